What follows belongs to an exercise in optimizing a design on an open flow for small area; a production flow would make more cautious choices. Where RTL was checked, it was by simulation tests only, not by an equivalence proof against the original. Order is by start time. A run may have started before the one above it ended, and the first run may already hold edits. The series may have gaps, and a smaller design here may also do less where the tests do not look. The RTL of runs 2, 4 to 6, 8, 18, 21 and 22 was laid out without a check of its function. Power and IR drop assume default switching activity.

[flow/constraint.sdc]
create_clock -name core_clock -period 5.0 [get_ports {clk}]
set_input_delay 1.0000 -clock core_clock [delete_from_list [all_inputs] [get_ports {clk}]]
set_output_delay 1.0000 -clock core_clock [all_outputs]
set_load 0.01 [all_outputs]
[flow/run.sh]
#!/bin/bash
# synth_recipe.tcl (not shown) runs the flow's synth.tcl, then flattens the netlist and writes it again
# the make line also repeats each setting of config.mk as NAME=value (left out here)
make -C /OpenROAD-flow-scripts/flow DESIGN_CONFIG=/design/flow/config.mk WORK_HOME=/design/flow/orfs CLKGATE_MAP_FILE= SYNTH_SCRIPT=/design/flow/synth_recipe.tcl finish
[flow/config.mk]
export PLATFORM = sky130hd
export DESIGN_NAME = rgb_led
export DESIGN_NICKNAME = rgb_led
export VERILOG_FILES = /design/flow/design.v
export SDC_FILE = /design/flow/constraint.sdc
export NUM_CORES = 4
export LEC_CHECK = 0
export CAP_MARGIN = 20
export CORE_MARGIN = 2
export CORE_UTILIZATION = 40
export PLACE_DENSITY = 0.6
export SLEW_MARGIN = 20
[flow/design.v]
`default_nettype none
module led_mux(
	input clk,
	input rst,
	input [10:0] ledir,
	input [10:0] ledig,
	input [10:0] ledib,
	output [10:0] ledc,
	output [2:0] leda
);
	reg prev_tim;
	reg [10:0] timer;
	reg [1:0] color;
	reg [10:0] led_out_latch;
	always @(posedge clk) begin
		if (rst) begin
			prev_tim <= 0;
			timer <= 0;
			color <= 0;
			led_out_latch <= 0;
		end else begin
			timer <= timer + 1;
			prev_tim <= timer[10];
			if (prev_tim != timer[10]) begin
				case (color)
					0: color <= 1;
					1: color <= 2;
					2: color <= 0;
				endcase
			end
			case (color)
				0: begin
					led_out_latch[0] <= ledir[0];
					led_out_latch[1] <= ledib[1];
					led_out_latch[2] <= ledir[2];
					led_out_latch[3] <= ledib[3];
					led_out_latch[4] <= ledir[4];
					led_out_latch[5] <= ledib[5];
					led_out_latch[6] <= ledib[6];
					led_out_latch[7] <= ledig[7];
					led_out_latch[8] <= ledig[8];
					led_out_latch[9] <= ledir[9];
					led_out_latch[10] <= ledir[10];
				end
				1: begin
					led_out_latch[0] <= ledig[0];
					led_out_latch[1] <= ledig[1];
					led_out_latch[2] <= ledig[2];
					led_out_latch[3] <= ledig[3];
					led_out_latch[4] <= ledig[4];
					led_out_latch[5] <= ledig[5];
					led_out_latch[6] <= ledig[6];
					led_out_latch[7] <= ledir[7];
					led_out_latch[8] <= ledir[8];
					led_out_latch[9] <= ledig[9];
					led_out_latch[10] <= ledig[10];
				end
				2: begin
					led_out_latch[0] <= ledib[0];
					led_out_latch[1] <= ledir[1];
					led_out_latch[2] <= ledib[2];
					led_out_latch[3] <= ledir[3];
					led_out_latch[4] <= ledib[4];
					led_out_latch[5] <= ledir[5];
					led_out_latch[6] <= ledir[6];
					led_out_latch[7] <= ledib[7];
					led_out_latch[8] <= ledib[8];
					led_out_latch[9] <= ledib[9];
					led_out_latch[10] <= ledib[10];
				end
			endcase
		end
	end
	assign ledc = led_out_latch;
	assign leda = 3'b001 << color;
endmodule
module led_pdm(
	input clk,
	input rst,
	input [16-1:0] pdm_level,
	output pdm_out
);
	reg [16+1:0] pdm_sigma;
	always @(posedge clk) begin
		if (rst)
			pdm_sigma <= 0;
		else
        	pdm_sigma <= pdm_sigma + {pdm_out, pdm_out, pdm_level};
	end
	assign pdm_out = ~pdm_sigma[16+1];
endmodule
module led_cycler(
	input clk,
	input rst,
	input tick,
	output [2:0] rgb
);
parameter SOFFSET = 0;
parameter SSTART = 0;
	reg [15:0] red;
	reg [15:0] grn;
	reg [15:0] blu;
	reg [16:0] counter;
	reg [2:0] rgb_s;
	always @(posedge clk) begin
			if (rst) begin
				red <= 0;
				grn <= 0;
				blu <= 0;
				counter <= SOFFSET;
				rgb_s <= SSTART;
			end else if (tick) begin
				case (rgb_s)
					0: begin
						if (counter[16] == 0) begin
							red <= 0;
							grn <= grn - 1;
							blu <= blu + 1;
							counter <= counter + 1;
						end else begin
							red <= 0;
							grn <= 0;
							blu <= 16'hFFFF;
							counter <= 0;
							rgb_s <= 1;
						end
					end
					1: begin
						if (counter[16] == 0) begin
							red <= red + 1;
							grn <= 0;
							blu <= blu - 1;
							counter <= counter + 1;
						end else begin
							red <= 16'hFFFF;
							grn <= 0;
							blu <= 0;
							counter <= 0;
							rgb_s <= 2;
						end
					end
					2: begin
						if (counter[16] == 0) begin
							red <= red - 1;
							grn <= grn + 1;
							blu <= 0;
							counter <= counter + 1;
						end else begin
							red <= 0;
							grn <= 16'hFFFF;
							blu <= 0;
							counter <= 0;
							rgb_s <= 0;
						end
					end
				endcase  
			end
	end
	wire redo;
	led_pdm led_pdm_red_inst (
		clk,
		rst,
		red,
		redo
	);
	wire grno;
	led_pdm led_pdm_grn_inst (
		clk,
		rst,
		grn,
		grno
	);
	wire bluo;
	led_pdm led_pdm_blu_inst (
		clk,
		rst,
		blu,
		bluo
	);
	assign rgb = {bluo, grno, redo};
endmodule
module rgb_led(
	input  clk,
	input  rst,
	input  tick,
	output [10:0] ledc,
	output [2:0] leda
);
	wire [10:0] lcred;
	wire [10:0] lcgrn;
	wire [10:0] lcblu;
	led_cycler #(
		.SOFFSET(0),
		.SSTART(0)
	) ledcyc0 (
		clk,
		rst,
		tick,
		{lcblu[0], lcred[0], lcgrn[0]}
	);
	led_cycler #(
		.SOFFSET(17873),
		.SSTART(0)
	) ledcyc1 (
		clk,
		rst,
		tick,
		{lcblu[1], lcred[1], lcgrn[1]}
	);
	led_cycler #(
		.SOFFSET(35746),
		.SSTART(0)
	) ledcyc2 (
		clk,
		rst,
		tick,
		{lcblu[2], lcred[2], lcgrn[2]}
	);
	led_cycler #(
		.SOFFSET(53619),
		.SSTART(0)
	) ledcyc3 (
		clk,
		rst,
		tick,
		{lcblu[3], lcred[3], lcgrn[3]}
	);
	led_cycler #(
		.SOFFSET(5957),
		.SSTART(1)
	) ledcyc4 (
		clk,
		rst,
		tick,
		{lcblu[4], lcred[4], lcgrn[4]}
	);
	led_cycler #(
		.SOFFSET(23830),
		.SSTART(1)
	) ledcyc5 (
		clk,
		rst,
		tick,
		{lcblu[5], lcred[5], lcgrn[5]}
	);
	led_cycler #(
		.SOFFSET(41704),
		.SSTART(1)
	) ledcyc6 (
		clk,
		rst,
		tick,
		{lcblu[6], lcred[6], lcgrn[6]}
	);
	led_cycler #(
		.SOFFSET(59577),
		.SSTART(1)
	) ledcyc7 (
		clk,
		rst,
		tick,
		{lcblu[7], lcred[7], lcgrn[7]}
	);
	led_cycler #(
		.SOFFSET(11915),
		.SSTART(2)
	) ledcyc8 (
		clk,
		rst,
		tick,
		{lcblu[8], lcred[8], lcgrn[8]}
	);
	led_cycler #(
		.SOFFSET(29788),
		.SSTART(2)
	) ledcyc9 (
		clk,
		rst,
		tick,
		{lcblu[9], lcred[9], lcgrn[9]}
	);
	led_cycler #(
		.SOFFSET(47661),
		.SSTART(2)
	) ledcyc10 (
		clk,
		rst,
		tick,
		{lcblu[10], lcred[10], lcgrn[10]}
	);
	led_mux led_mux_inst (
		clk,
		rst,
		lcred,
		lcgrn,
		lcblu,
		ledc,
		leda
	);
endmodule  
==> results of run 1 <==
[power groups by stage]
| stage | clock [mW] | combinational (mW) | sequential, mW |
|---|---|---|---|
| global route | 13.3 | 8.08 | 13.1 |
| finish | 12.5 | 7.08 | 12.9 |
| global placement | 0 | 6.77 | 13.1 |
| CTS | 12.9 | 7.05 | 12.9 |
| floorplan | 0 | 6.01 | 12.6 |
| detailed placement | 0 | 7.01 | 13.1 |
[worst paths after layout]
check                              from                    end  slack, ns  depth (start not counted)
setup / recovery  led_mux_inst.color[0]                leda[2]       1.26                          3
hold / removal    led_mux_inst.timer[0]  led_mux_inst.timer[0]       0.45                          1
setup reg to reg       ledcyc5.rgb_s[1]         ledcyc5.blu[7]       1.68                         10
hold reg to reg   led_mux_inst.timer[0]  led_mux_inst.timer[0]       0.45                          1
[worst max-delay path: stages, from the launching register on]
cell	delay (ns)
dfxtp_1	0.34
inv_1	0.09
ha_2	0.80
clkdlybuf4s50_1	0.70
[per-stage QoR]
stage / util, % / cells / worst slack, ns / hold slack, ns
after CTS: 43.7 / 14800 / 1.17 / 0.451
after floorplan: - / 12100 / 2.39 / 0.413
final: 43.7 / 14800 / 1.26 / 0.449
after global placement: 41.2 / 14500 / 1.21 / 0.429
after global routing: 43.7 / 14800 / 1.19 / 0.475
after detailed placement: 41.2 / 14500 / 1.16 / 0.442
[kinds of logic (layout without fill, tap and decap cells)]
| logic type | after synthesis | after routing | synth area share, % |
|---|---|---|---|
| AOI/OAI and AO/OA | 3528 | 3528 | 23.9 |
| other | 0 | 2 | 0 |
| DFF | 1356 | 1356 | 29.6 |
| buffers and inverters | 1086 | 792 | 4.50 |
| xor gates and xnor gates | 728 | 728 | 6.96 |
| muxes | 79 | 79 | 0.938 |
| and+or+nand+nor | 4572 | 4572 | 24.0 |
| adders and majority gates | 720 | 720 | 10.1 |
[routing by layer]
metal	routed length (um)	part of all wire (%)	vias up	GRT usage, %
met5	0	0	-	0
met4	4230	1.8	0	5.14
met3	9960	4.2	307	2.24
met2	108000	46	1917	32.6
met1	112000	48	40500	26.5
li1	-	-	42900	-
[layout by cell type (no fill, tap or decap), types with 42 or more instances in the layout]
cell	instances
a211o_1	42
a211oi_1	122
a21o_1	189
a21oi_1	945
a221oi_1	54
a22oi_1	111
a31oi_1	178
and2_1	61
and3_1	219
and4_1	46
buf_4	77
clkbuf_16	171
dfxtp_1	1355
ha_1	683
inv_1	383
mux2_2	45
nand2_1	934
nand2b_1	83
nand3_1	401
nand4_1	154
nor2_1	1487
nor2b_1	180
nor3_1	497
nor4_1	150
o211ai_1	68
o21a_1	140
o21ai_0	1055
o21bai_1	58
o221ai_1	64
o22ai_1	85
o31ai_1	50
or3_1	105
or4_1	46
xnor2_1	375
xor2_1	353
[layout make-up]
| class | instances | area (um2) |
|---|---|---|
| Antenna cell | 2 | 5.00 |
| Clock buffer | 249 | 4940 |
| Clock inverter | 53 | 676 |
| Fill cell | 22400 | 128000 |
| Inverter | 391 | 1480 |
| Multi-Input combinational cell | 9627 | 60500 |
| Sequential cell | 1356 | 27100 |
| Tap cell | 3009 | 3760 |
| Timing Repair Buffer | 99 | 858 |
==> results.json, run 1 <==
{
  "status": "timing/DRC/antenna clean",
  "final_weighted_congestion_in_routability_driven_placement": 0.867,
  "cp-start-kind": "register",
  "cts_num_sinks": 1356,
  "unrepaired_setup_endpoints_after_global_routing": "false",
  "yosys.area.top_type": "dfxtp_1",
  "cts_repair_resize_count": 0,
  "ir_worst_vdd_mv": 0.377,
  "netlist_top_cells_area": "dfxtp_1, ha_1, nor2_1",
  "highest_achievable_clock_rate_mhz": 268,
  "drive_gt1_share_pct": 4.37,
  "switching_share_pct": 31.2,
  "cts_hold_buf": 0,
  "floorplan.initialDensity_pct": 40.3,
  "report.final.setup_viol": 0,
  "slew-limit-headroom_pct": 27.7,
  "std_cell_rows": 175,
  "hold_path_class": "reg -> reg",
  "synthDistinctLibCells": 97,
  "clkSlewWorstSetupHoldPaths_ns": 0.06,
  "boundaryPins": 17,
  "synth.most_common_cell": "nor2_1",
  "grt_first_pass_wirelength_um": 396000,
  "ys.warnings.count": 13,
  "track_usage_pct": 19.5,
  "grt_antenna_before_repair": 1,
  "clock_latency_ns": 0.81,
  "h-tree-depth": 4,
  "synth.cell_area_mm2": 0.0917,
  "clkPwrFrac_pct": 38.4,
  "grt_max_degree": 152,
  "dr.pass1.iters": 6,
  "first_global_vias": 81000,
  "drt_iter0_markers": 6355,
  "fin_skew_ns": 0.0333,
  "post_synth_inst_count": 12100,
  "total_leakage_power_nw": 40.1,
  "wl_um": 234000,
  "min_period_over_period_pct": 74.7,
  "route.detailed.vias_per_inst": 5.79,
  "finish.instance_area_mm2": 0.0993,
  "worst-slew-pin-transition_ns": 1.08,
  "post_cts_buffers": 0,
  "synth-seq-cells": 1356,
  "number_of_enable_flip_flop_cells_after_synthesis": 0,
  "final_hpwl_from_detailed_placement_um": 156000,
  "report.final.slew_viol_count": 0,
  "setup.worst_path.class": "reg -> out",
  "clk_root_buffer_cell": "clkbuf_16",
  "p_int_mw": 22.3,
  "post_dp_cell_area_mm2": 0.0937,
  "tritoncts": "built",
  "synthArstFlopShare_pct": 0,
  "routed_via_count": 85600,
  "final_hold_viol_count": 0,
  "worst_ep_arrival_time_ns": 2.74,
  "power.net_switching_mw": 10.1,
  "route.detailed.wl_per_inst_um": 15.9,
  "grt_overflow": 0,
  "total_power_mw": 32.5,
  "synth_seq_area_share_pct": 29.6,
  "synth_commonest_cells": "nor2_1, dfxtp_1, o21ai_0, a21oi_1, nand2_1",
  "power.combinational.fraction_pct": 21.8,
  "critPathMaxFanout": 12,
  "die_x_um": 483,
  "power.density_mw_per_mm2": 327,
  "syn2layout_area_growth_pct": 8.36,
  "crit_required_ns": 4.00,
  "layout_min_cycle_time_ns": 3.74,
  "post-synth-top-area-fraction_pct": 29.6,
  "antenna_left": 0,
  "finalSetupTns_ns": 0,
  "nets": 12400,
  "die-area_mm2": 0.233,
  "ys_dominant_reg_cell": "dfxtp_1",
  "cts_max_path_buffers": 3,
  "tritoncts.num_buffers": 165,
  "detail_route.drc_violations": 0,
  "core_area_mm2": 0.227,
  "worst_setup_path_end_kind": "output pin",
  "max_cap_viol_count": 0,
  "chipHeight_um": 483,
  "port_buffers": 16,
  "synth.avg_cell_area_um2": 7.59,
  "seq_power_share_pct": 39.8
}
==> run 2, diff against run 1 <==
==> flow/design.v (replaced) <==
`default_nettype none
module led_rca #(parameter N = 8) (
	input [N-1:0] a,
	input [N-1:0] b,
	input ci,
	output [N-1:0] s,
	output co
);
	wire [N:0] c;
	assign c[0] = ci;
	genvar i;
	generate for (i = 0; i < N; i = i + 1) begin : g
		assign s[i] = a[i] ^ b[i] ^ c[i];
		assign c[i+1] = (a[i] & b[i]) | (c[i] & (a[i] ^ b[i]));
	end endgenerate
	assign co = c[N];
endmodule
module led_pdm #(parameter LO = 8) (
	input clk,
	input rst,                 
	input rst_d,               
	input [LO-1:0] lvl_lo,     
	input ci_lo,
	input [15-LO:0] lvl_hi,    
	output co
);
	reg [LO-1:0] acc_lo;
	reg [15-LO:0] acc_hi;
	reg c_mid;
	wire [LO-1:0] s_lo;
	wire [15-LO:0] s_hi;
	wire c_lo;
	led_rca #(LO) add_lo (acc_lo, lvl_lo, ci_lo, s_lo, c_lo);
	led_rca #(16-LO) add_hi (acc_hi, lvl_hi, c_mid, s_hi, co);
	always @(posedge clk) begin
		acc_lo <= rst ? {LO{1'b0}} : s_lo;
		c_mid <= c_lo;
		acc_hi <= rst_d ? {(16-LO){1'b0}} : s_hi;
	end
endmodule
module led_cycler(
	input clk,
	input rst,
	input rst_d,
	input tick_d,
	output [2:0] rgb
);
parameter SOFFSET = 0;
parameter SSTART = 0;
	localparam LO = 8;
	localparam [16:0] FIRST_END = 17'd65536 - SOFFSET;
	reg [16:0] q;
	reg [1:0] ph;
	reg first;
	wire done = first ? (q == FIRST_END) : q[16];
	wire [17:0] ic;
	wire [16:0] qinc;
	assign ic[0] = 1'b1;
	genvar i;
	generate for (i = 0; i < 17; i = i + 1) begin : ginc
		assign qinc[i] = q[i] ^ ic[i];
		assign ic[i+1] = q[i] & ic[i];
	end endgenerate
	reg [16:0] q_n;
	reg [1:0] ph_n;
	reg first_n;
	always @(*) begin
		q_n = q;
		ph_n = ph;
		first_n = first;
		if (rst_d) begin
			q_n = 17'd0;
			ph_n = SSTART;
			first_n = 1'b1;
		end else if (tick_d) begin
			if (done) begin
				q_n = 17'd0;
				ph_n = (ph == 2'd2) ? 2'd0 : ph + 2'd1;
				first_n = 1'b0;
			end else begin
				q_n = qinc;
			end
		end
	end
	always @(posedge clk) begin
		q <= q_n;
		ph <= ph_n;
		first <= first_n;
	end
	wire [2:0] up_n = {ph_n == 2'd0, ph_n == 2'd2, ph_n == 2'd1};
	wire [2:0] dn_n = {ph_n == 2'd1, ph_n == 2'd0, ph_n == 2'd2};
	wire [2:0] up = {ph == 2'd0, ph == 2'd2, ph == 2'd1};
	wire [2:0] dn = {ph == 2'd1, ph == 2'd0, ph == 2'd2};
	wire zf = first & ~|q[15:0];
	wire [2:0] co;
	genvar k;
	generate for (k = 0; k < 3; k = k + 1) begin : gp
		wire [LO-1:0] lvl_lo = {LO{up_n[k]}} & q_n[LO-1:0] | {LO{dn_n[k]}} & ~q_n[LO-1:0];
		wire [15-LO:0] lvl_hi = {(16-LO){up[k]}} & q[15:LO] | {(16-LO){dn[k]}} & ~q[15:LO];
		led_pdm #(LO) pdm (clk, rst, rst_d, lvl_lo, dn_n[k] & first_n, lvl_hi, co[k]);
	end endgenerate
	assign rgb = co & {3{~zf}};
endmodule
module rgb_led(
	input  clk,
	input  rst,
	input  tick,
	output [10:0] ledc,
	output [2:0] leda
);
	reg rst_d, tick_d;
	always @(posedge clk) begin
		rst_d <= rst;
		tick_d <= tick;
	end
	wire [2:0] c0, c1, c2, c3, c4, c5, c6, c7, c8, c9, c10;
	led_cycler #(.SOFFSET(0),     .SSTART(0)) ledcyc0  (clk, rst, rst_d, tick_d, c0);
	led_cycler #(.SOFFSET(17873), .SSTART(0)) ledcyc1  (clk, rst, rst_d, tick_d, c1);
	led_cycler #(.SOFFSET(35746), .SSTART(0)) ledcyc2  (clk, rst, rst_d, tick_d, c2);
	led_cycler #(.SOFFSET(53619), .SSTART(0)) ledcyc3  (clk, rst, rst_d, tick_d, c3);
	led_cycler #(.SOFFSET(5957),  .SSTART(1)) ledcyc4  (clk, rst, rst_d, tick_d, c4);
	led_cycler #(.SOFFSET(23830), .SSTART(1)) ledcyc5  (clk, rst, rst_d, tick_d, c5);
	led_cycler #(.SOFFSET(41704), .SSTART(1)) ledcyc6  (clk, rst, rst_d, tick_d, c6);
	led_cycler #(.SOFFSET(59577), .SSTART(1)) ledcyc7  (clk, rst, rst_d, tick_d, c7);
	led_cycler #(.SOFFSET(11915), .SSTART(2)) ledcyc8  (clk, rst, rst_d, tick_d, c8);
	led_cycler #(.SOFFSET(29788), .SSTART(2)) ledcyc9  (clk, rst, rst_d, tick_d, c9);
	led_cycler #(.SOFFSET(47661), .SSTART(2)) ledcyc10 (clk, rst, rst_d, tick_d, c10);
	wire [10:0] lcred = {c10[1], c9[1], c8[1], c7[1], c6[1], c5[1], c4[1], c3[1], c2[1], c1[1], c0[1]};
	wire [10:0] lcgrn = {c10[0], c9[0], c8[0], c7[0], c6[0], c5[0], c4[0], c3[0], c2[0], c1[0], c0[0]};
	wire [10:0] lcblu = {c10[2], c9[2], c8[2], c7[2], c6[2], c5[2], c4[2], c3[2], c2[2], c1[2], c0[2]};
	wire [10:0] ledir = lcred | {11{rst_d}};
	wire [10:0] ledig = lcgrn | {11{rst_d}};
	wire [10:0] ledib = lcblu | {11{rst_d}};
	reg [9:0] timer;
	reg [1:0] col;
	reg [10:0] led_out_latch;
	always @(posedge clk) begin
		if (rst) begin
			timer <= 0;
			col <= 2'd3;
			led_out_latch <= 0;
		end else begin
			timer <= timer + 1'b1;
			case (col)
				2'd3: col <= 2'd0;
				2'd0: if (timer == 0) col <= 2'd1;
				2'd1: if (timer == 0) col <= 2'd2;
				default: if (timer == 0) col <= 2'd0;
			endcase
			case (col)
				2'd1: begin
					led_out_latch[0] <= ledig[0];
					led_out_latch[1] <= ledig[1];
					led_out_latch[2] <= ledig[2];
					led_out_latch[3] <= ledig[3];
					led_out_latch[4] <= ledig[4];
					led_out_latch[5] <= ledig[5];
					led_out_latch[6] <= ledig[6];
					led_out_latch[7] <= ledir[7];
					led_out_latch[8] <= ledir[8];
					led_out_latch[9] <= ledig[9];
					led_out_latch[10] <= ledig[10];
				end
				2'd2: begin
					led_out_latch[0] <= ledib[0];
					led_out_latch[1] <= ledir[1];
					led_out_latch[2] <= ledib[2];
					led_out_latch[3] <= ledir[3];
					led_out_latch[4] <= ledib[4];
					led_out_latch[5] <= ledir[5];
					led_out_latch[6] <= ledir[6];
					led_out_latch[7] <= ledib[7];
					led_out_latch[8] <= ledib[8];
					led_out_latch[9] <= ledib[9];
					led_out_latch[10] <= ledib[10];
				end
				default: begin
					led_out_latch[0] <= ledir[0];
					led_out_latch[1] <= ledib[1];
					led_out_latch[2] <= ledir[2];
					led_out_latch[3] <= ledib[3];
					led_out_latch[4] <= ledir[4];
					led_out_latch[5] <= ledib[5];
					led_out_latch[6] <= ledib[6];
					led_out_latch[7] <= ledig[7];
					led_out_latch[8] <= ledig[8];
					led_out_latch[9] <= ledir[9];
					led_out_latch[10] <= ledir[10];
				end
			endcase
		end
	end
	assign ledc = led_out_latch;
	assign leda = {col == 2'd2, col == 2'd1, col[1] == col[0]};
endmodule  
==> run 2 against run 1 <==
Against the previous run:
- the layout now fails its checks (setup timing)
- sequential share of layout area increased by 0.70 points
- clock-buffer cell count shrank 110
- first-iteration DRC count fell by 79%
- core utilization grew 5.4 points
- via count is 62% lower
- sequential cell count is 550 lower
- synthesized cell count shrank 59%
- worst setup slack worse by 1.5 ns
- total power fell by 47%
- global-route usage is 2.7 points lower
- cell count is 53% lower
- clock skew decreased by 0.0082 ns
- critical endpoint is now ledcyc8.gp[2].pdm.acc_lo[7]
- largest cell class unchanged
==> results.json, run 2 <==
{
  "status": "finished with violations",
  "check-failures": "setup timing",
  "seq_area_mm2": 0.0162,
  "fin_skew_ns": 0.0251,
  "nets": 6070,
  "reg2regPathDepth": 18,
  "final_hold_viol_count": 0,
  "total_leakage_power_nw": 24.5,
  "layout_common_cells": "nor2_1, dfxtp_1, inv_1",
  "std_cell_rows": 126,
  "synth.most_common_cell": "dfxtp_1",
  "cp-start-kind": "register",
  "boundaryPins": 17,
  "report.final.slew_viol_count": 0,
  "synth-seq-cells": 806,
  "hold_slack_final_ns": 0.454,
  "multi_input_logic_area_mm2": 0.0292,
  "ir_worst_vdd_mv": 0.294,
  "final_hpwl_from_detailed_placement_um": 70500,
  "routed_via_count": 32400,
  "worst-r2r-setup-slack_ns": -0.26,
  "grt_antenna_before_repair": 0,
  "worst_ep_arrival_time_ns": 5.80,
  "yosys.area.top_type": "dfxtp_1",
  "drt_iter0_markers": 1324,
  "route.detailed.vias_per_inst": 4.65,
  "wl_um": 99400,
  "unrepaired_setup_endpoints_after_global_routing": "true",
  "synth_seq_area_share_pct": 34.0,
  "detail_route.drc_violations": 0,
  "ys_dominant_reg_cell": "dfxtp_1",
  "worst_setup_path_end_kind": "register",
  "drive_gt1_share_pct": 24.5,
  "min_period_over_period_pct": 105,
  "placedCellCount": 6697,
  "port_buffers": 16,
  "floorplan.initialDensity_pct": 40.3,
  "synth_xor_area_share_pct": 5.50,
  "worst_r2r_dst": "ledcyc8.gp[2].pdm.acc_lo[7]",
  "finish.instance_area_mm2": 0.0578,
  "synthSimpleGateAreaFrac_pct": 15.2,
  "slew-limit-headroom_pct": 52.0,
  "critPathMaxFanout": 4,
  "cts_num_sinks": 806,
  "synth_compound_gate_area_share_pct": 4.34,
  "setup.worst_path.class": "reg -> reg",
  "tritoncts": "built",
  "highest_achievable_clock_rate_mhz": 190,
  "die_x_um": 349,
  "hold_path_class": "reg -> reg",
  "core_area_mm2": 0.118,
  "total_power_mw": 17.2,
  "final_cell_count_no_fill": 6961,
  "max_cap_viol_count": 0,
  "power.density_mw_per_mm2": 297,
  "final_weighted_congestion_in_routability_driven_placement": 0.834,
  "synth.area.mux_share_pct": 5.87,
  "first_global_vias": 33900,
  "synthArstFlopShare_pct": 0,
  "critical_path.reg2reg.startpoint": "ledcyc8.q[13]",
  "post_dp_cell_area_mm2": 0.0527,
  "grt_first_pass_wirelength_um": 169000,
  "h-tree-depth": 3,
  "chipHeight_um": 349,
  "fin_ws_ns": -0.257,
  "critical_path.startpoint": "ledcyc8.q[13]",
  "dr.pass1.iters": 5,
  "worst-slew-pin-transition_ns": 0.721,
  "tritoncts.num_buffers": 93,
  "ys.warnings.count": 13,
  "number_of_enable_flip_flop_cells_after_synthesis": 0,
  "grt_overflow": 0,
  "syn2layout_area_growth_pct": 21.7,
  "crit_required_ns": 5.54,
  "netlist_top_cells_area": "dfxtp_1, fa_1, nor2_1",
  "report.final.setup_viol": 8,
  "layout_min_cycle_time_ns": 5.26,
  "worstSetupEndpoint": "ledcyc8.gp[2].pdm.acc_lo[7]",
  "synth_commonest_cells": "dfxtp_1, nor2_1, inv_1, fa_1, nand2_1",
  "utilization_pct": 49.0,
  "synth.cell_area_mm2": 0.0475,
  "synth_fa_ha_area_share_pct": 27.2,
  "clock_latency_ns": 0.66,
  "clk_root_buffer_cell": "clkbuf_16",
  "layout.filler_cells": 10900,
  "cts_max_path_buffers": 3,
  "die-area_mm2": 0.122,
  "mostFrequentLayoutCell": "nor2_1",
  "finalSetupTns_ns": -0.897,
  "synth.avg_cell_area_um2": 9.54,
  "detailedPlace.worstSlack_ns": -0.407,
  "post_synth_inst_count": 4979,
  "largest_family_of_logic_cells_by_synthesized_area": "adder cells",
  "antenna_left": 0,
  "clkSlewWorstSetupHoldPaths_ns": 0.06,
  "synthDistinctLibCells": 85,
  "route.detailed.wl_per_inst_um": 14.3,
  "track_usage_pct": 16.8,
  "grt_max_degree": 88,
  "post-synth-top-area-fraction_pct": 34.0,
  "num_antenna_cells": 0
}
==> run 2: power breakdown <==
part,switching (mW),leakage (nW),internal (mW)
Clock,2.79,1.57,4.33
Combinational,1.53,16.4,1.27
Sequential,0.207,6.55,7.05
Total,4.53,24.5,12.7
==> run 2: cell type report <==
cell class                      count  area share, %
Clock inverter                     28          0.725
Tap cell                         1536           3.32
Clock buffer                      139           4.80
Inverter                          682           4.46
Sequential cell                   806           28.0
Multi-Input combinational cell   3178           50.4
Timing Repair Buffer              592           8.23
==> run 2: worst max-delay path, cell delays in order (launching register included) <==
cell	delay (ns)
dfxtp_2	0.32
or4_4	0.55
buf_6	0.14
o41ai_4	0.40
nand2_1	0.15
xor2_1	0.16
or4_4	0.51
fa_2	0.35
fa_2	0.34
fa_2	0.34
fa_2	0.34
fa_2	0.34
inv_2	0.06
fa_2	0.18
inv_2	0.04
fa_2	0.32
inv_2	0.06
fa_1	0.39
nor2b_1	0.13
==> run 2: metal layers <==
metal  vias to the layer above  GRT usage, %  share of wire (%)
li1                      16100             -                  -
met1                     15800          22.7                 47
met2                       332          27.9                 47
met3                       156          2.38                2.9
met4                         0          4.98                2.5
met5                         -             0                  0
==> run 2: what timing repair did <==
item	in CTS	in global routing
gates cloned	0	0
setup buffers	76	27
hold buffers	0	0
pin swaps	192	159
hold endpoints to repair	0	0
setup endpoints to repair	37	47
resized for setup	215	189
==> run 2: cells by family (layout without fill, tap and decap cells) <==
logic type               Yosys count  in the layout
buffers and inverters            995           1441
AO/OA/AOI/OAI                    338            338
flip-flops                       806            806
adder cells (fa/ha/maj)          714            714
XOR/XNOR                         298            298
AND/OR/NAND/NOR                 1557           1557
multiplexers                     271            271
==> run 2: how the worst min path moves through the flow <==
| stage | start | end | slack (ns) | cells after the start |
|---|---|---|---|---|
| global route | timer[0] | timer[0] | 0.49 | 1 |
| finish | timer[0] | timer[0] | 0.45 | 1 |
| floorplan | timer[0] | timer[0] | 0.43 | 1 |
| CTS | timer[0] | timer[0] | 0.46 | 1 |
| detailed placement | timer[0] | timer[0] | 0.45 | 1 |
| global placement | timer[0] | timer[0] | 0.45 | 1 |
==> run 3, diff against run 2 <==
--- a/flow/design.v
+++ b/flow/design.v
@@ -15,32 +15,10 @@
 	end endgenerate
 	assign co = c[N];
 endmodule
-module led_pdm #(parameter LO = 8) (
-	input clk,
-	input rst,                 
-	input rst_d,               
-	input [LO-1:0] lvl_lo,     
-	input ci_lo,
-	input [15-LO:0] lvl_hi,    
-	output co
-);
-	reg [LO-1:0] acc_lo;
-	reg [15-LO:0] acc_hi;
-	reg c_mid;
-	wire [LO-1:0] s_lo;
-	wire [15-LO:0] s_hi;
-	wire c_lo;
-	led_rca #(LO) add_lo (acc_lo, lvl_lo, ci_lo, s_lo, c_lo);
-	led_rca #(16-LO) add_hi (acc_hi, lvl_hi, c_mid, s_hi, co);
-	always @(posedge clk) begin
-		acc_lo <= rst ? {LO{1'b0}} : s_lo;
-		c_mid <= c_lo;
-		acc_hi <= rst_d ? {(16-LO){1'b0}} : s_hi;
-	end
-endmodule
 module led_cycler(
 	input clk,
 	input rst,
+	input tick,
 	input rst_d,
 	input tick_d,
 	output [2:0] rgb
@@ -48,11 +26,12 @@
 parameter SOFFSET = 0;
 parameter SSTART = 0;
 	localparam LO = 8;
+	localparam HI = 16 - LO;
 	localparam [16:0] FIRST_END = 17'd65536 - SOFFSET;
 	reg [16:0] q;
 	reg [1:0] ph;
 	reg first;
-	wire done = first ? (q == FIRST_END) : q[16];
+	reg done;     
 	wire [17:0] ic;
 	wire [16:0] qinc;
 	assign ic[0] = 1'b1;
@@ -86,20 +65,44 @@
 		q <= q_n;
 		ph <= ph_n;
 		first <= first_n;
+		done <= done_n;
 	end
-	wire [2:0] up_n = {ph_n == 2'd0, ph_n == 2'd2, ph_n == 2'd1};
-	wire [2:0] dn_n = {ph_n == 2'd1, ph_n == 2'd0, ph_n == 2'd2};
-	wire [2:0] up = {ph == 2'd0, ph == 2'd2, ph == 2'd1};
-	wire [2:0] dn = {ph == 2'd1, ph == 2'd0, ph == 2'd2};
+	wire chg = ~rst_d & tick_d & done;
+	wire done_n = first_n ? (q_n == FIRST_END) : q_n[16];
+	wire chg_n = ~rst & tick & done_n;
+	reg [LO-1:0] u_lo, d_lo, z_lo;
+	reg [HI-1:0] u_hi, d_hi, z_hi;
+	reg cu_mid, cd_mid;
+	wire [LO-1:0] su_lo, sd_lo;
+	wire [HI-1:0] su_hi, sd_hi;
+	wire cu_lo, cd_lo, cu, cd;
+	led_rca #(LO) add_u_lo (u_lo, q_n[LO-1:0], 1'b0, su_lo, cu_lo);
+	led_rca #(LO) add_d_lo (d_lo, ~q_n[LO-1:0], first_n, sd_lo, cd_lo);
+	led_rca #(HI) add_u_hi (u_hi, q[15:LO], cu_mid, su_hi, cu);
+	led_rca #(HI) add_d_hi (d_hi, ~q[15:LO], cd_mid, sd_hi, cd);
+	wire lo_rot = chg_n;
+	wire lo_run = ~rst & ~chg_n;
+	wire lo_keep = ~rst & chg_n;
+	wire hi_rot = chg;
+	wire hi_run = ~rst_d & ~chg;
+	wire hi_keep = ~rst_d & chg;
+	always @(posedge clk) begin
+		cu_mid <= cu_lo;
+		cd_mid <= cd_lo;
+		u_lo <= {LO{lo_keep}} & z_lo | {LO{lo_run}} & su_lo;
+		d_lo <= {LO{lo_keep}} & su_lo | {LO{lo_run}} & sd_lo;
+		z_lo <= {LO{lo_keep}} & sd_lo | {LO{lo_run}} & z_lo;
+		u_hi <= {HI{hi_keep}} & z_hi | {HI{hi_run}} & su_hi;
+		d_hi <= {HI{hi_keep}} & su_hi | {HI{hi_run}} & sd_hi;
+		z_hi <= {HI{hi_keep}} & sd_hi | {HI{hi_run}} & z_hi;
+	end
 	wire zf = first & ~|q[15:0];
-	wire [2:0] co;
-	genvar k;
-	generate for (k = 0; k < 3; k = k + 1) begin : gp
-		wire [LO-1:0] lvl_lo = {LO{up_n[k]}} & q_n[LO-1:0] | {LO{dn_n[k]}} & ~q_n[LO-1:0];
-		wire [15-LO:0] lvl_hi = {(16-LO){up[k]}} & q[15:LO] | {(16-LO){dn[k]}} & ~q[15:LO];
-		led_pdm #(LO) pdm (clk, rst, rst_d, lvl_lo, dn_n[k] & first_n, lvl_hi, co[k]);
-	end endgenerate
-	assign rgb = co & {3{~zf}};
+	wire ou = cu;
+	wire od = cd & ~zf;
+	wire r = (ph == 2'd1) ? ou : (ph == 2'd2) ? od : 1'b0;
+	wire g = (ph == 2'd2) ? ou : (ph == 2'd0) ? od : 1'b0;
+	wire b = (ph == 2'd0) ? ou : (ph == 2'd1) ? od : 1'b0;
+	assign rgb = {b, g, r};
 endmodule
 module rgb_led(
 	input  clk,
@@ -114,17 +117,17 @@
 		tick_d <= tick;
 	end
 	wire [2:0] c0, c1, c2, c3, c4, c5, c6, c7, c8, c9, c10;
-	led_cycler #(.SOFFSET(0),     .SSTART(0)) ledcyc0  (clk, rst, rst_d, tick_d, c0);
-	led_cycler #(.SOFFSET(17873), .SSTART(0)) ledcyc1  (clk, rst, rst_d, tick_d, c1);
-	led_cycler #(.SOFFSET(35746), .SSTART(0)) ledcyc2  (clk, rst, rst_d, tick_d, c2);
-	led_cycler #(.SOFFSET(53619), .SSTART(0)) ledcyc3  (clk, rst, rst_d, tick_d, c3);
-	led_cycler #(.SOFFSET(5957),  .SSTART(1)) ledcyc4  (clk, rst, rst_d, tick_d, c4);
-	led_cycler #(.SOFFSET(23830), .SSTART(1)) ledcyc5  (clk, rst, rst_d, tick_d, c5);
-	led_cycler #(.SOFFSET(41704), .SSTART(1)) ledcyc6  (clk, rst, rst_d, tick_d, c6);
-	led_cycler #(.SOFFSET(59577), .SSTART(1)) ledcyc7  (clk, rst, rst_d, tick_d, c7);
-	led_cycler #(.SOFFSET(11915), .SSTART(2)) ledcyc8  (clk, rst, rst_d, tick_d, c8);
-	led_cycler #(.SOFFSET(29788), .SSTART(2)) ledcyc9  (clk, rst, rst_d, tick_d, c9);
-	led_cycler #(.SOFFSET(47661), .SSTART(2)) ledcyc10 (clk, rst, rst_d, tick_d, c10);
+	led_cycler #(.SOFFSET(0),     .SSTART(0)) ledcyc0  (clk, rst, tick, rst_d, tick_d, c0);
+	led_cycler #(.SOFFSET(17873), .SSTART(0)) ledcyc1  (clk, rst, tick, rst_d, tick_d, c1);
+	led_cycler #(.SOFFSET(35746), .SSTART(0)) ledcyc2  (clk, rst, tick, rst_d, tick_d, c2);
+	led_cycler #(.SOFFSET(53619), .SSTART(0)) ledcyc3  (clk, rst, tick, rst_d, tick_d, c3);
+	led_cycler #(.SOFFSET(5957),  .SSTART(1)) ledcyc4  (clk, rst, tick, rst_d, tick_d, c4);
+	led_cycler #(.SOFFSET(23830), .SSTART(1)) ledcyc5  (clk, rst, tick, rst_d, tick_d, c5);
+	led_cycler #(.SOFFSET(41704), .SSTART(1)) ledcyc6  (clk, rst, tick, rst_d, tick_d, c6);
+	led_cycler #(.SOFFSET(59577), .SSTART(1)) ledcyc7  (clk, rst, tick, rst_d, tick_d, c7);
+	led_cycler #(.SOFFSET(11915), .SSTART(2)) ledcyc8  (clk, rst, tick, rst_d, tick_d, c8);
+	led_cycler #(.SOFFSET(29788), .SSTART(2)) ledcyc9  (clk, rst, tick, rst_d, tick_d, c9);
+	led_cycler #(.SOFFSET(47661), .SSTART(2)) ledcyc10 (clk, rst, tick, rst_d, tick_d, c10);
 	wire [10:0] lcred = {c10[1], c9[1], c8[1], c7[1], c6[1], c5[1], c4[1], c3[1], c2[1], c1[1], c0[1]};
 	wire [10:0] lcgrn = {c10[0], c9[0], c8[0], c7[0], c6[0], c5[0], c4[0], c3[0], c2[0], c1[0], c0[0]};
 	wire [10:0] lcblu = {c10[2], c9[2], c8[2], c7[2], c6[2], c5[2], c4[2], c3[2], c2[2], c1[2], c0[2]};
--- a/flow/config.mk
+++ b/flow/config.mk
@@ -7,6 +7,8 @@
 export LEC_CHECK = 0
 export CAP_MARGIN = 20
 export CORE_MARGIN = 2
-export CORE_UTILIZATION = 40
-export PLACE_DENSITY = 0.6
+export CORE_UTILIZATION = 60
+export CTS_BUF_LIST = sky130_fd_sc_hd__clkbuf_4 sky130_fd_sc_hd__clkbuf_8
+export GPL_TIMING_DRIVEN = 0
+export PLACE_DENSITY = 0.7
 export SLEW_MARGIN = 20
==> run 3 against run 2 <==
Against the previous run:
- the run now finishes clean
- combinational power is 4% higher
- non-clock buffer count shrank 229
- sequential cell count stayed put
- critical path type unchanged
==> results.json, run 3 <==
{
  "clkSlewWorstSetupHoldPaths_ns": 0.06,
  "clock_latency_ns": 0.80,
  "synth_seq_area_share_pct": 40.4,
  "first_global_vias": 30300,
  "dr.pass1.iters": 5,
  "nets": 4837,
  "report.final.slew_viol_count": 0,
  "finish.instance_area_mm2": 0.0480,
  "worst-r2r-setup-slack_ns": 0.07,
  "worst_path_most_repeated_cell": "buf_4",
  "layout.filler_cells": 4667,
  "post_dp_cell_area_mm2": 0.0415,
  "detail_route.drc_violations": 0,
  "synth.most_common_cell": "dfxtp_1",
  "synth_commonest_cells": "dfxtp_1, inv_1, nand2_1, fa_1, nor2_1",
  "post_synth_inst_count": 3983,
  "cp-start-kind": "register",
  "netlist_top_cells_area": "dfxtp_1, fa_1, ha_1",
  "tritoncts.num_buffers": 140,
  "std_cell_rows": 94,
  "mostFrequentLayoutCell": "dfxtp_1",
  "layout_min_cycle_time_ns": 4.93,
  "syn2layout_area_growth_pct": 20.2,
  "ir_worst_vdd_mv": 0.279,
  "final_weighted_congestion_in_routability_driven_placement": 0.894,
  "ys.warnings.count": 12,
  "crit_required_ns": 5.72,
  "report.final.setup_viol": 0,
  "route.detailed.vias_per_inst": 5.68,
  "grt_overflow": 0,
  "floorplan.initialDensity_pct": 60.7,
  "number_of_enable_flip_flop_cells_after_synthesis": 0,
  "cts_max_path_buffers": 3,
  "boundaryPins": 17,
  "total_leakage_power_nw": 20.2,
  "routed_via_count": 29900,
  "chipHeight_um": 262,
  "finalSetupTns_ns": 0,
  "drt_iter0_markers": 2334,
  "timing.critical_path.slowest_cell_delay_ns": 0.36,
  "grt_max_degree": 18,
  "antenna_left": 0,
  "max_cap_viol_count": 0,
  "h-tree-depth": 4,
  "worst_path_max_delay_cell": "dfxtp_4",
  "worst-slew-pin-transition_ns": 1.35,
  "min_period_over_period_pct": 98.6,
  "grt_antenna_before_repair": 2,
  "wl_um": 109000,
  "highest_achievable_clock_rate_mhz": 203,
  "synthDistinctLibCells": 76,
  "timing.hold.worst_path_depth": 2,
  "reg2regPathDepth": 30,
  "cts_num_sinks": 806,
  "clk_root_buffer_cell": "clkbuf_8",
  "worst_hold_startpoint": "ledcyc7.z_hi[2]",
  "hold_slack_final_ns": 0.437,
  "post-synth-top-area-fraction_pct": 40.4,
  "hold_path_class": "reg -> reg",
  "setup.worst_path.class": "reg -> reg",
  "synth.cell_area_mm2": 0.0400,
  "die_x_um": 262,
  "cts_hold_buf": 0,
  "status": "timing/DRC/antenna clean",
  "final_hold_viol_count": 0,
  "die-area_mm2": 0.0687,
  "slew-limit-headroom_pct": 10.3,
  "worst_setup_path_end_kind": "register",
  "track_usage_pct": 32.2,
  "critical_path.reg2reg.startpoint": "ledcyc6.q[0]",
  "synth.avg_cell_area_um2": 10.0,
  "core_area_mm2": 0.0659,
  "tritoncts": "built",
  "synth-seq-cells": 806,
  "synthArstFlopShare_pct": 0,
  "layout_common_cells": "dfxtp_1, inv_1, nand2_1",
  "port_buffers": 16,
  "drive_gt1_share_pct": 20.6,
  "timing.hold.worst_endpoint": "ledcyc7.u_hi[2]",
  "power.density_mw_per_mm2": 343,
  "worst_r2r_dst": "ledcyc6.q[14]",
  "critPathMaxFanout": 2,
  "yosys.area.top_type": "dfxtp_1",
  "final_hpwl_from_detailed_placement_um": 71900,
  "fin_skew_ns": 0.0355,
  "grt_first_pass_wirelength_um": 169000,
  "ys_dominant_reg_cell": "dfxtp_1",
  "route.detailed.wl_per_inst_um": 20.8,
  "worst_ep_arrival_time_ns": 5.65
}
-- run 3: cell families after synthesis --
group                    after synthesis  synth area share, %
multiplexers                         203                 5.19
AO/OA/AOI/OAI                        681                 11.3
XOR/XNOR                              18                0.394
AND/OR/NAND/NOR                     1036                 12.7
flip-flops                           806                 40.4
adder cells (fa/ha/maj)              534                 23.1
buffers and inverters                705                 6.93
-- run 3: stage by stage --
step                utilization (%)  power [mW]  instances  setup slack, ns
floorplan                         -        9.13       3983          -0.0761
global placement               63.0        9.88       4863            -2.26
detailed placement             63.0        9.94       4864            -2.35
CTS                            71.0        16.5       5226           -0.118
global route                   72.9        17.3       5270          -0.0806
finish                         72.9        16.5       5270           0.0703
-- run 3: final cells by class --
| type | count | area [um2] | area share [%] |
|---|---|---|---|
| diodes | 1 | 2.50 | 0.00521 |
| plain buffers | 177 | 1680 | 3.49 |
| clock buffers | 231 | 2900 | 6.05 |
| clock inverters | 16 | 98.8 | 0.206 |
| inverters | 514 | 1940 | 4.03 |
| multi-input cells | 2475 | 22400 | 46.5 |
| flip-flops and latches | 806 | 16200 | 33.7 |
| well taps | 864 | 1080 | 2.25 |
| repair buffers | 186 | 1810 | 3.76 |
-- run 3: worst max path at each step --
stage                           end    startpoint  depth (start not counted)  slack, ns
floorplan           ledcyc4.z_lo[7]        tick_d                         22      -0.08
global placement    ledcyc8.z_lo[7]         rst_d                         19      -2.26
detailed placement  ledcyc7.z_lo[7]         rst_d                         18      -2.35
CTS                 ledcyc0.d_lo[7]        tick_d                         22      -0.12
global route        ledcyc5.d_lo[3]  ledcyc5.q[0]                         23      -0.08
finish                ledcyc6.q[14]  ledcyc6.q[0]                         30       0.07
-- run 3: timing repair --
item	in CTS	in global routing
buffers inserted	110	42
setup endpoints to repair	278	265
gates resized for setup	350	254
gates cloned	10	9
pin swaps	80	82
-- run 3: power by group --
group / switching (mW) / total, mW / internal (mW)
registers: 0.259 / 7.21 / 6.95
logic: 1.64 / 2.90 / 1.26
clock network: 2.74 / 6.39 / 3.65
total: 4.64 / 16.5 / 11.9
-- run 3: routing by layer --
metal / global-route usage (%) / wire (um) / vias to the layer above
li1: - / - / 13900
met1: 43.2 / 46000 / 14600
met2: 50.5 / 49800 / 1106
met3: 6.66 / 8800 / 276
met4: 14.4 / 4840 / 0
met5: 0 / 0 / -
-- run 3: worst max-delay path: cells and delay by family, from the launching register on --
kind | cells | cell delay [ns]
adder cells (fa/ha/maj) | 14 | 2.49
buffers and inverters | 14 | 1.75
flip-flops | 1 | 0.36
AND/OR/NAND/NOR | 1 | 0.14
AO/OA/AOI/OAI | 1 | 0.12
==> run 4, diff against run 3 <==
==> flow/design.v (replaced) <==
`default_nettype none
module led_rca #(parameter N = 8) (
	input [N-1:0] a,
	input [N-1:0] b,
	input ci,
	output [N-1:0] s,
	output co
);
	wire [N:0] c;
	assign c[0] = ci;
	genvar i;
	generate for (i = 0; i < N; i = i + 1) begin : g
		assign s[i] = a[i] ^ b[i] ^ c[i];
		assign c[i+1] = (a[i] & b[i]) | (c[i] & (a[i] ^ b[i]));
	end endgenerate
	assign co = c[N];
endmodule
module led_cycler(
	input clk,
	input rst,
	input tick,
	input rst_d,
	input tick_d,
	input [16:0] g,        
	input [16:0] g_n,      
	input g0,              
	output [2:0] rgb
);
parameter SOFFSET = 0;
parameter SSTART = 0;
	localparam LO = 8;
	localparam HI = 16 - LO;
	localparam [16:0] LAST = 17'd65536 - SOFFSET;    
	localparam [15:0] K1 = SOFFSET;                   
	localparam [15:0] K2 = SOFFSET - 1;               
	reg [1:0] ph;
	reg first;    
	reg w;        
	wire done = (g == LAST);
	wire done_n = (g_n == LAST);
	reg [1:0] ph_n;
	reg first_n, w_n;
	always @(*) begin
		ph_n = ph;
		first_n = first;
		w_n = w;
		if (rst_d) begin
			ph_n = SSTART;
			first_n = 1'b1;
			w_n = 1'b0;
		end else if (tick_d) begin
			if (done) begin
				ph_n = (ph == 2'd2) ? 2'd0 : ph + 2'd1;
				first_n = 1'b0;
				w_n = (SOFFSET != 0);
			end else if (g[16]) begin
				w_n = 1'b0;
			end
		end
	end
	always @(posedge clk) begin
		ph <= ph_n;
		first <= first_n;
		w <= w_n;
	end
	wire chg = ~rst_d & tick_d & done;
	wire chg_n = ~rst & tick & done_n;
	wire [15:0] k_n = {16{~first_n}} & (w_n ? K2 : K1);
	wire [15:0] k = {16{~first}} & (w ? K2 : K1);
	reg cl_mid;
	wire [LO-1:0] l_lo;
	wire [HI-1:0] l_hi;
	wire cl_lo, cl_unused;
	led_rca #(LO) add_l_lo (g_n[LO-1:0], k_n[LO-1:0], 1'b0, l_lo, cl_lo);
	led_rca #(HI) add_l_hi (g[15:LO], k[15:LO], cl_mid, l_hi, cl_unused);
	reg [LO-1:0] u_lo, d_lo, z_lo;
	reg [HI-1:0] u_hi, d_hi, z_hi;
	reg cu_mid, cd_mid;
	wire [LO-1:0] su_lo, sd_lo;
	wire [HI-1:0] su_hi, sd_hi;
	wire cu_lo, cd_lo, cu, cd;
	led_rca #(LO) add_u_lo (u_lo, l_lo, 1'b0, su_lo, cu_lo);
	led_rca #(LO) add_d_lo (d_lo, ~l_lo, first_n, sd_lo, cd_lo);
	led_rca #(HI) add_u_hi (u_hi, l_hi, cu_mid, su_hi, cu);
	led_rca #(HI) add_d_hi (d_hi, ~l_hi, cd_mid, sd_hi, cd);
	wire lo_run = ~rst & ~chg_n;
	wire lo_rot = ~rst & chg_n;
	wire hi_run = ~rst_d & ~chg;
	wire hi_rot = ~rst_d & chg;
	always @(posedge clk) begin
		cl_mid <= cl_lo;
		cu_mid <= cu_lo;
		cd_mid <= cd_lo;
		u_lo <= {LO{lo_rot}} & z_lo | {LO{lo_run}} & su_lo;
		d_lo <= {LO{lo_rot}} & su_lo | {LO{lo_run}} & sd_lo;
		z_lo <= {LO{lo_rot}} & sd_lo | {LO{lo_run}} & z_lo;
		u_hi <= {HI{hi_rot}} & z_hi | {HI{hi_run}} & su_hi;
		d_hi <= {HI{hi_rot}} & su_hi | {HI{hi_run}} & sd_hi;
		z_hi <= {HI{hi_rot}} & sd_hi | {HI{hi_run}} & z_hi;
	end
	wire zf = first & g0;
	wire ou = cu;
	wire od = cd & ~zf;
	wire r = (ph == 2'd1) ? ou : (ph == 2'd2) ? od : 1'b0;
	wire gr = (ph == 2'd2) ? ou : (ph == 2'd0) ? od : 1'b0;
	wire b = (ph == 2'd0) ? ou : (ph == 2'd1) ? od : 1'b0;
	assign rgb = {b, gr, r};
endmodule
module rgb_led(
	input  clk,
	input  rst,
	input  tick,
	output [10:0] ledc,
	output [2:0] leda
);
	reg rst_d, tick_d;
	always @(posedge clk) begin
		rst_d <= rst;
		tick_d <= tick;
	end
	reg [16:0] g;
	wire [16:0] g_n = rst_d ? 17'd0 : ~tick_d ? g : g[16] ? 17'd0 : g + 17'd1;
	always @(posedge clk)
		g <= g_n;
	wire g0 = ~|g[15:0];
	wire [2:0] c0, c1, c2, c3, c4, c5, c6, c7, c8, c9, c10;
	led_cycler #(.SOFFSET(0),     .SSTART(0)) ledcyc0  (clk, rst, tick, rst_d, tick_d, g, g_n, g0, c0);
	led_cycler #(.SOFFSET(17873), .SSTART(0)) ledcyc1  (clk, rst, tick, rst_d, tick_d, g, g_n, g0, c1);
	led_cycler #(.SOFFSET(35746), .SSTART(0)) ledcyc2  (clk, rst, tick, rst_d, tick_d, g, g_n, g0, c2);
	led_cycler #(.SOFFSET(53619), .SSTART(0)) ledcyc3  (clk, rst, tick, rst_d, tick_d, g, g_n, g0, c3);
	led_cycler #(.SOFFSET(5957),  .SSTART(1)) ledcyc4  (clk, rst, tick, rst_d, tick_d, g, g_n, g0, c4);
	led_cycler #(.SOFFSET(23830), .SSTART(1)) ledcyc5  (clk, rst, tick, rst_d, tick_d, g, g_n, g0, c5);
	led_cycler #(.SOFFSET(41704), .SSTART(1)) ledcyc6  (clk, rst, tick, rst_d, tick_d, g, g_n, g0, c6);
	led_cycler #(.SOFFSET(59577), .SSTART(1)) ledcyc7  (clk, rst, tick, rst_d, tick_d, g, g_n, g0, c7);
	led_cycler #(.SOFFSET(11915), .SSTART(2)) ledcyc8  (clk, rst, tick, rst_d, tick_d, g, g_n, g0, c8);
	led_cycler #(.SOFFSET(29788), .SSTART(2)) ledcyc9  (clk, rst, tick, rst_d, tick_d, g, g_n, g0, c9);
	led_cycler #(.SOFFSET(47661), .SSTART(2)) ledcyc10 (clk, rst, tick, rst_d, tick_d, g, g_n, g0, c10);
	wire [10:0] lcred = {c10[1], c9[1], c8[1], c7[1], c6[1], c5[1], c4[1], c3[1], c2[1], c1[1], c0[1]};
	wire [10:0] lcgrn = {c10[0], c9[0], c8[0], c7[0], c6[0], c5[0], c4[0], c3[0], c2[0], c1[0], c0[0]};
	wire [10:0] lcblu = {c10[2], c9[2], c8[2], c7[2], c6[2], c5[2], c4[2], c3[2], c2[2], c1[2], c0[2]};
	wire [10:0] ledir = lcred | {11{rst_d}};
	wire [10:0] ledig = lcgrn | {11{rst_d}};
	wire [10:0] ledib = lcblu | {11{rst_d}};
	reg [9:0] timer;
	reg [1:0] col;
	reg [10:0] led_out_latch;
	always @(posedge clk) begin
		if (rst) begin
			timer <= 0;
			col <= 2'd3;
			led_out_latch <= 0;
		end else begin
			timer <= timer + 1'b1;
			case (col)
				2'd3: col <= 2'd0;
				2'd0: if (timer == 0) col <= 2'd1;
				2'd1: if (timer == 0) col <= 2'd2;
				default: if (timer == 0) col <= 2'd0;
			endcase
			case (col)
				2'd1: begin
					led_out_latch[0] <= ledig[0];
					led_out_latch[1] <= ledig[1];
					led_out_latch[2] <= ledig[2];
					led_out_latch[3] <= ledig[3];
					led_out_latch[4] <= ledig[4];
					led_out_latch[5] <= ledig[5];
					led_out_latch[6] <= ledig[6];
					led_out_latch[7] <= ledir[7];
					led_out_latch[8] <= ledir[8];
					led_out_latch[9] <= ledig[9];
					led_out_latch[10] <= ledig[10];
				end
				2'd2: begin
					led_out_latch[0] <= ledib[0];
					led_out_latch[1] <= ledir[1];
					led_out_latch[2] <= ledib[2];
					led_out_latch[3] <= ledir[3];
					led_out_latch[4] <= ledib[4];
					led_out_latch[5] <= ledir[5];
					led_out_latch[6] <= ledir[6];
					led_out_latch[7] <= ledib[7];
					led_out_latch[8] <= ledib[8];
					led_out_latch[9] <= ledib[9];
					led_out_latch[10] <= ledib[10];
				end
				default: begin
					led_out_latch[0] <= ledir[0];
					led_out_latch[1] <= ledib[1];
					led_out_latch[2] <= ledir[2];
					led_out_latch[3] <= ledib[3];
					led_out_latch[4] <= ledir[4];
					led_out_latch[5] <= ledib[5];
					led_out_latch[6] <= ledib[6];
					led_out_latch[7] <= ledig[7];
					led_out_latch[8] <= ledig[8];
					led_out_latch[9] <= ledir[9];
					led_out_latch[10] <= ledir[10];
				end
			endcase
		end
	end
	assign ledc = led_out_latch;
	assign leda = {col == 2'd2, col == 2'd1, col[1] == col[0]};
endmodule  
--- a/flow/config.mk
+++ b/flow/config.mk
@@ -7,8 +7,7 @@
 export LEC_CHECK = 0
 export CAP_MARGIN = 20
 export CORE_MARGIN = 2
-export CORE_UTILIZATION = 60
-export CTS_BUF_LIST = sky130_fd_sc_hd__clkbuf_4 sky130_fd_sc_hd__clkbuf_8
+export CORE_UTILIZATION = 40
 export GPL_TIMING_DRIVEN = 0
-export PLACE_DENSITY = 0.7
+export PLACE_DENSITY = 0.6
 export SLEW_MARGIN = 20
==> run 4 against run 3 <==
Against the previous run:
- the layout now fails its checks (setup timing)
- clock-buffer cell count down 123
- first-iteration DRC count down 19%
- clock power down 12%
- clock skew down 0.012 ns
- critical path type unchanged
- highest routed layer is now met5
==> results.json, run 4 <==
{
  "status": "finished with violations",
  "check-failures": "setup timing",
  "cp-start-kind": "register",
  "cts_num_sinks": 647,
  "grt_overflow": 0,
  "worst-r2r-setup-slack_ns": -0.66,
  "grt_first_pass_wirelength_um": 160000,
  "h-tree-depth": 3,
  "tritoncts.num_buffers": 76,
  "clk_root_buffer_cell": "clkbuf_16",
  "die_x_um": 304,
  "total_power_mw": 15.0,
  "antenna_left": 0,
  "layout_min_cycle_time_ns": 5.66,
  "max_cap_viol_count": 0,
  "post_synth_inst_count": 3647,
  "finalSetupTns_ns": -17.00,
  "detail_route.drc_violations": 0,
  "synthDistinctLibCells": 64,
  "power.combinational.fraction_pct": 23.1,
  "nets": 4453,
  "synth.most_common_cell": "dfxtp_1",
  "ir_worst_vdd_mv": 0.226,
  "std_cell_rows": 110,
  "clock_latency_ns": 0.64,
  "synth.cell_area_mm2": 0.0360,
  "report.final.setup_viol": 64,
  "hold_path_class": "reg -> reg",
  "synth_commonest_cells": "dfxtp_1, inv_1, fa_1, nand2_1, nor2_1",
  "grt_antenna_before_repair": 6,
  "synth.avg_cell_area_um2": 9.88,
  "crit_required_ns": 5.52,
  "switching_share_pct": 29.4,
  "fin_ws_ns": -0.657,
  "tritoncts": "built",
  "route.detailed.vias_per_inst": 5.07,
  "cts_hold_buf": 0,
  "max_flop_register": "g",
  "route.detailed.wl_per_inst_um": 20.4,
  "critPathMaxFanout": 3,
  "first_global_vias": 26700,
  "number_of_enable_flip_flop_cells_after_synthesis": 0,
  "port_buffers": 16,
  "routed_via_count": 26200,
  "layout_common_cells": "dfxtp_1, inv_1, nand2_1",
  "highest_achievable_clock_rate_mhz": 177,
  "wl_um": 105000,
  "mostFrequentLayoutCell": "dfxtp_1",
  "dr.pass1.iters": 6,
  "power.density_mw_per_mm2": 340,
  "final_hpwl_from_detailed_placement_um": 72300,
  "clkPwrFrac_pct": 37.3,
  "reg2regPathDepth": 20,
  "power.net_switching_mw": 4.41,
  "drive_gt1_share_pct": 26.0,
  "largest_register_ff_count": 17,
  "largestRegisters": "g (17), led_out_latch (11), timer (10)",
  "p_int_mw": 10.6,
  "boundaryPins": 17,
  "total_leakage_power_nw": 17.6,
  "synth-seq-cells": 647,
  "syn2layout_area_growth_pct": 22.7,
  "worst_setup_path_end_kind": "register",
  "seq_power_share_pct": 39.5,
  "ys.warnings.count": 12,
  "min_period_over_period_pct": 113,
  "fin_skew_ns": 0.0232,
  "final_hold_viol_count": 0,
  "report.final.slew_viol_count": 0,
  "unrepaired_setup_endpoints_after_global_routing": "true",
  "final_weighted_congestion_in_routability_driven_placement": 0.919,
  "setup.worst_path.class": "reg -> reg",
  "grt_max_degree": 16,
  "cts_max_path_buffers": 3,
  "ys_dominant_reg_cell": "dfxtp_1",
  "drt_iter0_markers": 1882,
  "die-area_mm2": 0.0925,
  "worst-slew-pin-transition_ns": 1.21,
  "yosys.area.top_type": "dfxtp_1",
  "clkSlewWorstSetupHoldPaths_ns": 0.06,
  "synthArstFlopShare_pct": 0,
  "core_area_mm2": 0.0896,
  "layout.filler_cells": 8076,
  "num_antenna_cells": 0,
  "post-synth-top-area-fraction_pct": 36.0,
  "worst_ep_arrival_time_ns": 6.17,
  "chipHeight_um": 304,
  "timing.hold.worst_path_depth": 2,
  "netlist_top_cells_area": "dfxtp_1, fa_1, inv_1",
  "slew-limit-headroom_pct": 19.4,
  "synth_seq_area_share_pct": 36.0,
  "floorplan.initialDensity_pct": 40.2,
  "track_usage_pct": 22.7
}
-- run 4: worst paths after layout --
| check | end | from |
|---|---|---|
| worst max-delay path | ledcyc6.z_lo[7] | g[6] |
| worst min-delay path | ledcyc4.u_lo[6] | ledcyc4.z_lo[6] |
| worst max register to register | ledcyc6.z_lo[7] | g[6] |
| worst min register to register | ledcyc4.u_lo[6] | ledcyc4.z_lo[6] |
-- run 4: area by class of cell --
| class | count | area, um2 | area share [%] |
|---|---|---|---|
| Multi-Input combinational cell | 2301 | 22300 | 50.4 |
| Sequential cell | 647 | 13000 | 29.4 |
| Clock buffer | 108 | 2170 | 4.91 |
| Timing Repair Buffer | 225 | 2040 | 4.61 |
| Inverter | 492 | 1880 | 4.24 |
| Tap cell | 1176 | 1470 | 3.33 |
| Buffer | 180 | 1070 | 2.42 |
| Clock inverter | 32 | 309 | 0.699 |
-- run 4: worst max-delay path: stages, from the launching register on --
cell and delay, ns:
dfxtp_4 0.35, clkbuf_16 0.14, nand2b_4 0.14, or3_4 0.40, buf_6 0.14, or4_4 0.50, clkbuf_16 0.17, a21oi_4 0.25
ha_4 0.18, fa_2 0.47, fa_2 0.36, fa_2 0.35, fa_2 0.35, fa_2 0.34, inv_2 0.07, fa_2 0.19
inv_2 0.04, fa_2 0.33, inv_2 0.06, fa_2 0.44, mux2_4 0.27
-- run 4: cell families after synthesis --
| kind of cell | synth area share (%) |
|---|---|
| AOI/OAI and AO/OA | 8.05 |
| adders and majority gates | 27.1 |
| buffers and inverters | 7.49 |
| xor gates and xnor gates | 0.972 |
| DFF | 36.0 |
| and+or+nand+nor | 13.9 |
| muxes | 6.51 |
-- run 4: routing by layer --
metal / GRT usage [%] / vias to the layer above / part of all wire (%)
met4: 9.21 / 4 / 4.3
met1: 30.9 / 12800 / 44
li1: - / 12200 / -
met5: 0 / - / 0.022
met3: 4.49 / 231 / 6.6
met2: 35.5 / 861 / 45
-- run 4: what timing repair did --
item / in CTS / in global routing
buffers inserted: 181 / 54
gates cloned: 1 / 0
endpoints found under the setup margin: 205 / 127
pin swaps: 173 / 187
gates resized for setup: 391 / 187
hold endpoints to repair: 0 / 0
-- run 4: stage by stage --
step | worst slack, ns | util, % | hold slack, ns | area [um2] | std cells
6_report | -0.657 | 49.3 | 0.440 | 44200 | 5161
3_3_place_gp | -2.03 | 43.0 | 0.424 | 38500 | 4839
2_1_floorplan | -0.454 | - | 0.410 | 36900 | 3647
4_1_cts | -0.634 | 48.4 | 0.439 | 43400 | 5126
3_5_place_dp | -1.76 | 43.0 | 0.432 | 38600 | 4839
5_1_grt | -0.764 | 49.3 | 0.458 | 44200 | 5161
-- run 4: power groups by stage --
stage	Clock (mW)	Sequential, mW	Combinational, mW
global route	5.90	6.00	3.93
CTS	5.71	5.94	3.36
finish	5.61	5.94	3.47
detailed placement	0	6.04	3.08
global placement	0	6.03	3.05
floorplan	0	6.00	2.24
==> run 5, diff against run 4 <==
--- a/flow/design.v
+++ b/flow/design.v
@@ -21,14 +21,14 @@
 	input tick,
 	input rst_d,
 	input tick_d,
-	input [16:0] g,        
-	input [16:0] g_n,      
-	input g0,              
-	output [2:0] rgb
+	input [16:0] g0,       
+	input [16:0] g1,       
+	input g1z,             
+	output [2:0] rgb       
 );
 parameter SOFFSET = 0;
 parameter SSTART = 0;
-	localparam LO = 8;
+	localparam LO = 7;
 	localparam HI = 16 - LO;
 	localparam [16:0] LAST = 17'd65536 - SOFFSET;    
 	localparam [15:0] K1 = SOFFSET;                   
@@ -36,8 +36,8 @@
 	reg [1:0] ph;
 	reg first;    
 	reg w;        
-	wire done = (g == LAST);
-	wire done_n = (g_n == LAST);
+	reg done;     
+	wire done_n = (g0 == LAST);
 	reg [1:0] ph_n;
 	reg first_n, w_n;
 	always @(*) begin
@@ -53,7 +53,7 @@
 				ph_n = (ph == 2'd2) ? 2'd0 : ph + 2'd1;
 				first_n = 1'b0;
 				w_n = (SOFFSET != 0);
-			end else if (g[16]) begin
+			end else if (g1[16]) begin
 				w_n = 1'b0;
 			end
 		end
@@ -62,6 +62,7 @@
 		ph <= ph_n;
 		first <= first_n;
 		w <= w_n;
+		done <= done_n;
 	end
 	wire chg = ~rst_d & tick_d & done;
 	wire chg_n = ~rst & tick & done_n;
@@ -71,8 +72,8 @@
 	wire [LO-1:0] l_lo;
 	wire [HI-1:0] l_hi;
 	wire cl_lo, cl_unused;
-	led_rca #(LO) add_l_lo (g_n[LO-1:0], k_n[LO-1:0], 1'b0, l_lo, cl_lo);
-	led_rca #(HI) add_l_hi (g[15:LO], k[15:LO], cl_mid, l_hi, cl_unused);
+	led_rca #(LO) add_l_lo (g0[LO-1:0], k_n[LO-1:0], 1'b0, l_lo, cl_lo);
+	led_rca #(HI) add_l_hi (g1[15:LO], k[15:LO], cl_mid, l_hi, cl_unused);
 	reg [LO-1:0] u_lo, d_lo, z_lo;
 	reg [HI-1:0] u_hi, d_hi, z_hi;
 	reg cu_mid, cd_mid;
@@ -98,13 +99,10 @@
 		d_hi <= {HI{hi_rot}} & su_hi | {HI{hi_run}} & sd_hi;
 		z_hi <= {HI{hi_rot}} & sd_hi | {HI{hi_run}} & z_hi;
 	end
-	wire zf = first & g0;
-	wire ou = cu;
-	wire od = cd & ~zf;
-	wire r = (ph == 2'd1) ? ou : (ph == 2'd2) ? od : 1'b0;
-	wire gr = (ph == 2'd2) ? ou : (ph == 2'd0) ? od : 1'b0;
-	wire b = (ph == 2'd0) ? ou : (ph == 2'd1) ? od : 1'b0;
-	assign rgb = {b, gr, r};
+	wire od = cd & ~(first & g1z);
+	wire [2:0] is_u = {ph == 2'd0, ph == 2'd2, ph == 2'd1};    
+	wire [2:0] is_d = {ph == 2'd1, ph == 2'd0, ph == 2'd2};    
+	assign rgb = is_u & {3{cu}} | is_d & {3{od}};
 endmodule
 module rgb_led(
 	input  clk,
@@ -118,23 +116,24 @@
 		rst_d <= rst;
 		tick_d <= tick;
 	end
-	reg [16:0] g;
-	wire [16:0] g_n = rst_d ? 17'd0 : ~tick_d ? g : g[16] ? 17'd0 : g + 17'd1;
-	always @(posedge clk)
-		g <= g_n;
-	wire g0 = ~|g[15:0];
+	reg [16:0] g0, g1;
+	always @(posedge clk) begin
+		g0 <= rst ? 17'd0 : ~tick ? g0 : g0[16] ? 17'd0 : g0 + 17'd1;
+		g1 <= g0;
+	end
+	wire g1z = ~|g1[15:0];
 	wire [2:0] c0, c1, c2, c3, c4, c5, c6, c7, c8, c9, c10;
-	led_cycler #(.SOFFSET(0),     .SSTART(0)) ledcyc0  (clk, rst, tick, rst_d, tick_d, g, g_n, g0, c0);
-	led_cycler #(.SOFFSET(17873), .SSTART(0)) ledcyc1  (clk, rst, tick, rst_d, tick_d, g, g_n, g0, c1);
-	led_cycler #(.SOFFSET(35746), .SSTART(0)) ledcyc2  (clk, rst, tick, rst_d, tick_d, g, g_n, g0, c2);
-	led_cycler #(.SOFFSET(53619), .SSTART(0)) ledcyc3  (clk, rst, tick, rst_d, tick_d, g, g_n, g0, c3);
-	led_cycler #(.SOFFSET(5957),  .SSTART(1)) ledcyc4  (clk, rst, tick, rst_d, tick_d, g, g_n, g0, c4);
-	led_cycler #(.SOFFSET(23830), .SSTART(1)) ledcyc5  (clk, rst, tick, rst_d, tick_d, g, g_n, g0, c5);
-	led_cycler #(.SOFFSET(41704), .SSTART(1)) ledcyc6  (clk, rst, tick, rst_d, tick_d, g, g_n, g0, c6);
-	led_cycler #(.SOFFSET(59577), .SSTART(1)) ledcyc7  (clk, rst, tick, rst_d, tick_d, g, g_n, g0, c7);
-	led_cycler #(.SOFFSET(11915), .SSTART(2)) ledcyc8  (clk, rst, tick, rst_d, tick_d, g, g_n, g0, c8);
-	led_cycler #(.SOFFSET(29788), .SSTART(2)) ledcyc9  (clk, rst, tick, rst_d, tick_d, g, g_n, g0, c9);
-	led_cycler #(.SOFFSET(47661), .SSTART(2)) ledcyc10 (clk, rst, tick, rst_d, tick_d, g, g_n, g0, c10);
+	led_cycler #(.SOFFSET(0),     .SSTART(0)) ledcyc0  (clk, rst, tick, rst_d, tick_d, g0, g1, g1z, c0);
+	led_cycler #(.SOFFSET(17873), .SSTART(0)) ledcyc1  (clk, rst, tick, rst_d, tick_d, g0, g1, g1z, c1);
+	led_cycler #(.SOFFSET(35746), .SSTART(0)) ledcyc2  (clk, rst, tick, rst_d, tick_d, g0, g1, g1z, c2);
+	led_cycler #(.SOFFSET(53619), .SSTART(0)) ledcyc3  (clk, rst, tick, rst_d, tick_d, g0, g1, g1z, c3);
+	led_cycler #(.SOFFSET(5957),  .SSTART(1)) ledcyc4  (clk, rst, tick, rst_d, tick_d, g0, g1, g1z, c4);
+	led_cycler #(.SOFFSET(23830), .SSTART(1)) ledcyc5  (clk, rst, tick, rst_d, tick_d, g0, g1, g1z, c5);
+	led_cycler #(.SOFFSET(41704), .SSTART(1)) ledcyc6  (clk, rst, tick, rst_d, tick_d, g0, g1, g1z, c6);
+	led_cycler #(.SOFFSET(59577), .SSTART(1)) ledcyc7  (clk, rst, tick, rst_d, tick_d, g0, g1, g1z, c7);
+	led_cycler #(.SOFFSET(11915), .SSTART(2)) ledcyc8  (clk, rst, tick, rst_d, tick_d, g0, g1, g1z, c8);
+	led_cycler #(.SOFFSET(29788), .SSTART(2)) ledcyc9  (clk, rst, tick, rst_d, tick_d, g0, g1, g1z, c9);
+	led_cycler #(.SOFFSET(47661), .SSTART(2)) ledcyc10 (clk, rst, tick, rst_d, tick_d, g0, g1, g1z, c10);
 	wire [10:0] lcred = {c10[1], c9[1], c8[1], c7[1], c6[1], c5[1], c4[1], c3[1], c2[1], c1[1], c0[1]};
 	wire [10:0] lcgrn = {c10[0], c9[0], c8[0], c7[0], c6[0], c5[0], c4[0], c3[0], c2[0], c1[0], c0[0]};
 	wire [10:0] lcblu = {c10[2], c9[2], c8[2], c7[2], c6[2], c5[2], c4[2], c3[2], c2[2], c1[2], c0[2]};
==> run 5 against run 4 <==
Against the previous run:
- worst setup slack better by 0.57 ns
- non-clock buffer count shrank 183
- synthesized cell count is 7.1% lower
- largest power group unchanged
- critical path depth shrank 1
- the layout still fails its checks (setup timing)
- clock-buffer cell count fell by 5
- cell count fell by 8.2%
- combinational power shrank 8.1%
- first-iteration DRC count shrank 18%
- routed wire length down 13%
==> results.json, run 5 <==
{
  "status": "finished with violations",
  "yosys.area.top_type": "dfxtp_1",
  "placedCellCount": 4559,
  "worst-slew-pin-transition_ns": 1.15,
  "boundaryPins": 17,
  "synthArstFlopShare_pct": 0,
  "post_dp_cell_area_mm2": 0.0368,
  "track_usage_pct": 20.9,
  "ys.warnings.count": 12,
  "detail_route.drc_violations": 0,
  "largestRegisters": "g0 (17), g1 (17), led_out_latch (11)",
  "final_hpwl_from_detailed_placement_um": 64900,
  "route.detailed.wl_per_inst_um": 19.4,
  "power.density_mw_per_mm2": 376,
  "grt_first_pass_wirelength_um": 145000,
  "route.detailed.vias_per_inst": 5.02,
  "check-failures": "setup timing",
  "std_cell_rows": 108,
  "clock_latency_ns": 0.62,
  "chipHeight_um": 300,
  "synth.avg_cell_area_um2": 10.4,
  "antenna_left": 0,
  "unrepaired_setup_endpoints_after_global_routing": "true",
  "die-area_mm2": 0.0901,
  "cts_hold_buf": 0,
  "final_weighted_congestion_in_routability_driven_placement": 0.882,
  "report.final.slew_viol_count": 0,
  "netlist_top_cells_area": "dfxtp_1, fa_1, inv_1",
  "synth.cell_area_mm2": 0.0351,
  "min_period_over_period_pct": 102,
  "wl_um": 92100,
  "ir_worst_vdd_mv": 0.283,
  "number_of_enable_flip_flop_cells_after_synthesis": 0,
  "first_global_vias": 24500,
  "synth_seq_area_share_pct": 38.5,
  "cts_max_path_buffers": 3,
  "most_used_routing_layer_in_global_routing": "met2",
  "grt_overflow": 0,
  "post-synth-top-area-fraction_pct": 38.5,
  "final_hold_viol_count": 0,
  "critPathMaxFanout": 4,
  "grtUsageMet1_pct": 29.7,
  "core_area_mm2": 0.0869,
  "detailedPlace.worstSlack_ns": -1.78,
  "worst_setup_path_end_kind": "register",
  "worst_ep_arrival_time_ns": 5.57,
  "tritoncts": "built",
  "layout_common_cells": "dfxtp_1, inv_1, nand2_1",
  "highest_achievable_clock_rate_mhz": 197,
  "clkSlewWorstSetupHoldPaths_ns": 0.06,
  "grt_max_degree": 19,
  "dr.pass1.iters": 5,
  "grt_antenna_before_repair": 1,
  "fin_skew_ns": 0.0173,
  "floorplan.initialDensity_pct": 40.4,
  "synth_commonest_cells": "dfxtp_1, inv_1, fa_1, nand2_1, o21ai_0",
  "die_x_um": 300,
  "synth-seq-cells": 675,
  "mostFrequentLayoutCell": "dfxtp_1",
  "layout_min_cycle_time_ns": 5.09,
  "final_cell_count_no_fill": 4737,
  "setup.worst_path.class": "reg -> reg",
  "cp-start-kind": "register",
  "synth.most_common_cell": "dfxtp_1",
  "clk_root_buffer_cell": "clkbuf_16",
  "slew-limit-headroom_pct": 23.2,
  "total_leakage_power_nw": 16.9,
  "cts_num_sinks": 675,
  "ys_dominant_reg_cell": "dfxtp_1",
  "layout.filler_cells": 7898,
  "drt_iter0_markers": 1551,
  "fin_ws_ns": -0.0852,
  "finish.instance_area_mm2": 0.0410,
  "h-tree-depth": 3,
  "tritoncts.num_buffers": 75,
  "report.final.setup_viol": 5,
  "global_route.usage.met3_pct": 3.03,
  "syn2layout_area_growth_pct": 16.9,
  "crit_required_ns": 5.49,
  "max_cap_viol_count": 0,
  "grt_util_met2_pct": 32.5,
  "nets": 4053,
  "synthDistinctLibCells": 74,
  "hold_path_class": "reg -> reg",
  "port_buffers": 16,
  "drive_gt1_share_pct": 18.3,
  "post_synth_inst_count": 3388,
  "routed_via_count": 23800
}
run 5: worst paths after layout:
check	from	end	slack, ns	cells after the start
max	g1[7]	led_out_latch[7]	-0.09	19
min	g0[7]	g1[7]	0.34	0
max reg2reg	g1[7]	led_out_latch[7]	-0.09	19
min reg2reg	g0[7]	g1[7]	0.34	0
run 5: metal layers:
layer | wire, um | up-vias
li1 | - | 11300
met1 | 43000 | 11800
met2 | 41200 | 563
met3 | 4790 | 157
met4 | 3080 | 0
met5 | 0 | -
run 5: where the power goes:
part           switching, mW  total (mW)  internal (mW)
registers              0.230        6.21           5.98
clock network           2.34        6.05           3.70
logic                   1.75        3.19           1.44
total                   4.33        15.4           11.1
run 5: what timing repair did:
| item | 4_1_cts | 5_1_grt |
|---|---|---|
| setup buffers | 31 | 13 |
| resized for setup | 268 | 133 |
| pin swaps | 91 | 75 |
| setup endpoints to repair | 222 | 48 |
run 5: stage by stage:
step                util (%)  setup TNS (ns)  hold WS (ns)  power (mW)
finish                  47.2          -0.244         0.336        15.4
global route            47.2           -1.40         0.342        16.3
CTS                     46.7          -0.396         0.338        15.5
detailed placement      42.3         -162.53         0.334        9.19
global placement        42.3         -197.86         0.328        9.15
floorplan                  -         -0.0736         0.325        8.32
run 5: worst max-delay path: stages (launching register included):
cell	delay, ns
dfxtp_4	0.45
inv_8	0.08
buf_4	0.15
fa_1	0.55
inv_2	0.06
fa_2	0.34
fa_2	0.35
fa_2	0.36
fa_2	0.36
fa_2	0.35
fa_2	0.34
inv_2	0.07
fa_2	0.19
fa_2	0.20
fa_2	0.22
or2_2	0.11
a31oi_1	0.08
o21ai_1	0.18
o41ai_2	0.10
a211oi_2	0.39
run 5: kinds of logic (layout without fill, tap and decap cells):
group	Yosys count	after routing	synth area share, %
other cells	0	1	0
simple gates	843	843	12.7
compound gates	602	602	11.0
buf+inv	642	835	7.41
mux	49	49	1.48
fa+ha+maj	527	527	27.6
xor+xnor	50	50	1.25
flops	675	675	38.5
run 5: layout make-up:
type / instances / area [um2] / area share [%]
Clock buffer: 103 / 2240 / 5.46
Clock inverter: 32 / 455 / 1.11
Antenna cell: 1 / 2.50 / 0.00610
Inverter: 478 / 1810 / 4.41
Sequential cell: 675 / 13500 / 33.0
Timing Repair Buffer: 60 / 526 / 1.28
Tap cell: 1155 / 1450 / 3.52
Buffer: 162 / 938 / 2.29
Multi-Input combinational cell: 2071 / 20100 / 48.9
==> run 6, diff against run 5 <==
--- a/flow/config.mk
+++ b/flow/config.mk
@@ -7,7 +7,9 @@
 export LEC_CHECK = 0
 export CAP_MARGIN = 20
 export CORE_MARGIN = 2
-export CORE_UTILIZATION = 40
+export CORE_UTILIZATION = 55
+export CTS_CLUSTER_DIAMETER = 120
+export CTS_CLUSTER_SIZE = 30
 export GPL_TIMING_DRIVEN = 0
-export PLACE_DENSITY = 0.6
+export PLACE_DENSITY = 0.65
 export SLEW_MARGIN = 20
==> run 6 against run 5 <==
Against the previous run:
- the layout still fails its checks (setup timing)
- die area fell by 27%
- design area decreased by 5.3%
- clock power shrank 56%
- critical path type unchanged
- critical endpoint is now led_out_latch[0]
- highest routed layer unchanged
==> results.json, run 6 <==
{
  "floorplan.initialDensity_pct": 55.6,
  "route.detailed.wl_per_inst_um": 22.1,
  "synth.avg_cell_area_um2": 10.4,
  "antenna_left": 0,
  "chipHeight_um": 257,
  "status": "finished with violations",
  "crit_required_ns": 5.50,
  "worst_setup_path_end_kind": "register",
  "post_synth_inst_count": 3388,
  "core_area_mm2": 0.0631,
  "power.density_mw_per_mm2": 314,
  "final_cell_count_no_fill": 4328,
  "std_cell_rows": 92,
  "clkPwrFrac_pct": 22.1,
  "port_buffers": 16,
  "h-tree-depth": 1,
  "p_int_mw": 8.42,
  "synth-seq-cells": 675,
  "detailedPlace.worstSlack_ns": -1.74,
  "die-area_mm2": 0.0659,
  "wl_um": 95800,
  "slew-limit-headroom_pct": 22.2,
  "post-synth-top-area-fraction_pct": 38.5,
  "final_hpwl_from_detailed_placement_um": 68400,
  "grt_first_pass_wirelength_um": 149000,
  "syn2layout_area_growth_pct": 10.7,
  "number_of_enable_flip_flop_cells_after_synthesis": 0,
  "ys.warnings.count": 12,
  "layout_min_cycle_time_ns": 5.16,
  "worst_ep_arrival_time_ns": 5.67,
  "synth.most_common_cell": "dfxtp_1",
  "yosys.area.top_type": "dfxtp_1",
  "drive_gt1_share_pct": 17.3,
  "critPathMaxFanout": 4,
  "hold_path_class": "reg -> reg",
  "utilization_pct": 61.6,
  "largestRegisters": "g0 (17), g1 (17), led_out_latch (11)",
  "grt_antenna_before_repair": 1,
  "synth_commonest_cells": "dfxtp_1, inv_1, fa_1, nand2_1, o21ai_0",
  "cts_max_path_buffers": 3,
  "seq_power_share_pct": 51.0,
  "max_cap_viol_count": 0,
  "detail_route.drc_violations": 0,
  "post_dp_cell_area_mm2": 0.0364,
  "synth_seq_area_share_pct": 38.5,
  "mostFrequentLayoutCell": "dfxtp_1",
  "cp-start-kind": "register",
  "finish.instance_area_mm2": 0.0389,
  "netlist_top_cells_area": "dfxtp_1, fa_1, inv_1",
  "synthArstFlopShare_pct": 0,
  "num_antenna_cells": 0,
  "routed_via_count": 24500,
  "cts_num_sinks": 675,
  "ir_worst_vdd_mv": 0.241,
  "synthDistinctLibCells": 74,
  "placedCellCount": 4250,
  "cts_hold_buf": 0,
  "grt_max_degree": 32,
  "route.detailed.vias_per_inst": 5.65,
  "dr.pass1.iters": 5,
  "final_hold_viol_count": 0,
  "unrepaired_setup_endpoints_after_global_routing": "true",
  "drt_iter0_markers": 2152,
  "clk_root_buffer_cell": "clkbuf_16",
  "ys_dominant_reg_cell": "dfxtp_1",
  "first_global_vias": 26000,
  "setup.worst_path.class": "reg -> reg",
  "nets": 4009,
  "final_weighted_congestion_in_routability_driven_placement": 0.923,
  "track_usage_pct": 29.2,
  "switching_share_pct": 31.0,
  "worst-slew-pin-transition_ns": 1.17,
  "highest_achievable_clock_rate_mhz": 194,
  "synth.cell_area_mm2": 0.0351,
  "check-failures": "setup timing",
  "layout_common_cells": "dfxtp_1, inv_1, nand2_1",
  "min_period_over_period_pct": 103,
  "clkSlewWorstSetupHoldPaths_ns": 0.11,
  "total_leakage_power_nw": 15.9,
  "fin_ws_ns": -0.163,
  "grt_overflow": 0,
  "tritoncts.num_buffers": 26,
  "power.net_switching_mw": 3.77,
  "tritoncts": "built",
  "report.final.setup_viol": 8,
  "boundaryPins": 17,
  "power.combinational.fraction_pct": 26.9,
  "die_x_um": 257,
  "fin_skew_ns": 0.0223,
  "clock_latency_ns": 0.63,
  "report.final.slew_viol_count": 0
}
## run 6: cell families (layout without fill, tap and decap cells)
family | Yosys count | in the layout | synth area share (%)
DFF | 675 | 675 | 38.5
and+or+nand+nor | 843 | 843 | 12.7
xor gates and xnor gates | 50 | 50 | 1.25
AOI/OAI and AO/OA | 602 | 602 | 11.0
adders and majority gates | 527 | 527 | 27.6
buffers and inverters | 642 | 736 | 7.41
muxes | 49 | 49 | 1.48
## run 6: cell type report
type,count,area (um2)
buffer,162,942
clock buffer,28,679
clock inverter,3,21.3
fill,5119,24200
inverter,478,1820
multi-input combinational,2071,20200
sequential,675,13600
tap,846,1060
timing repair buffer,65,594
## run 6: final timing paths
path	slack (ns)	to	startpoint	depth (start not counted)
hold / removal	0.35	g1[12]	g0[12]	0
setup / recovery	-0.16	led_out_latch[0]	g1[7]	27
hold reg to reg	0.35	g1[12]	g0[12]	0
setup reg to reg	-0.16	led_out_latch[0]	g1[7]	27
## run 6: power by group through the flow
| stage | sequential (mW) | clock [mW] | combinational [mW] |
|---|---|---|---|
| final | 6.22 | 2.69 | 3.28 |
| after global routing | 6.28 | 2.93 | 3.70 |
| after CTS | 6.22 | 2.75 | 3.12 |
| after floorplan | 6.27 | 0 | 2.05 |
| after detailed placement | 6.34 | 0 | 2.89 |
| after global placement | 6.31 | 0 | 2.72 |
## run 6: metrics by stage
stage          hold WS, ns  setup TNS (ns)  total power [mW]
2_1_floorplan        0.325         -0.0736              8.32
3_3_place_gp         0.330         -159.81              9.03
3_5_place_dp         0.332         -179.11              9.23
4_1_cts              0.356          -0.270              12.1
5_1_grt              0.363           -2.59              12.9
6_report             0.351          -0.522              12.2
## run 6: timing repair
item | in CTS | in global routing
pin swaps | 81 | 140
cloned | 0 | 1
resized for setup | 277 | 169
buffers inserted | 28 | 21
setup endpoints to repair | 254 | 54
## run 6: layer usage
layer | routed length, um | global-route usage, %
met4 | 3720 | 9.16
met2 | 44900 | 47.9
met3 | 6560 | 3.95
met5 | 0 | 0
met1 | 40700 | 40.3
## run 6: critical path, cell delays in order (launching register included)
cell and delay, ns:
dfxtp_4 0.37, buf_12 0.14, clkinv_8 0.06, buf_12 0.14, xnor2_4 0.13, ha_4 0.16
a21o_1 0.18, ha_4 0.16, a21o_1 0.18, ha_4 0.16, a21o_1 0.15, ha_2 0.17
a21o_1 0.16, ha_2 0.17, a21o_1 0.15, ha_2 0.17, a21o_1 0.18, ha_4 0.27
xnor2_2 0.13, ha_2 0.18, a21o_1 0.16, ha_2 0.18, a21o_1 0.18, fa_2 0.39
nor2b_4 0.14, a221o_1 0.30, a32oi_2 0.17, a21oi_2 0.11
==> run 7, diff against run 6 <==
==> flow/design.v: back to that of run 3 <==
--- a/flow/config.mk
+++ b/flow/config.mk
@@ -7,9 +7,7 @@
 export LEC_CHECK = 0
 export CAP_MARGIN = 20
 export CORE_MARGIN = 2
-export CORE_UTILIZATION = 55
-export CTS_CLUSTER_DIAMETER = 120
-export CTS_CLUSTER_SIZE = 30
+export CORE_UTILIZATION = 40
 export GPL_TIMING_DRIVEN = 0
-export PLACE_DENSITY = 0.65
+export PLACE_DENSITY = 0.6
 export SLEW_MARGIN = 20
==> run 7 against run 6 <==
Against the previous run:
- the run now finishes clean
- fmax up 5.4%
- critical path depth down 8
- core utilization down 12 points
- area after synthesis up 14%
- synthesized cell count up 18%
- cell count up 30%
- clock skew up 0.0071 ns
- routed wire length up 17%
- worst setup slack better by 0.26 ns
- sequential share of layout area down 1.8 points
- largest cell class unchanged
==> results.json, run 7 <==
{
  "status": "timing/DRC/antenna clean",
  "antenna_left": 0,
  "netlist_top_cells_area": "dfxtp_1, fa_1, ha_1",
  "hold_slack_final_ns": 0.449,
  "synth_commonest_cells": "dfxtp_1, inv_1, nand2_1, fa_1, nor2_1",
  "cts_max_path_buffers": 3,
  "nets": 4801,
  "crit_required_ns": 5.59,
  "track_usage_pct": 22.0,
  "yosys.area.top_type": "dfxtp_1",
  "tritoncts": "built",
  "grt_first_pass_wirelength_um": 174000,
  "hold_path_class": "reg -> reg",
  "dr.pass1.iters": 5,
  "cp-start-kind": "register",
  "first_global_vias": 29400,
  "route.detailed.vias_per_inst": 5.21,
  "post_synth_inst_count": 3983,
  "utilization_pct": 49.6,
  "core_area_mm2": 0.0987,
  "critPathMaxFanout": 10,
  "wl_um": 113000,
  "ys_dominant_reg_cell": "dfxtp_1",
  "syn2layout_area_growth_pct": 22.5,
  "die_x_um": 320,
  "floorplan.initialDensity_pct": 40.5,
  "drive_gt1_share_pct": 19.5,
  "synthDistinctLibCells": 76,
  "min_period_over_period_pct": 98.0,
  "detailedPlace.worstSlack_ns": -2.28,
  "tritoncts.num_buffers": 91,
  "mostFrequentLayoutCell": "dfxtp_1",
  "worst_setup_path_end_kind": "register",
  "power.density_mw_per_mm2": 353,
  "post-synth-top-area-fraction_pct": 40.4,
  "final_cell_count_no_fill": 5628,
  "worst_ep_arrival_time_ns": 5.49,
  "synth.most_common_cell": "dfxtp_1",
  "cts_hold_buf": 0,
  "chipHeight_um": 320,
  "cts_num_sinks": 806,
  "grt_max_degree": 20,
  "clkSlewWorstSetupHoldPaths_ns": 0.06,
  "synthArstFlopShare_pct": 0,
  "report.final.slew_viol_count": 0,
  "synth.cell_area_mm2": 0.0400,
  "unrepaired_setup_endpoints_after_global_routing": "true",
  "clk_root_buffer_cell": "clkbuf_16",
  "seq_area_mm2": 0.0162,
  "std_cell_rows": 115,
  "layout.filler_cells": 8953,
  "multi_input_logic_area_mm2": 0.0224,
  "drt_iter0_markers": 2192,
  "grt_overflow": 0,
  "post_dp_cell_area_mm2": 0.0421,
  "placedCellCount": 5287,
  "layout_common_cells": "dfxtp_1, inv_1, nand2_1",
  "total_leakage_power_nw": 20.2,
  "fin_ws_ns": 0.0991,
  "slew-limit-headroom_pct": 21.4,
  "synth.avg_cell_area_um2": 10.0,
  "number_of_enable_flip_flop_cells_after_synthesis": 0,
  "grt_antenna_before_repair": 4,
  "clock_latency_ns": 0.67,
  "boundaryPins": 17,
  "routed_via_count": 29300,
  "h-tree-depth": 3,
  "port_buffers": 16,
  "ys.warnings.count": 12,
  "layout_min_cycle_time_ns": 4.90,
  "final_weighted_congestion_in_routability_driven_placement": 0.851,
  "route.detailed.wl_per_inst_um": 20.0,
  "ir_worst_vdd_mv": 0.264,
  "final_hold_viol_count": 0,
  "highest_achievable_clock_rate_mhz": 204,
  "synth_seq_area_share_pct": 40.4,
  "die-area_mm2": 0.102,
  "worst-slew-pin-transition_ns": 1.18,
  "fin_skew_ns": 0.0294,
  "synth-seq-cells": 806,
  "report.final.setup_viol": 0,
  "finish.instance_area_mm2": 0.0489,
  "max_cap_viol_count": 0,
  "setup.worst_path.class": "reg -> reg",
  "final_hpwl_from_detailed_placement_um": 75700,
  "detail_route.drc_violations": 0
}
==> run 7: area by class of cell <==
| cell class | instances | share of cell area (%) |
|---|---|---|
| Sequential cell | 806 | 33.1 |
| Inverter | 514 | 3.95 |
| Clock buffer | 133 | 5.55 |
| Tap cell | 1287 | 3.29 |
| Timing Repair Buffer | 205 | 3.98 |
| Clock inverter | 35 | 0.969 |
| Buffer | 171 | 3.39 |
| Antenna cell | 2 | 0.0102 |
| Multi-Input combinational cell | 2475 | 45.8 |
==> run 7: worst paths after layout <==
path	from	end	slack [ns]	depth (start not counted)
max	rst_d	ledcyc5.z_lo[7]	0.1	19
min	timer[0]	timer[0]	0.45	1
max reg2reg	rst_d	ledcyc5.z_lo[7]	0.1	19
min reg2reg	timer[0]	timer[0]	0.45	1
==> run 7: logic make-up (layout without fill, tap and decap cells) <==
group	Yosys count	after routing	share of synthesized area (%)
xor+xnor	18	18	0.394
simple gates	1036	1037	12.7
mux	203	203	5.19
other cells	0	2	0
flops	806	806	40.4
buf+inv	705	1058	6.93
fa+ha+maj	534	534	23.1
compound gates	681	683	11.3
==> run 7: what timing repair did <==
action / CTS / global route
setup endpoints to repair: 281 / 262
gates cloned: 16 / 6
pin swaps: 77 / 92
resized for setup: 372 / 258
buffers inserted: 103 / 68
==> run 7: report_power, final <==
| group | internal (mW) | total, mW | switching, mW |
|---|---|---|---|
| logic | 1.29 | 2.95 | 1.66 |
| clock network | 4.29 | 7.12 | 2.83 |
| registers | 6.95 | 7.20 | 0.256 |
| total | 12.5 | 17.3 | 4.75 |
==> run 7: metrics by stage <==
step,power [mW],setup TNS [ns]
floorplan,9.13,-0.349
global placement,9.92,-254.61
detailed placement,10.0,-214.65
CTS,17.3,-0.357
global route,18.1,-0.245
finish,17.3,0
==> run 7: critical path, stage by stage, from the launching register on <==
cell and delay [ns]:
dfxtp_4 0.35, buf_12 0.14, buf_4 0.14, buf_8 0.15, buf_12 0.15, buf_12 0.14
a21o_4 0.20, fa_2 0.39, fa_2 0.41, fa_2 0.41, fa_2 0.41, fa_2 0.39
inv_2 0.07, fa_2 0.19, inv_2 0.05, fa_2 0.38, inv_2 0.06, fa_1 0.42
or2_4 0.24, a21oi_2 0.12
==> run 7: metal layers <==
metal | up-vias | track usage, % | routed length, um
li1 | 13800 | - | -
met1 | 14400 | 30.8 | 51200
met2 | 836 | 34.0 | 49800
met3 | 226 | 3.63 | 7230
met4 | 2 | 8.38 | 4330
met5 | - | 0 | 13
==> run 8, diff against run 7 <==
==> flow/design.v (replaced) <==
`default_nettype none
module led_fa(input a, input b, input c, output s, output co);
	assign s = a ^ b ^ c;
	assign co = (a & b) | (c & (a ^ b));
endmodule
module led_slice(
	input clk,
	input rot,
	input run,
	input lu,
	input ld,
	input cu_i,
	input cd_i,
	output cu_o,
	output cd_o
);
	reg u, d, z;
	wire su, sd;
	led_fa fu (u, lu, cu_i, su, cu_o);
	led_fa fd (d, ld, cd_i, sd, cd_o);
	always @(posedge clk) begin
		u <= rot & z | run & su;
		d <= rot & su | run & sd;
		z <= rot & sd | run & z;
	end
endmodule
module led_cycler(
	input clk,
	input rst,
	input tick,
	input rst_d,
	input tick_d,
	input [16:0] g0,       
	input [16:8] g1,       
	input g1z,             
	output [2:0] is_u,     
	output [2:0] is_d,     
	output cu,             
	output cd              
);
parameter SOFFSET = 0;
parameter SSTART = 0;
	localparam LO = 8;
	localparam HI = 16 - LO;
	localparam [16:0] LAST = 17'd65536 - SOFFSET;    
	localparam [15:0] K1 = SOFFSET;                   
	localparam [15:0] K2 = SOFFSET - 1;               
	reg [1:0] ph;
	reg first;    
	reg w;        
	reg done;     
	wire done_n = (g0 == LAST);
	reg [1:0] ph_n;
	reg first_n, w_n;
	always @(*) begin
		ph_n = ph;
		first_n = first;
		w_n = w;
		if (rst_d) begin
			ph_n = SSTART;
			first_n = 1'b1;
			w_n = 1'b0;
		end else if (tick_d) begin
			if (done) begin
				ph_n = (ph == 2'd2) ? 2'd0 : ph + 2'd1;
				first_n = 1'b0;
				w_n = (SOFFSET != 0);
			end else if (g1[16]) begin
				w_n = 1'b0;
			end
		end
	end
	always @(posedge clk) begin
		ph <= ph_n;
		first <= first_n;
		w <= w_n;
		done <= done_n;
	end
	wire [15:0] k_n = {16{~first_n}} & (w_n ? K2 : K1);
	wire [15:0] k = {16{~first}} & (w ? K2 : K1);
	wire [16:0] cl;
	wire [15:0] lv;
	reg cl_mid;
	assign cl[0] = 1'b0;
	genvar j;
	generate for (j = 0; j < 16; j = j + 1) begin : gl
		if (j < LO) begin : lo
			led_fa fl (g0[j], k_n[j], cl[j], lv[j], cl[j+1]);
		end else begin : hi
			led_fa fl (g1[j], k[j], j == LO ? cl_mid : cl[j], lv[j], cl[j+1]);
		end
	end endgenerate
	wire chg_n = ~rst & tick & done_n;       
	wire chg = ~rst_d & tick_d & done;       
	wire lo_rot = ~rst & chg_n;
	wire lo_run = ~rst & ~chg_n;
	wire hi_rot = ~rst_d & chg;
	wire hi_run = ~rst_d & ~chg;
	wire [16:0] cuc, cdc;
	reg cu_mid, cd_mid;
	assign cuc[0] = 1'b0;
	assign cdc[0] = first_n;     
	generate for (j = 0; j < 16; j = j + 1) begin : gs
		if (j < LO) begin : lo
			led_slice sl (clk, lo_rot, lo_run, lv[j], ~lv[j],
				cuc[j], cdc[j], cuc[j+1], cdc[j+1]);
		end else begin : hi
			led_slice sl (clk, hi_rot, hi_run, lv[j], ~lv[j],
				j == LO ? cu_mid : cuc[j], j == LO ? cd_mid : cdc[j],
				cuc[j+1], cdc[j+1]);
		end
	end endgenerate
	always @(posedge clk) begin
		cl_mid <= cl[LO];
		cu_mid <= cuc[LO];
		cd_mid <= cdc[LO];
	end
	assign cu = cuc[16];
	assign cd = cdc[16];
	wire zf = first & g1z;
	assign is_u = {ph == 2'd0, ph == 2'd2, ph == 2'd1};
	assign is_d = {ph == 2'd1, ph == 2'd0, ph == 2'd2} & {3{~zf}};
endmodule
module rgb_led(
	input  clk,
	input  rst,
	input  tick,
	output [10:0] ledc,
	output [2:0] leda
);
	reg rst_d, tick_d;
	always @(posedge clk) begin
		rst_d <= rst;
		tick_d <= tick;
	end
	reg [16:0] g0;
	reg [16:8] g1;
	reg g1z;
	always @(posedge clk) begin
		g0 <= rst ? 17'd0 : ~tick ? g0 : g0[16] ? 17'd0 : g0 + 17'd1;
		g1 <= g0[16:8];
		g1z <= ~|g0[15:0];
	end
	wire [2:0] iu [0:10];
	wire [2:0] id [0:10];
	wire [10:0] cu, cd;
	led_cycler #(.SOFFSET(0),     .SSTART(0)) ledcyc0  (clk, rst, tick, rst_d, tick_d, g0, g1, g1z, iu[0],  id[0],  cu[0],  cd[0]);
	led_cycler #(.SOFFSET(17873), .SSTART(0)) ledcyc1  (clk, rst, tick, rst_d, tick_d, g0, g1, g1z, iu[1],  id[1],  cu[1],  cd[1]);
	led_cycler #(.SOFFSET(35746), .SSTART(0)) ledcyc2  (clk, rst, tick, rst_d, tick_d, g0, g1, g1z, iu[2],  id[2],  cu[2],  cd[2]);
	led_cycler #(.SOFFSET(53619), .SSTART(0)) ledcyc3  (clk, rst, tick, rst_d, tick_d, g0, g1, g1z, iu[3],  id[3],  cu[3],  cd[3]);
	led_cycler #(.SOFFSET(5957),  .SSTART(1)) ledcyc4  (clk, rst, tick, rst_d, tick_d, g0, g1, g1z, iu[4],  id[4],  cu[4],  cd[4]);
	led_cycler #(.SOFFSET(23830), .SSTART(1)) ledcyc5  (clk, rst, tick, rst_d, tick_d, g0, g1, g1z, iu[5],  id[5],  cu[5],  cd[5]);
	led_cycler #(.SOFFSET(41704), .SSTART(1)) ledcyc6  (clk, rst, tick, rst_d, tick_d, g0, g1, g1z, iu[6],  id[6],  cu[6],  cd[6]);
	led_cycler #(.SOFFSET(59577), .SSTART(1)) ledcyc7  (clk, rst, tick, rst_d, tick_d, g0, g1, g1z, iu[7],  id[7],  cu[7],  cd[7]);
	led_cycler #(.SOFFSET(11915), .SSTART(2)) ledcyc8  (clk, rst, tick, rst_d, tick_d, g0, g1, g1z, iu[8],  id[8],  cu[8],  cd[8]);
	led_cycler #(.SOFFSET(29788), .SSTART(2)) ledcyc9  (clk, rst, tick, rst_d, tick_d, g0, g1, g1z, iu[9],  id[9],  cu[9],  cd[9]);
	led_cycler #(.SOFFSET(47661), .SSTART(2)) ledcyc10 (clk, rst, tick, rst_d, tick_d, g0, g1, g1z, iu[10], id[10], cu[10], cd[10]);
	reg [9:0] timer;
	reg [1:0] col;
	always @(posedge clk) begin
		if (rst) begin
			timer <= 0;
			col <= 2'd3;
		end else begin
			timer <= timer + 1'b1;
			case (col)
				2'd3: col <= 2'd0;
				2'd0: if (timer == 0) col <= 2'd1;
				2'd1: if (timer == 0) col <= 2'd2;
				default: if (timer == 0) col <= 2'd0;
			endcase
		end
	end
	wire [2:0] leda_w = {col == 2'd2, col == 2'd1, col[1] == col[0]};
	localparam R = 0, G = 1, B = 2;
	localparam [21:0] MAP0 = {2'd1, 2'd1, 2'd0, 2'd0, 2'd2, 2'd2, 2'd1, 2'd2, 2'd1, 2'd2, 2'd1};
	localparam [21:0] MAP1 = {2'd0, 2'd0, 2'd1, 2'd1, 2'd0, 2'd0, 2'd0, 2'd0, 2'd0, 2'd0, 2'd0};
	localparam [21:0] MAP2 = {2'd2, 2'd2, 2'd2, 2'd2, 2'd1, 2'd1, 2'd2, 2'd1, 2'd2, 2'd1, 2'd2};
	reg [10:0] led_out_latch;
	wire [10:0] latch_n;
	genvar i;
	generate for (i = 0; i < 11; i = i + 1) begin : gled
		wire [2:0] u = iu[i];
		wire [2:0] d = id[i];
		wire su = leda_w[0] & u[MAP0[2*i +: 2]] | leda_w[1] & u[MAP1[2*i +: 2]] | leda_w[2] & u[MAP2[2*i +: 2]];
		wire sd = leda_w[0] & d[MAP0[2*i +: 2]] | leda_w[1] & d[MAP1[2*i +: 2]] | leda_w[2] & d[MAP2[2*i +: 2]];
		assign latch_n[i] = ~rst & (rst_d | su & cu[i] | sd & cd[i]);
	end endgenerate
	always @(posedge clk)
		led_out_latch <= latch_n;
	assign ledc = led_out_latch;
	assign leda = leda_w;
endmodule  
--- a/flow/config.mk
+++ b/flow/config.mk
@@ -7,7 +7,11 @@
 export LEC_CHECK = 0
 export CAP_MARGIN = 20
 export CORE_MARGIN = 2
-export CORE_UTILIZATION = 40
+export CORE_UTILIZATION = 55
+export CTS_CLUSTER_DIAMETER = 100
+export CTS_CLUSTER_SIZE = 20
 export GPL_TIMING_DRIVEN = 0
-export PLACE_DENSITY = 0.6
+export PLACE_DENSITY = 0.65
 export SLEW_MARGIN = 20
+export SYNTH_HIERARCHICAL = 1
+export SYNTH_MINIMUM_KEEP_SIZE = 0
==> run 8 against run 7 <==
Against the previous run:
- the layout now fails its checks (setup timing)
- sequential cell count down 138
- clock skew is 0.0011 ns lower
- cell count is 37% lower
- design area is 22% lower
- global-route usage rose by 3.8 points
- non-clock buffer count down 214
- die area shrank 40%
- sequential share of layout area increased by 2.3 points
- register-to-register slack lost 0.17 ns
- first-iteration DRC count decreased by 45%
- critical path depth down 4
- highest routed layer is now met4
==> results.json, run 8 <==
{
  "highest_achievable_clock_rate_mhz": 197,
  "final_weighted_congestion_in_routability_driven_placement": 0.792,
  "synthDistinctLibCells": 61,
  "grt_antenna_before_repair": 0,
  "track_usage_pct": 25.7,
  "antenna_left": 0,
  "layout_common_cells": "dfxtp_1, a22o_1, fa_2",
  "global_route.usage.met3_pct": 3.82,
  "h-tree-depth": 2,
  "slew-limit-headroom_pct": 11.6,
  "synthArstFlopShare_pct": 0,
  "ys.warnings.count": 19,
  "port_buffers": 16,
  "fin_ws_ns": -0.0674,
  "check-failures": "setup timing",
  "tritoncts.num_buffers": 39,
  "setup.worst_path.class": "reg -> reg",
  "ir_worst_vdd_mv": 0.375,
  "largestRegisters": "g0 (17), led_out_latch (11), timer (10)",
  "max_flop_register": "g0",
  "std_cell_rows": 89,
  "detail_route.drc_violations": 0,
  "worst_path_max_delay_cell": "fa_2",
  "chipHeight_um": 248,
  "switching_share_pct": 31.5,
  "post-synth-top-area-fraction_pct": 40.7,
  "first_global_vias": 22500,
  "finalSetupTns_ns": -0.307,
  "synth.cell_area_mm2": 0.0328,
  "min_period_over_period_pct": 101,
  "p_int_mw": 10.5,
  "final_hpwl_from_detailed_placement_um": 48100,
  "synth_seq_area_share_pct": 40.7,
  "multi_input_logic_area_mm2": 0.0200,
  "mostFrequentLayoutCell": "dfxtp_1",
  "tritoncts": "built",
  "layout_min_cycle_time_ns": 5.07,
  "synth.avg_cell_area_um2": 13.3,
  "worstPathBufferInverterCount": 2,
  "ys_dominant_reg_cell": "dfxtp_1",
  "syn2layout_area_growth_pct": 15.7,
  "netlist_top_cells_area": "dfxtp_1, fa_1, a22o_1",
  "layout.filler_cells": 4390,
  "worst_path_dominant_cell_family": "adder cells",
  "most_used_routing_layer_in_global_routing": "met2",
  "dr.pass1.iters": 5,
  "worst_hold_startpoint": "ledcyc10.gs[4].lo.sl.z",
  "fin_skew_ns": 0.0283,
  "boundaryPins": 17,
  "drive_gt1_share_pct": 23.1,
  "yosys.area.top_type": "dfxtp_1",
  "post_dp_cell_area_mm2": 0.0350,
  "worst_setup_path_end_kind": "register",
  "die-area_mm2": 0.0616,
  "grt_max_degree": 34,
  "route.detailed.wl_per_inst_um": 21.6,
  "clk_root_buffer_cell": "clkbuf_16",
  "post_synth_inst_count": 2473,
  "crit_required_ns": 5.47,
  "floorplan.initialDensity_pct": 55.6,
  "drt_iter0_markers": 1195,
  "critical_path.reg2reg.startpoint": "tick_d",
  "grt_util_met2_pct": 42.5,
  "critPathMaxFanout": 7,
  "cp-start-kind": "register",
  "largest_register_ff_count": 17,
  "grt_first_pass_wirelength_um": 122000,
  "seq_area_mm2": 0.0134,
  "grtUsageMet1_pct": 35.8,
  "core_area_mm2": 0.0590,
  "unrepaired_setup_endpoints_after_global_routing": "true",
  "nets": 3289,
  "status": "finished with violations",
  "crit_path_cell_trace": "buf_12 > a21bo_2 > a21oi_2 > nor3_2 > fa_2 > fa_2 > fa_2 > inv_2 > fa_2 > fa_2 > fa_2 > fa_2 > fa_2 > fa_1 > a22o_1",
  "clock_latency_ns": 0.60,
  "synth-seq-cells": 668,
  "clkPwrFrac_pct": 21.3,
  "route.detailed.vias_per_inst": 5.88,
  "report.final.setup_viol": 10,
  "power.combinational.fraction_pct": 32.8,
  "total_power_mw": 15.3,
  "worst_ep_arrival_time_ns": 5.54,
  "final_hold_viol_count": 0,
  "wl_um": 76100,
  "synth_commonest_cells": "dfxtp_1, a22o_1, fa_1, inv_1, nor2_1",
  "cts_num_sinks": 668,
  "routed_via_count": 20700,
  "number_of_enable_flip_flop_cells_after_synthesis": 0,
  "seq_power_share_pct": 45.9,
  "utilization_pct": 64.4,
  "total_leakage_power_nw": 15.4,
  "die_x_um": 248,
  "cts_max_path_buffers": 3,
  "finish.instance_area_mm2": 0.0380,
  "worst_path_most_repeated_cell": "fa_2",
  "worst-slew-pin-transition_ns": 1.33,
  "critical_path.startpoint": "tick_d",
  "timing.critical_path.slowest_cell_delay_ns": 0.58,
  "power.net_switching_mw": 4.82,
  "hold_path_class": "reg -> reg",
  "grt_overflow": 0,
  "synth.most_common_cell": "dfxtp_1",
  "hold_slack_final_ns": 0.464,
  "power.density_mw_per_mm2": 403,
  "max_cap_viol_count": 0,
  "report.final.slew_viol_count": 0,
  "clkSlewWorstSetupHoldPaths_ns": 0.09
}
[run 8: final timing paths]
path                            endpoint  slack (ns)  depth (start not counted)
setup / recovery   ledcyc8.gs[7].lo.sl.z       -0.07                         15
hold / removal    ledcyc10.gs[4].lo.sl.u        0.46                          1
setup reg to reg   ledcyc8.gs[7].lo.sl.z       -0.07                         15
hold reg to reg   ledcyc10.gs[4].lo.sl.u        0.46                          1
[run 8: modules after synthesis (local to each module, per instance), excerpt]
| module | times used | cells | flip-flops and latches |
|---|---|---|---|
| led_slice | 176 | 6 | 3 |
| rgb_led | 1 | 280 | 52 |
| led_fa | 528 | 1 | 0 |
[run 8: final cells by class]
type                       count  share of cell area (%)
multi-input combinational   1632                    52.7
sequential                   668                    35.4
timing repair buffer         150                    3.95
clock buffer                  44                    2.73
tap                          773                    2.55
inverter                     246                    2.47
buffer                        12                   0.128
clock inverter                 2                  0.0461
antenna                        1                 0.00659
[run 8: what timing repair did]
| item | CTS | global route |
|---|---|---|
| endpoints found under the hold margin | 0 | 0 |
| setup endpoints to repair | 139 | 52 |
| cloned | 0 | 0 |
| pin swaps | 80 | 101 |
| hold buffers | 0 | 0 |
| gates resized for setup | 236 | 135 |
| setup buffers | 66 | 34 |
[run 8: routing by layer]
layer	up-vias	share of wire [%]	wire, um
met2	506	48	36600
met4	0	2.8	2160
met5	-	0	0
met3	124	5.5	4220
li1	9218	-	-
met1	10900	43	33100
[run 8: kinds of logic (layout without fill, tap and decap cells)]
family / count (synthesis) / in the layout / synth area share [%]
xor gates and xnor gates: 17 / 17 / 0.454
buffers and inverters: 258 / 454 / 2.96
adders and majority gates: 537 / 537 / 32.6
muxes: 3 / 3 / 0.0915
other: 11 / 97 / 0.126
AOI/OAI and AO/OA: 705 / 705 / 17.9
DFF: 668 / 668 / 40.7
and+or+nand+nor: 274 / 274 / 5.21
[run 8: per-stage QoR]
| stage | cells | setup slack (ns) |
|---|---|---|
| finish | 3528 | -0.0674 |
| global route | 3527 | -0.207 |
| CTS | 3492 | -0.0691 |
| detailed placement | 3380 | -1.05 |
| global placement | 3347 | -1.17 |
| floorplan | 2558 | -0.0724 |
[run 8: power by group through the flow]
| stage | sequential, mW | combinational [mW] | clock, mW |
|---|---|---|---|
| finish | 7.03 | 5.02 | 3.25 |
| global route | 7.17 | 5.67 | 3.52 |
| CTS | 7.05 | 4.87 | 3.33 |
| detailed placement | 7.14 | 4.53 | 0 |
| global placement | 7.12 | 4.20 | 0 |
| floorplan | 7.00 | 3.40 | 0 |
==> run 9, diff against run 8 <==
--- a/flow/design.v
+++ b/flow/design.v
@@ -45,52 +45,54 @@
 	localparam [16:0] LAST = 17'd65536 - SOFFSET;    
 	localparam [15:0] K1 = SOFFSET;                   
 	localparam [15:0] K2 = SOFFSET - 1;               
+	reg first0, w0, first1, w1;
 	reg [1:0] ph;
-	reg first;    
-	reg w;        
-	reg done;     
-	wire done_n = (g0 == LAST);
-	reg [1:0] ph_n;
-	reg first_n, w_n;
-	always @(*) begin
-		ph_n = ph;
-		first_n = first;
-		w_n = w;
-		if (rst_d) begin
-			ph_n = SSTART;
-			first_n = 1'b1;
-			w_n = 1'b0;
-		end else if (tick_d) begin
-			if (done) begin
-				ph_n = (ph == 2'd2) ? 2'd0 : ph + 2'd1;
-				first_n = 1'b0;
-				w_n = (SOFFSET != 0);
-			end else if (g1[16]) begin
-				w_n = 1'b0;
+	reg done;
+	wire done0 = (g0 == LAST);
+	always @(posedge clk) begin
+		if (rst) begin
+			first0 <= 1'b1;
+			w0 <= 1'b0;
+		end else if (tick) begin
+			if (done0) begin
+				first0 <= 1'b0;
+				w0 <= (SOFFSET != 0);
+			end else if (g0[16]) begin
+				w0 <= 1'b0;
 			end
 		end
+		first1 <= first0;
+		w1 <= w0;
+		done <= done0;
+		if (rst_d)
+			ph <= SSTART;
+		else if (tick_d & done)
+			ph <= (ph == 2'd2) ? 2'd0 : ph + 2'd1;
 	end
-	always @(posedge clk) begin
-		ph <= ph_n;
-		first <= first_n;
-		w <= w_n;
-		done <= done_n;
-	end
-	wire [15:0] k_n = {16{~first_n}} & (w_n ? K2 : K1);
-	wire [15:0] k = {16{~first}} & (w ? K2 : K1);
+	wire [15:0] k0 = {16{~first0}} & (w0 ? K2 : K1);
+	wire [15:0] k1 = {16{~first1}} & (w1 ? K2 : K1);
 	wire [16:0] cl;
 	wire [15:0] lv;
-	reg cl_mid;
+	wire [LO:0] lv0;
+	reg l_mid, cl_mid;
 	assign cl[0] = 1'b0;
 	genvar j;
 	generate for (j = 0; j < 16; j = j + 1) begin : gl
-		if (j < LO) begin : lo
-			led_fa fl (g0[j], k_n[j], cl[j], lv[j], cl[j+1]);
+		if (j <= LO) begin : lo
+			assign lv0[j] = g0[j] ^ k0[j] ^ cl[j];
+			assign cl[j+1] = g0[j] & k0[j] | cl[j] & (g0[j] ^ k0[j]);
+			if (j < LO) begin : lo2
+				assign lv[j] = lv0[j];
+			end else begin : mid
+				assign lv[j] = l_mid;
+			end
 		end else begin : hi
-			led_fa fl (g1[j], k[j], j == LO ? cl_mid : cl[j], lv[j], cl[j+1]);
+			wire ci = j == LO + 1 ? cl_mid : cl[j];
+			assign lv[j] = g1[j] ^ k1[j] ^ ci;
+			assign cl[j+1] = g1[j] & k1[j] | ci & (g1[j] ^ k1[j]);
 		end
 	end endgenerate
-	wire chg_n = ~rst & tick & done_n;       
+	wire chg_n = ~rst & tick & done0;        
 	wire chg = ~rst_d & tick_d & done;       
 	wire lo_rot = ~rst & chg_n;
 	wire lo_run = ~rst & ~chg_n;
@@ -99,7 +101,7 @@
 	wire [16:0] cuc, cdc;
 	reg cu_mid, cd_mid;
 	assign cuc[0] = 1'b0;
-	assign cdc[0] = first_n;     
+	assign cdc[0] = first0;      
 	generate for (j = 0; j < 16; j = j + 1) begin : gs
 		if (j < LO) begin : lo
 			led_slice sl (clk, lo_rot, lo_run, lv[j], ~lv[j],
@@ -111,13 +113,14 @@
 		end
 	end endgenerate
 	always @(posedge clk) begin
-		cl_mid <= cl[LO];
+		l_mid <= lv0[LO];
+		cl_mid <= cl[LO+1];
 		cu_mid <= cuc[LO];
 		cd_mid <= cdc[LO];
 	end
 	assign cu = cuc[16];
 	assign cd = cdc[16];
-	wire zf = first & g1z;
+	wire zf = first1 & g1z;
 	assign is_u = {ph == 2'd0, ph == 2'd2, ph == 2'd1};
 	assign is_d = {ph == 2'd1, ph == 2'd0, ph == 2'd2} & {3{~zf}};
 endmodule
@@ -184,7 +187,8 @@
 		wire [2:0] d = id[i];
 		wire su = leda_w[0] & u[MAP0[2*i +: 2]] | leda_w[1] & u[MAP1[2*i +: 2]] | leda_w[2] & u[MAP2[2*i +: 2]];
 		wire sd = leda_w[0] & d[MAP0[2*i +: 2]] | leda_w[1] & d[MAP1[2*i +: 2]] | leda_w[2] & d[MAP2[2*i +: 2]];
-		assign latch_n[i] = ~rst & (rst_d | su & cu[i] | sd & cd[i]);
+		wire su_r = su & ~rst, sd_r = sd & ~rst, one = rst_d & ~rst;
+		assign latch_n[i] = su_r & cu[i] | sd_r & cd[i] | one;
 	end endgenerate
 	always @(posedge clk)
 		led_out_latch <= latch_n;
==> run 9 against run 8 <==
Against the previous run:
- worst setup slack better by 0.21 ns
- combinational power down 54%
- now clean on timing, DRC and antenna
- cell count down 3.0%
==> results.json, run 9 <==
{
  "routed_via_count": 20400,
  "max_cap_viol_count": 0,
  "detail_route.drc_violations": 0,
  "chipHeight_um": 247,
  "ir_worst_vdd_mv": 0.308,
  "die-area_mm2": 0.0610,
  "nets": 3159,
  "hold_path_class": "reg -> reg",
  "std_cell_rows": 89,
  "worst-slew-pin-transition_ns": 1.09,
  "status": "timing/DRC/antenna clean",
  "h-tree-depth": 2,
  "cp-start-kind": "register",
  "finalSetupTns_ns": 0,
  "floorplan.initialDensity_pct": 55.3,
  "drt_iter0_markers": 1227,
  "synth.cell_area_mm2": 0.0325,
  "route.detailed.wl_per_inst_um": 21.2,
  "dr.pass1.iters": 5,
  "ys.warnings.count": 19,
  "clk_root_buffer_cell": "clkbuf_16",
  "grt_antenna_before_repair": 1,
  "worst_setup_path_end_kind": "register",
  "worst_ep_arrival_time_ns": 5.26,
  "grt_first_pass_wirelength_um": 119000,
  "wl_um": 72400,
  "first_global_vias": 22000,
  "highest_achievable_clock_rate_mhz": 206,
  "synth.avg_cell_area_um2": 12.8,
  "post_synth_inst_count": 2538,
  "largestRegisters": "g0 (17), led_out_latch (11), timer (10)",
  "fin_skew_ns": 0.0307,
  "drive_gt1_share_pct": 7.14,
  "setup.worst_path.class": "reg -> reg",
  "grt_overflow": 0,
  "max_flop_register": "g0",
  "mostFrequentLayoutCell": "dfxtp_1",
  "total_leakage_power_nw": 15.2,
  "track_usage_pct": 25.1,
  "final_hold_viol_count": 0,
  "port_buffers": 16,
  "post_dp_cell_area_mm2": 0.0343,
  "largest_register_ff_count": 17,
  "report.final.slew_viol_count": 0,
  "grt_max_degree": 33,
  "tritoncts.num_buffers": 40,
  "report.final.setup_viol": 0,
  "cts_hold_buf": 0,
  "route.detailed.vias_per_inst": 5.97,
  "critPathMaxFanout": 5,
  "cts_max_path_buffers": 3,
  "layout_common_cells": "dfxtp_1, a22o_1, fa_1",
  "final_cell_count_no_fill": 3421,
  "antenna_left": 0,
  "num_antenna_cells": 0,
  "finish.instance_area_mm2": 0.0354,
  "min_period_over_period_pct": 97.1,
  "boundaryPins": 17,
  "power.density_mw_per_mm2": 338,
  "final_hpwl_from_detailed_placement_um": 48200,
  "reg2regPathDepth": 13,
  "core_area_mm2": 0.0587,
  "hold_slack_final_ns": 0.412,
  "syn2layout_area_growth_pct": 9.19,
  "clkSlewWorstSetupHoldPaths_ns": 0.09,
  "cts_num_sinks": 686,
  "timing.hold.worst_path_depth": 0,
  "crit_required_ns": 5.41,
  "placedCellCount": 3369,
  "clock_latency_ns": 0.60,
  "layout_min_cycle_time_ns": 4.86,
  "die_x_um": 247,
  "slew-limit-headroom_pct": 27.4,
  "tritoncts": "built",
  "final_weighted_congestion_in_routability_driven_placement": 0.784
}
## run 9: cell type report
cell class	count	area [um2]
flip-flops and latches	686	13800
clock inverters	3	33.8
well taps	773	967
clock buffers	43	1030
inverters	308	1160
fillers	4557	23200
plain buffers	11	56.3
repair buffers	64	791
multi-input cells	1533	17600
## run 9: power breakdown
part | internal [mW] | switching, mW | total, mW | leakage (nW)
sequential | 5.99 | 0.351 | 6.35 | 5.57
combinational | 1.15 | 1.15 | 2.30 | 9.10
clock | 1.48 | 1.83 | 3.32 | 0.524
## run 9: worst max-delay path, cell delays in order, from the launching register on
cell and delay [ns]:
dfxtp_4 0.44, inv_1 0.08, fa_1 0.58, inv_1 0.07, fa_1 0.41, fa_1 0.41, fa_1 0.42, fa_1 0.43
fa_1 0.41, fa_1 0.40, fa_1 0.41, a22o_1 0.24, a22oi_1 0.20, a21oi_2 0.15
## run 9: stage by stage
stage               power [mW]  utilization [%]  setup WS, ns
finish                    12.0             60.4         0.143
global route              12.6             60.4      -0.00340
CTS                       12.1             60.3        0.0470
detailed placement        8.71             58.4        -0.276
global placement          8.55             57.2        -0.957
floorplan                 8.02                -         0.240
## run 9: layer usage
metal | vias up | share of wire [%] | GRT usage, %
li1 | 9194 | - | -
met3 | 134 | 5.4 | 3.34
met5 | - | 0 | 0
met1 | 10600 | 43 | 34.0
met4 | 0 | 3.2 | 8.63
met2 | 536 | 48 | 41.6
## run 9: path summary, 6_finish.rpt
path,endpoint,slack [ns],start
setup / recovery,led_out_latch[4],0.14,g1[9]
hold / removal,ledcyc6.first1,0.41,ledcyc6.first0
setup reg to reg,led_out_latch[4],0.14,g1[9]
hold reg to reg,ledcyc6.first1,0.41,ledcyc6.first0
## run 9: timing repair
item	CTS	global route
resized for setup	1	5
setup endpoints to repair	7	14
buffers inserted	4	2
==> run 10, diff against run 9 <==
--- a/flow/config.mk
+++ b/flow/config.mk
@@ -7,11 +7,11 @@
 export LEC_CHECK = 0
 export CAP_MARGIN = 20
 export CORE_MARGIN = 2
-export CORE_UTILIZATION = 55
-export CTS_CLUSTER_DIAMETER = 100
-export CTS_CLUSTER_SIZE = 20
+export CORE_UTILIZATION = 65
+export CTS_CLUSTER_DIAMETER = 80
+export CTS_CLUSTER_SIZE = 24
 export GPL_TIMING_DRIVEN = 0
-export PLACE_DENSITY = 0.65
+export PLACE_DENSITY = 0.75
 export SLEW_MARGIN = 20
 export SYNTH_HIERARCHICAL = 1
 export SYNTH_MINIMUM_KEEP_SIZE = 0
==> run 10 against run 9 <==
Against the previous run:
- still clean on timing, DRC and antenna
- synthesized cell count unchanged
- combinational power about the same
- die area down 15%
- sequential cell count unchanged
- largest cell class unchanged
- highest routed layer unchanged
==> results.json, run 10 <==
{
  "grt_max_degree": 34,
  "port_buffers": 16,
  "max_cap_viol_count": 0,
  "die_x_um": 227,
  "final_weighted_congestion_in_routability_driven_placement": 0.806,
  "finish.instance_area_mm2": 0.0353,
  "cp-start-kind": "register",
  "floorplan.initialDensity_pct": 66.0,
  "post_dp_cell_area_mm2": 0.0341,
  "highest_achievable_clock_rate_mhz": 204,
  "ir_worst_vdd_mv": 0.283,
  "synth.cell_area_mm2": 0.0325,
  "worst_hold_startpoint": "ledcyc0.first0",
  "core_area_mm2": 0.0492,
  "final_hpwl_from_detailed_placement_um": 47300,
  "unrepaired_setup_endpoints_after_global_routing": "false",
  "status": "timing/DRC/antenna clean",
  "total_leakage_power_nw": 15.2,
  "first_global_vias": 22000,
  "worst_setup_path_end_kind": "register",
  "tritoncts.num_buffers": 35,
  "cts_max_path_buffers": 3,
  "post_synth_inst_count": 2538,
  "critical_path.reg2reg.startpoint": "g1[9]",
  "wl_um": 71700,
  "layout_min_cycle_time_ns": 4.90,
  "grt_first_pass_wirelength_um": 117000,
  "crit_required_ns": 5.42,
  "grt_antenna_before_repair": 2,
  "ys.warnings.count": 19,
  "detail_route.drc_violations": 0,
  "chipHeight_um": 227,
  "report.final.setup_viol": 0,
  "worst_ep_arrival_time_ns": 5.31,
  "setup.worst_path.class": "reg -> reg",
  "std_cell_rows": 81,
  "hold_slack_final_ns": 0.418,
  "mostFrequentLayoutCell": "dfxtp_1",
  "largestRegisters": "g0 (17), led_out_latch (11), timer (10)",
  "grt_overflow": 0,
  "route.detailed.vias_per_inst": 6.22,
  "clk_root_buffer_cell": "clkbuf_16",
  "largest_register_ff_count": 17,
  "routed_via_count": 20600,
  "critical_path.startpoint": "g1[9]",
  "slew-limit-headroom_pct": 22.3,
  "nets": 3152,
  "min_period_over_period_pct": 97.9,
  "antenna_left": 0,
  "critPathMaxFanout": 7,
  "utilization_pct": 71.7,
  "h-tree-depth": 2,
  "fin_skew_ns": 0.0128,
  "die-area_mm2": 0.0517,
  "synth.avg_cell_area_um2": 12.8,
  "hold_path_class": "reg -> reg",
  "clkSlewWorstSetupHoldPaths_ns": 0.09,
  "worst-slew-pin-transition_ns": 1.16,
  "max_flop_register": "g0",
  "route.detailed.wl_per_inst_um": 21.7,
  "tritoncts": "built",
  "num_antenna_cells": 0,
  "layout_common_cells": "dfxtp_1, a22o_1, fa_1",
  "drive_gt1_share_pct": 7.11,
  "cts_num_sinks": 686,
  "drt_iter0_markers": 1584,
  "dr.pass1.iters": 5,
  "report.final.slew_viol_count": 0,
  "finalSetupTns_ns": 0,
  "final_hold_viol_count": 0,
  "power.density_mw_per_mm2": 338,
  "syn2layout_area_growth_pct": 8.61,
  "track_usage_pct": 29.1,
  "clock_latency_ns": 0.58,
  "boundaryPins": 17
}
-- run 10: through the flow --
step	cells	worst slack, ns	power (mW)
finish	3310	0.103	11.9
global route	3310	0.00644	12.5
CTS	3303	0.0182	11.9
detailed placement	3257	-0.151	8.72
global placement	3218	-0.831	8.52
floorplan	2538	0.240	8.02
-- run 10: layout make-up --
cell class              instances  area, um2
fillers                      3354      13900
flip-flops and latches        686      13800
plain buffers                  11       56.3
clock buffers                  41        971
repair buffers                 62        779
clock inverters                 5       60.1
multi-input cells            1533      17600
well taps                     664        831
inverters                     308       1160
-- run 10: repair_timing --
action / 4_1_cts / 5_1_grt
hold buffers: 0 / 0
buffers inserted: 0 / 6
gates resized for setup: 2 / 7
setup endpoints to repair: 9 / 11
-- run 10: metal layers --
| metal | share of wire, % | wire, um | track usage, % |
|---|---|---|---|
| met1 | 43 | 31000 | 40.2 |
| met2 | 48 | 34400 | 47.8 |
| met3 | 5.6 | 4000 | 3.76 |
| met4 | 3.3 | 2340 | 10.0 |
| met5 | 0 | 0 | 0 |
-- run 10: path summary, 6_finish.rpt --
check                endpoint  slack (ns)  depth (start not counted)
max          led_out_latch[4]        0.10                         13
min            ledcyc0.first1        0.42                          0
max reg2reg  led_out_latch[4]        0.10                         13
min reg2reg    ledcyc0.first1        0.42                          0
-- run 10: power by group --
part           internal (mW)  switching, mW
logic                   1.16           1.17
registers               6.00          0.362
clock network           1.44           1.77
-- run 10: critical path: stages, from the launching register on --
cell and delay (ns):
dfxtp_4 0.51, inv_1 0.12, fa_2 0.63, inv_1 0.07
fa_1 0.42, fa_1 0.42, fa_1 0.42, fa_1 0.41
fa_1 0.42, fa_1 0.42, fa_1 0.41, a22o_1 0.25
a22oi_1 0.14, a21oi_1 0.10
==> run 11, diff against run 10 <==
--- a/flow/config.mk
+++ b/flow/config.mk
@@ -7,11 +7,11 @@
 export LEC_CHECK = 0
 export CAP_MARGIN = 20
 export CORE_MARGIN = 2
-export CORE_UTILIZATION = 65
-export CTS_CLUSTER_DIAMETER = 80
-export CTS_CLUSTER_SIZE = 24
+export CORE_UTILIZATION = 60
+export CTS_CLUSTER_DIAMETER = 60
+export CTS_CLUSTER_SIZE = 32
 export GPL_TIMING_DRIVEN = 0
-export PLACE_DENSITY = 0.75
+export PLACE_DENSITY = 0.7
 export SLEW_MARGIN = 20
 export SYNTH_HIERARCHICAL = 1
 export SYNTH_MINIMUM_KEEP_SIZE = 0
==> run 11 against run 10 <==
Against the previous run:
- die area grew 8.2%
- critical endpoint is now ledcyc6.gs[7].lo.sl.u
- still clean
- clock-buffer cell count is 9 higher
- routed wire length decreased by 0.66%
- design area rose by 1.7%
- combinational power about the same
- worst setup slack better by 0.046 ns
- highest routed layer unchanged
- global-route usage shrank 2.5 points
- largest cell class unchanged
- clock skew increased by 0.011 ns
==> results.json, run 11 <==
{
  "status": "timing/DRC/antenna clean",
  "clkPwrFrac_pct": 32.9,
  "route.detailed.vias_per_inst": 6.04,
  "grt_first_pass_wirelength_um": 118000,
  "largestRegisters": "g0 (17), led_out_latch (11), timer (10)",
  "clk_root_buffer_cell": "clkbuf_16",
  "nets": 3158,
  "grt_antenna_before_repair": 4,
  "layout_min_cycle_time_ns": 4.85,
  "drive_gt1_share_pct": 8.28,
  "clock_latency_ns": 0.61,
  "critical_path.startpoint": "g0[0]",
  "report.final.slew_viol_count": 0,
  "core_area_mm2": 0.0536,
  "seq_power_share_pct": 49.1,
  "final_weighted_congestion_in_routability_driven_placement": 0.839,
  "setup.worst_path.class": "reg -> reg",
  "max_flop_register": "g0",
  "h-tree-depth": 2,
  "crit_required_ns": 5.50,
  "post_synth_inst_count": 2538,
  "largest_register_ff_count": 17,
  "cts_hold_buf": 0,
  "hold_path_class": "reg -> reg",
  "worst-r2r-setup-slack_ns": 0.15,
  "detailedPlace.worstSlack_ns": -0.630,
  "reg2regPathDepth": 13,
  "die_x_um": 237,
  "power.net_switching_mw": 3.74,
  "switching_share_pct": 28.9,
  "ir_worst_vdd_mv": 0.344,
  "layout.filler_cells": 3862,
  "first_global_vias": 21900,
  "finalSetupTns_ns": 0,
  "slew-limit-headroom_pct": 26.9,
  "routed_via_count": 20400,
  "timing.hold.worst_path_depth": 0,
  "final_hold_viol_count": 0,
  "highest_achievable_clock_rate_mhz": 206,
  "layout_common_cells": "dfxtp_1, a22o_1, fa_1",
  "clkSlewWorstSetupHoldPaths_ns": 0.10,
  "floorplan.initialDensity_pct": 60.6,
  "mostFrequentLayoutCell": "dfxtp_1",
  "synth.avg_cell_area_um2": 12.8,
  "critPathMaxFanout": 17,
  "ys.warnings.count": 19,
  "grt_max_degree": 33,
  "route.detailed.wl_per_inst_um": 21.1,
  "report.final.setup_viol": 0,
  "die-area_mm2": 0.0560,
  "final_hpwl_from_detailed_placement_um": 46800,
  "max_cap_viol_count": 0,
  "cp-start-kind": "register",
  "power.density_mw_per_mm2": 361,
  "p_int_mw": 9.19,
  "cts_max_path_buffers": 3,
  "dr.pass1.iters": 5,
  "syn2layout_area_growth_pct": 10.4,
  "detail_route.drc_violations": 0,
  "cts_num_sinks": 686,
  "port_buffers": 16,
  "worst_ep_arrival_time_ns": 5.35,
  "tritoncts.num_buffers": 47,
  "fin_skew_ns": 0.0237,
  "std_cell_rows": 85,
  "drt_iter0_markers": 1440,
  "power.combinational.fraction_pct": 18.0,
  "worst_r2r_dst": "ledcyc6.gs[7].lo.sl.u",
  "worstSetupEndpoint": "ledcyc6.gs[7].lo.sl.u",
  "fin_ws_ns": 0.150,
  "grt_overflow": 0,
  "tritoncts": "built",
  "num_antenna_cells": 0,
  "wl_um": 71200,
  "worst_setup_path_end_kind": "register",
  "critical_path.reg2reg.startpoint": "g0[0]",
  "synth.cell_area_mm2": 0.0325,
  "track_usage_pct": 26.6,
  "antenna_left": 0,
  "total_leakage_power_nw": 15.4,
  "worst-slew-pin-transition_ns": 1.09,
  "min_period_over_period_pct": 97.0,
  "unrepaired_setup_endpoints_after_global_routing": "false",
  "chipHeight_um": 237,
  "boundaryPins": 17
}
-- run 11: per-layer routing --
metal	track usage [%]	wire (um)
met1	37.0	31100
met2	43.2	33800
met3	4.81	4690
met4	7.38	1650
met5	0	0
-- run 11: critical path, cell delays in order, from the launching register on --
cell and delay [ns]:
dfxtp_4 0.56, buf_16 0.21, ha_1 0.16, inv_1 0.05, fa_1 0.39, fa_1 0.39
fa_1 0.56, inv_1 0.08, fa_1 0.42, fa_1 0.41, fa_1 0.42, fa_1 0.40
fa_1 0.47, a22o_1 0.23
-- run 11: what timing repair did --
item	CTS	global route
gates cloned	0	0
pin swaps	0	1
resized for setup	2	8
setup buffers	3	0
setup endpoints to repair	25	16
-- run 11: how the worst min path moves through the flow --
stage                              start              to  slack [ns]
after floorplan           ledcyc0.first0  ledcyc0.first1        0.36
after global placement    ledcyc3.first0  ledcyc3.first1        0.41
after detailed placement  ledcyc3.first0  ledcyc3.first1        0.41
after CTS                 ledcyc0.first0  ledcyc0.first1        0.42
after global routing      ledcyc6.first0  ledcyc6.first1        0.42
final                     ledcyc6.first0  ledcyc6.first1        0.41
-- run 11: area by class of cell --
cell class | count | area, um2 | share of cell area, %
Tap cell | 696 | 871 | 2.43
Clock buffer | 50 | 1230 | 3.43
Timing Repair Buffer | 56 | 663 | 1.85
Sequential cell | 686 | 13800 | 38.4
Buffer | 11 | 56.3 | 0.157
Clock inverter | 37 | 460 | 1.28
Multi-Input combinational cell | 1533 | 17600 | 49.2
Inverter | 308 | 1160 | 3.23
-- run 11: metrics by stage --
stage	cells	cell area [um2]	hold slack (ns)	power [mW]	utilization, %
after floorplan	2538	32500	0.364	8.02	-
after CTS	3377	35800	0.421	13.0	66.8
after global placement	3250	33500	0.414	8.55	62.5
after detailed placement	3287	34100	0.414	8.71	63.6
after global routing	3377	35800	0.419	13.6	66.9
final	3377	35800	0.410	12.9	66.9
-- run 11: power groups by stage --
stage	Combinational (mW)	Sequential [mW]	Clock, mW
finish	2.33	6.35	4.25
global route	2.62	6.44	4.54
CTS	2.31	6.37	4.34
detailed placement	2.23	6.48	0
global placement	2.07	6.47	0
floorplan	1.61	6.42	0
==> run 12, diff against run 11 <==
--- a/flow/config.mk
+++ b/flow/config.mk
@@ -7,11 +7,11 @@
 export LEC_CHECK = 0
 export CAP_MARGIN = 20
 export CORE_MARGIN = 2
-export CORE_UTILIZATION = 60
-export CTS_CLUSTER_DIAMETER = 60
-export CTS_CLUSTER_SIZE = 32
+export CORE_UTILIZATION = 55
+export CTS_CLUSTER_DIAMETER = 140
+export CTS_CLUSTER_SIZE = 22
 export GPL_TIMING_DRIVEN = 0
-export PLACE_DENSITY = 0.7
+export PLACE_DENSITY = 0.65
 export SLEW_MARGIN = 20
 export SYNTH_HIERARCHICAL = 1
 export SYNTH_MINIMUM_KEEP_SIZE = 0
==> run 12 against run 11 <==
Against the previous run:
- clock power is 26% lower
- first-iteration DRC count rose by 1.6%
- fmax up 0.13%
- critical path depth grew 1
- critical endpoint is now led_out_latch[2]
- cell count rose by 1.1%
- clock skew increased by 0.0059 ns
- area after synthesis did not move
- register-to-register slack is essentially flat
- design area decreased by 1.5%
- largest cell class unchanged
- die area up 8.9%
==> results.json, run 12 <==
{
  "grt_antenna_before_repair": 3,
  "die_x_um": 247,
  "ir_worst_vdd_mv": 0.307,
  "critPathMaxFanout": 6,
  "timing.critical_path.slowest_cell_delay_ns": 0.58,
  "syn2layout_area_growth_pct": 8.75,
  "cts_max_path_buffers": 3,
  "post_dp_cell_area_mm2": 0.0343,
  "reg2regPathDepth": 14,
  "largest_register_ff_count": 17,
  "mostFrequentLayoutCell": "dfxtp_1",
  "worst_setup_path_end_kind": "register",
  "power.density_mw_per_mm2": 333,
  "drt_iter0_markers": 1463,
  "highest_achievable_clock_rate_mhz": 206,
  "critical_path.startpoint": "g1[9]",
  "die-area_mm2": 0.0610,
  "routed_via_count": 20400,
  "floorplan.initialDensity_pct": 55.3,
  "final_hold_viol_count": 0,
  "final_hpwl_from_detailed_placement_um": 48200,
  "tritoncts.num_buffers": 37,
  "hold_slack_final_ns": 0.413,
  "most_used_routing_layer_in_global_routing": "met2",
  "hold_path_class": "reg -> reg",
  "first_global_vias": 21900,
  "synth.cell_area_mm2": 0.0325,
  "global_route.usage.met3_pct": 3.30,
  "crit_required_ns": 5.42,
  "grt_first_pass_wirelength_um": 120000,
  "grt_util_met2_pct": 41.6,
  "clk_root_buffer_cell": "clkbuf_16",
  "grtUsageMet1_pct": 34.1,
  "worst-r2r-setup-slack_ns": 0.16,
  "finish.instance_area_mm2": 0.0353,
  "fin_skew_ns": 0.0295,
  "layout_min_cycle_time_ns": 4.84,
  "timing.hold.worst_path_depth": 0,
  "h-tree-depth": 2,
  "layout_common_cells": "dfxtp_1, a22o_1, fa_1",
  "worst_ep_arrival_time_ns": 5.27,
  "ys.warnings.count": 19,
  "cts_hold_buf": 0,
  "dr.pass1.iters": 5,
  "std_cell_rows": 89,
  "crit_path_cell_trace": "buf_12 > inv_1 > fa_1 > inv_1 > fa_1 > fa_1 > fa_1 > fa_1 > fa_1 > fa_1 > fa_1 > a22o_1 > a22oi_1 > a21oi_1",
  "boundaryPins": 17,
  "port_buffers": 16,
  "timing.hold.worst_endpoint": "ledcyc6.first1",
  "max_cap_viol_count": 0,
  "worst-slew-pin-transition_ns": 1.06,
  "synth.avg_cell_area_um2": 12.8,
  "worst_hold_startpoint": "ledcyc6.first0",
  "critical_path.reg2reg.startpoint": "g1[9]",
  "post_synth_inst_count": 2538,
  "cts_num_sinks": 686,
  "track_usage_pct": 25.1,
  "worst_r2r_dst": "led_out_latch[2]",
  "antenna_left": 0,
  "grt_max_degree": 33,
  "clock_latency_ns": 0.58,
  "report.final.setup_viol": 0,
  "min_period_over_period_pct": 96.9,
  "slew-limit-headroom_pct": 29.5,
  "setup.worst_path.class": "reg -> reg",
  "chipHeight_um": 247,
  "final_weighted_congestion_in_routability_driven_placement": 0.784,
  "route.detailed.wl_per_inst_um": 21.1,
  "nets": 3155,
  "max_flop_register": "g0",
  "cp-start-kind": "register",
  "worst_path_most_repeated_cell": "fa_1",
  "wl_um": 72200,
  "tritoncts": "built",
  "total_leakage_power_nw": 15.1,
  "largestRegisters": "g0 (17), led_out_latch (11), timer (10)",
  "status": "timing/DRC/antenna clean",
  "core_area_mm2": 0.0587,
  "worst_path_max_delay_cell": "fa_1",
  "total_power_mw": 11.8,
  "grt_overflow": 0,
  "route.detailed.vias_per_inst": 5.97,
  "layout.filler_cells": 4579,
  "clkSlewWorstSetupHoldPaths_ns": 0.09,
  "report.final.slew_viol_count": 0,
  "utilization_pct": 60.1,
  "detail_route.drc_violations": 0,
  "drive_gt1_share_pct": 6.93
}
-- run 12: cell types whose count changed in the layout (fill, tap and decap cells not counted), sizes merged --
cell / delta
clkinvlp: -3
clkinv: -13
inv: -18
bufinv: -2
diode: +1
buf: +7
clkbuf: -11
-- run 12: worst max-delay path, delay by kind of cell (launching register included) --
kind,cells,cell delay (ns)
flip-flops,1,0.45
buffers and inverters,3,0.25
AO/OA/AOI/OAI,3,0.47
adder cells (fa/ha/maj),8,3.50
-- run 12: cell type report --
| type | instances | area (um2) | area share, % |
|---|---|---|---|
| multi-input combinational | 1533 | 17600 | 50.0 |
| sequential | 686 | 13800 | 39.0 |
| inverter | 308 | 1160 | 3.28 |
| tap | 773 | 967 | 2.74 |
| clock buffer | 39 | 933 | 2.64 |
| timing repair buffer | 63 | 758 | 2.15 |
| buffer | 11 | 56.3 | 0.160 |
| clock inverter | 1 | 20.0 | 0.0567 |
| antenna | 1 | 2.50 | 0.00709 |
-- run 12: report_power, final --
| group | total (mW) | internal, mW | switching [mW] | leakage, nW |
|---|---|---|---|---|
| Combinational | 2.30 | 1.15 | 1.15 | 9.08 |
| Clock | 3.13 | 1.35 | 1.78 | 0.468 |
| Sequential | 6.35 | 6.00 | 0.351 | 5.57 |
| Total | 11.8 | 8.49 | 3.28 | 15.1 |
-- run 12: how the worst max path moves through the flow --
stage                                   to  slack [ns]  cells past startpoint
finish                    led_out_latch[2]        0.16                     14
global route              led_out_latch[4]      -0.005                     13
CTS                 ledcyc10.gs[7].lo.sl.d        0.03                     11
detailed placement       led_out_latch[10]       -0.28                     13
global placement     ledcyc2.gs[7].lo.sl.u       -0.96                     12
floorplan            ledcyc5.gs[7].lo.sl.d        0.24                     11
-- run 12: metrics by stage --
stage | setup TNS [ns] | std cells | setup slack [ns]
after detailed placement | -0.950 | 3369 | -0.276
after global routing | -0.00459 | 3414 | -0.00459
after CTS | 0 | 3413 | 0.0309
after global placement | -91.52 | 3327 | -0.957
final | 0 | 3415 | 0.156
after floorplan | 0 | 2538 | 0.240
-- run 12: metal layers --
| metal | vias to the layer above | wire length, um |
|---|---|---|
| met5 | - | 13 |
| met4 | 2 | 2380 |
| met3 | 139 | 3680 |
| met2 | 488 | 34800 |
| met1 | 10600 | 31300 |
| li1 | 9186 | - |
-- run 12: timing repair --
| action | in CTS | in global routing |
|---|---|---|
| setup endpoints to repair | 6 | 19 |
| buffers inserted | 4 | 1 |
| gates resized for setup | 1 | 6 |
| pin swaps | 0 | 0 |
==> run 13, diff against run 12 <==
--- a/flow/config.mk
+++ b/flow/config.mk
@@ -8,8 +8,9 @@
 export CAP_MARGIN = 20
 export CORE_MARGIN = 2
 export CORE_UTILIZATION = 55
-export CTS_CLUSTER_DIAMETER = 140
-export CTS_CLUSTER_SIZE = 22
+export CTS_BUF_LIST = sky130_fd_sc_hd__clkbuf_8
+export CTS_CLUSTER_DIAMETER = 90
+export CTS_CLUSTER_SIZE = 18
 export GPL_TIMING_DRIVEN = 0
 export PLACE_DENSITY = 0.65
 export SLEW_MARGIN = 20
==> run 13 against run 12 <==
Against the previous run:
- still clean on timing, DRC and antenna
- worst hold slack improved by 0.011 ns
- clock-buffer cell count increased by 6
- worst setup slack got worse by 0.0062 ns
- global-route usage decreased by 0.087 points
- first-iteration DRC count decreased by 13%
- critical path depth unchanged
- design area decreased by 0.88%
- via count increased by 0.22%
- clock skew increased by 0.0073 ns
- fmax decreased by 0.13%
- area after synthesis unchanged
- die area unchanged
- critical path type unchanged
- largest power group unchanged
- highest routed layer unchanged
==> results.json, run 13 <==
{
  "cts_max_path_buffers": 3,
  "report.final.slew_viol_count": 0,
  "cp-start-kind": "register",
  "largest_register_ff_count": 17,
  "die-area_mm2": 0.0610,
  "timing.critical_path.slowest_cell_delay_ns": 0.58,
  "ir_worst_vdd_mv": 0.257,
  "cts_hold_buf": 0,
  "post_synth_inst_count": 2538,
  "core_area_mm2": 0.0587,
  "worst_path_most_repeated_cell": "fa_1",
  "dr.pass1.iters": 5,
  "ys.warnings.count": 19,
  "routed.top_layer": "met5",
  "finalSetupTns_ns": 0,
  "h-tree-depth": 2,
  "fin_skew_ns": 0.0369,
  "final_hold_viol_count": 0,
  "slew-limit-headroom_pct": 27.9,
  "boundaryPins": 17,
  "std_cell_rows": 89,
  "drive_gt1_share_pct": 7.21,
  "status": "timing/DRC/antenna clean",
  "met2_wl_post_dr_um": 34700,
  "first_global_vias": 21900,
  "critPathMaxFanout": 6,
  "tritoncts": "built",
  "worst-slew-pin-transition_ns": 1.08,
  "drt_iter0_markers": 1273,
  "detailedPlace.worstSlack_ns": -0.276,
  "layout_common_cells": "dfxtp_1, a22o_1, fa_1",
  "crit_required_ns": 5.52,
  "setup.worst_path.class": "reg -> reg",
  "wirelength_met1_um": 32000,
  "max_cap_viol_count": 0,
  "worst_path_dominant_cell_family": "adder cells",
  "hold_path_class": "reg -> reg",
  "synth.cell_area_mm2": 0.0325,
  "wl_met3_um": 3350,
  "worst_ep_arrival_time_ns": 5.37,
  "die_x_um": 247,
  "crit_path_cell_trace": "buf_12 > inv_1 > fa_1 > inv_1 > fa_1 > fa_1 > fa_1 > fa_1 > fa_1 > fa_1 > fa_1 > a22o_1 > a22oi_1 > a21oi_1",
  "power.density_mw_per_mm2": 320,
  "worstPathBufferInverterCount": 3,
  "nets": 3162,
  "tritoncts.num_buffers": 44,
  "syn2layout_area_growth_pct": 7.79,
  "track_usage_pct": 25.0,
  "clock_latency_ns": 0.66,
  "route.detailed.wl_per_inst_um": 21.1,
  "chipHeight_um": 247,
  "total_leakage_power_nw": 15.0,
  "mostFrequentLayoutCell": "dfxtp_1",
  "largestRegisters": "g0 (17), led_out_latch (11), timer (10)",
  "route.detailed.vias_per_inst": 5.96,
  "report.final.setup_viol": 0,
  "antenna_left": 0,
  "worst_setup_path_end_kind": "register",
  "detail_route.drc_violations": 0,
  "port_buffers": 16,
  "final_weighted_congestion_in_routability_driven_placement": 0.784,
  "cts_num_sinks": 686,
  "fin_ws_ns": 0.150,
  "grt_antenna_before_repair": 3,
  "highest_achievable_clock_rate_mhz": 206,
  "max_flop_register": "g0",
  "grt_overflow": 0,
  "wl_um": 72400,
  "synth.avg_cell_area_um2": 12.8,
  "layout_min_cycle_time_ns": 4.85,
  "grt_max_degree": 33,
  "min_period_over_period_pct": 97.0,
  "routed_via_count": 20400,
  "clk_root_buffer_cell": "clkbuf_8",
  "clkSlewWorstSetupHoldPaths_ns": 0.12,
  "grt_first_pass_wirelength_um": 119000,
  "worst_path_max_delay_cell": "fa_1",
  "final_hpwl_from_detailed_placement_um": 48200,
  "floorplan.initialDensity_pct": 55.3
}
run 13: cell types whose count changed in the layout (fill, tap and decap cells not counted), moves of 2 or more:
| cell | change |
|---|---|
| clkbuf_16 | -37 |
| inv_6 | +2 |
| clkbuf_8 | +45 |
| clkbuf_1 | -2 |
run 13: metrics by stage:
stage / total power [mW] / util [%] / std cells / hold WS, ns / area, um2
detailed placement: 8.71 / 58.4 / 3369 / 0.424 / 34300
global placement: 8.55 / 57.2 / 3327 / 0.422 / 33600
floorplan: 8.02 / - / 2538 / 0.364 / 32500
finish: 11.2 / 59.6 / 3425 / 0.424 / 35000
CTS: 11.3 / 59.6 / 3422 / 0.447 / 35000
global route: 11.9 / 59.6 / 3424 / 0.438 / 35000
run 13: path summary, 6_finish.rpt:
kind	from	cells after the start	slack (ns)	endpoint
worst min-delay path	ledcyc6.first0	0	0.42	ledcyc6.first1
worst min register to register	ledcyc6.first0	0	0.42	ledcyc6.first1
worst max-delay path	g1[9]	14	0.15	led_out_latch[2]
worst max register to register	g1[9]	14	0.15	led_out_latch[2]
run 13: where the power goes:
| group | internal (mW) | total, mW | switching (mW) |
|---|---|---|---|
| Sequential | 6.00 | 6.35 | 0.351 |
| Combinational | 1.15 | 2.30 | 1.15 |
| Clock | 0.824 | 2.56 | 1.74 |
| Total | 7.97 | 11.2 | 3.24 |
run 13: timing repair:
action	CTS	global route
buffers inserted	4	1
gates resized for setup	1	5
endpoints found under the setup margin	5	12
run 13: per-layer routing:
layer / GRT usage [%] / vias to the layer above
met4: 8.13 / 2
met3: 3.18 / 150
met1: 34.1 / 10600
met5: 0 / -
met2: 41.6 / 491
li1: - / 9186
run 13: final cells by class:
type                    count  area (um2)
inverters                 308        1160
repair buffers             63         758
clock buffers              45         619
clock inverters             4        25.0
fillers                  4599       23700
flip-flops and latches    686       13800
diodes                      2        5.00
well taps                 773         967
multi-input cells        1533       17600
plain buffers              11        56.3
==> run 14, diff against run 13 <==
--- a/flow/config.mk
+++ b/flow/config.mk
@@ -9,8 +9,8 @@
 export CORE_MARGIN = 2
 export CORE_UTILIZATION = 55
 export CTS_BUF_LIST = sky130_fd_sc_hd__clkbuf_8
-export CTS_CLUSTER_DIAMETER = 90
-export CTS_CLUSTER_SIZE = 18
+export CTS_CLUSTER_DIAMETER = 80
+export CTS_CLUSTER_SIZE = 14
 export GPL_TIMING_DRIVEN = 0
 export PLACE_DENSITY = 0.65
 export SLEW_MARGIN = 20
==> run 14 against run 13 <==
Against the previous run:
- still clean
- clock skew decreased by 0.0010 ns
- worst setup slack worse by 0.0054 ns
- core utilization rose by 0.20 points
- sequential power is essentially flat
- design area grew 0.34%
- total power is 1.7% higher
- fmax down 0.11%
- via count shrank 0.14%
- critical endpoint is now led_out_latch[4]
- largest power group unchanged
==> results.json, run 14 <==
{
  "nets": 3171,
  "cp-start-kind": "register",
  "boundaryPins": 17,
  "wirelength_met1_um": 31600,
  "dr.pass1.iters": 5,
  "layout_min_cycle_time_ns": 4.86,
  "final_weighted_congestion_in_routability_driven_placement": 0.784,
  "first_global_vias": 21900,
  "detail_route.drc_violations": 0,
  "worst_setup_path_end_kind": "register",
  "worst-r2r-setup-slack_ns": 0.14,
  "syn2layout_area_growth_pct": 8.16,
  "drt_iter0_markers": 1264,
  "wl_um": 72500,
  "synth.cell_area_mm2": 0.0325,
  "min_period_over_period_pct": 97.1,
  "core_area_mm2": 0.0587,
  "timing.hold.worst_path_depth": 0,
  "cts_num_sinks": 686,
  "grt_max_degree": 33,
  "timing.hold.worst_endpoint": "ledcyc6.first1",
  "grt_first_pass_wirelength_um": 120000,
  "fin_ws_ns": 0.144,
  "post_synth_inst_count": 2538,
  "total_leakage_power_nw": 15.1,
  "report.final.setup_viol": 0,
  "max_flop_register": "g0",
  "floorplan.initialDensity_pct": 55.3,
  "met2_wl_post_dr_um": 34700,
  "hold_path_class": "reg -> reg",
  "tritoncts.num_buffers": 54,
  "max_cap_viol_count": 0,
  "crit_required_ns": 5.48,
  "detailedPlace.worstSlack_ns": -0.276,
  "route.detailed.vias_per_inst": 5.94,
  "slew-limit-headroom_pct": 27.7,
  "mostFrequentLayoutCell": "dfxtp_1",
  "synth.avg_cell_area_um2": 12.8,
  "report.final.slew_viol_count": 0,
  "finalSetupTns_ns": 0,
  "chipHeight_um": 247,
  "final_hold_viol_count": 0,
  "largestRegisters": "g0 (17), led_out_latch (11), timer (10)",
  "layout.filler_cells": 4608,
  "port_buffers": 16,
  "layout_common_cells": "dfxtp_1, a22o_1, fa_1",
  "h-tree-depth": 2,
  "wl_met3_um": 3800,
  "worst_hold_startpoint": "ledcyc6.first0",
  "grt_overflow": 0,
  "track_usage_pct": 25.1,
  "worst_r2r_dst": "led_out_latch[4]",
  "worst-slew-pin-transition_ns": 1.08,
  "worst_ep_arrival_time_ns": 5.34,
  "die-area_mm2": 0.0610,
  "ys.warnings.count": 19,
  "antenna_left": 0,
  "tritoncts": "built",
  "final_cell_count_no_fill": 3432,
  "total_power_mw": 11.4,
  "grt_antenna_before_repair": 2,
  "setup.worst_path.class": "reg -> reg",
  "hold_slack_final_ns": 0.411,
  "critPathMaxFanout": 6,
  "placedCellCount": 3369,
  "largest_register_ff_count": 17,
  "reg2regPathDepth": 13,
  "drive_gt1_share_pct": 7.49,
  "ir_worst_vdd_mv": 0.260,
  "routed.top_layer": "met4",
  "clk_root_buffer_cell": "clkbuf_8",
  "cts_hold_buf": 0,
  "clock_latency_ns": 0.69,
  "power.density_mw_per_mm2": 325,
  "highest_achievable_clock_rate_mhz": 206,
  "routed_via_count": 20400,
  "die_x_um": 247,
  "cts_max_path_buffers": 3,
  "final_hpwl_from_detailed_placement_um": 48200,
  "status": "timing/DRC/antenna clean",
  "std_cell_rows": 89,
  "clkSlewWorstSetupHoldPaths_ns": 0.09,
  "critical_path.reg2reg.startpoint": "g1[9]",
  "route.detailed.wl_per_inst_um": 21.1,
  "fin_skew_ns": 0.0359
}
run 14: routing by layer:
metal | track usage (%) | vias up
li1 | - | 9214
met1 | 34.2 | 10500
met2 | 41.4 | 547
met4 | 8.33 | 0
met5 | 0 | -
met3 | 3.46 | 140
run 14: how the worst max path moves through the flow:
stage | from | slack, ns | endpoint | cells past startpoint
after floorplan | g0[1] | 0.24 | ledcyc5.gs[7].lo.sl.d | 11
after global placement | g0[0] | -0.96 | ledcyc2.gs[7].lo.sl.u | 12
after detailed placement | g1[9] | -0.28 | led_out_latch[10] | 13
after CTS | g0[0] | 0.04 | ledcyc10.gs[7].lo.sl.d | 11
after global routing | g1[9] | -0.005 | led_out_latch[4] | 13
final | g1[9] | 0.14 | led_out_latch[4] | 13
run 14: where the power goes:
part	total, mW	internal [mW]	switching, mW
sequential	6.35	5.99	0.350
clock	2.75	0.984	1.76
combinational	2.31	1.15	1.15
total	11.4	8.13	3.27
run 14: cell type report:
class / instances / area (um2) / share of cell area [%]
Clock inverter: 3 / 15.0 / 0.0428
Multi-Input combinational cell: 1533 / 17600 / 50.2
Antenna cell: 1 / 2.50 / 0.00713
Timing Repair Buffer: 62 / 751 / 2.14
Inverter: 308 / 1160 / 3.29
Sequential cell: 686 / 13800 / 39.2
Buffer: 11 / 56.3 / 0.160
Clock buffer: 55 / 757 / 2.16
Tap cell: 773 / 967 / 2.75
run 14: critical path, cell delays in order, from the launching register on:
cell	delay (ns)
dfxtp_4	0.46
inv_1	0.08
fa_1	0.58
inv_1	0.07
fa_1	0.41
fa_1	0.41
fa_1	0.43
fa_1	0.43
fa_1	0.41
fa_1	0.41
fa_1	0.40
a22o_1	0.24
a22oi_1	0.18
a21oi_2	0.15
run 14: timing repair:
action / 4_1_cts / 5_1_grt
resized for setup: 1 / 5
endpoints found under the setup margin: 6 / 17
buffers inserted: 4 / 0
run 14: through the flow:
stage               instance area (um2)  utilization, %
detailed placement                34300            58.4
global route                      35100            59.8
CTS                               35100            59.8
finish                            35100            59.8
global placement                  33600            57.2
floorplan                         32500               -
==> run 15, diff against run 14 <==
--- a/flow/config.mk
+++ b/flow/config.mk
@@ -7,12 +7,12 @@
 export LEC_CHECK = 0
 export CAP_MARGIN = 20
 export CORE_MARGIN = 2
-export CORE_UTILIZATION = 55
+export CORE_UTILIZATION = 72
 export CTS_BUF_LIST = sky130_fd_sc_hd__clkbuf_8
 export CTS_CLUSTER_DIAMETER = 80
 export CTS_CLUSTER_SIZE = 14
 export GPL_TIMING_DRIVEN = 0
-export PLACE_DENSITY = 0.65
+export PLACE_DENSITY = 0.8
 export SLEW_MARGIN = 20
 export SYNTH_HIERARCHICAL = 1
 export SYNTH_MINIMUM_KEEP_SIZE = 0
==> run 15 against run 14 <==
Against the previous run:
- still clean
- sequential power is essentially flat
- clock power is essentially flat
- critical path depth stayed put
- largest power group unchanged
==> results.json, run 15 <==
{
  "status": "timing/DRC/antenna clean",
  "max_flop_register": "g0",
  "tritoncts": "built",
  "finalSetupTns_ns": 0,
  "layout_common_cells": "dfxtp_1, a22o_1, fa_1",
  "report.final.setup_viol": 0,
  "crit_required_ns": 5.50,
  "route.detailed.vias_per_inst": 6.35,
  "worst-slew-pin-transition_ns": 1.17,
  "syn2layout_area_growth_pct": 7.40,
  "unrepaired_setup_endpoints_after_global_routing": "false",
  "tritoncts.num_buffers": 54,
  "core_area_mm2": 0.0443,
  "grt_antenna_before_repair": 2,
  "ys.warnings.count": 19,
  "first_global_vias": 22600,
  "drive_gt1_share_pct": 7.24,
  "post_synth_inst_count": 2538,
  "reg2regPathDepth": 13,
  "slew-limit-headroom_pct": 21.9,
  "dr.pass1.iters": 5,
  "routed_via_count": 20600,
  "wl_um": 70700,
  "synth.cell_area_mm2": 0.0325,
  "highest_achievable_clock_rate_mhz": 204,
  "clkSlewWorstSetupHoldPaths_ns": 0.09,
  "hold_slack_final_ns": 0.415,
  "drt_iter0_markers": 1735,
  "detail_route.drc_violations": 0,
  "synth.avg_cell_area_um2": 12.8,
  "cp-start-kind": "register",
  "route.detailed.wl_per_inst_um": 21.8,
  "critPathMaxFanout": 9,
  "chipHeight_um": 216,
  "track_usage_pct": 31.9,
  "h-tree-depth": 2,
  "grt_first_pass_wirelength_um": 118000,
  "grt_overflow": 0,
  "worst_setup_path_end_kind": "register",
  "port_buffers": 16,
  "die_x_um": 216,
  "grt_max_degree": 34,
  "min_period_over_period_pct": 97.9,
  "finish.instance_area_mm2": 0.0349,
  "fin_skew_ns": 0.0173,
  "final_hold_viol_count": 0,
  "mostFrequentLayoutCell": "dfxtp_1",
  "post_dp_cell_area_mm2": 0.0340,
  "cts_max_path_buffers": 3,
  "report.final.slew_viol_count": 0,
  "max_cap_viol_count": 0,
  "boundaryPins": 17,
  "layout_min_cycle_time_ns": 4.89,
  "ir_worst_vdd_mv": 0.290,
  "antenna_left": 0,
  "hold_path_class": "reg -> reg",
  "largestRegisters": "g0 (17), led_out_latch (11), timer (10)",
  "nets": 3166,
  "final_hpwl_from_detailed_placement_um": 47100,
  "timing.hold.worst_path_depth": 0,
  "clock_latency_ns": 0.69,
  "worst_ep_arrival_time_ns": 5.39,
  "cts_num_sinks": 686,
  "std_cell_rows": 77,
  "num_antenna_cells": 0,
  "final_weighted_congestion_in_routability_driven_placement": 0.823,
  "total_power_mw": 11.4,
  "clk_root_buffer_cell": "clkbuf_8",
  "floorplan.initialDensity_pct": 73.2,
  "power.density_mw_per_mm2": 328,
  "die-area_mm2": 0.0468,
  "total_leakage_power_nw": 15.0,
  "largest_register_ff_count": 17,
  "setup.worst_path.class": "reg -> reg"
}
## run 15: per-layer routing
layer	wire length [um]	vias up	share of wire, %	GRT usage [%]
met5	0	-	0	0
met4	2430	0	3.4	10.8
met3	4670	178	6.6	6.02
met2	34000	699	48	51.6
met1	29500	10500	42	44.0
li1	-	9196	-	-
## run 15: final cells by class
class / instances / area [um2]
well taps: 592 / 741
repair buffers: 57 / 729
multi-input cells: 1533 / 17600
plain buffers: 11 / 56.3
flip-flops and latches: 686 / 13800
clock buffers: 57 / 785
inverters: 308 / 1160
fillers: 2673 / 9460
## run 15: repair_timing
action / in CTS / in global routing
hold buffers: 0 / 0
buffers inserted: 0 / 4
endpoints found under the hold margin: 0 / 0
resized for setup: 3 / 6
cloned: 0 / 0
endpoints found under the setup margin: 27 / 15
pin swaps: 0 / 0
## run 15: critical path: stages (launching register included)
cell	delay [ns]
dfxtp_4	0.49
inv_1	0.10
fa_1	0.60
inv_1	0.08
fa_1	0.44
fa_1	0.41
fa_1	0.41
fa_1	0.40
fa_1	0.39
fa_1	0.40
fa_1	0.43
a22o_1	0.26
a22oi_1	0.14
a21oi_1	0.16
## run 15: worst paths after layout
path | startpoint | end | slack [ns]
max | g1[9] | led_out_latch[4] | 0.11
min | ledcyc6.first0 | ledcyc6.first1 | 0.42
max reg2reg | g1[9] | led_out_latch[4] | 0.11
min reg2reg | ledcyc6.first0 | ledcyc6.first1 | 0.42
## run 15: power by group
part | switching, mW | internal (mW) | total, mW
logic | 1.17 | 1.16 | 2.34
clock network | 1.72 | 1.01 | 2.74
registers | 0.360 | 6.00 | 6.36
total | 3.26 | 8.17 | 11.4
## run 15: through the flow
stage | worst slack, ns | cells | utilization [%]
after floorplan | 0.240 | 2538 | -
after global placement | -0.843 | 3146 | 75.3
after detailed placement | -0.508 | 3183 | 76.8
after CTS | 0.0191 | 3240 | 78.5
after global routing | 0.00499 | 3244 | 78.7
final | 0.106 | 3244 | 78.7
==> run 16, diff against run 15 <==
--- a/flow/design.v
+++ b/flow/design.v
@@ -2,6 +2,10 @@
 module led_fa(input a, input b, input c, output s, output co);
 	assign s = a ^ b ^ c;
 	assign co = (a & b) | (c & (a ^ b));
+endmodule
+module led_ha(input a, input b, output s, output co);
+	assign s = a ^ b;
+	assign co = a & b;
 endmodule
 module led_slice(
 	input clk,
@@ -78,18 +82,31 @@
 	assign cl[0] = 1'b0;
 	genvar j;
 	generate for (j = 0; j < 16; j = j + 1) begin : gl
+		wire ga = j <= LO ? g0[j] : g1[j];
+		wire kb = j <= LO ? k0[j] : k1[j];
+		wire ci = j == LO + 1 ? cl_mid : cl[j];
+		wire s;
+		if (j == 0) begin : b0
+			if (K1[0] | (K2[0] & (SOFFSET != 0))) begin : h
+				led_ha ha (ga, kb, s, cl[j+1]);
+			end else begin : w
+				assign s = ga;
+				assign cl[j+1] = 1'b0;
+			end
+		end else if (K1[j] | (K2[j] & (SOFFSET != 0))) begin : f
+			led_fa fa (ga, kb, ci, s, cl[j+1]);
+		end else begin : h
+			led_ha ha (ga, ci, s, cl[j+1]);
+		end
 		if (j <= LO) begin : lo
-			assign lv0[j] = g0[j] ^ k0[j] ^ cl[j];
-			assign cl[j+1] = g0[j] & k0[j] | cl[j] & (g0[j] ^ k0[j]);
+			assign lv0[j] = s;
 			if (j < LO) begin : lo2
-				assign lv[j] = lv0[j];
+				assign lv[j] = s;
 			end else begin : mid
 				assign lv[j] = l_mid;
 			end
 		end else begin : hi
-			wire ci = j == LO + 1 ? cl_mid : cl[j];
-			assign lv[j] = g1[j] ^ k1[j] ^ ci;
-			assign cl[j+1] = g1[j] & k1[j] | ci & (g1[j] ^ k1[j]);
+			assign lv[j] = s;
 		end
 	end endgenerate
 	wire chg_n = ~rst & tick & done0;        
==> run 16 against run 15 <==
Against the previous run:
- cell count fell by 2.0%
- total power up 1.9%
- clock skew rose by 0.0098 ns
- design area decreased by 0.25%
- non-clock buffer count shrank 4
- via count is 0.41% lower
- critical path type unchanged
- routed wire length fell by 0.47%
==> results.json, run 16 <==
{
  "status": "timing/DRC/antenna clean",
  "fin_skew_ns": 0.0271,
  "antenna_left": 0,
  "worst_ep_arrival_time_ns": 5.44,
  "tritoncts": "built",
  "port_buffers": 16,
  "worstSetupEndpoint": "ledcyc8.gs[7].lo.sl.z",
  "crit_path_cell_trace": "buf_16 > fa_1 > inv_1 > fa_1 > fa_1 > fa_1 > fa_1 > fa_1 > fa_1 > fa_1 > a22o_1",
  "worst_path_dominant_cell_family": "adder cells",
  "cts_hold_buf": 0,
  "clock_latency_ns": 0.69,
  "worst_path_most_repeated_cell": "fa_1",
  "h-tree-depth": 2,
  "nets": 3123,
  "max_cap_viol_count": 0,
  "reg2regPathDepth": 11,
  "dr.pass1.iters": 5,
  "critPathMaxFanout": 18,
  "critical_path.startpoint": "g0[1]",
  "detail_route.drc_violations": 0,
  "critical_path.reg2reg.startpoint": "g0[1]",
  "floorplan.initialDensity_pct": 73.1,
  "largest_register_ff_count": 17,
  "crit_required_ns": 5.59,
  "utilization_pct": 78.5,
  "min_period_over_period_pct": 97.1,
  "slew-limit-headroom_pct": 19.4,
  "largestRegisters": "g0 (17), led_out_latch (11), timer (10)",
  "final_weighted_congestion_in_routability_driven_placement": 0.829,
  "final_hpwl_from_detailed_placement_um": 47100,
  "clkSlewWorstSetupHoldPaths_ns": 0.10,
  "core_area_mm2": 0.0443,
  "ir_worst_vdd_mv": 0.342,
  "worst_setup_path_end_kind": "register",
  "std_cell_rows": 77,
  "report.final.slew_viol_count": 0,
  "cts_num_sinks": 687,
  "syn2layout_area_growth_pct": 7.28,
  "layout_common_cells": "dfxtp_1, a22o_1, fa_1",
  "clk_root_buffer_cell": "clkbuf_8",
  "hold_slack_final_ns": 0.396,
  "worst_path_max_delay_cell": "fa_1",
  "cts_max_path_buffers": 3,
  "die-area_mm2": 0.0467,
  "track_usage_pct": 31.7,
  "wl_um": 70400,
  "grt_antenna_before_repair": 0,
  "routed_via_count": 20500,
  "route.detailed.vias_per_inst": 6.45,
  "layout_min_cycle_time_ns": 4.85,
  "post_synth_inst_count": 2474,
  "synth.cell_area_mm2": 0.0324,
  "timing.hold.worst_path_depth": 0,
  "cp-start-kind": "register",
  "hold_path_class": "reg -> reg",
  "final_hold_viol_count": 0,
  "drt_iter0_markers": 1419,
  "grt_first_pass_wirelength_um": 117000,
  "num_antenna_cells": 0,
  "drive_gt1_share_pct": 7.11,
  "worst_r2r_dst": "ledcyc8.gs[7].lo.sl.z",
  "chipHeight_um": 216,
  "grt_max_degree": 34,
  "report.final.setup_viol": 0,
  "setup.worst_path.class": "reg -> reg",
  "unrepaired_setup_endpoints_after_global_routing": "false",
  "timing.critical_path.slowest_cell_delay_ns": 0.62,
  "mostFrequentLayoutCell": "dfxtp_1",
  "max_flop_register": "g0",
  "worst-r2r-setup-slack_ns": 0.15,
  "synth.avg_cell_area_um2": 13.1,
  "die_x_um": 216,
  "detailedPlace.worstSlack_ns": 0.112,
  "first_global_vias": 22300,
  "power.density_mw_per_mm2": 335,
  "ys.warnings.count": 19,
  "total_leakage_power_nw": 15.1,
  "tritoncts.num_buffers": 55,
  "worst-slew-pin-transition_ns": 1.21,
  "fin_ws_ns": 0.146,
  "total_power_mw": 11.6,
  "worstPathBufferInverterCount": 2,
  "highest_achievable_clock_rate_mhz": 206,
  "grt_overflow": 0,
  "route.detailed.wl_per_inst_um": 22.1,
  "boundaryPins": 17,
  "path_depth": 11,
  "layout.filler_cells": 2728
}
## run 16: per-stage QoR
stage / instances / instance area [um2] / TNS (ns)
2_1_floorplan: 2475 / 32400 / 0
5_1_grt: 3179 / 34800 / 0
3_5_place_dp: 3119 / 34000 / 0
6_report: 3179 / 34800 / 0
4_1_cts: 3179 / 34800 / 0
3_3_place_gp: 3083 / 33300 / -41.69
## run 16: area by class of cell
cell class / count / area (um2) / share of cell area [%]
clock inverter: 3 / 20.0 / 0.0576
inverter: 242 / 908 / 2.61
sequential: 687 / 13800 / 39.6
multi-input combinational: 1534 / 17800 / 51.2
tap: 592 / 741 / 2.13
timing repair buffer: 52 / 667 / 1.92
buffer: 12 / 66.3 / 0.191
clock buffer: 57 / 785 / 2.26
## run 16: layer usage
metal,routed length (um),GRT usage (%),vias to the layer above
met5,0,0,-
met4,2070,10.2,0
met3,4900,6.33,182
met2,33300,50.7,694
met1,30100,44.2,10600
li1,-,-,9060
## run 16: worst min path at each step
stage                    from              to  slack (ns)
2_1_floorplan  ledcyc0.first0  ledcyc0.first1        0.36
3_3_place_gp   ledcyc0.first0  ledcyc0.first1        0.38
3_5_place_dp   ledcyc0.first0  ledcyc0.first1        0.38
4_1_cts        ledcyc0.first0  ledcyc0.first1        0.40
5_1_grt        ledcyc0.first0  ledcyc0.first1        0.41
6_report       ledcyc0.first0  ledcyc0.first1        0.40
## run 16: timing repair
item | 4_1_cts | 5_1_grt
setup endpoints to repair | 0 | 6
buffers inserted | 0 | 0
hold endpoints to repair | 0 | 0
resized for setup | 0 | 2
## run 16: worst reg2reg max path, stage by stage (launching register included)
cell	delay (ns)
dfxtp_2	0.56
buf_16	0.28
fa_1	0.63
inv_1	0.08
fa_1	0.41
fa_1	0.40
fa_1	0.40
fa_1	0.42
fa_1	0.42
fa_1	0.41
fa_1	0.48
a22o_1	0.26
## run 16: where the power goes
group	switching, mW	internal, mW	total [mW]
combinational	1.23	1.23	2.46
clock	1.75	1.02	2.77
sequential	0.374	6.03	6.40
==> run 17, diff against run 16 <==
--- a/flow/config.mk
+++ b/flow/config.mk
@@ -5,7 +5,7 @@
 export SDC_FILE = /design/flow/constraint.sdc
 export NUM_CORES = 4
 export LEC_CHECK = 0
-export CAP_MARGIN = 20
+export CAP_MARGIN = 5
 export CORE_MARGIN = 2
 export CORE_UTILIZATION = 72
 export CTS_BUF_LIST = sky130_fd_sc_hd__clkbuf_8
@@ -13,6 +13,6 @@
 export CTS_CLUSTER_SIZE = 14
 export GPL_TIMING_DRIVEN = 0
 export PLACE_DENSITY = 0.8
-export SLEW_MARGIN = 20
+export SLEW_MARGIN = 5
 export SYNTH_HIERARCHICAL = 1
 export SYNTH_MINIMUM_KEEP_SIZE = 0
==> run 17 against run 16 <==
Against the previous run:
- via count up 0.21%
- non-clock buffer count stayed put
- fmax grew 0.17%
- first-iteration DRC count fell by 1.9%
- worst hold slack worse by 0.0024 ns
- still clean on timing, DRC and antenna
- combinational power about the same
- core utilization is essentially flat
- worst setup slack improved by 0.0083 ns
- sequential power is essentially flat
- sequential cell count unchanged
- total power barely moved
- routed wire length is 0.37% lower
==> results.json, run 17 <==
{
  "status": "timing/DRC/antenna clean",
  "grt_max_degree": 35,
  "drive_gt1_share_pct": 6.96,
  "h-tree-depth": 2,
  "chipHeight_um": 216,
  "report.final.setup_viol": 0,
  "crit_required_ns": 5.52,
  "max_cap_viol_count": 0,
  "std_cell_rows": 77,
  "min_period_over_period_pct": 96.9,
  "layout_common_cells": "dfxtp_1, a22o_1, fa_1",
  "power.density_mw_per_mm2": 335,
  "worst-slew-pin-transition_ns": 1.29,
  "grt_first_pass_wirelength_um": 117000,
  "setup.worst_path.class": "reg -> reg",
  "worst_hold_startpoint": "ledcyc0.first0",
  "synth.cell_area_mm2": 0.0324,
  "synth.avg_cell_area_um2": 13.1,
  "unrepaired_setup_endpoints_after_global_routing": "false",
  "report.final.slew_viol_count": 0,
  "final_hold_viol_count": 0,
  "cts_num_sinks": 687,
  "tritoncts": "built",
  "worst_setup_path_end_kind": "register",
  "ys.warnings.count": 19,
  "worst_r2r_dst": "led_out_latch[2]",
  "post_dp_cell_area_mm2": 0.0340,
  "track_usage_pct": 31.6,
  "largest_register_ff_count": 17,
  "route.detailed.wl_per_inst_um": 22.1,
  "ir_worst_vdd_mv": 0.313,
  "first_global_vias": 22400,
  "antenna_left": 0,
  "tritoncts.num_buffers": 55,
  "slew-limit-headroom_pct": 14.0,
  "worstPathBufferInverterCount": 2,
  "reg2regPathDepth": 13,
  "multi_input_logic_area_mm2": 0.0178,
  "seq_area_mm2": 0.0138,
  "syn2layout_area_growth_pct": 7.30,
  "post_cts_buffers": 0,
  "die-area_mm2": 0.0467,
  "cp-start-kind": "register",
  "worst_ep_arrival_time_ns": 5.36,
  "detailedPlace.worstSlack_ns": -0.307,
  "layout_min_cycle_time_ns": 4.85,
  "boundaryPins": 17,
  "drt_iter0_markers": 1392,
  "timing.hold.worst_endpoint": "ledcyc0.first1",
  "timing.hold.worst_path_depth": 0,
  "routed_via_count": 20600,
  "nets": 3123,
  "worst_path_max_delay_cell": "fa_1",
  "wl_um": 70100,
  "critical_path.reg2reg.startpoint": "ledcyc2.first1",
  "fin_skew_ns": 0.0457,
  "final_weighted_congestion_in_routability_driven_placement": 0.829,
  "grt_antenna_before_repair": 0,
  "worst-r2r-setup-slack_ns": 0.15,
  "dr.pass1.iters": 5,
  "clkSlewWorstSetupHoldPaths_ns": 0.10,
  "total_leakage_power_nw": 15.1,
  "floorplan.initialDensity_pct": 73.1,
  "mostFrequentLayoutCell": "dfxtp_1",
  "timing.critical_path.slowest_cell_delay_ns": 0.58,
  "final_hpwl_from_detailed_placement_um": 46800,
  "grt_overflow": 0,
  "core_area_mm2": 0.0443,
  "largestRegisters": "g0 (17), led_out_latch (11), timer (10)",
  "route.detailed.vias_per_inst": 6.47,
  "fin_ws_ns": 0.155,
  "worst_path_most_repeated_cell": "fa_1",
  "highest_achievable_clock_rate_mhz": 206,
  "worst_path_dominant_cell_family": "adder cells",
  "clock_latency_ns": 0.70,
  "path_depth": 13,
  "finish.instance_area_mm2": 0.0348,
  "post_synth_inst_count": 2474,
  "die_x_um": 216,
  "crit_path_cell_trace": "inv_1 > fa_1 > inv_1 > fa_1 > fa_1 > fa_1 > fa_1 > fa_1 > fa_1 > fa_1 > a22o_1 > a22oi_1 > a21oi_1",
  "num_antenna_cells": 0,
  "detail_route.drc_violations": 0,
  "hold_path_class": "reg -> reg",
  "layout.filler_cells": 2715,
  "cts_max_path_buffers": 3,
  "max_flop_register": "g0",
  "port_buffers": 16,
  "clk_root_buffer_cell": "clkbuf_8",
  "critPathMaxFanout": 4
}
-- run 17: cell types whose count changed in the layout (fill, tap and decap cells not counted), sizes merged --
cell / previous run / this run
inv: 244 / 243
-- run 17: routing by layer --
| layer | vias to the layer above | GRT usage, % | share of wire [%] |
|---|---|---|---|
| li1 | 9077 | - | - |
| met1 | 10600 | 43.7 | 42 |
| met2 | 725 | 50.4 | 47 |
| met3 | 158 | 6.41 | 7.3 |
| met4 | 0 | 11.3 | 3.1 |
| met5 | - | 0 | 0 |
-- run 17: repair_timing --
action	4_1_cts	5_1_grt
gates resized for setup	1	3
endpoints found under the setup margin	13	7
gates cloned	0	0
hold buffers	0	0
-- run 17: worst max-delay path by stage --
stage | from | to | slack, ns
floorplan | g0[0] | ledcyc6.gs[7].lo.sl.u | 0.37
global placement | g0[1] | ledcyc8.gs[7].lo.sl.d | -0.71
detailed placement | g1[9] | led_out_latch[4] | -0.31
CTS | g0[0] | ledcyc8.gs[7].lo.sl.z | 0.07
global route | ledcyc4.first1 | led_out_latch[4] | 0.002
finish | ledcyc2.first1 | led_out_latch[2] | 0.15
-- run 17: final cells by class --
| type | instances | share of cell area (%) |
|---|---|---|
| multi-input combinational | 1534 | 51.2 |
| buffer | 12 | 0.191 |
| inverter | 242 | 2.61 |
| sequential | 687 | 39.6 |
| clock buffer | 57 | 2.26 |
| clock inverter | 2 | 0.0576 |
| timing repair buffer | 52 | 1.95 |
| tap | 592 | 2.13 |
-- run 17: per-stage QoR --
stage | TNS [ns] | power [mW] | util (%) | hold WS [ns] | instances
after global routing | 0 | 12.2 | 78.5 | 0.411 | 3178
after floorplan | 0 | 8.16 | - | 0.364 | 2475
final | 0 | 11.6 | 78.5 | 0.393 | 3178
after detailed placement | -1.56 | 8.88 | 76.6 | 0.382 | 3119
after CTS | 0 | 11.7 | 78.5 | 0.395 | 3178
after global placement | -41.69 | 8.66 | 75.2 | 0.377 | 3083
-- run 17: worst reg2reg max path: stages, from the launching register on --
cell and delay, ns:
dfxtp_1 0.41, inv_1 0.15, fa_1 0.58, inv_1 0.07
fa_1 0.40, fa_1 0.39, fa_1 0.42, fa_1 0.41
fa_1 0.40, fa_1 0.41, fa_1 0.43, a22o_1 0.22
a22oi_1 0.20, a21oi_1 0.18
-- run 17: report_power, final --
| group | switching (mW) | leakage (nW) | internal, mW |
|---|---|---|---|
| Combinational | 1.23 | 9.06 | 1.23 |
| Clock | 1.75 | 0.422 | 1.02 |
| Sequential | 0.369 | 5.58 | 6.03 |
==> run 18, diff against run 17 <==
--- a/flow/design.v
+++ b/flow/design.v
@@ -7,7 +7,7 @@
 	assign s = a ^ b;
 	assign co = a & b;
 endmodule
-module led_slice(
+module led_slice #(parameter U0 = 0) (    
 	input clk,
 	input rot,
 	input run,
@@ -20,7 +20,11 @@
 );
 	reg u, d, z;
 	wire su, sd;
-	led_fa fu (u, lu, cu_i, su, cu_o);
+	generate if (U0) begin : h
+		led_ha fu (u, lu, su, cu_o);
+	end else begin : f
+		led_fa fu (u, lu, cu_i, su, cu_o);
+	end endgenerate
 	led_fa fd (d, ld, cd_i, sd, cd_o);
 	always @(posedge clk) begin
 		u <= rot & z | run & su;
@@ -86,7 +90,10 @@
 		wire kb = j <= LO ? k0[j] : k1[j];
 		wire ci = j == LO + 1 ? cl_mid : cl[j];
 		wire s;
-		if (j == 0) begin : b0
+		if (SOFFSET == 0) begin : z
+			assign s = ga;
+			assign cl[j+1] = 1'b0;
+		end else if (j == 0) begin : b0
 			if (K1[0] | (K2[0] & (SOFFSET != 0))) begin : h
 				led_ha ha (ga, kb, s, cl[j+1]);
 			end else begin : w
@@ -121,7 +128,7 @@
 	assign cdc[0] = first0;      
 	generate for (j = 0; j < 16; j = j + 1) begin : gs
 		if (j < LO) begin : lo
-			led_slice sl (clk, lo_rot, lo_run, lv[j], ~lv[j],
+			led_slice #(.U0(j == 0)) sl (clk, lo_rot, lo_run, lv[j], ~lv[j],
 				cuc[j], cdc[j], cuc[j+1], cdc[j+1]);
 		end else begin : hi
 			led_slice sl (clk, hi_rot, hi_run, lv[j], ~lv[j],
--- a/flow/config.mk
+++ b/flow/config.mk
@@ -5,7 +5,7 @@
 export SDC_FILE = /design/flow/constraint.sdc
 export NUM_CORES = 4
 export LEC_CHECK = 0
-export CAP_MARGIN = 5
+export CAP_MARGIN = 20
 export CORE_MARGIN = 2
 export CORE_UTILIZATION = 72
 export CTS_BUF_LIST = sky130_fd_sc_hd__clkbuf_8
@@ -13,6 +13,6 @@
 export CTS_CLUSTER_SIZE = 14
 export GPL_TIMING_DRIVEN = 0
 export PLACE_DENSITY = 0.8
-export SLEW_MARGIN = 5
+export SLEW_MARGIN = 20
 export SYNTH_HIERARCHICAL = 1
 export SYNTH_MINIMUM_KEEP_SIZE = 0
==> run 18 against run 17 <==
Against the previous run:
- still clean on timing, DRC and antenna
- register-to-register slack lost 0.04 ns
- design area is 1.1% lower
- global-route usage up 0.25 points
- worst setup slack worse by 0.035 ns
- fmax decreased by 0.72%
- cell count shrank 0.98%
- core utilization shrank 0.55 points
- worst hold slack improved by 0.011 ns
- clock skew decreased by 0.0055 ns
- non-clock buffer count is 1 lower
- first-iteration DRC count increased by 12%
- largest power group unchanged
- highest routed layer is now met5
==> results.json, run 18 <==
{
  "status": "timing/DRC/antenna clean",
  "fin_ws_ns": 0.119,
  "max_flop_register": "g0",
  "max_cap_viol_count": 0,
  "die_x_um": 215,
  "power.density_mw_per_mm2": 328,
  "std_cell_rows": 77,
  "wl_um": 70800,
  "clkSlewWorstSetupHoldPaths_ns": 0.10,
  "fin_skew_ns": 0.0403,
  "ys.warnings.count": 21,
  "first_global_vias": 22200,
  "min_period_over_period_pct": 97.6,
  "core_area_mm2": 0.0441,
  "mostFrequentLayoutCell": "dfxtp_1",
  "grt_overflow": 0,
  "highest_achievable_clock_rate_mhz": 205,
  "grt_max_degree": 34,
  "total_leakage_power_nw": 14.8,
  "critPathMaxFanout": 15,
  "clock_latency_ns": 0.70,
  "chipHeight_um": 215,
  "crit_required_ns": 5.57,
  "post_cts_buffers": 0,
  "finish.instance_area_mm2": 0.0344,
  "route.detailed.vias_per_inst": 6.48,
  "route.detailed.wl_per_inst_um": 22.5,
  "largestRegisters": "g0 (17), led_out_latch (11), timer (10)",
  "cts_num_sinks": 686,
  "layout_common_cells": "dfxtp_1, a22o_1, fa_1",
  "num_antenna_cells": 0,
  "unrepaired_setup_endpoints_after_global_routing": "false",
  "cp-start-kind": "register",
  "post_dp_cell_area_mm2": 0.0336,
  "track_usage_pct": 31.9,
  "grt_first_pass_wirelength_um": 116000,
  "antenna_left": 0,
  "synth.avg_cell_area_um2": 13.1,
  "cts_max_path_buffers": 3,
  "port_buffers": 16,
  "reg2regPathDepth": 10,
  "slew-limit-headroom_pct": 25.9,
  "tritoncts": "built",
  "dr.pass1.iters": 5,
  "syn2layout_area_growth_pct": 7.23,
  "final_weighted_congestion_in_routability_driven_placement": 0.809,
  "ir_worst_vdd_mv": 0.262,
  "die-area_mm2": 0.0462,
  "grt_antenna_before_repair": 1,
  "floorplan.initialDensity_pct": 72.7,
  "timing.hold.worst_path_depth": 0,
  "h-tree-depth": 2,
  "final_hold_viol_count": 0,
  "finalSetupTns_ns": 0,
  "utilization_pct": 77.9,
  "detailedPlace.worstSlack_ns": 0.0140,
  "worst_ep_arrival_time_ns": 5.45,
  "largest_register_ff_count": 17,
  "boundaryPins": 17,
  "tritoncts.num_buffers": 54,
  "nets": 3077,
  "report.final.slew_viol_count": 0,
  "cts_hold_buf": 0,
  "synth.cell_area_mm2": 0.0321,
  "final_hpwl_from_detailed_placement_um": 46200,
  "layout_min_cycle_time_ns": 4.88,
  "drt_iter0_markers": 1556,
  "report.final.setup_viol": 0,
  "clk_root_buffer_cell": "clkbuf_8",
  "detail_route.drc_violations": 0,
  "setup.worst_path.class": "reg -> reg",
  "worst-slew-pin-transition_ns": 1.11,
  "routed_via_count": 20400,
  "hold_path_class": "reg -> reg",
  "post_synth_inst_count": 2446,
  "worst_setup_path_end_kind": "register",
  "drive_gt1_share_pct": 7.08
}
run 18: what timing repair did:
action / CTS / global route
setup endpoints to repair: 2 / 3
resized for setup: 1 / 1
endpoints found under the hold margin: 0 / 0
run 18: power by group:
group / internal [mW] / switching, mW / leakage (nW)
sequential: 5.97 / 0.339 / 5.57
clock: 1.01 / 1.71 / 0.415
combinational: 1.11 / 1.14 / 8.86
total: 8.08 / 3.19 / 14.8
run 18: critical path, cell delays in order (launching register included):
cell and delay, ns:
dfxtp_2 0.75, buf_16 0.25, fa_1 0.46, fa_1 0.44, fa_1 0.42, fa_1 0.43, fa_1 0.44, fa_1 0.43
fa_1 0.40, fa_1 0.49, a22o_1 0.23
run 18: stage by stage:
step	instances	total power [mW]	hold WS, ns
after floorplan	2446	7.88	0.364
after global routing	3147	11.8	0.410
final	3147	11.3	0.405
after global placement	3054	8.35	0.396
after CTS	3147	11.3	0.411
after detailed placement	3089	8.55	0.398
run 18: final timing paths:
kind / from / end / slack (ns)
setup / recovery: g0[1] / ledcyc9.gs[7].lo.sl.d / 0.12
setup reg to reg: g0[1] / ledcyc9.gs[7].lo.sl.d / 0.12
hold reg to reg: ledcyc0.first0 / ledcyc0.first1 / 0.40
hold / removal: ledcyc0.first0 / ledcyc0.first1 / 0.40
run 18: layout make-up:
type / count / area, um2
repair buffers: 51 / 639
plain buffers: 12 / 66.3
flip-flops and latches: 686 / 13800
clock buffers: 57 / 785
inverters: 242 / 908
fillers: 2758 / 9740
clock inverters: 1 / 3.75
well taps: 592 / 741
multi-input cells: 1506 / 17500
run 18: layer usage:
metal  GRT usage, %  routed length [um]  vias up
li1               -                   -     9015
met1           43.5               29500    10500
met2           51.9               34000      673
met3           5.11                4600      202
met4           12.8                2660        2
met5              0                  13        -
==> run 19, diff against run 18 <==
--- a/flow/design.v
+++ b/flow/design.v
@@ -10,26 +10,27 @@
 module led_slice #(parameter U0 = 0) (    
 	input clk,
 	input rot,
+	input rotn,    
 	input run,
-	input lu,
-	input ld,
+	input runn,    
+	input l,
 	input cu_i,
-	input cd_i,
+	input cdn_i,
 	output cu_o,
-	output cd_o
+	output cdn_o
 );
-	reg u, d, z;
-	wire su, sd;
+	reg u, dn, zn;
+	wire su, sdn;
 	generate if (U0) begin : h
-		led_ha fu (u, lu, su, cu_o);
+		led_ha fu (u, l, su, cu_o);
 	end else begin : f
-		led_fa fu (u, lu, cu_i, su, cu_o);
-	end endgenerate
-	led_fa fd (d, ld, cd_i, sd, cd_o);
-	always @(posedge clk) begin
-		u <= rot & z | run & su;
-		d <= rot & su | run & sd;
-		z <= rot & sd | run & z;
+		led_fa fu (u, l, cu_i, su, cu_o);
+	end endgenerate
+	led_fa fd (dn, l, cdn_i, sdn, cdn_o);
+	always @(posedge clk) begin
+		u <= ~rotn & ~zn | run & su;
+		dn <= (~rot | ~su) & (runn | sdn);
+		zn <= (rotn | sdn) & (runn | zn);
 	end
 endmodule
 module led_cycler(
@@ -122,16 +123,16 @@
 	wire lo_run = ~rst & ~chg_n;
 	wire hi_rot = ~rst_d & chg;
 	wire hi_run = ~rst_d & ~chg;
-	wire [16:0] cuc, cdc;
+	wire [16:0] cuc, cdc;     
 	reg cu_mid, cd_mid;
 	assign cuc[0] = 1'b0;
-	assign cdc[0] = first0;      
+	assign cdc[0] = ~first0;     
 	generate for (j = 0; j < 16; j = j + 1) begin : gs
 		if (j < LO) begin : lo
-			led_slice #(.U0(j == 0)) sl (clk, lo_rot, lo_run, lv[j], ~lv[j],
+			led_slice #(.U0(j == 0)) sl (clk, lo_rot, ~lo_rot, lo_run, ~lo_run, lv[j],
 				cuc[j], cdc[j], cuc[j+1], cdc[j+1]);
 		end else begin : hi
-			led_slice sl (clk, hi_rot, hi_run, lv[j], ~lv[j],
+			led_slice sl (clk, hi_rot, ~hi_rot, hi_run, ~hi_run, lv[j],
 				j == LO ? cu_mid : cuc[j], j == LO ? cd_mid : cdc[j],
 				cuc[j+1], cdc[j+1]);
 		end
@@ -143,7 +144,7 @@
 		cd_mid <= cdc[LO];
 	end
 	assign cu = cuc[16];
-	assign cd = cdc[16];
+	assign cd = ~cdc[16];
 	wire zf = first1 & g1z;
 	assign is_u = {ph == 2'd0, ph == 2'd2, ph == 2'd1};
 	assign is_d = {ph == 2'd1, ph == 2'd0, ph == 2'd2} & {3{~zf}};
==> run 19 against run 18 <==
Against the previous run:
- non-clock buffer count down 18
- largest cell class unchanged
- sequential share of layout area rose by 0.70 points
- largest power group unchanged
- die area shrank 0.88%
- sequential cell count did not move
- critical path type unchanged
- combinational power is 4% higher
- area after synthesis down 0.89%
- core utilization about the same
- critical path depth is 1 higher
- routed wire length up 3.6%
- cell count is 5.0% lower
==> results.json, run 19 <==
{
  "layout.filler_cells": 2687,
  "ys.warnings.count": 21,
  "total_leakage_power_nw": 14.1,
  "grt_first_pass_wirelength_um": 119000,
  "layout_min_cycle_time_ns": 4.89,
  "post_cts_buffers": 0,
  "clock_latency_ns": 0.69,
  "finish.instance_area_mm2": 0.0338,
  "total_power_mw": 11.3,
  "first_global_vias": 21800,
  "worst_ep_arrival_time_ns": 5.41,
  "critical_path.reg2reg.startpoint": "g1[9]",
  "chipHeight_um": 214,
  "post_dp_cell_area_mm2": 0.0330,
  "final_weighted_congestion_in_routability_driven_placement": 0.851,
  "tritoncts.num_buffers": 54,
  "std_cell_rows": 76,
  "core_area_mm2": 0.0434,
  "status": "timing/DRC/antenna clean",
  "hold_path_class": "reg -> reg",
  "die_x_um": 214,
  "tritoncts": "built",
  "nets": 2926,
  "mostFrequentLayoutCell": "dfxtp_1",
  "worst-slew-pin-transition_ns": 1.17,
  "critical_path.startpoint": "g1[9]",
  "report.final.setup_viol": 0,
  "largestRegisters": "g0 (17), led_out_latch (11), timer (10)",
  "min_period_over_period_pct": 97.9,
  "antenna_left": 0,
  "track_usage_pct": 33.0,
  "dr.pass1.iters": 5,
  "setup.worst_path.class": "reg -> reg",
  "detail_route.drc_violations": 0,
  "drt_iter0_markers": 1497,
  "crit_required_ns": 5.51,
  "power.density_mw_per_mm2": 335,
  "cts_num_sinks": 686,
  "worst-r2r-setup-slack_ns": 0.11,
  "synth.cell_area_mm2": 0.0318,
  "clkSlewWorstSetupHoldPaths_ns": 0.09,
  "fin_ws_ns": 0.106,
  "route.detailed.vias_per_inst": 6.71,
  "critPathMaxFanout": 12,
  "h-tree-depth": 2,
  "floorplan.initialDensity_pct": 73.3,
  "cp-start-kind": "register",
  "die-area_mm2": 0.0458,
  "grt_antenna_before_repair": 1,
  "route.detailed.wl_per_inst_um": 24.5,
  "routed_via_count": 20100,
  "final_hold_viol_count": 0,
  "ir_worst_vdd_mv": 0.338,
  "synth.avg_cell_area_um2": 13.7,
  "cts_max_path_buffers": 3,
  "wl_um": 73300,
  "fin_skew_ns": 0.0339,
  "port_buffers": 16,
  "worst_hold_startpoint": "ledcyc0.first0",
  "final_cell_count_no_fill": 2990,
  "boundaryPins": 17,
  "highest_achievable_clock_rate_mhz": 204,
  "grt_overflow": 0,
  "layout_common_cells": "dfxtp_1, fa_1, o22a_1",
  "placedCellCount": 2931,
  "max_cap_viol_count": 0,
  "worst_setup_path_end_kind": "register",
  "cts_hold_buf": 0,
  "report.final.slew_viol_count": 0,
  "final_hpwl_from_detailed_placement_um": 47700,
  "post_synth_inst_count": 2316,
  "hold_slack_final_ns": 0.383,
  "cts_repair_resize_count": 1,
  "syn2layout_area_growth_pct": 6.31,
  "drive_gt1_share_pct": 6.24,
  "slew-limit-headroom_pct": 22.2,
  "grt_max_degree": 34,
  "unrepaired_setup_endpoints_after_global_routing": "false",
  "max_flop_register": "g0",
  "detailedPlace.worstSlack_ns": -0.0722,
  "clk_root_buffer_cell": "clkbuf_8",
  "largest_register_ff_count": 17
}
## run 19: changes by cell type in the layout (fill, tap and decap cells not counted), sizes merged, moves of 10 or more
cell / change
o22a: +183
and2: +18
o2bb2ai: +176
inv: -156
nor2: -19
a22o: -532
a21oi: -10
nand4b: -10
buf: -19
a2bb2oi: +176
## run 19: stage by stage
step | utilization, % | setup TNS, ns
floorplan | - | 0
global placement | 75.3 | -33.57
detailed placement | 76.1 | -0.0990
CTS | 77.9 | 0
global route | 77.9 | 0
finish | 77.9 | 0
## run 19: layout make-up
class | count | area, um2 | share of cell area (%)
diodes | 1 | 2.50 | 0.00741
plain buffers | 15 | 90.1 | 0.267
clock buffers | 57 | 785 | 2.32
clock inverters | 1 | 3.75 | 0.0111
inverters | 86 | 323 | 0.955
multi-input cells | 1529 | 17700 | 52.3
flip-flops and latches | 686 | 13800 | 40.7
well taps | 585 | 732 | 2.17
repair buffers | 30 | 418 | 1.24
## run 19: final timing paths
kind	to	depth (start not counted)
setup / recovery	led_out_latch[8]	11
hold / removal	ledcyc0.first1	0
setup reg to reg	led_out_latch[8]	11
hold reg to reg	ledcyc0.first1	0
## run 19: per-layer routing
layer | part of all wire, % | wire, um | vias to the layer above | track usage (%)
met5 | 0.012 | 9 | - | 0
met4 | 3.0 | 2220 | 2 | 11.4
met3 | 6.4 | 4720 | 161 | 5.76
met2 | 50 | 36400 | 728 | 55.2
met1 | 41 | 30000 | 10400 | 44.0
li1 | - | - | 8772 | -
## run 19: worst max-delay path, stage by stage (launching register included)
cell     delay, ns
dfxtp_4       0.68
fa_1          0.55
fa_1          0.46
fa_1          0.41
fa_1          0.42
fa_1          0.43
fa_1          0.44
fa_1          0.40
fa_1          0.43
a22o_1        0.25
a22oi_1       0.13
a21oi_1       0.12
## run 19: report_power, final
group | switching (mW) | internal (mW)
registers | 0.322 | 5.93
clock network | 1.72 | 1.01
logic | 1.09 | 1.24
==> run 20, diff against run 19 <==
--- a/flow/config.mk
+++ b/flow/config.mk
@@ -9,8 +9,8 @@
 export CORE_MARGIN = 2
 export CORE_UTILIZATION = 72
 export CTS_BUF_LIST = sky130_fd_sc_hd__clkbuf_8
-export CTS_CLUSTER_DIAMETER = 80
-export CTS_CLUSTER_SIZE = 14
+export CTS_CLUSTER_DIAMETER = 70
+export CTS_CLUSTER_SIZE = 16
 export GPL_TIMING_DRIVEN = 0
 export PLACE_DENSITY = 0.8
 export SLEW_MARGIN = 20
==> run 20 against run 19 <==
Against the previous run:
- core utilization shrank 0.19 points
- combinational power is essentially flat
- via count shrank 0.45%
- clock skew shrank 0.0095 ns
- worst hold slack gained 0.0022 ns
- non-clock buffer count is the same
- critical path depth is the same
- sequential share of layout area grew 0.096 points
- register-to-register slack gained 0.02 ns
- clock power shrank 4%
- critical path type unchanged
==> results.json, run 20 <==
{
  "critPathMaxFanout": 12,
  "syn2layout_area_growth_pct": 6.05,
  "worstPathBufferInverterCount": 0,
  "detailedPlace.worstSlack_ns": -0.0722,
  "power.density_mw_per_mm2": 332,
  "mostFrequentLayoutCell": "dfxtp_1",
  "layout_common_cells": "dfxtp_1, fa_1, o22a_1",
  "setup.worst_path.class": "reg -> reg",
  "core_area_mm2": 0.0434,
  "tritoncts.num_buffers": 49,
  "total_power_mw": 11.2,
  "route.detailed.wl_per_inst_um": 24.5,
  "total_leakage_power_nw": 14.1,
  "ir_worst_vdd_mv": 0.354,
  "cts_num_sinks": 686,
  "report.final.setup_viol": 0,
  "final_weighted_congestion_in_routability_driven_placement": 0.851,
  "synth.avg_cell_area_um2": 13.7,
  "timing.critical_path.slowest_cell_delay_ns": 0.68,
  "cts_repair_resize_count": 1,
  "worst_ep_arrival_time_ns": 5.38,
  "worst_setup_path_end_kind": "register",
  "drt_iter0_markers": 1558,
  "final_hold_viol_count": 0,
  "detail_route.drc_violations": 0,
  "report.final.slew_viol_count": 0,
  "max_flop_register": "g0",
  "first_global_vias": 21800,
  "cts_hold_buf": 0,
  "dr.pass1.iters": 5,
  "port_buffers": 16,
  "finalSetupTns_ns": 0,
  "grt_first_pass_wirelength_um": 119000,
  "layout_min_cycle_time_ns": 4.88,
  "clk_root_buffer_cell": "clkbuf_8",
  "tritoncts": "built",
  "drive_gt1_share_pct": 6.04,
  "wl_um": 73000,
  "post_synth_inst_count": 2316,
  "max_cap_viol_count": 0,
  "nets": 2921,
  "highest_achievable_clock_rate_mhz": 205,
  "ys.warnings.count": 21,
  "post_cts_buffers": 0,
  "std_cell_rows": 76,
  "placedCellCount": 2931,
  "status": "timing/DRC/antenna clean",
  "track_usage_pct": 33.0,
  "crit_path_cell_trace": "fa_1 > fa_1 > fa_1 > fa_1 > fa_1 > fa_1 > fa_1 > fa_1 > a22o_1 > a22oi_1 > a21oi_1",
  "min_period_over_period_pct": 97.5,
  "die-area_mm2": 0.0458,
  "antenna_left": 0,
  "utilization_pct": 77.7,
  "grt_max_degree": 34,
  "worst_path_most_repeated_cell": "fa_1",
  "worst-slew-pin-transition_ns": 1.24,
  "crit_required_ns": 5.51,
  "fin_ws_ns": 0.123,
  "worst_path_dominant_cell_family": "adder cells",
  "worst_path_max_delay_cell": "dfxtp_4",
  "finish.instance_area_mm2": 0.0337,
  "floorplan.initialDensity_pct": 73.3,
  "post_dp_cell_area_mm2": 0.0330,
  "slew-limit-headroom_pct": 17.3,
  "final_hpwl_from_detailed_placement_um": 47700,
  "cp-start-kind": "register",
  "grt_antenna_before_repair": 1,
  "hold_slack_final_ns": 0.385,
  "routed_via_count": 20000,
  "hold_path_class": "reg -> reg",
  "h-tree-depth": 2,
  "route.detailed.vias_per_inst": 6.69,
  "layout.filler_cells": 2719,
  "grt_overflow": 0,
  "die_x_um": 214,
  "clock_latency_ns": 0.68,
  "cts_max_path_buffers": 3,
  "fin_skew_ns": 0.0243,
  "largest_register_ff_count": 17,
  "unrepaired_setup_endpoints_after_global_routing": "false",
  "boundaryPins": 17,
  "clkSlewWorstSetupHoldPaths_ns": 0.10,
  "largestRegisters": "g0 (17), led_out_latch (11), timer (10)",
  "synth.cell_area_mm2": 0.0318,
  "final_cell_count_no_fill": 2987,
  "chipHeight_um": 214
}
## run 20: power by group
| part | internal [mW] | switching (mW) | total (mW) |
|---|---|---|---|
| logic | 1.24 | 1.08 | 2.32 |
| registers | 5.93 | 0.321 | 6.25 |
| clock network | 0.891 | 1.73 | 2.62 |
| total | 8.06 | 3.13 | 11.2 |
## run 20: worst paths after layout
| check | start | to | slack, ns | cells past startpoint |
|---|---|---|---|---|
| worst max-delay path | g1[9] | led_out_latch[8] | 0.12 | 11 |
| worst min-delay path | ledcyc10.first0 | ledcyc10.first1 | 0.39 | 0 |
| worst max register to register | g1[9] | led_out_latch[8] | 0.12 | 11 |
| worst min register to register | ledcyc10.first0 | ledcyc10.first1 | 0.39 | 0 |
## run 20: area by class of cell
cell class                      instances  area (um2)  area share (%)
Multi-Input combinational cell       1529       17700            52.4
Sequential cell                       686       13800            40.8
Tap cell                              585         732            2.17
Clock buffer                           49         674            2.00
Timing Repair Buffer                   30         418            1.24
Inverter                               86         323           0.958
Buffer                                 15        90.1           0.267
Clock inverter                          5        30.0          0.0891
Antenna cell                            2        5.00          0.0149
## run 20: metal layers
layer	vias up	part of all wire, %	global-route usage, %
met2	702	49	54.9
li1	8758	-	-
met4	0	3.5	12.9
met5	-	0	0
met1	10300	41	43.9
met3	181	6.2	5.48
## run 20: worst register-to-register path: cells and delay by family (launching register included)
family / cells / cell delay [ns]
adder cells (fa/ha/maj): 8 / 3.52
flip-flops: 1 / 0.68
AO/OA/AOI/OAI: 3 / 0.50
==> run 21, diff against run 20 <==
--- a/flow/design.v
+++ b/flow/design.v
@@ -49,7 +49,7 @@
 );
 parameter SOFFSET = 0;
 parameter SSTART = 0;
-	localparam LO = 8;
+	localparam LO = 9;
 	localparam HI = 16 - LO;
 	localparam [16:0] LAST = 17'd65536 - SOFFSET;    
 	localparam [15:0] K1 = SOFFSET;                   
==> run 21 against run 20 <==
Against the previous run:
- sequential share of layout area shrank 0.14 points
- synthesized cell count is essentially flat
- fmax shrank 0.60%
- sequential cell count shrank 1
- highest routed layer unchanged
- design area grew 0.30%
- sequential power is essentially flat
- register-to-register slack lost 0.03 ns
- critical endpoint is now ledcyc2.gs[8].lo.sl.dn
- worst setup slack lost 0.030 ns
==> results.json, run 21 <==
{
  "status": "timing/DRC/antenna clean",
  "track_usage_pct": 32.7,
  "tritoncts": "built",
  "clk_root_buffer_cell": "clkbuf_8",
  "worst-slew-pin-transition_ns": 1.18,
  "highest_achievable_clock_rate_mhz": 204,
  "report.final.setup_viol": 0,
  "synth.avg_cell_area_um2": 13.7,
  "largest_register_ff_count": 17,
  "hold_slack_final_ns": 0.382,
  "power.net_switching_mw": 3.11,
  "power.combinational.fraction_pct": 21.1,
  "worst_ep_arrival_time_ns": 5.50,
  "antenna_left": 0,
  "report.final.slew_viol_count": 0,
  "tritoncts.num_buffers": 48,
  "grt_overflow": 0,
  "routed.top_layer": "met4",
  "utilization_pct": 78.1,
  "min_period_over_period_pct": 98.1,
  "detail_route.drc_violations": 0,
  "std_cell_rows": 76,
  "critPathMaxFanout": 4,
  "slew-limit-headroom_pct": 21.3,
  "worst_hold_startpoint": "ledcyc4.first0",
  "max_cap_viol_count": 0,
  "synth.cell_area_mm2": 0.0318,
  "nets": 2918,
  "grt_first_pass_wirelength_um": 118000,
  "clkSlewWorstSetupHoldPaths_ns": 0.10,
  "worst-r2r-setup-slack_ns": 0.09,
  "cts_num_sinks": 685,
  "grt_antenna_before_repair": 1,
  "route.detailed.vias_per_inst": 6.69,
  "layout.filler_cells": 2604,
  "final_hold_viol_count": 0,
  "floorplan.initialDensity_pct": 73.4,
  "timing.hold.worst_path_depth": 0,
  "grt_max_degree": 34,
  "wl_um": 72300,
  "cts_max_path_buffers": 3,
  "mostFrequentLayoutCell": "dfxtp_1",
  "cts_hold_buf": 0,
  "final_weighted_congestion_in_routability_driven_placement": 0.831,
  "total_leakage_power_nw": 14.0,
  "dr.pass1.iters": 5,
  "total_power_mw": 11.2,
  "h-tree-depth": 2,
  "clock_latency_ns": 0.68,
  "num_antenna_cells": 0,
  "p_int_mw": 8.08,
  "layout_common_cells": "dfxtp_1, fa_1, o22a_1",
  "die_x_um": 214,
  "cp-start-kind": "register",
  "syn2layout_area_growth_pct": 6.44,
  "fin_ws_ns": 0.0936,
  "drive_gt1_share_pct": 7.21,
  "route.detailed.wl_per_inst_um": 24.2,
  "seq_area_mm2": 0.0138,
  "hold_path_class": "reg -> reg",
  "critical_path.reg2reg.startpoint": "g0[0]",
  "first_global_vias": 21600,
  "reg2regPathDepth": 12,
  "worst_r2r_dst": "ledcyc2.gs[8].lo.sl.dn",
  "crit_required_ns": 5.60,
  "routed_via_count": 19900,
  "layout_min_cycle_time_ns": 4.91,
  "wirelength_met1_um": 29800,
  "max_flop_register": "g0",
  "final_hpwl_from_detailed_placement_um": 46000,
  "boundaryPins": 17,
  "switching_share_pct": 27.8,
  "core_area_mm2": 0.0433,
  "die-area_mm2": 0.0458,
  "setup.worst_path.class": "reg -> reg",
  "ys.warnings.count": 21,
  "ir_worst_vdd_mv": 0.271,
  "finalSetupTns_ns": 0,
  "post_synth_inst_count": 2315,
  "seq_power_share_pct": 55.7,
  "largestRegisters": "g0 (17), led_out_latch (11), timer (10)",
  "detailedPlace.worstSlack_ns": -0.484,
  "worst_setup_path_end_kind": "register",
  "fin_skew_ns": 0.0297,
  "clkPwrFrac_pct": 23.2,
  "multi_input_logic_area_mm2": 0.0178,
  "met2_wl_post_dr_um": 34300,
  "port_buffers": 16,
  "chipHeight_um": 214,
  "timing.hold.worst_endpoint": "ledcyc4.first1",
  "drt_iter0_markers": 1462,
  "wl_met3_um": 5410,
  "power.density_mw_per_mm2": 331
}
-- run 21: critical path: stages (launching register included) --
cell	delay [ns]
dfxtp_4	0.38
buf_12	0.15
ha_1	0.33
fa_1	0.41
fa_1	0.40
fa_1	0.41
fa_1	0.41
fa_1	0.41
fa_1	0.41
fa_2	0.37
fa_1	0.40
fa_1	0.55
a2bb2oi_1	0.21
-- run 21: power by group through the flow --
stage | clock network [mW] | registers, mW | logic, mW
floorplan | 0 | 6.31 | 1.64
global placement | 0 | 6.36 | 2.07
detailed placement | 0 | 6.37 | 2.20
CTS | 2.65 | 6.24 | 2.30
global route | 2.83 | 6.30 | 2.58
finish | 2.59 | 6.23 | 2.37
-- run 21: final cells by class --
type                    instances  share of cell area (%)
multi-input cells            1529                    52.7
flip-flops and latches        685                    40.7
well taps                     585                    2.17
clock buffers                  50                    2.04
repair buffers                 29                    1.14
inverters                      86                   0.955
plain buffers                  15                   0.266
clock inverters                 4                  0.0444
-- run 21: per-layer routing --
metal / track usage, % / vias to the layer above
met3: 7.12 / 184
met5: 0 / -
met2: 51.8 / 718
met4: 11.8 / 0
li1: - / 8758
met1: 45.1 / 10300
-- run 21: what timing repair did --
item                                    in CTS  in global routing
gates cloned                                 0                  0
endpoints found under the setup margin      72                 22
pin swaps                                    0                  1
resized for setup                            5                 28
hold endpoints to repair                     0                  0
setup buffers                                7                  0
-- run 21: stage by stage --
step	cell area (um2)	cells
floorplan	31800	2315
global placement	32700	2916
detailed placement	32900	2922
CTS	33700	2983
global route	33800	2983
finish	33800	2983
-- run 21: worst max-delay path by stage --
stage	start	to	slack [ns]	cells after the start
2_1_floorplan	ledcyc6.w0	ledcyc6.gs[8].lo.sl.zn	0.24	12
3_3_place_gp	g0[2]	ledcyc10.gs[8].lo.sl.zn	-0.93	9
3_5_place_dp	g0[0]	ledcyc1.gs[8].lo.sl.dn	-0.48	11
4_1_cts	g0[0]	ledcyc1.gs[8].lo.sl.dn	0.02	12
5_1_grt	ledcyc9.w0	ledcyc9.gs[8].lo.sl.u	-0.01	12
6_report	g0[0]	ledcyc2.gs[8].lo.sl.dn	0.09	12
==> run 22, diff against run 21 <==
--- a/flow/design.v
+++ b/flow/design.v
@@ -49,7 +49,7 @@
 );
 parameter SOFFSET = 0;
 parameter SSTART = 0;
-	localparam LO = 9;
+	localparam LO = 7;
 	localparam HI = 16 - LO;
 	localparam [16:0] LAST = 17'd65536 - SOFFSET;    
 	localparam [15:0] K1 = SOFFSET;                   
==> run 22 against run 21 <==
Against the previous run:
- cell count up 0.34%
- sequential power about the same
- critical path depth up 1
- critical path type unchanged
- largest cell class unchanged
==> results.json, run 22 <==
{
  "worstSetupEndpoint": "led_out_latch[7]",
  "final_hold_viol_count": 0,
  "power.density_mw_per_mm2": 333,
  "critPathMaxFanout": 8,
  "die-area_mm2": 0.0459,
  "report.final.slew_viol_count": 0,
  "ys.warnings.count": 21,
  "h-tree-depth": 2,
  "cts_hold_buf": 0,
  "unrepaired_setup_endpoints_after_global_routing": "true",
  "critical_path.reg2reg.startpoint": "g1[8]",
  "layout_min_cycle_time_ns": 4.93,
  "max_flop_register": "g0",
  "track_usage_pct": 32.8,
  "grt_overflow": 0,
  "std_cell_rows": 76,
  "tritoncts": "built",
  "detail_route.drc_violations": 0,
  "reg2regPathDepth": 13,
  "cts_num_sinks": 687,
  "mostFrequentLayoutCell": "dfxtp_1",
  "max_cap_viol_count": 0,
  "drive_gt1_share_pct": 8.01,
  "die_x_um": 214,
  "clock_latency_ns": 0.69,
  "drt_iter0_markers": 1466,
  "total_power_mw": 11.3,
  "clk_root_buffer_cell": "clkbuf_8",
  "critical_path.startpoint": "g1[8]",
  "setup.worst_path.class": "reg -> reg",
  "routed_via_count": 20000,
  "layout_common_cells": "dfxtp_1, fa_1, o22a_1",
  "dr.pass1.iters": 5,
  "cp-start-kind": "register",
  "worst_ep_arrival_time_ns": 5.47,
  "tritoncts.num_buffers": 49,
  "clkSlewWorstSetupHoldPaths_ns": 0.10,
  "total_leakage_power_nw": 14.0,
  "floorplan.initialDensity_pct": 73.3,
  "num_antenna_cells": 0,
  "ir_worst_vdd_mv": 0.288,
  "highest_achievable_clock_rate_mhz": 203,
  "route.detailed.wl_per_inst_um": 24.1,
  "grt_antenna_before_repair": 0,
  "nets": 2927,
  "largest_register_ff_count": 17,
  "boundaryPins": 17,
  "min_period_over_period_pct": 98.5,
  "final_hpwl_from_detailed_placement_um": 48800,
  "status": "timing/DRC/antenna clean",
  "grt_first_pass_wirelength_um": 119000,
  "cts_max_path_buffers": 3,
  "report.final.setup_viol": 0,
  "fin_skew_ns": 0.0244,
  "final_weighted_congestion_in_routability_driven_placement": 0.847,
  "worst_setup_path_end_kind": "register",
  "synth.cell_area_mm2": 0.0318,
  "synth.avg_cell_area_um2": 13.7,
  "syn2layout_area_growth_pct": 6.51,
  "port_buffers": 16,
  "grt_max_degree": 41,
  "antenna_left": 0,
  "slew-limit-headroom_pct": 26.1,
  "finalSetupTns_ns": 0,
  "chipHeight_um": 214,
  "post_synth_inst_count": 2317,
  "worst_r2r_dst": "led_out_latch[7]",
  "wl_um": 72100,
  "route.detailed.vias_per_inst": 6.67,
  "hold_slack_final_ns": 0.375,
  "hold_path_class": "reg -> reg",
  "worst-r2r-setup-slack_ns": 0.07,
  "worst-slew-pin-transition_ns": 1.11,
  "largestRegisters": "g0 (17), led_out_latch (11), timer (10)",
  "crit_required_ns": 5.55,
  "core_area_mm2": 0.0434,
  "utilization_pct": 78.1,
  "first_global_vias": 21600
}
[run 22: what timing repair did]
| item | in CTS | in global routing |
|---|---|---|
| setup endpoints to repair | 24 | 10 |
| setup buffers | 5 | 0 |
| gates cloned | 0 | 0 |
| resized for setup | 19 | 33 |
| pin swaps | 1 | 8 |
[run 22: layout make-up]
class,instances,area [um2]
buffer,15,90.1
clock buffer,53,729
multi-input combinational,1529,17700
sequential,687,13800
fill,2702,9490
tap,585,732
clock inverter,3,27.5
inverter,86,332
timing repair buffer,35,419
[run 22: power breakdown]
part	total, mW	switching (mW)	leakage [nW]	internal [mW]
Sequential	6.26	0.321	5.59	5.94
Clock	2.68	1.73	0.393	0.954
Combinational	2.33	1.08	8.05	1.26
[run 22: how the worst min path moves through the flow]
stage / slack [ns] / start / cells after the start / endpoint
2_1_floorplan: 0.35 / ledcyc10.first0 / 0 / ledcyc10.first1
6_report: 0.38 / ledcyc4.first0 / 0 / ledcyc4.first1
4_1_cts: 0.37 / ledcyc4.first0 / 0 / ledcyc4.first1
5_1_grt: 0.39 / ledcyc4.first0 / 0 / ledcyc4.first1
3_5_place_dp: 0.36 / ledcyc4.first0 / 0 / ledcyc4.first1
3_3_place_gp: 0.36 / ledcyc4.first0 / 0 / ledcyc4.first1
[run 22: routing by layer]
layer,global-route usage (%),vias up,part of all wire (%)
li1,-,8767,-
met4,9.26,0,2.4
met5,0,-,0
met3,6.33,141,7.2
met1,47.3,10400,43
met2,51.4,694,47
[run 22: critical path, cell delays in order (launching register included)]
cell     delay [ns]
dfxtp_4        0.51
buf_6          0.16
ha_1           0.27
fa_1           0.44
fa_1           0.42
fa_1           0.43
fa_1           0.42
fa_1           0.41
fa_1           0.40
fa_1           0.39
fa_1           0.43
a22o_1         0.25
a22oi_1        0.14
a21oi_1        0.10
[run 22: stage by stage]
step	std cells	cell area, um2	worst slack [ns]
after floorplan	2317	31800	0.141
after detailed placement	2932	32900	-0.373
after CTS	2993	33800	0.00213
final	2993	33900	0.0742
after global routing	2993	33900	-0.0383
after global placement	2918	32700	-0.775
==> run 23, diff against run 22 <==
==> flow/design.v (replaced) <==
`default_nettype none
module led_fa(input a, input b, input c, output s, output co);
	assign s = a ^ b ^ c;
	assign co = (a & b) | (c & (a ^ b));
endmodule
module led_ha(input a, input b, output s, output co);
	assign s = a ^ b;
	assign co = a & b;
endmodule
module led_slice #(parameter U0 = 0) (    
	input clk,
	input rot,
	input rotn,    
	input run,
	input runn,    
	input l,
	input cu_i,
	input cdn_i,
	output cu_o,
	output cdn_o
);
	reg u, dn, zn;
	wire su, sdn;
	generate if (U0) begin : h
		led_ha fu (u, l, su, cu_o);
	end else begin : f
		led_fa fu (u, l, cu_i, su, cu_o);
	end endgenerate
	led_fa fd (dn, l, cdn_i, sdn, cdn_o);
	always @(posedge clk) begin
		u <= ~rotn & ~zn | run & su;
		dn <= (~rot | ~su) & (runn | sdn);
		zn <= (rotn | sdn) & (runn | zn);
	end
endmodule
module rgb_led(
	input  clk,
	input  rst,
	input  tick,
	output [10:0] ledc,
	output [2:0] leda
);
	reg rst_d, tick_d;
	always @(posedge clk) begin
		rst_d <= rst;
		tick_d <= tick;
	end
	reg [16:0] g0;
	reg [16:8] g1;
	reg g1z;
	always @(posedge clk) begin
		g0 <= rst ? 17'd0 : ~tick ? g0 : g0[16] ? 17'd0 : g0 + 17'd1;
		g1 <= g0[16:8];
		g1z <= ~|g0[15:0];
	end
	wire [2:0] iu [0:10];
	wire [2:0] id [0:10];
	wire [10:0] cu, cd;
	localparam [11*17-1:0] SOFFS = {17'd47661, 17'd29788, 17'd11915, 17'd59577, 17'd41704, 17'd23830, 17'd5957, 17'd53619, 17'd35746, 17'd17873, 17'd0};
	localparam [11*2-1:0] SSTARTS = {2'd2, 2'd2, 2'd2, 2'd1, 2'd1, 2'd1, 2'd1, 2'd0, 2'd0, 2'd0, 2'd0};
	genvar i, j;
	generate for (i = 0; i < 11; i = i + 1) begin : ledcyc
		localparam [16:0] SOFFSET = SOFFS[17*i +: 17];
		localparam [1:0] SSTART = SSTARTS[2*i +: 2];
		localparam LO = 8;
		localparam HI = 16 - LO;
		localparam [16:0] LAST = 17'd65536 - SOFFSET;    
		localparam [15:0] K1 = SOFFSET;                   
		localparam [15:0] K2 = SOFFSET - 1;               
		reg first0, w0, first1, w1;
		reg [1:0] ph;
		reg done;
		wire done0 = (g0 == LAST);
		always @(posedge clk) begin
			if (rst) begin
				first0 <= 1'b1;
				w0 <= 1'b0;
			end else if (tick) begin
				if (done0) begin
					first0 <= 1'b0;
					w0 <= (SOFFSET != 0);
				end else if (g0[16]) begin
					w0 <= 1'b0;
				end
			end
			first1 <= first0;
			w1 <= w0;
			done <= done0;
			if (rst_d)
				ph <= SSTART;
			else if (tick_d & done)
				ph <= (ph == 2'd2) ? 2'd0 : ph + 2'd1;
		end
		wire [15:0] k0 = {16{~first0}} & (w0 ? K2 : K1);
		wire [15:0] k1 = {16{~first1}} & (w1 ? K2 : K1);
		wire [16:0] cl;
		wire [15:0] lv;
		wire [LO:0] lv0;
		reg l_mid, cl_mid;
		assign cl[0] = 1'b0;
		for (j = 0; j < 16; j = j + 1) begin : gl
			wire ga = j <= LO ? g0[j] : g1[j];
			wire kb = j <= LO ? k0[j] : k1[j];
			wire ci = j == LO + 1 ? cl_mid : cl[j];
			wire s;
			if (SOFFSET == 0) begin : z
				assign s = ga;
				assign cl[j+1] = 1'b0;
			end else if (j == 0) begin : b0
				if (K1[0] | (K2[0] & (SOFFSET != 0))) begin : h
					led_ha ha (ga, kb, s, cl[j+1]);
				end else begin : w
					assign s = ga;
					assign cl[j+1] = 1'b0;
				end
			end else if (K1[j] | (K2[j] & (SOFFSET != 0))) begin : f
				led_fa fa (ga, kb, ci, s, cl[j+1]);
			end else begin : h
				led_ha ha (ga, ci, s, cl[j+1]);
			end
			if (j <= LO) begin : lo
				assign lv0[j] = s;
				if (j < LO) begin : lo2
					assign lv[j] = s;
				end else begin : mid
					assign lv[j] = l_mid;
				end
			end else begin : hi
				assign lv[j] = s;
			end
		end
		wire chg_n = ~rst & tick & done0;        
		wire chg = ~rst_d & tick_d & done;       
		wire lo_rot = ~rst & chg_n;
		wire lo_run = ~rst & ~chg_n;
		wire hi_rot = ~rst_d & chg;
		wire hi_run = ~rst_d & ~chg;
		wire [16:0] cuc, cdc;     
		reg cu_mid, cd_mid;
		assign cuc[0] = 1'b0;
		assign cdc[0] = ~first0;     
		for (j = 0; j < 16; j = j + 1) begin : gs
			if (j < LO) begin : lo
				led_slice #(.U0(j == 0)) sl (clk, lo_rot, ~lo_rot, lo_run, ~lo_run, lv[j],
					cuc[j], cdc[j], cuc[j+1], cdc[j+1]);
			end else begin : hi
				led_slice sl (clk, hi_rot, ~hi_rot, hi_run, ~hi_run, lv[j],
					j == LO ? cu_mid : cuc[j], j == LO ? cd_mid : cdc[j],
					cuc[j+1], cdc[j+1]);
			end
		end
		always @(posedge clk) begin
			l_mid <= lv0[LO];
			cl_mid <= cl[LO+1];
			cu_mid <= cuc[LO];
			cd_mid <= cdc[LO];
		end
		assign cu[i] = cuc[16];
		assign cd[i] = ~cdc[16];
		wire zf = first1 & g1z;
		assign iu[i] = {ph == 2'd0, ph == 2'd2, ph == 2'd1};
		assign id[i] = {ph == 2'd1, ph == 2'd0, ph == 2'd2} & {3{~zf}};
	end endgenerate
	reg [9:0] timer;
	reg [1:0] col;
	always @(posedge clk) begin
		if (rst) begin
			timer <= 0;
			col <= 2'd3;
		end else begin
			timer <= timer + 1'b1;
			case (col)
				2'd3: col <= 2'd0;
				2'd0: if (timer == 0) col <= 2'd1;
				2'd1: if (timer == 0) col <= 2'd2;
				default: if (timer == 0) col <= 2'd0;
			endcase
		end
	end
	wire [2:0] leda_w = {col == 2'd2, col == 2'd1, col[1] == col[0]};
	localparam R = 0, G = 1, B = 2;
	localparam [21:0] MAP0 = {2'd1, 2'd1, 2'd0, 2'd0, 2'd2, 2'd2, 2'd1, 2'd2, 2'd1, 2'd2, 2'd1};
	localparam [21:0] MAP1 = {2'd0, 2'd0, 2'd1, 2'd1, 2'd0, 2'd0, 2'd0, 2'd0, 2'd0, 2'd0, 2'd0};
	localparam [21:0] MAP2 = {2'd2, 2'd2, 2'd2, 2'd2, 2'd1, 2'd1, 2'd2, 2'd1, 2'd2, 2'd1, 2'd2};
	reg [10:0] led_out_latch;
	wire [10:0] latch_n;
	generate for (i = 0; i < 11; i = i + 1) begin : gled
		wire [2:0] u = iu[i];
		wire [2:0] d = id[i];
		wire su = leda_w[0] & u[MAP0[2*i +: 2]] | leda_w[1] & u[MAP1[2*i +: 2]] | leda_w[2] & u[MAP2[2*i +: 2]];
		wire sd = leda_w[0] & d[MAP0[2*i +: 2]] | leda_w[1] & d[MAP1[2*i +: 2]] | leda_w[2] & d[MAP2[2*i +: 2]];
		wire su_r = su & ~rst, sd_r = sd & ~rst, one = rst_d & ~rst;
		assign latch_n[i] = su_r & cu[i] | sd_r & cd[i] | one;
	end endgenerate
	always @(posedge clk)
		led_out_latch <= latch_n;
	assign ledc = led_out_latch;
	assign leda = leda_w;
endmodule  
==> run 23 against run 22 <==
Against the previous run:
- via count is 4.6% lower
- critical endpoint is now ledcyc[2].gs[7].lo.sl.zn
- largest cell class unchanged
- clock skew up 0.014 ns
- global-route usage down 0.17 points
- design area is 4.2% lower
- worst setup slack better by 0.12 ns
- sequential cell count down 1
- cell count down 4.0%
==> results.json, run 23 <==
{
  "total_power_mw": 11.8,
  "grtUsageMet1_pct": 46.1,
  "worst_path_max_delay_cell": "dfxtp_2",
  "final_hpwl_from_detailed_placement_um": 47000,
  "report.final.slew_viol_count": 0,
  "max_cap_viol_count": 0,
  "route.detailed.wl_per_inst_um": 23.9,
  "critPathMaxFanout": 17,
  "drive_gt1_share_pct": 3.99,
  "power.density_mw_per_mm2": 365,
  "hold_path_class": "reg -> reg",
  "worst_hold_startpoint": "g0[14]",
  "clk_root_buffer_cell": "clkbuf_8",
  "status": "timing/DRC/antenna clean",
  "wl_um": 68600,
  "finalSetupTns_ns": 0,
  "most_used_routing_layer_in_global_routing": "met2",
  "cts_num_sinks": 686,
  "slew-limit-headroom_pct": 23.6,
  "num_antenna_cells": 0,
  "critical_path.startpoint": "g0[0]",
  "clkSlewWorstSetupHoldPaths_ns": 0.10,
  "layout.filler_cells": 2610,
  "die-area_mm2": 0.0445,
  "port_buffers": 16,
  "cp-start-kind": "register",
  "worst_ep_arrival_time_ns": 5.35,
  "track_usage_pct": 32.6,
  "worstPathBufferInverterCount": 0,
  "worst_setup_path_end_kind": "register",
  "crit_required_ns": 5.55,
  "chipHeight_um": 211,
  "dr.pass1.iters": 5,
  "detailedPlace.worstSlack_ns": -0.114,
  "total_leakage_power_nw": 13.5,
  "timing.critical_path.slowest_cell_delay_ns": 0.71,
  "post_synth_inst_count": 2265,
  "cts_max_path_buffers": 3,
  "grt_first_pass_wirelength_um": 112000,
  "routed_via_count": 19000,
  "report.final.setup_viol": 0,
  "final_cell_count_no_fill": 2872,
  "nets": 2857,
  "std_cell_rows": 75,
  "min_period_over_period_pct": 96.2,
  "synth.avg_cell_area_um2": 13.6,
  "critical_path.reg2reg.startpoint": "g0[0]",
  "fin_ws_ns": 0.191,
  "mostFrequentLayoutCell": "dfxtp_1",
  "first_global_vias": 20600,
  "antenna_left": 0,
  "tritoncts.num_buffers": 48,
  "final_weighted_congestion_in_routability_driven_placement": 0.939,
  "grt_overflow": 0,
  "floorplan.initialDensity_pct": 73.3,
  "syn2layout_area_growth_pct": 5.09,
  "tritoncts": "built",
  "placedCellCount": 2821,
  "worst_path_most_repeated_cell": "fa_1",
  "setup.worst_path.class": "reg -> reg",
  "worst-slew-pin-transition_ns": 1.14,
  "die_x_um": 211,
  "final_hold_viol_count": 0,
  "post_dp_cell_area_mm2": 0.0317,
  "h-tree-depth": 2,
  "layout_common_cells": "dfxtp_1, fa_1, o22a_1",
  "worst_path_dominant_cell_family": "adder cells",
  "finish.instance_area_mm2": 0.0324,
  "cts_hold_buf": 0,
  "highest_achievable_clock_rate_mhz": 208,
  "ys.warnings.count": 10,
  "unrepaired_setup_endpoints_after_global_routing": "false",
  "layout_min_cycle_time_ns": 4.81,
  "boundaryPins": 17,
  "utilization_pct": 77.0,
  "detail_route.drc_violations": 0,
  "hold_slack_final_ns": 0.354,
  "route.detailed.vias_per_inst": 6.63,
  "core_area_mm2": 0.0421,
  "crit_path_cell_trace": "ha_1 > fa_1 > fa_1 > fa_1 > fa_1 > fa_1 > fa_1 > fa_1 > fa_1 > o22a_1",
  "post_cts_buffers": 0,
  "drt_iter0_markers": 1579,
  "grt_max_degree": 20,
  "synth.cell_area_mm2": 0.0309,
  "global_route.usage.met3_pct": 7.45,
  "worst-r2r-setup-slack_ns": 0.19,
  "grt_antenna_before_repair": 0,
  "clock_latency_ns": 0.68,
  "ir_worst_vdd_mv": 0.313,
  "fin_skew_ns": 0.0383,
  "grt_util_met2_pct": 50.4
}
## run 23: path summary, 6_finish.rpt
path                              end  cells after the start
max reg2reg  ledcyc[2].gs[7].lo.sl.zn                     10
max          ledcyc[2].gs[7].lo.sl.zn                     10
min reg2reg                     g1[6]                      0
min                             g1[6]                      0
## run 23: layout make-up
cell class,count,area [um2],area share (%)
multi-input cells,1467,16700,51.5
well taps,539,674,2.08
inverters,77,289,0.891
plain buffers,35,158,0.486
flip-flops and latches,686,13800,42.4
repair buffers,17,188,0.579
clock buffers,49,674,2.08
clock inverters,2,7.51,0.0231
## run 23: repair_timing
item                       in CTS  in global routing
pin swaps                       0                  0
resized for setup               1                  1
setup endpoints to repair      26                  4
## run 23: power by group
part	internal (mW)	switching, mW	total, mW	leakage (nW)
registers	6.05	0.387	6.44	5.58
logic	1.53	1.32	2.85	7.60
clock network	0.881	1.67	2.55	0.363
## run 23: per-layer routing
metal  up-vias  share of wire, %
met5         -                 0
met4         0               3.4
met3       167               7.0
met2       634                46
met1      9861                44
li1       8379                 -
## run 23: worst reg2reg max path: cells and delay by family (launching register included)
kind | cells | cell delay [ns]
flip-flops | 1 | 0.71
adder cells (fa/ha/maj) | 9 | 3.75
AO/OA/AOI/OAI | 1 | 0.23
==> run 24, diff against run 23 <==
--- a/flow/config.mk
+++ b/flow/config.mk
@@ -9,8 +9,8 @@
 export CORE_MARGIN = 2
 export CORE_UTILIZATION = 72
 export CTS_BUF_LIST = sky130_fd_sc_hd__clkbuf_8
-export CTS_CLUSTER_DIAMETER = 70
-export CTS_CLUSTER_SIZE = 16
+export CTS_CLUSTER_DIAMETER = 80
+export CTS_CLUSTER_SIZE = 14
 export GPL_TIMING_DRIVEN = 0
 export PLACE_DENSITY = 0.8
 export SLEW_MARGIN = 20
==> run 24 against run 23 <==
Against the previous run:
- largest cell class unchanged
- first-iteration DRC count down 2.2%
- fmax decreased by 0.63%
- still clean on timing, DRC and antenna
- non-clock buffer count did not move
- area after synthesis did not move
- clock-buffer cell count grew 8
==> results.json, run 24 <==
{
  "unrepaired_setup_endpoints_after_global_routing": "false",
  "total_power_mw": 12.0,
  "final_weighted_congestion_in_routability_driven_placement": 0.939,
  "p_int_mw": 8.59,
  "synth.cell_area_mm2": 0.0309,
  "total_leakage_power_nw": 13.6,
  "status": "timing/DRC/antenna clean",
  "grt_overflow": 0,
  "min_period_over_period_pct": 96.8,
  "power.combinational.fraction_pct": 23.7,
  "ys.warnings.count": 10,
  "wl_um": 68700,
  "crit_required_ns": 5.59,
  "synth.avg_cell_area_um2": 13.6,
  "grt_antenna_before_repair": 0,
  "clkSlewWorstSetupHoldPaths_ns": 0.10,
  "first_global_vias": 20600,
  "fin_skew_ns": 0.0327,
  "die-area_mm2": 0.0445,
  "hold_path_class": "reg -> reg",
  "report.final.setup_viol": 0,
  "finalSetupTns_ns": 0,
  "grt_max_degree": 20,
  "die_x_um": 211,
  "h-tree-depth": 2,
  "seq_power_share_pct": 53.6,
  "mostFrequentLayoutCell": "dfxtp_1",
  "port_buffers": 16,
  "worst_setup_path_end_kind": "register",
  "critPathMaxFanout": 17,
  "antenna_left": 0,
  "chipHeight_um": 211,
  "utilization_pct": 77.2,
  "drt_iter0_markers": 1544,
  "cts_num_sinks": 686,
  "cp-start-kind": "register",
  "clk_root_buffer_cell": "clkbuf_8",
  "cts_hold_buf": 0,
  "clkPwrFrac_pct": 22.6,
  "worst_ep_arrival_time_ns": 5.43,
  "layout_common_cells": "dfxtp_1, fa_1, o22a_1",
  "clock_latency_ns": 0.69,
  "report.final.slew_viol_count": 0,
  "max_cap_viol_count": 0,
  "drive_gt1_share_pct": 4.32,
  "tritoncts": "built",
  "routed_via_count": 19100,
  "switching_share_pct": 28.4,
  "cts_max_path_buffers": 3,
  "power.net_switching_mw": 3.41,
  "worst-slew-pin-transition_ns": 1.17,
  "grt_first_pass_wirelength_um": 112000,
  "tritoncts.num_buffers": 54,
  "final_hold_viol_count": 0,
  "std_cell_rows": 75,
  "slew-limit-headroom_pct": 21.9,
  "power.density_mw_per_mm2": 369,
  "boundaryPins": 17,
  "post_synth_inst_count": 2265,
  "num_antenna_cells": 0,
  "ir_worst_vdd_mv": 0.291,
  "dr.pass1.iters": 5,
  "setup.worst_path.class": "reg -> reg",
  "layout_min_cycle_time_ns": 4.84,
  "final_hpwl_from_detailed_placement_um": 47000,
  "track_usage_pct": 32.7,
  "floorplan.initialDensity_pct": 73.3,
  "detail_route.drc_violations": 0,
  "highest_achievable_clock_rate_mhz": 207,
  "route.detailed.vias_per_inst": 6.62,
  "syn2layout_area_growth_pct": 5.42,
  "route.detailed.wl_per_inst_um": 23.9,
  "nets": 2863,
  "core_area_mm2": 0.0421
}
-- run 24: final cells by class --
type	instances	area (um2)
repair buffers	17	188
flip-flops and latches	686	13800
inverters	77	289
plain buffers	35	158
clock buffers	57	785
multi-input cells	1467	16700
well taps	539	674
fillers	2596	9590
-- run 24: path summary, 6_finish.rpt --
path	start	endpoint	slack, ns	depth (start not counted)
worst max-delay path	g0[0]	ledcyc[6].gs[7].lo.sl.dn	0.16	10
worst max register to register	g0[0]	ledcyc[6].gs[7].lo.sl.dn	0.16	10
worst min register to register	g0[13]	g1[5]	0.34	0
worst min-delay path	g0[13]	g1[5]	0.34	0
-- run 24: power by group through the flow --
| stage | clock [mW] | combinational [mW] | sequential (mW) |
|---|---|---|---|
| finish | 2.72 | 2.85 | 6.44 |
| global route | 2.97 | 3.13 | 6.53 |
| CTS | 2.77 | 2.79 | 6.45 |
| detailed placement | 0 | 2.71 | 6.57 |
| global placement | 0 | 2.57 | 6.54 |
| floorplan | 0 | 2.03 | 6.48 |
-- run 24: per-stage QoR --
stage | cell area (um2) | hold slack (ns) | setup WS [ns] | cells
6_report | 32500 | 0.345 | 0.161 | 2878
5_1_grt | 32500 | 0.359 | 0.0345 | 2878
4_1_cts | 32500 | 0.341 | 0.0743 | 2878
3_5_place_dp | 31700 | 0.335 | -0.114 | 2821
3_3_place_gp | 31700 | 0.336 | -0.401 | 2820
2_1_floorplan | 30900 | 0.329 | 0.561 | 2265
-- run 24: per-layer routing --
layer | vias up | track usage, % | wire (um)
met4 | 0 | 11.1 | 2310
met2 | 660 | 50.4 | 31400
met3 | 161 | 7.63 | 5170
met5 | - | 0 | 0
li1 | 8391 | - | -
met1 | 9850 | 46.2 | 29900
-- run 24: critical path, cell delays in order (launching register included) --
cell and delay, ns:
dfxtp_2 0.71, ha_1 0.38, fa_1 0.43, fa_1 0.39, fa_1 0.40, fa_1 0.40
fa_1 0.41, fa_1 0.41, fa_1 0.43, fa_1 0.55, a2bb2oi_1 0.21
-- run 24: what timing repair did --
item,CTS,global route
setup buffers,0,0
endpoints found under the hold margin,0,0
pin swaps,0,0
gates cloned,0,0
setup endpoints to repair,28,4
resized for setup,1,1
==> run 25, diff against run 24 <==
--- a/flow/config.mk
+++ b/flow/config.mk
@@ -7,12 +7,12 @@
 export LEC_CHECK = 0
 export CAP_MARGIN = 20
 export CORE_MARGIN = 2
-export CORE_UTILIZATION = 72
+export CORE_UTILIZATION = 80
 export CTS_BUF_LIST = sky130_fd_sc_hd__clkbuf_8
-export CTS_CLUSTER_DIAMETER = 80
-export CTS_CLUSTER_SIZE = 14
+export CTS_CLUSTER_DIAMETER = 75
+export CTS_CLUSTER_SIZE = 15
 export GPL_TIMING_DRIVEN = 0
-export PLACE_DENSITY = 0.8
+export PLACE_DENSITY = 0.85
 export SLEW_MARGIN = 20
 export SYNTH_HIERARCHICAL = 1
 export SYNTH_MINIMUM_KEEP_SIZE = 0
==> run 25 against run 24 <==
Against the previous run:
- combinational power grew 3%
- worst setup slack got worse by 0.042 ns
- sequential share of layout area is 0.15 points higher
- worst hold slack better by 0.019 ns
- routed wire length grew 6.1%
- core utilization rose by 8.5 points
- first-iteration DRC count rose by 16%
- critical path depth is the same
- non-clock buffer count fell by 1
- clock power down 3%
- critical path type unchanged
- critical endpoint is now ledcyc[5].gs[7].lo.sl.dn
- largest cell class unchanged
- highest routed layer is now met5
==> results.json, run 25 <==
{
  "drt_iter0_markers": 1792,
  "post_dp_cell_area_mm2": 0.0317,
  "mostFrequentLayoutCell": "dfxtp_1",
  "boundaryPins": 17,
  "ir_worst_vdd_mv": 0.337,
  "p_int_mw": 8.54,
  "first_global_vias": 21400,
  "final_weighted_congestion_in_routability_driven_placement": 0.933,
  "route.detailed.wl_per_inst_um": 25.6,
  "final_hpwl_from_detailed_placement_um": 49700,
  "layout.filler_cells": 1906,
  "power.net_switching_mw": 3.48,
  "grt_max_degree": 20,
  "report.final.setup_viol": 0,
  "clock_latency_ns": 0.69,
  "setup.worst_path.class": "reg -> reg",
  "drive_gt1_share_pct": 4.11,
  "crit_required_ns": 5.61,
  "grt_util_met2_pct": 60.1,
  "cts_hold_buf": 0,
  "core_area_mm2": 0.0378,
  "syn2layout_area_growth_pct": 5.05,
  "power.density_mw_per_mm2": 371,
  "power.combinational.fraction_pct": 24.3,
  "total_leakage_power_nw": 13.6,
  "unrepaired_setup_endpoints_after_global_routing": "false",
  "ys.warnings.count": 10,
  "wl_um": 72900,
  "clkPwrFrac_pct": 22.0,
  "grt_overflow": 0,
  "routed_via_count": 19600,
  "cp-start-kind": "register",
  "switching_share_pct": 29.0,
  "tritoncts.num_buffers": 51,
  "layout_min_cycle_time_ns": 4.88,
  "grtUsageMet1_pct": 51.9,
  "critPathMaxFanout": 17,
  "antenna_left": 0,
  "worst_setup_path_end_kind": "register",
  "max_cap_viol_count": 0,
  "worst-slew-pin-transition_ns": 1.17,
  "clk_root_buffer_cell": "clkbuf_8",
  "std_cell_rows": 71,
  "cts_num_sinks": 686,
  "hold_path_class": "reg -> reg",
  "slew-limit-headroom_pct": 21.9,
  "port_buffers": 16,
  "detail_route.drc_violations": 0,
  "utilization_pct": 85.7,
  "synth.avg_cell_area_um2": 13.6,
  "highest_achievable_clock_rate_mhz": 205,
  "layout_common_cells": "dfxtp_1, fa_1, o22a_1",
  "placedCellCount": 2792,
  "post_synth_inst_count": 2265,
  "grt_first_pass_wirelength_um": 118000,
  "final_hold_viol_count": 0,
  "chipHeight_um": 200,
  "track_usage_pct": 38.1,
  "seq_power_share_pct": 53.6,
  "global_route.usage.met3_pct": 9.59,
  "final_cell_count_no_fill": 2848,
  "route.detailed.vias_per_inst": 6.87,
  "clkSlewWorstSetupHoldPaths_ns": 0.10,
  "dr.pass1.iters": 6,
  "die_x_um": 200,
  "report.final.slew_viol_count": 0,
  "most_used_routing_layer_in_global_routing": "met2",
  "h-tree-depth": 2,
  "min_period_over_period_pct": 97.6,
  "floorplan.initialDensity_pct": 81.6,
  "finish.instance_area_mm2": 0.0324,
  "grt_antenna_before_repair": 2,
  "die-area_mm2": 0.0402,
  "synth.cell_area_mm2": 0.0309,
  "cts_max_path_buffers": 3,
  "worst_ep_arrival_time_ns": 5.50,
  "status": "timing/DRC/antenna clean",
  "post_cts_buffers": 0,
  "tritoncts": "built",
  "fin_skew_ns": 0.0265,
  "nets": 2859
}
==> run 25: final timing paths <==
| path | depth (start not counted) | slack (ns) | endpoint | startpoint |
|---|---|---|---|---|
| worst max register to register | 10 | 0.12 | ledcyc[5].gs[7].lo.sl.dn | g0[0] |
| worst min register to register | 0 | 0.36 | g1[4] | g0[12] |
| worst min-delay path | 0 | 0.36 | g1[4] | g0[12] |
| worst max-delay path | 10 | 0.12 | ledcyc[5].gs[7].lo.sl.dn | g0[0] |
==> run 25: area by class of cell <==
type | count | area (um2) | share of cell area [%]
diodes | 1 | 2.50 | 0.00772
plain buffers | 35 | 158 | 0.486
clock buffers | 53 | 729 | 2.25
clock inverters | 2 | 8.76 | 0.0270
inverters | 77 | 289 | 0.891
multi-input cells | 1467 | 16700 | 51.5
flip-flops and latches | 686 | 13800 | 42.4
well taps | 511 | 639 | 1.97
repair buffers | 16 | 160 | 0.494
==> run 25: metrics by stage <==
stage          worst slack, ns  power (mW)  TNS [ns]  hold slack [ns]
6_report                 0.119        12.0         0            0.364
3_5_place_dp            -0.215        9.33     -2.34            0.343
4_1_cts                0.00854        12.0         0            0.370
2_1_floorplan            0.561        8.51         0            0.329
5_1_grt                 0.0383        12.6         0            0.375
3_3_place_gp            -0.384        9.08     -4.72            0.335
==> run 25: power by group through the flow <==
stage / combinational, mW / sequential (mW) / clock [mW]
after floorplan: 2.03 / 6.48 / 0
after global placement: 2.54 / 6.54 / 0
after detailed placement: 2.75 / 6.57 / 0
after CTS: 2.85 / 6.46 / 2.68
after global routing: 3.18 / 6.54 / 2.87
final: 2.93 / 6.45 / 2.65
==> run 25: what timing repair did <==
item / in CTS / in global routing
resized for setup: 1 / 1
endpoints found under the setup margin: 26 / 6
pin swaps: 0 / 0
==> run 25: metal layers <==
metal / vias to the layer above / part of all wire (%)
met5: - / 0.045
met4: 4 / 4.1
met3: 218 / 9.3
met2: 930 / 47
met1: 10000 / 39
li1: 8372 / -
==> run 25: worst max-delay path, stage by stage, from the launching register on <==
cell and delay (ns):
dfxtp_2 0.72, ha_1 0.38, fa_1 0.42, fa_1 0.41, fa_1 0.39, fa_1 0.41, fa_1 0.42, fa_1 0.41
fa_1 0.44, fa_1 0.58, a2bb2oi_1 0.22
==> run 26, diff against run 25 <==
--- a/flow/design.v
+++ b/flow/design.v
@@ -48,10 +48,18 @@
 	reg [16:0] g0;
 	reg [16:8] g1;
 	reg g1z;
+	reg lapped0, lapped1, wrap1;
+	reg [1:0] laps0, laps1;
+	wire wrap0 = ~rst & tick & g0[16];
 	always @(posedge clk) begin
 		g0 <= rst ? 17'd0 : ~tick ? g0 : g0[16] ? 17'd0 : g0 + 17'd1;
 		g1 <= g0[16:8];
 		g1z <= ~|g0[15:0];
+		lapped0 <= ~rst & (lapped0 | wrap0);
+		laps0 <= rst ? 2'd0 : ~wrap0 ? laps0 : (laps0 == 2'd2) ? 2'd0 : laps0 + 2'd1;
+		lapped1 <= lapped0;
+		laps1 <= laps0;
+		wrap1 <= wrap0;
 	end
 	wire [2:0] iu [0:10];
 	wire [2:0] id [0:10];
@@ -67,30 +75,28 @@
 		localparam [16:0] LAST = 17'd65536 - SOFFSET;    
 		localparam [15:0] K1 = SOFFSET;                   
 		localparam [15:0] K2 = SOFFSET - 1;               
-		reg first0, w0, first1, w1;
-		reg [1:0] ph;
-		reg done;
-		wire done0 = (g0 == LAST);
+		reg w0, w1;
+		wire done0 = (g0 == LAST);     
 		always @(posedge clk) begin
 			if (rst) begin
-				first0 <= 1'b1;
 				w0 <= 1'b0;
 			end else if (tick) begin
 				if (done0) begin
-					first0 <= 1'b0;
 					w0 <= (SOFFSET != 0);
 				end else if (g0[16]) begin
 					w0 <= 1'b0;
 				end
 			end
-			first1 <= first0;
 			w1 <= w0;
-			done <= done0;
-			if (rst_d)
-				ph <= SSTART;
-			else if (tick_d & done)
-				ph <= (ph == 2'd2) ? 2'd0 : ph + 2'd1;
-		end
+		end
+		wire first0 = ~lapped0 & ~w0;
+		wire first1 = ~lapped1 & ~w1;
+		localparam [1:0] P0 = SSTART;
+		localparam [1:0] P1 = SSTART == 2'd2 ? 2'd0 : SSTART + 2'd1;
+		localparam [1:0] P2 = SSTART == 2'd0 ? 2'd2 : SSTART - 2'd1;
+		wire [1:0] ph =     
+			laps1 == 2'd0 ? (w1 ? P1 : P0) :
+			laps1 == 2'd1 ? (w1 ? P2 : P1) : (w1 ? P0 : P2);
 		wire [15:0] k0 = {16{~first0}} & (w0 ? K2 : K1);
 		wire [15:0] k1 = {16{~first1}} & (w1 ? K2 : K1);
 		wire [16:0] cl;
@@ -130,7 +136,7 @@
 			end
 		end
 		wire chg_n = ~rst & tick & done0;        
-		wire chg = ~rst_d & tick_d & done;       
+		wire chg = SOFFSET == 0 ? wrap1 : w0 & ~w1;     
 		wire lo_rot = ~rst & chg_n;
 		wire lo_run = ~rst & ~chg_n;
 		wire hi_rot = ~rst_d & chg;
@@ -163,17 +169,19 @@
 	end endgenerate
 	reg [9:0] timer;
 	reg [1:0] col;
+	wire t0 = ~|timer[8:0];
+	wire tz = t0 & ~timer[9];
 	always @(posedge clk) begin
 		if (rst) begin
 			timer <= 0;
 			col <= 2'd3;
 		end else begin
-			timer <= timer + 1'b1;
+			timer <= {timer[8:0], timer[9] ^ timer[6] ^ t0};
 			case (col)
 				2'd3: col <= 2'd0;
-				2'd0: if (timer == 0) col <= 2'd1;
-				2'd1: if (timer == 0) col <= 2'd2;
-				default: if (timer == 0) col <= 2'd0;
+				2'd0: if (tz) col <= 2'd1;
+				2'd1: if (tz) col <= 2'd2;
+				default: if (tz) col <= 2'd0;
 			endcase
 		end
 	end
--- a/flow/config.mk
+++ b/flow/config.mk
@@ -7,12 +7,12 @@
 export LEC_CHECK = 0
 export CAP_MARGIN = 20
 export CORE_MARGIN = 2
-export CORE_UTILIZATION = 80
+export CORE_UTILIZATION = 72
 export CTS_BUF_LIST = sky130_fd_sc_hd__clkbuf_8
-export CTS_CLUSTER_DIAMETER = 75
-export CTS_CLUSTER_SIZE = 15
+export CTS_CLUSTER_DIAMETER = 70
+export CTS_CLUSTER_SIZE = 16
 export GPL_TIMING_DRIVEN = 0
-export PLACE_DENSITY = 0.85
+export PLACE_DENSITY = 0.8
 export SLEW_MARGIN = 20
 export SYNTH_HIERARCHICAL = 1
 export SYNTH_MINIMUM_KEEP_SIZE = 0
==> run 26 against run 25 <==
Against the previous run:
- core utilization is 9.2 points lower
- die area is 8.5% higher
- synthesized cell count is 1.1% lower
- via count is 3.8% lower
- design area is 1.8% lower
- non-clock buffer count is 11 higher
- largest power group unchanged
==> results.json, run 26 <==
{
  "status": "timing/DRC/antenna clean",
  "grt_max_degree": 20,
  "max_cap_viol_count": 0,
  "clock_latency_ns": 0.66,
  "worst_path_max_delay_cell": "fa_2",
  "syn2layout_area_growth_pct": 5.51,
  "die-area_mm2": 0.0436,
  "worst_setup_path_end_kind": "register",
  "track_usage_pct": 33.1,
  "hold_path_class": "reg -> reg",
  "detail_route.drc_violations": 0,
  "placedCellCount": 2797,
  "worst_hold_startpoint": "g0[13]",
  "layout_min_cycle_time_ns": 4.88,
  "path_depth": 15,
  "tritoncts": "built",
  "core_area_mm2": 0.0417,
  "h-tree-depth": 2,
  "crit_required_ns": 5.53,
  "std_cell_rows": 75,
  "timing.hold.worst_endpoint": "g1[5]",
  "cts_hold_buf": 0,
  "layout.filler_cells": 2650,
  "critPathMaxFanout": 10,
  "detailedPlace.worstSlack_ns": -0.371,
  "chipHeight_um": 209,
  "critical_path.reg2reg.startpoint": "lapped1",
  "clk_root_buffer_cell": "clkbuf_8",
  "wl_um": 68600,
  "boundaryPins": 17,
  "synth.avg_cell_area_um2": 13.5,
  "drt_iter0_markers": 1538,
  "worst_r2r_dst": "led_out_latch[8]",
  "tritoncts.num_buffers": 47,
  "highest_achievable_clock_rate_mhz": 205,
  "timing.hold.worst_path_depth": 0,
  "final_cell_count_no_fill": 2850,
  "cts_num_sinks": 647,
  "unrepaired_setup_endpoints_after_global_routing": "true",
  "grt_first_pass_wirelength_um": 112000,
  "fin_skew_ns": 0.0213,
  "layout_common_cells": "dfxtp_1, fa_1, a2bb2oi_1, o22a_1, o2bb2ai_1",
  "report.final.setup_viol": 0,
  "worst_path_dominant_cell_family": "adder cells",
  "fin_ws_ns": 0.123,
  "post_synth_inst_count": 2241,
  "floorplan.initialDensity_pct": 72.5,
  "final_hold_viol_count": 0,
  "slew-limit-headroom_pct": 28.6,
  "setup.worst_path.class": "reg -> reg",
  "routed_via_count": 18800,
  "clkSlewWorstSetupHoldPaths_ns": 0.10,
  "route.detailed.wl_per_inst_um": 24.1,
  "first_global_vias": 20400,
  "final_weighted_congestion_in_routability_driven_placement": 0.980,
  "antenna_left": 0,
  "report.final.slew_viol_count": 0,
  "min_period_over_period_pct": 97.5,
  "mostFrequentLayoutCell": "dfxtp_1",
  "final_hpwl_from_detailed_placement_um": 47400,
  "nets": 2833,
  "ir_worst_vdd_mv": 0.268,
  "worst-r2r-setup-slack_ns": 0.12,
  "grt_overflow": 0,
  "synth.cell_area_mm2": 0.0302,
  "num_antenna_cells": 0,
  "worstPathBufferInverterCount": 1,
  "die_x_um": 209,
  "cts_max_path_buffers": 3,
  "power.density_mw_per_mm2": 343,
  "critical_path.startpoint": "lapped1",
  "route.detailed.vias_per_inst": 6.60,
  "grt_antenna_before_repair": 1,
  "timing.critical_path.slowest_cell_delay_ns": 0.46,
  "drive_gt1_share_pct": 6.14,
  "crit_path_cell_trace": "clkbuf_8 > or2_4 > fa_2 > fa_2 > fa_1 > fa_1 > fa_1 > fa_2 > fa_2 > fa_1 > nor2b_1 > o21ai_0 > a21oi_1 > a22oi_1 > nand3_1",
  "worst-slew-pin-transition_ns": 1.07,
  "total_leakage_power_nw": 13.2,
  "dr.pass1.iters": 5,
  "cp-start-kind": "register",
  "port_buffers": 15,
  "worst_ep_arrival_time_ns": 5.41,
  "reg2regPathDepth": 15,
  "ys.warnings.count": 10
}
run 26: final cells by class:
class	count	area (um2)	area share, %
timing repair buffer	18	193	0.605
tap	539	674	2.12
clock inverter	5	38.8	0.122
multi-input combinational	1489	16900	52.9
inverter	59	221	0.695
sequential	647	13000	40.7
buffer	44	213	0.668
clock buffer	49	674	2.12
run 26: stage by stage:
stage	util [%]	hold WS (ns)	TNS [ns]	power, mW	area (um2)
2_1_floorplan	-	0.326	0	7.76	30200
3_3_place_gp	74.4	0.333	-5.86	8.25	31000
3_5_place_dp	74.6	0.331	-3.38	8.40	31100
4_1_cts	76.4	0.348	-0.00178	10.9	31800
5_1_grt	76.4	0.357	-0.00128	11.5	31900
6_report	76.4	0.344	0	10.9	31900
run 26: timing repair:
item	CTS	global route
pin swaps	0	5
endpoints found under the setup margin	33	17
setup buffers	0	1
gates resized for setup	14	12
run 26: power breakdown:
group	switching [mW]	internal [mW]
Combinational	1.12	1.31
Clock	1.63	0.891
Sequential	0.325	5.65
Total	3.08	7.84
run 26: worst max-delay path by stage:
stage / to / slack (ns)
3_5_place_dp: led_out_latch[8] / -0.37
6_report: led_out_latch[8] / 0.12
5_1_grt: led_out_latch[6] / -0.001
4_1_cts: led_out_latch[8] / -0.002
3_3_place_gp: led_out_latch[8] / -0.53
2_1_floorplan: led_out_latch[8] / 0.34
run 26: layer usage:
metal / global-route usage [%] / part of all wire [%] / vias to the layer above
met1: 47.2 / 43 / 9728
met3: 5.14 / 6.4 / 170
li1: - / - / 8260
met2: 52.1 / 47 / 647
met4: 12.5 / 3.7 / 2
met5: 0 / 0.012 / -
==> run 27, diff against run 26 <==
--- a/flow/config.mk
+++ b/flow/config.mk
@@ -9,8 +9,8 @@
 export CORE_MARGIN = 2
 export CORE_UTILIZATION = 72
 export CTS_BUF_LIST = sky130_fd_sc_hd__clkbuf_8
-export CTS_CLUSTER_DIAMETER = 70
-export CTS_CLUSTER_SIZE = 16
+export CTS_CLUSTER_DIAMETER = 60
+export CTS_CLUSTER_SIZE = 18
 export GPL_TIMING_DRIVEN = 0
 export PLACE_DENSITY = 0.8
 export SLEW_MARGIN = 20
==> run 27 against run 26 <==
Against the previous run:
- area after synthesis stayed put
- core utilization is 0.46 points higher
- largest cell class unchanged
- register-to-register slack worse by 0.02 ns
- clock skew rose by 0.0098 ns
- clock power is 13% higher
- synthesized cell count stayed put
- fmax decreased by 0.45%
==> results.json, run 27 <==
{
  "detail_route.drc_violations": 0,
  "worst_ep_arrival_time_ns": 5.43,
  "cp-start-kind": "register",
  "die_x_um": 209,
  "cts_hold_buf": 0,
  "switching_share_pct": 28.2,
  "route.detailed.vias_per_inst": 6.54,
  "die-area_mm2": 0.0436,
  "fin_skew_ns": 0.0312,
  "cts_max_path_buffers": 3,
  "grt_overflow": 0,
  "ir_worst_vdd_mv": 0.346,
  "tritoncts.num_buffers": 47,
  "p_int_mw": 8.07,
  "slew-limit-headroom_pct": 26.9,
  "final_hpwl_from_detailed_placement_um": 47400,
  "worst-slew-pin-transition_ns": 1.09,
  "route.detailed.wl_per_inst_um": 23.8,
  "worst_path_max_delay_cell": "fa_2",
  "layout.filler_cells": 2604,
  "max_cap_viol_count": 0,
  "crit_path_cell_trace": "clkbuf_8 > or2_4 > fa_2 > fa_2 > fa_1 > fa_1 > fa_1 > fa_2 > fa_2 > fa_1 > nor2b_1 > o21ai_0 > a21oi_1 > a22oi_1 > nand3_1",
  "floorplan.initialDensity_pct": 72.5,
  "timing.critical_path.slowest_cell_delay_ns": 0.47,
  "worst_setup_path_end_kind": "register",
  "drive_gt1_share_pct": 6.49,
  "syn2layout_area_growth_pct": 6.14,
  "h-tree-depth": 2,
  "post_dp_cell_area_mm2": 0.0311,
  "report.final.slew_viol_count": 0,
  "highest_achievable_clock_rate_mhz": 204,
  "wl_um": 68100,
  "chipHeight_um": 209,
  "grt_antenna_before_repair": 1,
  "drt_iter0_markers": 1562,
  "post_synth_inst_count": 2241,
  "worst_path_dominant_cell_family": "adder cells",
  "tritoncts": "built",
  "mostFrequentLayoutCell": "dfxtp_1",
  "antenna_left": 0,
  "synth.avg_cell_area_um2": 13.5,
  "power.density_mw_per_mm2": 351,
  "final_weighted_congestion_in_routability_driven_placement": 0.980,
  "layout_min_cycle_time_ns": 4.90,
  "crit_required_ns": 5.53,
  "track_usage_pct": 32.8,
  "critPathMaxFanout": 10,
  "hold_path_class": "reg -> reg",
  "min_period_over_period_pct": 98.0,
  "cts_num_sinks": 647,
  "clk_root_buffer_cell": "clkbuf_8",
  "first_global_vias": 20300,
  "seq_power_share_pct": 53.1,
  "ys.warnings.count": 10,
  "clkSlewWorstSetupHoldPaths_ns": 0.10,
  "routed_via_count": 18700,
  "grt_first_pass_wirelength_um": 111000,
  "status": "timing/DRC/antenna clean",
  "finish.instance_area_mm2": 0.0320,
  "boundaryPins": 17,
  "clkPwrFrac_pct": 25.3,
  "final_hold_viol_count": 0,
  "core_area_mm2": 0.0417,
  "post_cts_buffers": 0,
  "total_leakage_power_nw": 13.3,
  "unrepaired_setup_endpoints_after_global_routing": "true",
  "clock_latency_ns": 0.67,
  "report.final.setup_viol": 0,
  "synth.cell_area_mm2": 0.0302,
  "grt_max_degree": 20,
  "total_power_mw": 11.2,
  "power.combinational.fraction_pct": 21.5,
  "layout_common_cells": "dfxtp_1, fa_1, a2bb2oi_1, o22a_1, o2bb2ai_1",
  "setup.worst_path.class": "reg -> reg",
  "hold_slack_final_ns": 0.333,
  "dr.pass1.iters": 6,
  "std_cell_rows": 75,
  "worstPathBufferInverterCount": 1,
  "num_antenna_cells": 0,
  "port_buffers": 15,
  "power.net_switching_mw": 3.17,
  "nets": 2831
}
## run 27: path summary, 6_finish.rpt
path | start | endpoint | slack, ns | cells past startpoint
setup reg to reg | lapped1 | led_out_latch[8] | 0.10 | 15
hold / removal | g0[11] | g1[3] | 0.33 | 0
hold reg to reg | g0[11] | g1[3] | 0.33 | 0
setup / recovery | lapped1 | led_out_latch[8] | 0.10 | 15
## run 27: power groups by stage
stage | Clock [mW] | Sequential (mW) | Combinational [mW]
after floorplan | 0 | 6.03 | 1.73
after global placement | 0 | 6.07 | 2.18
after detailed placement | 0 | 6.10 | 2.30
after CTS | 2.91 | 5.98 | 2.37
after global routing | 3.07 | 6.05 | 2.66
final | 2.85 | 5.97 | 2.42
## run 27: layout make-up
class	count	area, um2	area share [%]
Clock buffer	51	702	2.19
Sequential cell	647	13000	40.5
Timing Repair Buffer	17	185	0.578
Inverter	59	221	0.691
Buffer	43	208	0.648
Clock inverter	19	225	0.703
Tap cell	539	674	2.10
Multi-Input combinational cell	1489	16900	52.6
## run 27: worst reg2reg max path, delay by kind of cell, from the launching register on
| family | cells | cell delay (ns) |
|---|---|---|
| compound gates | 3 | 0.39 |
| fa+ha+maj | 8 | 3.23 |
| buf+inv | 1 | 0.18 |
| flops | 1 | 0.34 |
| simple gates | 3 | 0.63 |
## run 27: what timing repair did
action | CTS | global route
pin swaps | 1 | 3
endpoints found under the hold margin | 0 | 0
resized for setup | 13 | 11
endpoints found under the setup margin | 34 | 20
cloned | 0 | 0
## run 27: routing by layer
| layer | GRT usage, % | part of all wire, % | vias up |
|---|---|---|---|
| met2 | 52.0 | 47 | 627 |
| met3 | 4.96 | 5.9 | 143 |
| met1 | 47.2 | 44 | 9666 |
| met4 | 10.9 | 3.0 | 2 |
| li1 | - | - | 8290 |
| met5 | 0 | 0.019 | - |
## run 27: metrics by stage
stage | setup slack (ns) | utilization [%] | setup TNS [ns] | cells
2_1_floorplan | 0.337 | - | 0 | 2241
3_3_place_gp | -0.525 | 74.4 | -5.86 | 2795
3_5_place_dp | -0.371 | 74.6 | -3.38 | 2797
4_1_cts | 0.0102 | 76.9 | 0 | 2867
5_1_grt | -0.0279 | 76.9 | -0.0412 | 2864
6_report | 0.101 | 76.9 | 0 | 2864
==> run 28, diff against run 27 <==
--- a/flow/config.mk
+++ b/flow/config.mk
@@ -7,12 +7,12 @@
 export LEC_CHECK = 0
 export CAP_MARGIN = 20
 export CORE_MARGIN = 2
-export CORE_UTILIZATION = 72
+export CORE_UTILIZATION = 78
 export CTS_BUF_LIST = sky130_fd_sc_hd__clkbuf_8
-export CTS_CLUSTER_DIAMETER = 60
-export CTS_CLUSTER_SIZE = 18
+export CTS_CLUSTER_DIAMETER = 70
+export CTS_CLUSTER_SIZE = 16
 export GPL_TIMING_DRIVEN = 0
-export PLACE_DENSITY = 0.8
+export PLACE_DENSITY = 0.82
 export SLEW_MARGIN = 20
 export SYNTH_HIERARCHICAL = 1
 export SYNTH_MINIMUM_KEEP_SIZE = 0
==> run 28 against run 27 <==
Against the previous run:
- still clean
- fmax is 0.90% higher
- clock skew increased by 0.00061 ns
- non-clock buffer count stayed put
- critical path depth fell by 3
- global-route usage grew 2.8 points
- die area is 7.5% lower
- core utilization increased by 5.7 points
- sequential share of layout area grew 0.32 points
- worst hold slack improved by 0.013 ns
- design area is 0.78% lower
- critical endpoint is now ledcyc[3].gs[7].lo.sl.zn
- largest cell class unchanged
==> results.json, run 28 <==
{
  "status": "timing/DRC/antenna clean",
  "drt_iter0_markers": 1615,
  "min_period_over_period_pct": 97.1,
  "dr.pass1.iters": 7,
  "power.net_switching_mw": 3.07,
  "route.detailed.vias_per_inst": 6.69,
  "clk_root_buffer_cell": "clkbuf_8",
  "worst_ep_arrival_time_ns": 5.40,
  "ys.warnings.count": 10,
  "tritoncts.num_buffers": 46,
  "seq_area_mm2": 0.0130,
  "nets": 2830,
  "cts_hold_buf": 0,
  "floorplan.initialDensity_pct": 78.5,
  "synth.cell_area_mm2": 0.0302,
  "grt_overflow": 0,
  "core_area_mm2": 0.0385,
  "max_cap_viol_count": 0,
  "grt_first_pass_wirelength_um": 112000,
  "ir_worst_vdd_mv": 0.361,
  "port_buffers": 15,
  "clock_latency_ns": 0.67,
  "cts_max_path_buffers": 3,
  "fin_skew_ns": 0.0318,
  "post_cts_buffers": 0,
  "std_cell_rows": 72,
  "final_hold_viol_count": 0,
  "layout_common_cells": "dfxtp_1, fa_1, a2bb2oi_1, o22a_1, o2bb2ai_1",
  "critical_path.startpoint": "lapped0",
  "layout_min_cycle_time_ns": 4.86,
  "synth.avg_cell_area_um2": 13.5,
  "critical_path.reg2reg.startpoint": "lapped0",
  "switching_share_pct": 28.1,
  "post_dp_cell_area_mm2": 0.0310,
  "routed_via_count": 18900,
  "h-tree-depth": 2,
  "cp-start-kind": "register",
  "highest_achievable_clock_rate_mhz": 206,
  "grt_max_degree": 20,
  "power.density_mw_per_mm2": 344,
  "grt_antenna_before_repair": 2,
  "total_power_mw": 10.9,
  "num_antenna_cells": 0,
  "report.final.slew_viol_count": 0,
  "p_int_mw": 7.87,
  "antenna_left": 0,
  "wl_um": 68500,
  "worst_setup_path_end_kind": "register",
  "boundaryPins": 17,
  "clkPwrFrac_pct": 23.1,
  "report.final.setup_viol": 0,
  "post_synth_inst_count": 2241,
  "die_x_um": 201,
  "worst_hold_startpoint": "g0[9]",
  "die-area_mm2": 0.0403,
  "clkSlewWorstSetupHoldPaths_ns": 0.11,
  "final_weighted_congestion_in_routability_driven_placement": 0.949,
  "seq_power_share_pct": 54.6,
  "cts_num_sinks": 647,
  "multi_input_logic_area_mm2": 0.0169,
  "detail_route.drc_violations": 0,
  "chipHeight_um": 201,
  "power.combinational.fraction_pct": 22.3,
  "crit_required_ns": 5.55,
  "drive_gt1_share_pct": 5.94,
  "route.detailed.wl_per_inst_um": 24.2,
  "worst-slew-pin-transition_ns": 1.11,
  "finish.instance_area_mm2": 0.0318,
  "hold_path_class": "reg -> reg",
  "track_usage_pct": 35.5,
  "tritoncts": "built",
  "syn2layout_area_growth_pct": 5.31,
  "utilization_pct": 82.7,
  "setup.worst_path.class": "reg -> reg",
  "total_leakage_power_nw": 13.2,
  "layout.filler_cells": 2168,
  "first_global_vias": 20500,
  "mostFrequentLayoutCell": "dfxtp_1",
  "final_hpwl_from_detailed_placement_um": 47200,
  "critPathMaxFanout": 10,
  "slew-limit-headroom_pct": 25.8
}
-- run 28: power groups by stage --
stage	clock (mW)	sequential [mW]	combinational (mW)
floorplan	0	6.03	1.73
global placement	0	6.07	2.17
detailed placement	0	6.10	2.32
CTS	2.55	5.98	2.39
global route	2.74	6.05	2.65
finish	2.53	5.97	2.44
-- run 28: layout make-up --
| cell class | instances | area share [%] |
|---|---|---|
| plain buffers | 43 | 0.626 |
| clock buffers | 51 | 2.21 |
| clock inverters | 1 | 0.0236 |
| inverters | 59 | 0.697 |
| multi-input cells | 1489 | 53.0 |
| flip-flops and latches | 647 | 40.8 |
| well taps | 518 | 2.04 |
| repair buffers | 17 | 0.551 |
-- run 28: path summary, 6_finish.rpt --
path	end	slack, ns	depth (start not counted)
hold reg to reg	g1[1]	0.35	0
setup / recovery	ledcyc[3].gs[7].lo.sl.zn	0.14	12
hold / removal	g1[1]	0.35	0
setup reg to reg	ledcyc[3].gs[7].lo.sl.zn	0.14	12
-- run 28: worst max-delay path: stages, from the launching register on --
cell and delay, ns:
dfxtp_2 0.43, buf_2 0.32, nor2b_1 0.21, ha_1 0.20
fa_1 0.48, fa_1 0.43, fa_1 0.40, fa_1 0.41
fa_1 0.41, fa_1 0.40, fa_1 0.40, fa_1 0.47
o22a_1 0.22
-- run 28: metrics by stage --
step	std cells	TNS, ns	hold WS [ns]	setup slack, ns
6_report	2825	0	0.346	0.145
3_3_place_gp	2774	-4.08	0.331	-0.366
4_1_cts	2827	0	0.347	0.0225
5_1_grt	2825	-0.0143	0.353	-0.0143
2_1_floorplan	2241	0	0.326	0.337
3_5_place_dp	2776	-3.10	0.332	-0.216
-- run 28: layer usage --
metal | wire length [um] | share of wire, % | GRT usage [%] | vias up
met5 | 8 | 0.012 | 0 | -
met4 | 2400 | 3.5 | 12.3 | 2
met3 | 5110 | 7.5 | 7.39 | 178
met2 | 32400 | 47 | 56.3 | 761
met1 | 28600 | 42 | 49.9 | 9721
li1 | - | - | - | 8246
-- run 28: what timing repair did --
action,in CTS,in global routing
pin swaps,1,2
gates resized for setup,11,18
endpoints found under the setup margin,33,8

## what the ideal ports hide
The results above use ideal ports. As a check the final layouts listed here were re-extracted and re-timed, cells and wires unchanged.
Step 1 assumes that a clkbuf_16 drives the clock port and a buf_2 every other input.
Step 2, shift: input delay + t, output delay - t, t = (earliest + latest rising clock arrival at the registers) / 2. This alone moves slack from input paths to output paths.
a / b / c = ideal / step 1 / step 2; a / b = the first two.
| run | shift t [ns] | slack for setup (ns) | hold WS [ns] | latest minus earliest clock arrival (ns) | worst register clock-pin slew, ns |
|---|---|---|---|---|---|
| run 1 | 0.887 | 1.263 / 1.176 / 1.169 | 0.449 / 0.449 / 0.449 | 0.040 / 0.039 | 0.07 / 0.07 |
| run 2 | 0.717 | -0.257 / -0.257 / -0.257 | 0.454 / 0.454 / 0.454 | 0.032 / 0.032 | 0.06 / 0.06 |
| run 3 | 0.843 | 0.070 / 0.070 / 0.070 | 0.437 / 0.437 / 0.437 | 0.036 / 0.036 | 0.06 / 0.06 |
| run 4 | 0.691 | -0.657 / -0.657 / -0.657 | 0.440 / 0.440 / 0.440 | 0.027 / 0.027 | 0.07 / 0.07 |
| run 5 | 0.679 | -0.085 / -0.085 / -0.085 | 0.336 / 0.336 / 0.336 | 0.020 / 0.020 | 0.07 / 0.07 |
| run 6 | 0.684 | -0.163 / -0.163 / -0.163 | 0.351 / 0.351 / 0.351 | 0.023 / 0.024 | 0.12 / 0.12 |
| run 7 | 0.725 | 0.099 / 0.099 / 0.099 | 0.449 / 0.449 / 0.449 | 0.029 / 0.030 | 0.07 / 0.07 |
| run 8 | 0.651 | -0.067 / -0.067 / -0.067 | 0.464 / 0.464 / 0.464 | 0.028 / 0.029 | 0.09 / 0.09 |
| run 9 | 0.645 | 0.143 / 0.143 / 0.143 | 0.412 / 0.412 / 0.412 | 0.032 / 0.031 | 0.09 / 0.09 |
| run 10 | 0.639 | 0.103 / 0.103 / 0.103 | 0.418 / 0.418 / 0.418 | 0.014 / 0.014 | 0.10 / 0.10 |
| run 11 | 0.658 | 0.150 / 0.150 / 0.150 | 0.410 / 0.410 / 0.410 | 0.024 / 0.024 | 0.11 / 0.11 |
| run 12 | 0.627 | 0.156 / 0.156 / 0.156 | 0.413 / 0.413 / 0.413 | 0.032 / 0.031 | 0.10 / 0.10 |
| run 13 | 0.712 | 0.150 / 0.150 / 0.150 | 0.424 / 0.424 / 0.424 | 0.045 / 0.044 | 0.12 / 0.12 |
| run 14 | 0.739 | 0.144 / 0.144 / 0.144 | 0.411 / 0.411 / 0.411 | 0.041 / 0.040 | 0.10 / 0.10 |
| run 15 | 0.738 | 0.106 / 0.106 / 0.106 | 0.415 / 0.415 / 0.415 | 0.021 / 0.021 | 0.10 / 0.10 |
| run 16 | 0.736 | 0.146 / 0.146 / 0.146 | 0.396 / 0.396 / 0.396 | 0.027 / 0.027 | 0.10 / 0.10 |
| run 17 | 0.734 | 0.155 / 0.155 / 0.155 | 0.393 / 0.393 / 0.393 | 0.047 / 0.047 | 0.10 / 0.10 |
| run 18 | 0.732 | 0.119 / 0.119 / 0.119 | 0.405 / 0.405 / 0.405 | 0.041 / 0.041 | 0.10 / 0.10 |
| run 19 | 0.731 | 0.106 / 0.106 / 0.106 | 0.383 / 0.383 / 0.383 | 0.036 / 0.036 | 0.10 / 0.10 |
| run 20 | 0.725 | 0.123 / 0.123 / 0.123 | 0.385 / 0.385 / 0.385 | 0.027 / 0.026 | 0.11 / 0.11 |
| run 21 | 0.724 | 0.094 / 0.094 / 0.094 | 0.382 / 0.382 / 0.382 | 0.030 / 0.030 | 0.11 / 0.11 |
| run 22 | 0.732 | 0.074 / 0.074 / 0.074 | 0.375 / 0.375 / 0.375 | 0.029 / 0.029 | 0.11 / 0.11 |
| run 23 | 0.715 | 0.191 / 0.191 / 0.191 | 0.354 / 0.354 / 0.354 | 0.039 / 0.038 | 0.12 / 0.12 |
| run 24 | 0.730 | 0.161 / 0.161 / 0.161 | 0.345 / 0.345 / 0.345 | 0.033 / 0.033 | 0.10 / 0.10 |
| run 25 | 0.728 | 0.119 / 0.119 / 0.119 | 0.364 / 0.364 / 0.364 | 0.026 / 0.027 | 0.10 / 0.10 |
| run 26 | 0.714 | 0.123 / 0.123 / 0.123 | 0.344 / 0.344 / 0.344 | 0.036 / 0.036 | 0.11 / 0.11 |
| run 27 | 0.714 | 0.101 / 0.101 / 0.101 | 0.333 / 0.333 / 0.333 | 0.034 / 0.035 | 0.11 / 0.11 |
| run 28 | 0.708 | 0.145 / 0.145 / 0.145 | 0.346 / 0.346 / 0.346 | 0.032 / 0.031 | 0.11 / 0.11 |
The setup slack of run 1, which loses most, moves by -0.087 ns with the drivers and by -0.094 ns with both steps.
